Context: an optimization exercise on an open-source flow, tuned for small area. The choices shown serve that exercise and are no tape-out recipe.
RTL that was checked went through simulation tests only; none was proved equivalent to the original.
Order is by start time. A run may have started before the one above it ended, and the first run may already hold edits.
Not every run is shown, and edits may drop behaviour that the tests do not exercise.
Function not checked in runs 3, 4 and 9 to 11: the RTL went through the layout flow alone.
In runs 10 to 13 the design's own scripts or RTL, not TritonCTS, make the clock network.
The clock input has no modelled driver; a real chip could not lean on it and would need a root buffer or a full tree.
Power is estimated from default activity; no workload was simulated.

==> design/flow/design.v <==
module RX (
    input CLK,
    input RST,
    input Rx,
    output reg DI,
    output reg enviando
);
reg IDLE;
reg [3:0] bitcounter;
reg [$clog2(5208):0] counter;
reg CLKinterno;
reg activo;
reg [$clog2(384):0] lineCounter;
reg [1:0] filterCounter;
wire tick = (counter == 5208/2) && !CLKinterno;
reg n_IDLE;
reg [3:0] n_bitcounter;
reg n_DI;
reg n_enviando;
reg n_activo;
reg [$clog2(384):0] n_lineCounter;
reg [1:0] n_filterCounter;
always @(posedge CLK) begin
    if (RST) begin
        counter <= 0;
        CLKinterno <= 0;
    end else if (counter==5208/2) begin
        counter <= 0;
        CLKinterno <= ~CLKinterno;
    end
    else begin
        counter <= counter+1;
    end
end
always @(*) begin
    n_IDLE = IDLE;
    n_bitcounter = bitcounter;
    n_DI = DI;
    n_enviando = enviando;
    n_activo = activo;
    n_lineCounter = lineCounter;
    n_filterCounter = filterCounter;
    case (n_IDLE)
        1'b1: begin 
            n_DI=0;
            n_bitcounter=0;
            n_enviando=0;
            n_activo=0;
            if (Rx==0) begin
                n_IDLE = 0;
                n_activo=1;
            end
        end
        1'b0: begin 
            if (n_activo) begin
                if (n_enviando) begin
                    n_enviando = 0;
                    n_DI=0;
                end
                n_bitcounter = n_bitcounter+1;
                if (n_bitcounter == 1 || n_bitcounter == 5) begin
                    if (n_lineCounter==384) begin
                        n_DI=0;
                        n_enviando=0;
                        if (n_filterCounter==3)begin
                            n_lineCounter=0;
                            n_filterCounter=0;
                        end else begin
                            n_filterCounter=n_filterCounter+1;
                        end
                    end else begin
                        n_DI = Rx;
                        n_enviando=1;
                        n_lineCounter=n_lineCounter+1;
                    end
                end
                if (n_bitcounter==8) begin
                    n_activo=0;
                end
            end else begin
                n_DI=0;
                n_enviando=0;
                n_bitcounter =0;
                n_IDLE =1;
            end
        end
    endcase
end
always @(posedge CLK) begin
    if (RST) begin
        bitcounter <= 0;
        IDLE <= 1;
        DI <= 0;
        enviando <= 0;
        activo <= 0;
        lineCounter <= 0;
        filterCounter <= 0;
    end else if (tick) begin
        IDLE <= n_IDLE;
        bitcounter <= n_bitcounter;
        DI <= n_DI;
        enviando <= n_enviando;
        activo <= n_activo;
        lineCounter <= n_lineCounter;
        filterCounter <= n_filterCounter;
    end
end
endmodule
module enviaDatos (
	input DI,
	input enviando,
	input CLK,
	input RST,
	output DO,
	output CLKimpr
);
reg [63:0] serialPara1;
reg [63:0] serialPara2;
reg [8:0] cuentaBits;
reg enable;
reg CLK200khz;
reg [7:0] cCLK;
reg [9:0] cCLKimpr;
reg enableCLKimpr;
reg enviando2;
wire tick = (cCLK >= 125) && !CLK200khz;
wire x;
and(x, enableCLKimpr, ~CLK200khz);
assign CLKimpr = x;
assign DO = serialPara2[0];
always @(posedge CLK) begin
	if (RST) begin
		cCLK <= 0;
		CLK200khz <= 0;
	end else if (cCLK >= 125) begin
		cCLK <= 0;
		CLK200khz <= ~CLK200khz;
	end else begin
		cCLK <= cCLK + 1;
	end
end
always @(posedge CLK) begin
	if (RST) begin
		serialPara1 <= 0;
		serialPara2 <= 0;
		enable <= 0;
		cuentaBits <= 0;
		enableCLKimpr <= 0;
		cCLKimpr <= 0;
		enviando2 <= 0;
	end else if (tick) begin
	enviando2 <= enviando;
    if (enviando && !enviando2) begin
        serialPara1 <= {DI, serialPara1[63:1]};
        cuentaBits  <= cuentaBits + 1;
    end
	if (cuentaBits==64) begin 
		enable<=1;
		enableCLKimpr<=1;
		cuentaBits<=0;
	end
	if (enable) begin
		serialPara2 <= serialPara1;
		enable <=0; 
	end
	else begin
		serialPara2 <= serialPara2 >> 1;
	end
	if (enableCLKimpr) begin
		if (cCLKimpr>=384) begin
			cCLKimpr<=0;
			enableCLKimpr<=0;
		end else begin
			cCLKimpr<=cCLKimpr+1;
		end
	end
	end
end
endmodule
module LATSTB(
    input  CLKimpr,
    input  CLK,
    input  RST,
    input  DO,
    output reg LAT,
    output reg STB
);
reg [9:0] numDatos;
reg [2:0] paquete;
reg termine;
reg lat_toggle;
reg lat_sync0;
reg lat_sync1;
reg lat_sync1_d;
reg lat_event;
reg [5:0] cLAT;
reg enableLAT;
reg [12:0] cSTB;
reg enableSTB;
reg [9:0] posicion;
reg CLKimpr_d;
wire tick = CLKimpr && !CLKimpr_d;
always @(*) begin
    case (paquete)
        3'd0: posicion = 10'd64;
        3'd1: posicion = 10'd128;
        3'd2: posicion = 10'd192;
        3'd3: posicion = 10'd256;
        3'd4: posicion = 10'd320;
        3'd5: posicion = 10'd384;
        default: posicion = 10'd64;
    endcase
end
always @(posedge CLK) begin
    if (RST) begin
        CLKimpr_d <= 0;
        numDatos <= 0;
        paquete <= 0;
        termine <= 0;
        lat_toggle <= 0;
    end else begin
    CLKimpr_d <= CLKimpr;
    if (tick) begin
    if (numDatos == posicion) begin
        if (!termine) begin
            termine    <= 1;
            lat_toggle <= ~lat_toggle;
        end
    end
    if (numDatos == 10'd384) begin
        numDatos <= 0;
        termine  <= 0;
        if (paquete == 3'd5)
            paquete <= 0;
        else
            paquete <= paquete + 1;
    end
    else begin
        numDatos <= numDatos + 1;
    end
    end
    end
end
always @(posedge CLK) begin
    if (RST) begin
        lat_sync0   <= 0;
        lat_sync1   <= 0;
        lat_sync1_d <= 0;
        lat_event   <= 0;
        LAT         <= 0;
        enableLAT   <= 0;
        cLAT        <= 0;
        STB         <= 0;
        enableSTB   <= 0;
        cSTB        <= 0;
    end else begin
    lat_sync0   <= lat_toggle;
    lat_sync1   <= lat_sync0;
    lat_event   <= (lat_sync1 != lat_sync1_d);
    lat_sync1_d <= lat_sync1;
    if (lat_event)
        enableLAT <= 1;
    if (enableLAT) begin
        LAT <= 1;
        if (cLAT == 6'd10) begin
            LAT       <= 0;
            enableLAT <= 0;
            cLAT      <= 0;
            enableSTB <= 1;
        end
        else
            cLAT <= cLAT + 1;
    end
    if (enableSTB) begin
        STB <= 1;
        if (cSTB == 13'd2500) begin
            STB <= 0;
            enableSTB <= 0;
            cSTB <= 0;
        end
        else
            cSTB <= cSTB + 1;
    end
    end
end
endmodule
module pwm (
    input CLK,
    input RST,
    input [7:0] duty,
    output reg pwmOut
);
reg [16:0] counter;
reg [31:0] duty_scaled;
always @(posedge CLK) begin
    if (RST) begin
        duty_scaled <= 0;
        counter <= 0;
        pwmOut <= 0;
    end else begin
    duty_scaled <= duty * 17'd390;
    if (counter >= 17'd99999)
        counter <= 0;
    else
        counter <= counter + 1;
    pwmOut <= (counter < duty_scaled);
    end
end
endmodule
module Motor(
    input mover,
    input CLK,
    input RST,
    output INA,
    output INA2,
    output INB,
    output INB2
);
parameter STEP_FREQ_DIV = 375000-1;  
localparam [7:0] duty = 8'd180; 
reg CLKint;
reg [$clog2(STEP_FREQ_DIV-1):0] counter;
reg [3:0] PASO;
localparam sentido = 1'b1;
reg [7:0] dutyA;
reg [7:0] dutyA2;
reg [7:0] dutyB;
reg [7:0] dutyB2;
wire pwmINA;
wire pwmINA2;
wire pwmINB;
wire pwmINB2;
assign INA = pwmINA;
assign INA2 = pwmINA2;
assign INB = pwmINB;
assign INB2 = pwmINB2;
wire tick = (counter >= STEP_FREQ_DIV) && !CLKint;
always @(posedge CLK) begin
    if (RST) begin
        counter <= 0;
        CLKint <= 0;
    end else if (counter>=STEP_FREQ_DIV) begin
        counter<=0;
        CLKint<=~CLKint;
    end
    else begin
        counter <= counter+1;
    end
end
always @(posedge CLK) begin
    if (RST) begin
        PASO <= 4'b0000;
    end else if (tick) begin
    if (mover) begin
        case(PASO)
            4'b0000: PASO<=4'b0001; 
            4'b0001: PASO<=(sentido) ? 4'b0101 : 4'b1001;
            4'b0101: PASO<=(sentido) ? 4'b0100 : 4'b0001;
            4'b0100: PASO<=(sentido) ? 4'b0110 : 4'b0101;
            4'b0110: PASO<=(sentido) ? 4'b0010 : 4'b0100;
            4'b0010: PASO<=(sentido) ? 4'b1010 : 4'b0110;
            4'b1010: PASO<=(sentido) ? 4'b1000 : 4'b0010;
            4'b1000: PASO<=(sentido) ? 4'b1001 : 4'b1010;
            4'b1001: PASO<=(sentido) ? 4'b0001 : 4'b1000;
            default: PASO<=PASO;
        endcase
    end
    else begin
        PASO<=4'b0000;
    end
    end
end
always @(*) begin
    case(PASO)
        4'b0001: begin
            dutyA =0;
            dutyA2 =0;
            dutyB =0;
            dutyB2 = duty; end
        4'b0101: begin
            dutyA  = 0;
            dutyA2 = duty;
            dutyB  = 0;
            dutyB2 = duty; end
        4'b0100: begin
            dutyA  = 0;
            dutyA2 = duty;
            dutyB  = 0;
            dutyB2 = 0; end
        4'b0110: begin
            dutyA  = 0;
            dutyA2 = duty;
            dutyB  = duty;
            dutyB2 = 0; end
        4'b0010: begin
            dutyA  = 0;
            dutyA2 = 0;
            dutyB  = duty;
            dutyB2 = 0; end
        4'b1010: begin
            dutyA  = duty;
            dutyA2 = 0;
            dutyB  = duty;
            dutyB2 = 0; end
        4'b1000: begin
            dutyA  = duty;
            dutyA2 = 0;
            dutyB  = 0;
            dutyB2 = 0; end
        4'b1001: begin
            dutyA  = duty;
            dutyA2 = 0;
            dutyB  = 0;
            dutyB2 = duty; end
        default: begin
            dutyA  = 0;
            dutyA2 = 0;
            dutyB  = 0;
            dutyB2 = 0; end
    endcase
end
pwm p1(
    .CLK(CLK),
    .RST(RST),
    .duty(dutyA),
    .pwmOut(pwmINA)
);
pwm p2(
    .CLK(CLK),
    .RST(RST),
    .duty(dutyA2),
    .pwmOut(pwmINA2)
);
pwm p3(
    .CLK(CLK),
    .RST(RST),
    .duty(dutyB),
    .pwmOut(pwmINB)
);
pwm p4(
    .CLK(CLK),
    .RST(RST),
    .duty(dutyB2),
    .pwmOut(pwmINB2)
);
endmodule
module moverMotor(
    input STB,
    input CLK,
    input RST,
    output INA,
    output INA2,
    output INB,
    output INB2
);
reg [3:0] cSTB;
reg [$clog2(20000000):0] cMotor;
reg enableMotor;
reg [1:0] magia;
wire x;
assign x=magia[0];
always @(posedge CLK) begin
    if (RST)
        magia <= 2'b00;
    else
    case (magia)
        2'b00: magia <= STB ? 2'b01:2'b00;
        2'b01: magia <= 2'b10;
        2'b10: magia <= STB? 2'b10: 2'b00;
        default: magia <= 2'b00;
    endcase
end
always @(posedge CLK) begin
    if (RST) begin
        cSTB <= 0;
        cMotor <= 0;
        enableMotor <= 0;
    end else if (enableMotor) begin
        if (cMotor>=20000000) begin
            cMotor<=0;
            enableMotor<= 0;
        end else begin
            cMotor<=cMotor+1;
        end
    end else begin
        if (x) begin
            if (cSTB==5) begin
                cSTB<=0;
                enableMotor <=1;
            end else begin
                cSTB<=cSTB+1;
            end
        end
    end
end
Motor m(
    .mover(enableMotor),
    .CLK(CLK),
    .RST(RST),
    .INA(INA),
    .INA2(INA2),
    .INB(INB),
    .INB2(INB2)
);
endmodule
module RETO(
    input Rx,
    input CLK,
    input RST,
    output INA,
    output INA2,
    output INB,
    output INB2,
    output DO,
    output LAT,
    output STB,
    output CLKimpr
);
wire DI;
wire enviando;
wire DO_;
wire CLKimpr_;
wire STB_;
assign DO=DO_;
assign CLKimpr=CLKimpr_;
assign STB=STB_;
RX r1(
    .CLK(CLK),
    .RST(RST),
    .Rx(Rx),
    .DI(DI),
    .enviando(enviando)
);
enviaDatos ed1(
    .DI(DI),
    .enviando(enviando),
    .CLK(CLK),
    .RST(RST),
    .DO(DO_),
    .CLKimpr(CLKimpr_)
);
LATSTB l(
    .DO(DO_),
    .CLKimpr(CLKimpr_),
    .CLK(CLK),
    .RST(RST),
    .LAT(LAT),
    .STB(STB_)
);
moverMotor mt(
    .STB(STB_),
    .CLK(CLK),
    .RST(RST),
    .INA(INA),
    .INA2(INA2),
    .INB(INB),
    .INB2(INB2)
);
endmodule
==> design/flow/run.sh <==
#!/bin/bash
# synth_recipe.tcl (not shown) runs the flow's synth.tcl, then flattens the netlist and writes it again
# the make line also repeats each setting of config.mk as NAME=value (left out here)
make -C /OpenROAD-flow-scripts/flow DESIGN_CONFIG=/design/flow/config.mk WORK_HOME=/design/flow/orfs CLKGATE_MAP_FILE= SYNTH_SCRIPT=/design/flow/synth_recipe.tcl finish
==> design/flow/config.mk <==
export PLATFORM = sky130hd
export DESIGN_NAME = RETO
export DESIGN_NICKNAME = RETO
export VERILOG_FILES = /design/flow/design.v
export SDC_FILE = /design/flow/constraint.sdc
export NUM_CORES = 4
export LEC_CHECK = 0
export CAP_MARGIN = 20
export CORE_MARGIN = 2
export CORE_UTILIZATION = 40
export SLEW_MARGIN = 20
==> design/flow/constraint.sdc <==
create_clock -name core_clock -period 20.0 [get_ports {CLK}]
set_input_delay 4.0000 -clock core_clock [delete_from_list [all_inputs] [get_ports {CLK}]]
set_output_delay 4.0000 -clock core_clock [all_outputs]
set_load 0.01 [all_outputs]
==> results of run 1 <==
-- logic make-up after synthesis --
| kind of cell | share of synthesized area [%] |
|---|---|
| AOI/OAI and AO/OA | 13.17 |
| xor gates and xnor gates | 6.635 |
| DFF | 44.43 |
| adders and majority gates | 3.851 |
| other | 0.02219 |
| and+or+nand+nor | 24.29 |
| muxes | 4.095 |
| buffers and inverters | 3.510 |
-- layout by cell type (no fill, tap or decap), types with 4 or more instances in the layout --
cell / netlist / layout
sky130_fd_sc_hd__and2_1: 13 / 13
sky130_fd_sc_hd__clkbuf_16: 0 / 45
sky130_fd_sc_hd__nor4b_1: 7 / 7
sky130_fd_sc_hd__nand4_1: 46 / 46
sky130_fd_sc_hd__or2_2: 5 / 5
sky130_fd_sc_hd__o21ai_0: 42 / 42
sky130_fd_sc_hd__ha_1: 52 / 52
sky130_fd_sc_hd__nand2_1: 221 / 220
sky130_fd_sc_hd__and3_1: 28 / 28
sky130_fd_sc_hd__clkbuf_1: 76 / 7
sky130_fd_sc_hd__nor2_1: 287 / 286
sky130_fd_sc_hd__a31o_2: 7 / 7
sky130_fd_sc_hd__nand3_1: 85 / 85
sky130_fd_sc_hd__nor2b_1: 17 / 17
sky130_fd_sc_hd__a21boi_0: 4 / 4
sky130_fd_sc_hd__inv_1: 52 / 52
sky130_fd_sc_hd__a31oi_1: 18 / 17
sky130_fd_sc_hd__nor3_1: 39 / 39
sky130_fd_sc_hd__or4_1: 10 / 10
sky130_fd_sc_hd__buf_4: 1 / 8
sky130_fd_sc_hd__dfxtp_1: 375 / 374
sky130_fd_sc_hd__o31ai_1: 11 / 10
sky130_fd_sc_hd__a311oi_1: 9 / 9
sky130_fd_sc_hd__o41ai_1: 5 / 5
sky130_fd_sc_hd__nand2b_1: 19 / 19
sky130_fd_sc_hd__o21a_1: 6 / 6
sky130_fd_sc_hd__and4_1: 10 / 10
sky130_fd_sc_hd__xnor2_1: 61 / 61
sky130_fd_sc_hd__or4b_1: 4 / 4
sky130_fd_sc_hd__nor4_1: 25 / 25
sky130_fd_sc_hd__a21oi_1: 118 / 118
sky130_fd_sc_hd__clkbuf_8: 1 / 15
sky130_fd_sc_hd__clkdlybuf4s50_1: 0 / 9
sky130_fd_sc_hd__clkinv_2: 0 / 5
sky130_fd_sc_hd__or3_1: 12 / 12
sky130_fd_sc_hd__xor2_1: 67 / 67
sky130_fd_sc_hd__a211oi_1: 69 / 69
sky130_fd_sc_hd__mux2i_1: 68 / 68
sky130_fd_sc_hd__nor3b_1: 7 / 7
sky130_fd_sc_hd__o211ai_1: 7 / 7
-- worst register-to-register path, cell delays in order, from the launching register on --
cell and delay [ps]:
sky130_fd_sc_hd__dfxtp_1 360, sky130_fd_sc_hd__inv_1 70, sky130_fd_sc_hd__ha_1 140, sky130_fd_sc_hd__nor3b_1 220, sky130_fd_sc_hd__and4_1 270, sky130_fd_sc_hd__nand4_1 550
sky130_fd_sc_hd__or4_1 700, sky130_fd_sc_hd__a21oi_1 160
-- cell type report --
cell class	instances	area share, %
Tap cell	539	3.574
Timing Repair Buffer	20	1.021
Clock inverter	9	0.5371
Sequential cell	375	39.81
Multi-Input combinational cell	1447	46.83
Clock buffer	67	7.201
Inverter	52	1.034
-- sequential cells by signal (all words and copies together) (netlist names), 4 cells and up --
signal	flops
mt.cMotor	26
mt.m.p4.counter	17
ed1.cCLK	8
mt.m.p3.counter	17
ed1.cCLKimpr	10
ed1.serialPara1	64
ed1.serialPara2	64
mt.m.PASO	4
r1.counter	14
l.cLAT	6
mt.m.p1.counter	17
mt.m.p2.counter	17
ed1.cuentaBits	9
l.numDatos	10
l.cSTB	13
r1.bitcounter	4
r1.lineCounter	10
mt.m.counter	20
mt.cSTB	4
-- how the worst min path moves through the flow --
stage          depth (start not counted)              startpoint                endpoint  slack, ps
2_1_floorplan                          2  l.lat_event$_SDFF_PP0_  l.enableLAT$_SDFF_PP0_        410
3_5_place_dp                           2  l.lat_event$_SDFF_PP0_  l.enableLAT$_SDFF_PP0_        420
6_report                               1  mt.magia[1]$_SDFF_PP0_  mt.magia[0]$_SDFF_PP0_        440
5_1_grt                                1  mt.magia[1]$_SDFF_PP0_  mt.magia[0]$_SDFF_PP0_        450
3_3_place_gp                           1  mt.magia[1]$_SDFF_PP0_  mt.magia[0]$_SDFF_PP0_        420
4_1_cts                                1  mt.magia[1]$_SDFF_PP0_  mt.magia[0]$_SDFF_PP0_        440
-- power groups by stage --
stage / clock, mW / sequential, mW / combinational, mW
floorplan: 0 / 0.774 / 0.0237
global route: 0.851 / 0.760 / 0.0340
finish: 0.796 / 0.760 / 0.0296
global placement: 0 / 0.776 / 0.0288
CTS: 0.819 / 0.759 / 0.0299
detailed placement: 0 / 0.776 / 0.0297
-- stage by stage --
stage               cells  cell area [um2]  total power [mW]  worst slack (ps)  util (%)
detailed placement   2432            17370            0.8056             13630     41.49
finish               2509            18870             1.585             14130     45.09
floorplan            1971            16900            0.7976             14690         -
global route         2509            18870             1.645             14000     45.09
global placement     2432            17370            0.8047             13730     41.49
CTS                  2508            18830             1.609             14100     44.98
-- per-layer routing --
| layer | global-route usage [%] | vias to the layer above | routed length (um) |
|---|---|---|---|
| met5 | 0 | - | 0 |
| met4 | 4.329 | 0 | 615 |
| met3 | 2.993 | 48 | 1150 |
| met2 | 24.67 | 129 | 14620 |
| met1 | 19.97 | 6129 | 16260 |
| li1 | - | 6850 | - |
==> results_tabular.tex, run 1 <==
\begin{tabular}{lr}
\hline
Metric & Value \\
\hline
\multicolumn{2}{l}{\textbf{Detailed routing}} \\
\quad DR iter-0 viols & 581 \\
\quad Post-Route WL & 32640 um \\
\quad Vias & 13160 \\
\quad Residual DRC & 0 \\
\quad Post-route ant nets & 0 \\
\quad Detailed Routing Iterations Pass 1 & 5 \\
\quad Routed length per placed instance & 13.01 um \\
\quad Detailed-route vias per instance & 5.244 \\
\multicolumn{2}{l}{\textbf{Die}} \\
\quad Die Outline Area & 0.04390 mm2 \\
\quad Die extent in x & 209.5 um \\
\quad Chip height & 209.5 um \\
\quad Number of placement rows & 75 \\
\quad Starting density of the core & 40.37\% \\
\quad Core Area & 0.04185 mm2 \\
\quad Total I/O pin count & 11 \\
\multicolumn{2}{l}{\textbf{Power}} \\
\quad Total leakage power & 6.154 nW \\
\quad Gate power share & 1.9\% \\
\quad VDD IR-drop max & 0.05331 mV \\
\quad Cell-internal power & 1.252 mW \\
\quad Clk pwr share & 50.2\% \\
\quad Net switching share of the total power & 21.01\% \\
\quad Relative contribution of sequential cells to total power & 47.9\% \\
\quad NetSw & 0.3330 mW \\
\quad Power density over cell area & 84.00 mW/mm2 \\
\multicolumn{2}{l}{\textbf{Critical path}} \\
\quad CP delay by family, top & buffers and inverters \\
\quad Cell-by-cell trace of the critical path & inv\_1, nand2\_1, inv\_1, clkdlybuf4s50\_1 \\
\quad Crit path from & ed1.CLK200khz\$\_SDFFE\_PP0N\_ \\
\quad Crit path max fanout & 5 \\
\quad Delay contributed by the slowest stage of the critical path & 560 ps \\
\quad Type of the worst setup path & flip-flop to primary output \\
\quad Crit-path slowest cell & sky130\_fd\_sc\_hd\_\_clkdlybuf4s50\_1 \\
\quad Critical path data arrival time & 1870 ps \\
\quad Capture point of the worst path & CLKimpr \\
\quad Critical Path Source Type & flip-flop \\
\quad Number of buffers and inverters on the critical path & 3 \\
\quad Count of cell instances traversed by the critical path & 4 \\
\quad Endpoint kind of the worst setup timing path & primary output \\
\quad Reg2reg end & r1.lineCounter[8]\$\_SDFFE\_PP0P\_ \\
\quad Worst path required time & 16000 ps \\
\quad Cell depth of the worst flop-to-flop path & 7 \\
\quad Source of the worst register-to-register timing path & r1.counter[0]\$\_SDFF\_PP0\_ \\
\quad Internal reg-to-reg setup slack & 17460 ps \\
\quad Library cell appearing most often on the critical path & sky130\_fd\_sc\_hd\_\_inv\_1 \\
\multicolumn{2}{l}{\textbf{Yosys}} \\
\quad Post-synthesis instance area & 0.01690 mm2 \\
\quad Cells after synthesis & 1971 \\
\quad Portion of synthesized cell area occupied by the leading cell type & 44.43\% \\
\quad EDFF count, synth & 0 \\
\quad Synth async-reset ratio & 0\% \\
\quad \#FFs+latches synth & 375 \\
\quad Number of distinct library cells after synthesis & 87 \\
\quad Sequential cell area fraction in the yosys report & 44.43\% \\
\quad Yosys warning total & 6 \\
\quad List of most frequent post-synthesis cells & sky130\_fd\_sc\_hd\_\_dfxtp\_1 (375), sky130\_fd\_sc\_hd\_\_nor2\_1 (287), sky130\_fd\_sc\_hd\_\_nand2\_1 (221) \\
\quad Flip-flop cell with the highest count after synthesis & sky130\_fd\_sc\_hd\_\_dfxtp\_1 \\
\quad Syn\_nets & 2026 \\
\quad Dominant cell type by area after synthesis & sky130\_fd\_sc\_hd\_\_dfxtp\_1 \\
\quad Top post-synthesis cells by area & sky130\_fd\_sc\_hd\_\_dfxtp\_1 (44\%), sky130\_fd\_sc\_hd\_\_nor2\_1 (6.4\%), sky130\_fd\_sc\_hd\_\_nand2\_1 (4.9\%) \\
\quad Most repeated cell in the gate-level netlist after synthesis & sky130\_fd\_sc\_hd\_\_dfxtp\_1 \\
\quad Average size of a mapped cell & 8.572 um2 \\
\multicolumn{2}{l}{\textbf{Layout}} \\
\quad Filler cell count & 4056 \\
\quad Sequential cell area & 0.007511 mm2 \\
\quad Area added between synthesis and finish & 11.68\% \\
\quad Layout cell share with drive strength beyond 1 & 5.939\% \\
\quad Multi-input logic area & 0.008836 mm2 \\
\quad N\_diodes & 0 \\
\quad Final \#Nets & 1993 \\
\multicolumn{2}{l}{\textbf{Clocking}} \\
\quad Cts-stage hold buffer count & 0 \\
\quad Max clock buf depth & 3 \\
\quad Sink count of the clock tree & 375 \\
\quad Clock-pin slew reported for the worst setup and hold paths after clock tree synthesis & 60 ps \\
\quad Total clock buffers created by CTS & 42 \\
\quad Post-CTS setup buffers & 0 \\
\quad Total of cells resized after clock tree synthesis & 0 \\
\quad Cell at the root of the clock tree & sky130\_fd\_sc\_hd\_\_clkbuf\_16 \\
\quad Clock network latency to the later pin of the worst-skew pair & 560 ps \\
\quad \# H-tree levels & 2 \\
\quad Clock tree from TritonCTS & built \\
\multicolumn{2}{l}{\textbf{GRT}} \\
\quad All-layer global routing usage & 14.98\% \\
\quad Congestion Overflow GR & 0 \\
\quad Global-route wire length before repair & 57170 um \\
\quad Via count of the first global-routing pass & 12350 \\
\quad Pin count of the biggest net entering global routing & 123 \\
\quad Number of antenna violations at the first check in global routing & 0 \\
\multicolumn{2}{l}{\textbf{STA}} \\
\quad Post-layout minimum cycle time & 5874 ps \\
\quad Final TNS setup & 0 ps \\
\quad Hold Violations, Final & 0 \\
\quad Worst slew margin relative to its limit & 44.91\% \\
\quad Fmax & 170.2 MHz \\
\quad Worst-case clock skew & 16.70 ps \\
\quad Total count of max-transition violations in the final report & 0 \\
\quad Measured slew at the worst slew-check pin & 826.3 ps \\
\quad Share of the clock period used by the worst path after layout & 29.37\% \\
\quad \# setup viols final & 0 \\
\quad Unrepaired setup endpoints after global routing & false \\
\quad Min Hold Slack & 435.1 ps \\
\multicolumn{2}{l}{\textbf{Place}} \\
\quad Buffers added on ports & 10 \\
\quad Final weighted congestion in routability-driven placement & 0.8078 \\
\quad Post-DP HPWL & 20050 um \\
\multicolumn{2}{l}{\textbf{Run}} \\
\quad Number of violations of the max-capacitance limit & 0 \\
\multicolumn{2}{l}{\textbf{Hold path}} \\
\quad Tightest Hold Check Type & flip-flop to flip-flop \\
\multicolumn{2}{l}{\textbf{Status}} \\
\quad Status & timing/DRC/antenna clean \\
\hline
\end{tabular}
==> run 2: changes to the inputs <==
==> design/flow/design.v (replaced) <==
module RETO(
    input Rx,
    input CLK,
    input RST,
    output INA,
    output INA2,
    output INB,
    output INB2,
    output DO,
    output LAT,
    output STB,
    output CLKimpr
);
reg [11:0] rxc;
reg        rxph;
wire rxc_end = (rxc & 12'd2604) == 12'd2604;    
wire rxtick  = rxc_end && !rxph;
always @(posedge CLK) begin
    if (RST) begin
        rxc  <= 0;
        rxph <= 0;
    end else if (rxc_end) begin
        rxc  <= 0;
        rxph <= ~rxph;
    end else begin
        rxc <= rxc + 1'b1;
    end
end
reg [3:0] st;
reg       DI;
reg       env;
reg [8:0] L;
wire cand   = (st == 4'd1) || (st == 4'd5);
wire accept = !(L[8] && L[7]);
wire L_end  = (L & 9'd387) == 9'd387;
always @(posedge CLK) begin
    if (RST) begin
        st  <= 0;
        DI  <= 0;
        env <= 0;
        L   <= 0;
    end else if (rxtick) begin
        if (st == 4'd0)
            st <= Rx ? 4'd0 : 4'd1;
        else if (st == 4'd9)
            st <= 4'd0;
        else
            st <= st + 1'b1;
        env <= cand && accept;
        DI  <= cand && accept && Rx;
        if (cand)
            L <= L_end ? 9'd0 : L + 1'b1;
    end
end
reg [6:0] c;
reg       ph;
wire c_end  = (c & 7'd125) == 7'd125;
wire edtick = c_end && !ph;
always @(posedge CLK) begin
    if (RST) begin
        c  <= 0;
        ph <= 0;
    end else if (c_end) begin
        c  <= 0;
        ph <= ~ph;
    end else begin
        c <= c + 1'b1;
    end
end
reg       env2;
reg [8:0] K;
wire start = env && !env2 && (L[5:0] == 6'd0);
always @(posedge CLK) begin
    if (RST) begin
        env2 <= 0;
        K    <= 9'd511;
    end else if (edtick) begin
        env2 <= env;
        if (start)
            K <= 0;
        else if (K != 9'd511)
            K <= K + 1'b1;
    end
end
wire en = (K != 0) && (K <= 9'd385);
assign CLKimpr = en && !ph;
reg [5:0]  rot;
reg [63:0] ring;
reg        S;
reg        DOr;
wire wr = env && (rot == L[5:0]);
always @(posedge CLK) begin
    if (RST)
        rot <= 0;
    else
        rot <= rot + 1'b1;
end
always @(posedge CLK) begin
    ring <= {wr ? DI : ring[0], ring[63:1]};
    if (rot == K[5:0])
        S <= ring[0];
end
always @(posedge CLK) begin
    if (RST)
        DOr <= 0;
    else if (edtick)
        DOr <= (K != 0) && (K <= 9'd64) && S;
end
assign DO = DOr;
wire [2:0] q  = (L[8:6] == 3'd0) ? 3'd6 : L[8:6];
wire       kq = (K[8:6] == q);
wire [5:0] d  = K[5:0];
assign LAT = kq && (d == 6'd1) && !ph && (c >= 7'd6) && (c <= 7'd15);
assign STB = kq && (((d == 6'd1) && !ph && (c >= 7'd17)) ||
                    ((d >= 6'd2) && (d <= 6'd10)) ||
                    ((d == 6'd11) && ph && (c <= 7'd122)));
wire x2 = kq && (d == 6'd1) && !ph && (c == 7'd20);
reg [2:0]  cSTB;
reg        menab;        
reg [16:0] cM;           
wire ph20 = !ph && (c == 7'd20);
wire ph41 = !ph && (c == 7'd41);
always @(posedge CLK) begin
    if (RST) begin
        cSTB  <= 0;
        menab <= 0;
        cM    <= 0;
    end else if (menab) begin
        if (ph41 && (cM == 17'd79365))
            menab <= 0;
        if (ph20)
            cM <= cM + 1'b1;
    end else if (x2) begin
        cM <= 0;
        if (cSTB == 3'd5) begin
            cSTB  <= 0;
            menab <= 1;
        end else begin
            cSTB <= cSTB + 1'b1;
        end
    end
end
reg [15:0] lo;
reg        h;
reg [3:0]  km;
wire lo_end = (lo & 16'd49999) == 16'd49999;
always @(posedge CLK) begin
    if (RST) begin
        lo <= 0;
        h  <= 0;
        km <= 0;
    end else if (lo_end) begin
        lo <= 0;
        h  <= ~h;
        km <= ((km & 4'd14) == 4'd14) ? 4'd0 : km + 1'b1;
    end else begin
        lo <= lo + 1'b1;
    end
end
reg [3:0] PASO;
wire ptick = (km == 4'd7) && (lo == 16'd25001);
always @(posedge CLK) begin
    if (RST)
        PASO <= 0;
    else if (ptick) begin
        if (menab)
            case (PASO)
                4'b0000: PASO <= 4'b0001;
                4'b0001: PASO <= 4'b0101;
                4'b0101: PASO <= 4'b0100;
                4'b0100: PASO <= 4'b0110;
                4'b0110: PASO <= 4'b0010;
                4'b0010: PASO <= 4'b1010;
                4'b1010: PASO <= 4'b1000;
                4'b1000: PASO <= 4'b1001;
                4'b1001: PASO <= 4'b0001;
                default: PASO <= PASO;
            endcase
        else
            PASO <= 0;
    end
end
wire pw = h ? (lo <= 16'd20200) : (lo != 0);
assign INA  = pw && PASO[3];
assign INA2 = pw && PASO[2];
assign INB  = pw && PASO[1];
assign INB2 = pw && PASO[0];
endmodule
==> results_tabular.tex, run 2 <==
\begin{tabular}{lr}
\hline
Metric & Value \\
\hline
\multicolumn{2}{l}{\textbf{Status}} \\
\quad Status & timing/DRC/antenna clean \\
\multicolumn{2}{l}{\textbf{Layout}} \\
\quad Filler cell count & 1516 \\
\quad Final \#Nets & 708 \\
\quad N\_diodes & 0 \\
\quad Post-route standard cell area excluding fillers & 0.007355 mm2 \\
\quad Register bank with the most flops & ring \\
\quad Most frequent cells in the layout & sky130\_fd\_sc\_hd\_\_dfxtp\_1 (163), sky130\_fd\_sc\_hd\_\_nor2\_1 (79), sky130\_fd\_sc\_hd\_\_a21oi\_1 (39) \\
\quad Layout cell share with drive strength beyond 1 & 6.857\% \\
\quad Area added between synthesis and finish & 12.30\% \\
\quad Biggest regs & ring (64), cM (17), lo (16) \\
\quad Most frequent standard cell in the layout excluding fill and tap cells & sky130\_fd\_sc\_hd\_\_dfxtp\_1 \\
\quad Number of flip-flops under the largest register name & 64 \\
\multicolumn{2}{l}{\textbf{Critical path}} \\
\quad Cell depth of the worst flop-to-flop path & 6 \\
\quad Internal reg-to-reg setup slack & 17710 ps \\
\quad Delay contributed by the slowest stage of the critical path & 530 ps \\
\quad Cell-by-cell trace of the critical path & and4\_1, o31a\_1, a211o\_1, a21boi\_0, and2\_1, clkdlybuf4s50\_1 \\
\quad Number of buffers and inverters on the critical path & 1 \\
\quad Reg2reg end & cM[3]\$\_SDFFE\_PP0P\_ \\
\quad Source of the worst register-to-register timing path & c[0]\$\_SDFF\_PP0\_ \\
\quad Type of the worst setup path & flip-flop to primary output \\
\quad CP delay by family, top & compound AO/OA/AOI/OAI gates \\
\quad Critical path data arrival time & 2540 ps \\
\quad Crit-path slowest cell & sky130\_fd\_sc\_hd\_\_clkdlybuf4s50\_1 \\
\quad Critical Path Source Type & flip-flop \\
\quad Worst path required time & 16000 ps \\
\quad Crit path max fanout & 7 \\
\quad Endpoint kind of the worst setup timing path & primary output \\
\multicolumn{2}{l}{\textbf{Yosys}} \\
\quad Sequential cell area fraction in the yosys report & 50.29\% \\
\quad Cells after synthesis & 696 \\
\quad Dominant cell type by area after synthesis & sky130\_fd\_sc\_hd\_\_dfxtp\_1 \\
\quad Average size of a mapped cell & 9.409 um2 \\
\quad EDFF count, synth & 1 \\
\quad List of most frequent post-synthesis cells & sky130\_fd\_sc\_hd\_\_dfxtp\_1 (163), sky130\_fd\_sc\_hd\_\_nor2\_1 (79), sky130\_fd\_sc\_hd\_\_a21oi\_1 (39) \\
\quad \#FFs+latches synth & 164 \\
\quad Most repeated cell in the gate-level netlist after synthesis & sky130\_fd\_sc\_hd\_\_dfxtp\_1 \\
\quad Syn\_nets & 717 \\
\quad Yosys warning total & 1 \\
\quad Flip-flop cell with the highest count after synthesis & sky130\_fd\_sc\_hd\_\_dfxtp\_1 \\
\quad Portion of synthesized cell area occupied by the leading cell type & 49.83\% \\
\quad Top post-synthesis cells by area & sky130\_fd\_sc\_hd\_\_dfxtp\_1 (50\%), sky130\_fd\_sc\_hd\_\_nor2\_1 (4.5\%), sky130\_fd\_sc\_hd\_\_xnor2\_1 (4.0\%) \\
\quad Post-synthesis instance area & 0.006549 mm2 \\
\quad Number of distinct library cells after synthesis & 72 \\
\quad Synth async-reset ratio & 0\% \\
\multicolumn{2}{l}{\textbf{Die}} \\
\quad Die Outline Area & 0.01741 mm2 \\
\quad Chip height & 132.0 um \\
\quad Die extent in x & 132.0 um \\
\quad Number of placement rows & 46 \\
\quad Starting density of the core & 41.08\% \\
\quad Core Area & 0.01594 mm2 \\
\quad Total I/O pin count & 11 \\
\multicolumn{2}{l}{\textbf{Detailed routing}} \\
\quad Routed length per placed instance & 13.46 um \\
\quad Detailed Routing Iterations Pass 1 & 4 \\
\quad Detailed-route vias per instance & 5.204 \\
\quad Post-Route WL & 12330 um \\
\quad Residual DRC & 0 \\
\quad Vias & 4767 \\
\quad DR iter-0 viols & 347 \\
\quad Post-route ant nets & 0 \\
\multicolumn{2}{l}{\textbf{Clocking}} \\
\quad Post-CTS setup buffers & 0 \\
\quad Clock-pin slew reported for the worst setup and hold paths after clock tree synthesis & 70 ps \\
\quad Sink count of the clock tree & 164 \\
\quad Max clock buf depth & 2 \\
\quad Clock network latency to the later pin of the worst-skew pair & 420 ps \\
\quad Cell at the root of the clock tree & sky130\_fd\_sc\_hd\_\_clkbuf\_16 \\
\quad \# H-tree levels & 4 \\
\quad Clock tree from TritonCTS & built \\
\quad Total clock buffers created by CTS & 17 \\
\quad Total of cells resized after clock tree synthesis & 0 \\
\quad Cts-stage hold buffer count & 0 \\
\multicolumn{2}{l}{\textbf{STA}} \\
\quad Worst-case clock skew & 6.206 ps \\
\quad \# setup viols final & 0 \\
\quad Worst slew margin relative to its limit & 34.68\% \\
\quad Hold Violations, Final & 0 \\
\quad Unrepaired setup endpoints after global routing & false \\
\quad Measured slew at the worst slew-check pin & 979.8 ps \\
\quad Total count of max-transition violations in the final report & 0 \\
\quad Post-layout minimum cycle time & 6543 ps \\
\quad Fmax & 152.8 MHz \\
\quad Share of the clock period used by the worst path after layout & 32.72\% \\
\quad Min Hold Slack & 326.6 ps \\
\quad Final TNS setup & 0 ps \\
\multicolumn{2}{l}{\textbf{Place}} \\
\quad Post-DP HPWL & 8156 um \\
\quad Total cell area at the placement stage & 0.006756 mm2 \\
\quad Final weighted congestion in routability-driven placement & 0.8165 \\
\quad Buffers added on ports & 10 \\
\multicolumn{2}{l}{\textbf{Power}} \\
\quad Total leakage power & 2.657 nW \\
\quad NetSw & 0.1489 mW \\
\quad Relative contribution of sequential cells to total power & 49.7\% \\
\quad Cell-internal power & 0.5190 mW \\
\quad Gate power share & 1.6\% \\
\quad Power density over cell area & 90.80 mW/mm2 \\
\quad Clk pwr share & 48.7\% \\
\quad VDD IR-drop max & 0.06125 mV \\
\quad Net switching share of the total power & 22.29\% \\
\multicolumn{2}{l}{\textbf{Hold path}} \\
\quad Tightest Hold Check Type & flip-flop to flip-flop \\
\quad HP Start & ring[7]\$\_DFF\_P\_ \\
\quad Sink of the worst hold path & ring[6]\$\_DFF\_P\_ \\
\quad Worst hold path cell count & 0 \\
\multicolumn{2}{l}{\textbf{GRT}} \\
\quad Number of antenna violations at the first check in global routing & 0 \\
\quad Pin count of the biggest net entering global routing & 53 \\
\quad All-layer global routing usage & 15.09\% \\
\quad Congestion Overflow GR & 0 \\
\quad Via count of the first global-routing pass & 4652 \\
\quad Global-route wire length before repair & 21870 um \\
\multicolumn{2}{l}{\textbf{Run}} \\
\quad Number of violations of the max-capacitance limit & 0 \\
\hline
\end{tabular}
[run 2: how the worst max path moves through the flow]
stage                           startpoint                 end  slack [ps]  cells after the start
after global routing      lo[9]$_SDFF_PP0_                INA2       13300                      6
after CTS                 lo[9]$_SDFF_PP0_                INA2       13410                      6
after detailed placement               RST   rxc[8]$_SDFF_PP0_       13740                      4
final                     lo[9]$_SDFF_PP0_                INA2       13460                      6
after floorplan           lo[8]$_SDFF_PP0_                 INA       14470                      6
after global placement                 RST  rxc[10]$_SDFF_PP0_       13830                      4
[run 2: layout make-up]
type	count	area (um2)	share of cell area [%]
inverter	24	90.09	1.225
sequential	164	3293	44.78
multi-input combinational	469	3000	40.80
tap	216	270.3	3.675
clock buffer	20	466.7	6.346
clock inverter	12	131.4	1.786
timing repair buffer	11	102.6	1.395
[run 2: per-stage QoR]
stage | instances | total power [mW] | util (%) | setup slack [ps]
floorplan | 696 | 0.3469 | - | 14470
global placement | 884 | 0.3494 | 42.38 | 13830
detailed placement | 884 | 0.3499 | 42.38 | 13740
CTS | 916 | 0.6757 | 46.13 | 13410
global route | 916 | 0.6925 | 46.13 | 13300
finish | 916 | 0.6678 | 46.13 | 13460
[run 2: power by group through the flow]
stage | logic (mW) | registers [mW] | clock network, mW
after floorplan | 0.00893 | 0.338 | 0
after global placement | 0.0103 | 0.339 | 0
after detailed placement | 0.0106 | 0.339 | 0
after CTS | 0.0107 | 0.332 | 0.333
after global routing | 0.0119 | 0.332 | 0.348
final | 0.0104 | 0.332 | 0.326
[run 2: routing by layer]
metal | GRT usage, % | wire [um] | part of all wire, % | up-vias
met4 | 5.556 | 141 | 1.1 | 0
met2 | 23.58 | 5720 | 46 | 68
met5 | 0 | 0 | 0 | -
met3 | 4.344 | 451 | 3.7 | 13
li1 | - | - | - | 2437
met1 | 19.85 | 6015 | 49 | 2249
[run 2: logic make-up after synthesis]
family	share of synthesized area [%]
buffers and inverters	3.898
xor gates and xnor gates	7.489
muxes	0.1719
adders and majority gates	3.439
AOI/OAI and AO/OA	12.42
DFF	50.29
and+or+nand+nor	22.30
==> run 3: changes to the inputs <==
--- a/design/flow/design.v
+++ b/design/flow/design.v
@@ -13,16 +13,11 @@
 );
-reg [11:0] rxc;
-reg        rxph;
-wire rxc_end = (rxc & 12'd2604) == 12'd2604;    
-wire rxtick  = rxc_end && !rxph;
+reg [12:0] rxs;
+wire rxtick = (rxs == 13'd6713);
 always @(posedge CLK) begin
-    if (RST) begin
-        rxc  <= 0;
-        rxph <= 0;
-    end else if (rxc_end) begin
-        rxc  <= 0;
-        rxph <= ~rxph;
-    end else begin
-        rxc <= rxc + 1'b1;
-    end
+    if (RST)
+        rxs <= 13'd7005;
+    else if (rxtick)
+        rxs <= 0;
+    else
+        rxs <= {rxs[11:0], ~(rxs[12] ^ rxs[0])};
 end
@@ -54,15 +49,19 @@
 end
-reg [6:0] c;
+reg [5:0] cl;
+reg       ch;
 reg       ph;
-wire c_end  = (c & 7'd125) == 7'd125;
-wire edtick = c_end && !ph;
+wire cl_end = (cl & 6'd62) == 6'd62;            
+wire edtick = cl_end && ch && !ph;
 always @(posedge CLK) begin
     if (RST) begin
-        c  <= 0;
+        cl <= 0;
+        ch <= 0;
         ph <= 0;
-    end else if (c_end) begin
-        c  <= 0;
-        ph <= ~ph;
+    end else if (cl_end) begin
+        cl <= 0;
+        ch <= ~ch;
+        if (ch)
+            ph <= ~ph;
     end else begin
-        c <= c + 1'b1;
+        cl <= cl + 1'b1;
     end
@@ -86,17 +85,17 @@
 assign CLKimpr = en && !ph;
-reg [5:0]  rot;
-reg [63:0] ring;
+reg [62:0] ring;
 reg        S;
 reg        DOr;
-wire wr = env && (rot == L[5:0]);
+wire [5:0] wslot = (&L[5:0]) ? 6'd1 : L[5:0];
+wire [5:0] rslot = (&K[5:0]) ? 6'd1 : K[5:0];
+wire wr    = env && (cl == wslot);
+wire kread = ((K[8:6] == 3'd0) && (K[5:1] != 5'd0)) || (K == 9'd64);   
+wire rd    = kread && (cl == rslot);
+wire rd0   = env && (L[5:0] == 6'd1);
 always @(posedge CLK) begin
-    if (RST)
-        rot <= 0;
-    else
-        rot <= rot + 1'b1;
-end
-always @(posedge CLK) begin
-    ring <= {wr ? DI : ring[0], ring[63:1]};
-    if (rot == K[5:0])
+    ring <= {wr ? DI : ring[0], ring[62:1]};
+    if (rd)
         S <= ring[0];
+    else if (rd0)
+        S <= DI;
 end
@@ -112,12 +111,12 @@
 wire [5:0] d  = K[5:0];
-assign LAT = kq && (d == 6'd1) && !ph && (c >= 7'd6) && (c <= 7'd15);
-assign STB = kq && (((d == 6'd1) && !ph && (c >= 7'd17)) ||
+assign LAT = kq && (d == 6'd1) && !ph && !ch && (cl >= 6'd6) && (cl <= 6'd15);
+assign STB = kq && (((d == 6'd1) && !ph && (ch || (cl >= 6'd17))) ||
                     ((d >= 6'd2) && (d <= 6'd10)) ||
-                    ((d == 6'd11) && ph && (c <= 7'd122)));
-wire x2 = kq && (d == 6'd1) && !ph && (c == 7'd20);
+                    ((d == 6'd11) && ph && (!ch || (cl <= 6'd59))));
+wire x2 = kq && (d == 6'd1) && !ph && !ch && (cl == 6'd20);
 reg [2:0]  cSTB;
 reg        menab;        
-reg [16:0] cM;           
-wire ph20 = !ph && (c == 7'd20);
-wire ph41 = !ph && (c == 7'd41);
+reg [16:0] cM;
+wire ph20 = !ph && !ch && (cl == 6'd20);
+wire ph41 = !ph && !ch && (cl == 6'd41);
 always @(posedge CLK) begin
@@ -126,10 +125,6 @@
         menab <= 0;
-        cM    <= 0;
     end else if (menab) begin
-        if (ph41 && (cM == 17'd79365))
+        if (ph41 && (cM == 17'd46593))
             menab <= 0;
-        if (ph20)
-            cM <= cM + 1'b1;
     end else if (x2) begin
-        cM <= 0;
         if (cSTB == 3'd5) begin
@@ -141,2 +136,8 @@
     end
+end
+always @(posedge CLK) begin
+    if (RST || (x2 && !menab))
+        cM <= 0;
+    else if (ph20)
+        cM <= {cM[15:0], ~(cM[16] ^ cM[1])};
 end
@@ -154,3 +155,3 @@
         h  <= ~h;
-        km <= ((km & 4'd14) == 4'd14) ? 4'd0 : km + 1'b1;
+        km <= {km[2:0], ~(km[3] ^ km[0])};
     end else begin
@@ -160,3 +161,3 @@
 reg [3:0] PASO;
-wire ptick = (km == 4'd7) && (lo == 16'd25001);
+wire ptick = (km == 4'd3) && (lo == 16'd25001);
 always @(posedge CLK) begin
==> results_tabular.tex, run 3 <==
\begin{tabular}{lr}
\hline
Metric & Value \\
\hline
\multicolumn{2}{l}{\textbf{Status}} \\
\quad Status & timing/DRC/antenna clean \\
\multicolumn{2}{l}{\textbf{STA}} \\
\quad Worst-case clock skew & 9.276 ps \\
\quad Share of the clock period used by the worst path after layout & 33.15\% \\
\quad Unrepaired setup endpoints after global routing & false \\
\quad Final TNS setup & 0 ps \\
\quad \# setup viols final & 0 \\
\quad Total count of max-transition violations in the final report & 0 \\
\quad Hold Violations, Final & 0 \\
\quad Fmax & 150.8 MHz \\
\quad Post-layout minimum cycle time & 6630 ps \\
\quad Min Hold Slack & 324.8 ps \\
\quad Measured slew at the worst slew-check pin & 848.2 ps \\
\quad Worst slew margin relative to its limit & 43.24\% \\
\multicolumn{2}{l}{\textbf{Die}} \\
\quad Total I/O pin count & 11 \\
\quad Die extent in x & 127.3 um \\
\quad Core Area & 0.01503 mm2 \\
\quad Number of placement rows & 45 \\
\quad Starting density of the core & 40.43\% \\
\quad Chip height & 127.3 um \\
\quad Die Outline Area & 0.01620 mm2 \\
\multicolumn{2}{l}{\textbf{Layout}} \\
\quad N\_diodes & 0 \\
\quad Number of flip-flops under the largest register name & 63 \\
\quad Post-route standard cell area excluding fillers & 0.006935 mm2 \\
\quad Biggest regs & ring (63), cM (17), lo (16) \\
\quad Register bank with the most flops & ring \\
\quad Most frequent cells in the layout & sky130\_fd\_sc\_hd\_\_dfxtp\_1 (156), sky130\_fd\_sc\_hd\_\_nor2\_1 (72), sky130\_fd\_sc\_hd\_\_a21oi\_1 (33) \\
\quad Most frequent standard cell in the layout excluding fill and tap cells & sky130\_fd\_sc\_hd\_\_dfxtp\_1 \\
\quad Area added between synthesis and finish & 14.10\% \\
\quad Final \#Nets & 644 \\
\quad Filler cell count & 1394 \\
\quad Layout cell share with drive strength beyond 1 & 9.688\% \\
\multicolumn{2}{l}{\textbf{Yosys}} \\
\quad Top post-synthesis cells by area & sky130\_fd\_sc\_hd\_\_dfxtp\_1 (51\%), sky130\_fd\_sc\_hd\_\_nor2\_1 (4.4\%), sky130\_fd\_sc\_hd\_\_mux2i\_1 (3.3\%) \\
\quad Syn\_nets & 641 \\
\quad \#FFs+latches synth & 157 \\
\quad Cells after synthesis & 624 \\
\quad Sequential cell area fraction in the yosys report & 51.87\% \\
\quad Number of distinct library cells after synthesis & 67 \\
\quad List of most frequent post-synthesis cells & sky130\_fd\_sc\_hd\_\_dfxtp\_1 (156), sky130\_fd\_sc\_hd\_\_nor2\_1 (72), sky130\_fd\_sc\_hd\_\_a21oi\_1 (33) \\
\quad EDFF count, synth & 1 \\
\quad Average size of a mapped cell & 9.741 um2 \\
\quad Flip-flop cell with the highest count after synthesis & sky130\_fd\_sc\_hd\_\_dfxtp\_1 \\
\quad Dominant cell type by area after synthesis & sky130\_fd\_sc\_hd\_\_dfxtp\_1 \\
\quad Yosys warning total & 1 \\
\quad Synth async-reset ratio & 0\% \\
\quad Portion of synthesized cell area occupied by the leading cell type & 51.38\% \\
\quad Most repeated cell in the gate-level netlist after synthesis & sky130\_fd\_sc\_hd\_\_dfxtp\_1 \\
\quad Post-synthesis instance area & 0.006078 mm2 \\
\multicolumn{2}{l}{\textbf{Power}} \\
\quad Power density over cell area & 94.12 mW/mm2 \\
\quad VDD IR-drop max & 0.06655 mV \\
\quad Total leakage power & 2.673 nW \\
\quad Total Power Consumption & 0.6527 mW \\
\multicolumn{2}{l}{\textbf{Clocking}} \\
\quad Total of cells resized after clock tree synthesis & 0 \\
\quad Cell at the root of the clock tree & sky130\_fd\_sc\_hd\_\_clkbuf\_16 \\
\quad Clock tree from TritonCTS & built \\
\quad Total clock buffers created by CTS & 17 \\
\quad \# H-tree levels & 4 \\
\quad Cts-stage hold buffer count & 0 \\
\quad Clock-pin slew reported for the worst setup and hold paths after clock tree synthesis & 70 ps \\
\quad Sink count of the clock tree & 157 \\
\quad Clock network latency to the later pin of the worst-skew pair & 420 ps \\
\quad Max clock buf depth & 2 \\
\quad Post-CTS setup buffers & 0 \\
\multicolumn{2}{l}{\textbf{Detailed routing}} \\
\quad Vias & 4360 \\
\quad Detailed Routing Iterations Pass 1 & 5 \\
\quad Routed length per placed instance & 14.16 um \\
\quad Detailed-route vias per instance & 5.266 \\
\quad Post-route ant nets & 0 \\
\quad DR iter-0 viols & 351 \\
\quad Residual DRC & 0 \\
\quad Post-Route WL & 11720 um \\
\multicolumn{2}{l}{\textbf{Hold path}} \\
\quad Tightest Hold Check Type & flip-flop to flip-flop \\
\multicolumn{2}{l}{\textbf{GRT}} \\
\quad Congestion Overflow GR & 0 \\
\quad Number of antenna violations at the first check in global routing & 0 \\
\quad Global-route wire length before repair & 19930 um \\
\quad Via count of the first global-routing pass & 4179 \\
\quad All-layer global routing usage & 15.01\% \\
\quad Pin count of the biggest net entering global routing & 42 \\
\multicolumn{2}{l}{\textbf{Critical path}} \\
\quad Critical Path Source Type & flip-flop \\
\quad Endpoint kind of the worst setup timing path & primary output \\
\quad Critical path data arrival time & 2630 ps \\
\quad Crit path max fanout & 10 \\
\quad Worst path required time & 16000 ps \\
\quad Type of the worst setup path & flip-flop to primary output \\
\multicolumn{2}{l}{\textbf{Place}} \\
\quad Final weighted congestion in routability-driven placement & 0.8386 \\
\quad Buffers added on ports & 10 \\
\quad Post-DP HPWL & 7634 um \\
\quad Total cell area at the placement stage & 0.006314 mm2 \\
\multicolumn{2}{l}{\textbf{Run}} \\
\quad Number of violations of the max-capacitance limit & 0 \\
\hline
\end{tabular}
[run 3: cell count changes after synthesis, sizes merged, moves of 6 or more]
cell,previous run,this run
nand2,38,32
nor3,18,12
nand4,20,14
nand3,33,21
clkbuf,31,21
a21oi,39,33
xor2,26,20
nor2,79,72
a31oi,9,3
xnor2,30,16
mux2i,0,20
dfxtp,163,156
[run 3: routing by layer]
metal  track usage (%)  part of all wire (%)
met1             19.85                    50
met2             24.32                    46
met3             3.769                   3.2
met4             4.525                  0.87
met5                 0                     0
[run 3: critical path, cell delays in order, from the launching register on]
cell and delay (ps):
sky130_fd_sc_hd__dfxtp_1 520, sky130_fd_sc_hd__xnor2_1 110, sky130_fd_sc_hd__a31oi_1 200, sky130_fd_sc_hd__a2bb2oi_1 720
sky130_fd_sc_hd__nor3_1 150, sky130_fd_sc_hd__clkdlybuf4s50_1 510
[run 3: logic make-up (layout without fill, tap and decap cells)]
family	after synthesis	in the layout	share of synthesized area, %
muxes	23	23	3.849
buffers and inverters	51	67	3.438
xor gates and xnor gates	36	36	5.187
DFF	157	157	51.87
AOI/OAI and AO/OA	105	105	11.36
and+or+nand+nor	238	238	21.41
adders and majority gates	14	14	2.882
[run 3: metrics by stage]
stage               util (%)  setup WS (ps)  cells
floorplan                  -          14470    624
global placement       42.00          13750    796
detailed placement     42.00          13650    796
CTS                    46.11          13350    828
global route           46.13          13210    828
finish                 46.13          13370    828
[run 3: cell type report]
cell class | count | area, um2 | share of cell area, %
multi-input combinational | 416 | 2720 | 39.22
timing repair buffer | 14 | 130.1 | 1.876
sequential | 157 | 3153 | 45.46
clock buffer | 17 | 425.4 | 6.134
inverter | 21 | 78.83 | 1.137
tap | 188 | 235.2 | 3.392
clock inverter | 15 | 192.7 | 2.778
[run 3: final timing paths]
check	startpoint	to	slack, ps	cells past startpoint
setup / recovery	K[7]$_SDFFE_PP1P_	LAT	13370	5
hold / removal	ring[2]$_DFF_P_	ring[1]$_DFF_P_	320	0
setup reg to reg	K[1]$_SDFFE_PP1P_	S$_DFFE_PP_	17190	6
hold reg to reg	ring[2]$_DFF_P_	ring[1]$_DFF_P_	320	0
[run 3: power by group]
group | leakage, nW | internal, mW | switching, mW | total, mW
Sequential | 1.27 | 0.315 | 0.00310 | 0.319
Combinational | 1.11 | 0.00497 | 0.00697 | 0.0119
Clock | 0.296 | 0.171 | 0.151 | 0.322
Total | 2.67 | 0.491 | 0.161 | 0.653
==> run 4: changes to the inputs <==
--- a/design/flow/config.mk
+++ b/design/flow/config.mk
@@ -10,2 +10,3 @@
 export CORE_UTILIZATION = 40
+export CTS_BUF_LIST = sky130_fd_sc_hd__clkbuf_8
 export SLEW_MARGIN = 20
==> results_tabular.tex, run 4 <==
\begin{tabular}{lr}
\hline
Metric & Value \\
\hline
\multicolumn{2}{l}{\textbf{STA}} \\
\quad Share of the clock period used by the worst path after layout & 33.39\% \\
\quad Total count of max-transition violations in the final report & 0 \\
\quad \# setup viols final & 0 \\
\quad Fmax & 149.7 MHz \\
\quad Min Hold Slack & 331.4 ps \\
\quad Hold Violations, Final & 0 \\
\quad Measured slew at the worst slew-check pin & 847.2 ps \\
\quad Post-layout minimum cycle time & 6678 ps \\
\quad Worst-case clock skew & 8.957 ps \\
\quad Worst slew margin relative to its limit & 43.30\% \\
\quad Final TNS setup & 0 ps \\
\quad Final setup slack of the worst path & 13320 ps \\
\quad Unrepaired setup endpoints after global routing & false \\
\multicolumn{2}{l}{\textbf{Yosys}} \\
\quad Number of distinct library cells after synthesis & 67 \\
\quad Portion of synthesized cell area occupied by the leading cell type & 51.38\% \\
\quad Syn\_nets & 641 \\
\quad Dominant cell type by area after synthesis & sky130\_fd\_sc\_hd\_\_dfxtp\_1 \\
\quad Synth async-reset ratio & 0\% \\
\quad Top post-synthesis cells by area & sky130\_fd\_sc\_hd\_\_dfxtp\_1 (51\%), sky130\_fd\_sc\_hd\_\_nor2\_1 (4.4\%), sky130\_fd\_sc\_hd\_\_mux2i\_1 (3.3\%) \\
\quad \#FFs+latches synth & 157 \\
\quad Combinational family with the most area after synthesis & simple AND/OR/NAND/NOR gates \\
\quad Average size of a mapped cell & 9.741 um2 \\
\quad Sequential cell area fraction in the yosys report & 51.87\% \\
\quad Cells after synthesis & 624 \\
\quad Post-synthesis instance area & 0.006078 mm2 \\
\quad Yosys warning total & 1 \\
\quad Area share of fa/ha/maj cells after synthesis & 2.882\% \\
\quad List of most frequent post-synthesis cells & sky130\_fd\_sc\_hd\_\_dfxtp\_1 (156), sky130\_fd\_sc\_hd\_\_nor2\_1 (72), sky130\_fd\_sc\_hd\_\_a21oi\_1 (33) \\
\quad Most repeated cell in the gate-level netlist after synthesis & sky130\_fd\_sc\_hd\_\_dfxtp\_1 \\
\quad Fraction of synthesized cell area in xor and xnor cells & 5.187\% \\
\quad Flip-flop cell with the highest count after synthesis & sky130\_fd\_sc\_hd\_\_dfxtp\_1 \\
\quad Synthesized-area fraction occupied by ao, oa, aoi and oai cells & 11.36\% \\
\quad EDFF count, synth & 1 \\
\quad Simple-gate share of the synthesized area & 21.41\% \\
\quad Multiplexer share of the synthesized area & 3.849\% \\
\multicolumn{2}{l}{\textbf{Power}} \\
\quad NetSw & 0.1509 mW \\
\quad Total leakage power & 2.586 nW \\
\quad VDD IR-drop max & 0.06139 mV \\
\quad Clk pwr share & 41.9\% \\
\quad Relative contribution of sequential cells to total power & 56.0\% \\
\quad Cell-internal power & 0.4180 mW \\
\quad Net switching share of the total power & 26.53\% \\
\quad Power density over cell area & 84.36 mW/mm2 \\
\quad Gate power share & 2.1\% \\
\multicolumn{2}{l}{\textbf{Die}} \\
\quad Core Area & 0.01503 mm2 \\
\quad Starting density of the core & 40.43\% \\
\quad Die Outline Area & 0.01620 mm2 \\
\quad Chip height & 127.3 um \\
\quad Die extent in x & 127.3 um \\
\quad Number of placement rows & 45 \\
\quad Total I/O pin count & 11 \\
\multicolumn{2}{l}{\textbf{Clocking}} \\
\quad Clock network latency to the later pin of the worst-skew pair & 450 ps \\
\quad Cts-stage hold buffer count & 0 \\
\quad Clock tree from TritonCTS & built \\
\quad Total of cells resized after clock tree synthesis & 0 \\
\quad Post-CTS setup buffers & 0 \\
\quad Cell at the root of the clock tree & sky130\_fd\_sc\_hd\_\_clkbuf\_8 \\
\quad \# H-tree levels & 4 \\
\quad Total clock buffers created by CTS & 17 \\
\quad Max clock buf depth & 2 \\
\quad Sink count of the clock tree & 157 \\
\quad Clock-pin slew reported for the worst setup and hold paths after clock tree synthesis & 100 ps \\
\multicolumn{2}{l}{\textbf{Detailed routing}} \\
\quad Residual DRC & 0 \\
\quad Metal3 WL & 306 um \\
\quad Met2 routed WL & 5322 um \\
\quad Post-route ant nets & 0 \\
\quad Routed length per placed instance & 14.01 um \\
\quad Uppermost layer routed & met4 \\
\quad Vias & 4358 \\
\quad Detailed-route vias per instance & 5.263 \\
\quad Detailed Routing Iterations Pass 1 & 4 \\
\quad DR iter-0 viols & 323 \\
\quad Post-Route WL & 11600 um \\
\quad Met1 routed wirelength after detailed routing & 5812 um \\
\multicolumn{2}{l}{\textbf{Layout}} \\
\quad Non-filler cells, final & 828 \\
\quad N\_diodes & 0 \\
\quad Register bank with the most flops & ring \\
\quad Number of flip-flops under the largest register name & 63 \\
\quad Biggest regs & ring (63), cM (17), lo (16) \\
\quad Final \#Nets & 644 \\
\quad Layout cell share with drive strength beyond 1 & 9.688\% \\
\quad Most frequent standard cell in the layout excluding fill and tap cells & sky130\_fd\_sc\_hd\_\_dfxtp\_1 \\
\quad Area added between synthesis and finish & 10.95\% \\
\quad Most frequent cells in the layout & sky130\_fd\_sc\_hd\_\_dfxtp\_1 (156), sky130\_fd\_sc\_hd\_\_nor2\_1 (72), sky130\_fd\_sc\_hd\_\_a21oi\_1 (33) \\
\multicolumn{2}{l}{\textbf{Hold path}} \\
\quad Tightest Hold Check Type & flip-flop to flip-flop \\
\quad Worst hold path cell count & 0 \\
\quad HP Start & ring[16]\$\_DFF\_P\_ \\
\multicolumn{2}{l}{\textbf{Critical path}} \\
\quad Critical Path Source Type & flip-flop \\
\quad Source of the worst register-to-register timing path & K[1]\$\_SDFFE\_PP1P\_ \\
\quad Cell depth of the worst flop-to-flop path & 6 \\
\quad Endpoint kind of the worst setup timing path & primary output \\
\quad Worst path required time & 16000 ps \\
\quad Delay contributed by the slowest stage of the critical path & 720 ps \\
\quad CP delay by family, top & compound AO/OA/AOI/OAI gates \\
\quad Critical path data arrival time & 2680 ps \\
\quad Crit-path slowest cell & sky130\_fd\_sc\_hd\_\_a2bb2oi\_1 \\
\quad Type of the worst setup path & flip-flop to primary output \\
\quad Cell-by-cell trace of the critical path & xnor2\_1, a31oi\_1, a2bb2oi\_1, nor3\_1, clkdlybuf4s50\_1 \\
\quad Count of cell instances traversed by the critical path & 5 \\
\quad Crit path from & K[7]\$\_SDFFE\_PP1P\_ \\
\quad Crit path max fanout & 10 \\
\quad Number of buffers and inverters on the critical path & 1 \\
\multicolumn{2}{l}{\textbf{Place}} \\
\quad Post-DP HPWL & 7634 um \\
\quad Buffers added on ports & 10 \\
\quad Worst setup slack before clock tree synthesis & 13650 ps \\
\quad Final weighted congestion in routability-driven placement & 0.8386 \\
\quad Number of cells after detailed placement & 796 \\
\multicolumn{2}{l}{\textbf{Run}} \\
\quad Number of violations of the max-capacitance limit & 0 \\
\multicolumn{2}{l}{\textbf{GRT}} \\
\quad Global-route wire length before repair & 19840 um \\
\quad All-layer global routing usage & 15.03\% \\
\quad Congestion Overflow GR & 0 \\
\quad Number of antenna violations at the first check in global routing & 0 \\
\quad Via count of the first global-routing pass & 4173 \\
\quad Pin count of the biggest net entering global routing & 42 \\
\multicolumn{2}{l}{\textbf{Status}} \\
\quad Status & timing/DRC/antenna clean \\
\hline
\end{tabular}
## run 4: cell counts after synthesis
No cell type changed its count.
## run 4: area by class of cell
type | count | area, um2
fill | 1413 | 8289
clock buffer | 17 | 234.0
timing repair buffer | 14 | 130.1
clock inverter | 15 | 192.7
tap | 188 | 235.2
inverter | 21 | 78.83
multi-input combinational | 416 | 2720
sequential | 157 | 3153
## run 4: logic make-up after synthesis
kind of cell | Yosys count
compound gates | 105
buf+inv | 51
xor+xnor | 36
fa+ha+maj | 14
simple gates | 238
flops | 157
mux | 23
## run 4: worst reg2reg max path: stages (launching register included)
cell and delay, ps:
sky130_fd_sc_hd__dfxtp_1 530, sky130_fd_sc_hd__ha_1 340, sky130_fd_sc_hd__nand3_1 200, sky130_fd_sc_hd__or2_2 360
sky130_fd_sc_hd__o311a_1 300, sky130_fd_sc_hd__nor4_1 460, sky130_fd_sc_hd__mux2_2 400
## run 4: layer usage
metal / track usage [%] / vias to the layer above
met4: 5.688 / 0
met5: 0 / -
met2: 23.91 / 47
met1: 19.71 / 2075
met3: 3.894 / 15
li1: - / 2221
## run 4: worst paths after layout
check / end / slack, ps
setup reg to reg: S$_DFFE_PP_ / 17180
hold reg to reg: ring[15]$_DFF_P_ / 330
hold / removal: ring[15]$_DFF_P_ / 330
setup / recovery: LAT / 13320
## run 4: power groups by stage
stage | logic (mW) | registers (mW) | clock network [mW]
after floorplan | 0.00992 | 0.324 | 0
after global placement | 0.0116 | 0.326 | 0
after detailed placement | 0.0120 | 0.326 | 0
after CTS | 0.0120 | 0.318 | 0.247
after global routing | 0.0138 | 0.319 | 0.260
final | 0.0119 | 0.318 | 0.239
## run 4: stage by stage
stage	util [%]	power, mW	instance area, um2
final	44.86	0.5689	6744
after CTS	44.84	0.5770	6740
after floorplan	-	0.3340	6078
after global routing	44.86	0.5928	6744
after detailed placement	42.00	0.3376	6314
after global placement	42.00	0.3371	6314
==> run 5: changes to the inputs <==
--- a/design/flow/design.v
+++ b/design/flow/design.v
@@ -74,3 +74,3 @@
         env2 <= 0;
-        K    <= 9'd511;
+        K    <= 9'd448;
     end else if (edtick) begin
@@ -79,3 +79,3 @@
             K <= 0;
-        else if (K != 9'd511)
+        else if (K[8:6] != 3'd7)
             K <= K + 1'b1;
@@ -138,3 +138,3 @@
 always @(posedge CLK) begin
-    if (RST || (x2 && !menab))
+    if (x2 && !menab)
         cM <= 0;
@@ -146,7 +146,8 @@
 reg [3:0]  km;
-wire lo_end = (lo & 16'd49999) == 16'd49999;
+reg        pw;           
+wire lo_end = (lo == 16'd33928);
 always @(posedge CLK) begin
     if (RST) begin
-        lo <= 0;
-        h  <= 0;
+        lo <= 16'd33928;
+        h  <= 1'b1;
         km <= 0;
@@ -157,7 +158,15 @@
     end else begin
-        lo <= lo + 1'b1;
+        lo <= {lo[14:0], ~(lo[15] ^ lo[2])};
     end
 end
+always @(posedge CLK) begin
+    if (RST)
+        pw <= 0;
+    else if (lo_end && h)
+        pw <= 1;
+    else if (h && (lo == 16'd42215))
+        pw <= 0;
+end
 reg [3:0] PASO;
-wire ptick = (km == 4'd3) && (lo == 16'd25001);
+wire ptick = (km == 4'd6) && (lo == 16'd31823);
 always @(posedge CLK) begin
@@ -183,3 +192,2 @@
 end
-wire pw = h ? (lo <= 16'd20200) : (lo != 0);
 assign INA  = pw && PASO[3];
==> results_tabular.tex, run 5 <==
\begin{tabular}{lr}
\hline
Metric & Value \\
\hline
\multicolumn{2}{l}{\textbf{Critical path}} \\
\quad Type of the worst setup path & flip-flop to primary output \\
\quad Critical path data arrival time & 2690 ps \\
\quad Cell-by-cell trace of the critical path & or4\_1, o311a\_1, a311oi\_1, clkdlybuf4s50\_1 \\
\quad Number of buffers and inverters on the critical path & 1 \\
\quad Worst path required time & 16000 ps \\
\quad Cell depth of the worst flop-to-flop path & 6 \\
\quad Source of the worst register-to-register timing path & cl[0]\$\_SDFF\_PP0\_ \\
\quad Crit path max fanout & 11 \\
\quad Crit-path slowest cell & sky130\_fd\_sc\_hd\_\_or4\_1 \\
\quad Endpoint kind of the worst setup timing path & primary output \\
\quad Delay contributed by the slowest stage of the critical path & 630 ps \\
\quad CP delay by family, top & simple AND/OR/NAND/NOR gates \\
\quad Critical Path Source Type & flip-flop \\
\quad Count of cell instances traversed by the critical path & 4 \\
\quad Crit path from & K[2]\$\_SDFFE\_PP0P\_ \\
\multicolumn{2}{l}{\textbf{Clocking}} \\
\quad Post-CTS setup buffers & 0 \\
\quad Clock-pin slew reported for the worst setup and hold paths after clock tree synthesis & 80 ps \\
\quad Cts-stage hold buffer count & 0 \\
\quad Total clock buffers created by CTS & 17 \\
\quad Clock tree from TritonCTS & built \\
\quad \# H-tree levels & 4 \\
\quad Cell at the root of the clock tree & sky130\_fd\_sc\_hd\_\_clkbuf\_8 \\
\quad Sink count of the clock tree & 158 \\
\quad Max clock buf depth & 2 \\
\quad Total of cells resized after clock tree synthesis & 0 \\
\quad Clock network latency to the later pin of the worst-skew pair & 450 ps \\
\multicolumn{2}{l}{\textbf{Yosys}} \\
\quad Simple-gate share of the synthesized area & 21.75\% \\
\quad Number of distinct library cells after synthesis & 70 \\
\quad Cells after synthesis & 563 \\
\quad Dominant cell type by area after synthesis & sky130\_fd\_sc\_hd\_\_dfxtp\_1 \\
\quad Multiplexer share of the synthesized area & 4.539\% \\
\quad List of most frequent post-synthesis cells & sky130\_fd\_sc\_hd\_\_dfxtp\_1 (157), sky130\_fd\_sc\_hd\_\_nor2\_1 (64), sky130\_fd\_sc\_hd\_\_a21oi\_1 (22), sky130\_fd\_sc\_hd\_\_mux2i\_1 (22) \\
\quad Top post-synthesis cells by area & sky130\_fd\_sc\_hd\_\_dfxtp\_1 (54\%), sky130\_fd\_sc\_hd\_\_nor2\_1 (4.1\%), sky130\_fd\_sc\_hd\_\_mux2i\_1 (3.8\%) \\
\quad Yosys warning total & 1 \\
\quad Fraction of synthesized cell area in xor and xnor cells & 4.646\% \\
\quad Flip-flop cell with the highest count after synthesis & sky130\_fd\_sc\_hd\_\_dfxtp\_1 \\
\quad Post-synthesis instance area & 0.005844 mm2 \\
\quad EDFF count, synth & 1 \\
\quad Syn\_nets & 576 \\
\quad Synth async-reset ratio & 0\% \\
\quad \#FFs+latches synth & 158 \\
\quad Sequential cell area fraction in the yosys report & 54.29\% \\
\quad Portion of synthesized cell area occupied by the leading cell type & 53.78\% \\
\quad Average size of a mapped cell & 10.38 um2 \\
\quad Area share of fa/ha/maj cells after synthesis & 2.141\% \\
\quad Most repeated cell in the gate-level netlist after synthesis & sky130\_fd\_sc\_hd\_\_dfxtp\_1 \\
\quad Synthesized-area fraction occupied by ao, oa, aoi and oai cells & 9.463\% \\
\quad Combinational family with the most area after synthesis & simple AND/OR/NAND/NOR gates \\
\multicolumn{2}{l}{\textbf{STA}} \\
\quad Worst slew margin relative to its limit & 28.05\% \\
\quad Post-layout minimum cycle time & 6686 ps \\
\quad Min Hold Slack & 324.0 ps \\
\quad Fmax & 149.6 MHz \\
\quad Measured slew at the worst slew-check pin & 1079 ps \\
\quad \# setup viols final & 0 \\
\quad Final TNS setup & 0 ps \\
\quad Hold Violations, Final & 0 \\
\quad Unrepaired setup endpoints after global routing & false \\
\quad Worst-case clock skew & 20.40 ps \\
\quad Share of the clock period used by the worst path after layout & 33.43\% \\
\quad Total count of max-transition violations in the final report & 0 \\
\quad Final setup slack of the worst path & 13310 ps \\
\multicolumn{2}{l}{\textbf{Hold path}} \\
\quad Tightest Hold Check Type & flip-flop to flip-flop \\
\quad Worst hold path cell count & 0 \\
\quad HP Start & ring[17]\$\_DFF\_P\_ \\
\multicolumn{2}{l}{\textbf{GRT}} \\
\quad Pin count of the biggest net entering global routing & 58 \\
\quad All-layer global routing usage & 14.14\% \\
\quad Congestion Overflow GR & 0 \\
\quad Via count of the first global-routing pass & 3859 \\
\quad Global-route wire length before repair & 18120 um \\
\quad Number of antenna violations at the first check in global routing & 0 \\
\multicolumn{2}{l}{\textbf{Layout}} \\
\quad Register bank with the most flops & ring \\
\quad N\_diodes & 0 \\
\quad Most frequent standard cell in the layout excluding fill and tap cells & sky130\_fd\_sc\_hd\_\_dfxtp\_1 \\
\quad Number of flip-flops under the largest register name & 63 \\
\quad Most frequent cells in the layout & sky130\_fd\_sc\_hd\_\_dfxtp\_1 (157), sky130\_fd\_sc\_hd\_\_nor2\_1 (64), sky130\_fd\_sc\_hd\_\_a21oi\_1 (22), sky130\_fd\_sc\_hd\_\_mux2i\_1 (22) \\
\quad Layout cell share with drive strength beyond 1 & 10.05\% \\
\quad Final \#Nets & 578 \\
\quad Post-route standard cell area excluding fillers & 0.006431 mm2 \\
\quad Area added between synthesis and finish & 10.04\% \\
\quad Biggest regs & ring (63), cM (17), lo (16) \\
\quad Filler cell count & 1375 \\
\multicolumn{2}{l}{\textbf{Power}} \\
\quad Cell-internal power & 0.4287 mW \\
\quad Net switching share of the total power & 23.37\% \\
\quad Total Power Consumption & 0.5595 mW \\
\quad Total leakage power & 2.540 nW \\
\quad Relative contribution of sequential cells to total power & 57.6\% \\
\quad NetSw & 0.1308 mW \\
\quad Power density over cell area & 87.00 mW/mm2 \\
\quad Clk pwr share & 40.1\% \\
\quad Gate power share & 2.2\% \\
\quad VDD IR-drop max & 0.06198 mV \\
\multicolumn{2}{l}{\textbf{Place}} \\
\quad Final weighted congestion in routability-driven placement & 0.8351 \\
\quad Worst setup slack before clock tree synthesis & 13780 ps \\
\quad Total cell area at the placement stage & 0.006052 mm2 \\
\quad Post-DP HPWL & 6783 um \\
\quad Buffers added on ports & 10 \\
\multicolumn{2}{l}{\textbf{Die}} \\
\quad Number of placement rows & 44 \\
\quad Total I/O pin count & 11 \\
\quad Chip height & 124.9 um \\
\quad Starting density of the core & 40.52\% \\
\quad Core Area & 0.01442 mm2 \\
\quad Die extent in x & 124.9 um \\
\quad Die Outline Area & 0.01559 mm2 \\
\multicolumn{2}{l}{\textbf{Detailed routing}} \\
\quad DR iter-0 viols & 225 \\
\quad Detailed Routing Iterations Pass 1 & 4 \\
\quad Routed length per placed instance & 13.53 um \\
\quad Detailed-route vias per instance & 5.099 \\
\quad Vias & 3880 \\
\quad Post-route ant nets & 0 \\
\quad Residual DRC & 0 \\
\quad Post-Route WL & 10290 um \\
\multicolumn{2}{l}{\textbf{Status}} \\
\quad Status & timing/DRC/antenna clean \\
\multicolumn{2}{l}{\textbf{Run}} \\
\quad Number of violations of the max-capacitance limit & 0 \\
\hline
\end{tabular}
==> run 5: logic make-up (layout without fill, tap and decap cells) <==
family          count (synthesis)  in the layout
compound gates                 78             78
xor+xnor                       31             31
fa+ha+maj                      10             10
buf+inv                        44             58
flops                         158            158
mux                            26             26
simple gates                  216            216
==> run 5: final cells by class <==
type | instances | area [um2] | share of cell area, %
Sequential cell | 158 | 3173 | 49.34
Multi-Input combinational cell | 361 | 2486 | 38.66
Clock buffer | 18 | 247.7 | 3.852
Tap cell | 184 | 230.2 | 3.580
Clock inverter | 13 | 131.4 | 2.043
Timing Repair Buffer | 11 | 102.6 | 1.595
Inverter | 16 | 60.06 | 0.9339
==> run 5: worst register-to-register path, cell delays in order, from the launching register on <==
cell and delay (ps):
sky130_fd_sc_hd__dfxtp_1 380, sky130_fd_sc_hd__inv_1 200, sky130_fd_sc_hd__ha_1 180, sky130_fd_sc_hd__nand2b_1 70, sky130_fd_sc_hd__or3_1 790, sky130_fd_sc_hd__nor4_4 840, sky130_fd_sc_hd__mux2_1 390
==> run 5: through the flow <==
| stage | cells | util (%) |
|---|---|---|
| detailed placement | 730 | 41.96 |
| CTS | 761 | 44.59 |
| global placement | 730 | 41.96 |
| global route | 761 | 44.59 |
| finish | 761 | 44.59 |
| floorplan | 563 | - |
==> run 5: final timing paths <==
path	end	slack, ps
max	CLKimpr	13310
min reg2reg	ring[16]$_DFF_P_	320
min	ring[16]$_DFF_P_	320
max reg2reg	cSTB[0]$_SDFFE_PP0P_	17030
==> run 5: power groups by stage <==
| stage | Combinational [mW] | Clock (mW) | Sequential, mW |
|---|---|---|---|
| floorplan | 0.0110 | 0 | 0.328 |
| global placement | 0.0123 | 0 | 0.330 |
| detailed placement | 0.0125 | 0 | 0.330 |
| CTS | 0.0126 | 0.233 | 0.322 |
| global route | 0.0141 | 0.247 | 0.323 |
| finish | 0.0125 | 0.225 | 0.322 |
==> run 5: metal layers <==
layer	vias to the layer above	routed length, um	share of wire, %	GRT usage [%]
li1	1963	-	-	-
met1	1861	5206	51	18.29
met2	41	4669	45	21.67
met3	15	227	2.2	4.167
met4	0	189	1.8	6.797
met5	-	0	0	0
==> run 6: changes to the inputs <==
==> design/flow/flow/run.sh (new file) <==
#!/bin/bash
# The standard layout, except that clock tree synthesis inserts no dummy
# loads and builds the tree from clkbuf_8 buffers only.
set -euo pipefail
export CTS_ARGS="-sink_clustering_enable -repair_clock_nets -dont_use_dummy_load -buf_list sky130_fd_sc_hd__clkbuf_8"
bash standard.sh > standard.log 2>&1
==> design/flow/standard.sh (new file) <==
#!/bin/bash
# synth_recipe.tcl (not shown) runs the flow's synth.tcl, then flattens the netlist and writes it again
# the make line also repeats each setting of config.mk as NAME=value (left out here)
make -C /OpenROAD-flow-scripts/flow DESIGN_CONFIG=/design/flow/config.mk WORK_HOME=/design/flow/orfs CLKGATE_MAP_FILE= SYNTH_SCRIPT=/design/flow/synth_recipe.tcl "${@:-finish}"
--- a/design/flow/config.mk
+++ b/design/flow/config.mk
@@ -10,3 +10,2 @@
 export CORE_UTILIZATION = 40
-export CTS_BUF_LIST = sky130_fd_sc_hd__clkbuf_8
 export SLEW_MARGIN = 20
removed: design/flow/run.sh
==> results_tabular.tex, run 6 <==
\begin{tabular}{lr}
\hline
Metric & Value \\
\hline
\multicolumn{2}{l}{\textbf{Status}} \\
\quad Status & timing/DRC/antenna clean \\
\multicolumn{2}{l}{\textbf{Clocking}} \\
\quad Cell at the root of the clock tree & sky130\_fd\_sc\_hd\_\_clkbuf\_8 \\
\quad \# H-tree levels & 4 \\
\quad Total of cells resized after clock tree synthesis & 0 \\
\quad Total clock buffers created by CTS & 17 \\
\quad Clock network latency to the later pin of the worst-skew pair & 440 ps \\
\quad Max clock buf depth & 2 \\
\quad Cts-stage hold buffer count & 0 \\
\quad Clock tree from TritonCTS & built \\
\quad Sink count of the clock tree & 158 \\
\quad Clock-pin slew reported for the worst setup and hold paths after clock tree synthesis & 80 ps \\
\quad Post-CTS setup buffers & 0 \\
\multicolumn{2}{l}{\textbf{Yosys}} \\
\quad Top post-synthesis cells by area & sky130\_fd\_sc\_hd\_\_dfxtp\_1 (54\%), sky130\_fd\_sc\_hd\_\_nor2\_1 (4.1\%), sky130\_fd\_sc\_hd\_\_mux2i\_1 (3.8\%) \\
\quad Sequential cell area fraction in the yosys report & 54.29\% \\
\quad Post-synthesis instance area & 0.005844 mm2 \\
\quad Number of distinct library cells after synthesis & 70 \\
\quad EDFF count, synth & 1 \\
\quad Synth async-reset ratio & 0\% \\
\quad Yosys warning total & 1 \\
\quad Flip-flop cell with the highest count after synthesis & sky130\_fd\_sc\_hd\_\_dfxtp\_1 \\
\quad \#FFs+latches synth & 158 \\
\quad Syn\_nets & 576 \\
\quad Average size of a mapped cell & 10.38 um2 \\
\quad Cells after synthesis & 563 \\
\quad Most repeated cell in the gate-level netlist after synthesis & sky130\_fd\_sc\_hd\_\_dfxtp\_1 \\
\quad Portion of synthesized cell area occupied by the leading cell type & 53.78\% \\
\quad List of most frequent post-synthesis cells & sky130\_fd\_sc\_hd\_\_dfxtp\_1 (157), sky130\_fd\_sc\_hd\_\_nor2\_1 (64), sky130\_fd\_sc\_hd\_\_a21oi\_1 (22), sky130\_fd\_sc\_hd\_\_mux2i\_1 (22) \\
\quad Dominant cell type by area after synthesis & sky130\_fd\_sc\_hd\_\_dfxtp\_1 \\
\multicolumn{2}{l}{\textbf{GRT}} \\
\quad Global-route wire length before repair & 17920 um \\
\quad Number of antenna violations at the first check in global routing & 0 \\
\quad Via count of the first global-routing pass & 3843 \\
\quad Pin count of the biggest net entering global routing & 58 \\
\quad Congestion Overflow GR & 0 \\
\quad All-layer global routing usage & 13.97\% \\
\multicolumn{2}{l}{\textbf{Place}} \\
\quad Final weighted congestion in routability-driven placement & 0.8351 \\
\quad Buffers added on ports & 10 \\
\quad Worst setup slack before clock tree synthesis & 13780 ps \\
\quad Post-DP HPWL & 6783 um \\
\multicolumn{2}{l}{\textbf{STA}} \\
\quad Share of the clock period used by the worst path after layout & 33.27\% \\
\quad Final setup slack of the worst path & 13350 ps \\
\quad Fmax & 150.3 MHz \\
\quad Worst slew margin relative to its limit & 27.85\% \\
\quad Total count of max-transition violations in the final report & 0 \\
\quad Hold Violations, Final & 0 \\
\quad Min Hold Slack & 314.5 ps \\
\quad Final TNS setup & 0 ps \\
\quad Unrepaired setup endpoints after global routing & false \\
\quad \# setup viols final & 0 \\
\quad Post-layout minimum cycle time & 6654 ps \\
\quad Worst-case clock skew & 33.26 ps \\
\quad Measured slew at the worst slew-check pin & 1082 ps \\
\multicolumn{2}{l}{\textbf{Critical path}} \\
\quad Crit path max fanout & 11 \\
\quad Critical Path Source Type & flip-flop \\
\quad Internal reg-to-reg setup slack & 17020 ps \\
\quad Source of the worst register-to-register timing path & cl[0]\$\_SDFF\_PP0\_ \\
\quad Worst path required time & 16000 ps \\
\quad Reg2reg end & cSTB[0]\$\_SDFFE\_PP0P\_ \\
\quad Cell depth of the worst flop-to-flop path & 6 \\
\quad Critical path data arrival time & 2650 ps \\
\quad Endpoint kind of the worst setup timing path & primary output \\
\quad Type of the worst setup path & flip-flop to primary output \\
\multicolumn{2}{l}{\textbf{Die}} \\
\quad Die Outline Area & 0.01559 mm2 \\
\quad Chip height & 124.9 um \\
\quad Number of placement rows & 44 \\
\quad Starting density of the core & 40.52\% \\
\quad Die extent in x & 124.9 um \\
\quad Core Area & 0.01442 mm2 \\
\quad Total I/O pin count & 11 \\
\multicolumn{2}{l}{\textbf{Detailed routing}} \\
\quad DR iter-0 viols & 209 \\
\quad Post-route ant nets & 0 \\
\quad Vias & 3866 \\
\quad Detailed Routing Iterations Pass 1 & 4 \\
\quad Residual DRC & 0 \\
\quad Routed length per placed instance & 13.71 um \\
\quad Detailed-route vias per instance & 5.175 \\
\quad Post-Route WL & 10240 um \\
\multicolumn{2}{l}{\textbf{Layout}} \\
\quad N\_diodes & 0 \\
\quad Area added between synthesis and finish & 7.557\% \\
\quad Biggest regs & ring (63), cM (17), lo (16) \\
\quad Register bank with the most flops & ring \\
\quad Most frequent standard cell in the layout excluding fill and tap cells & sky130\_fd\_sc\_hd\_\_dfxtp\_1 \\
\quad Layout cell share with drive strength beyond 1 & 7.815\% \\
\quad Final \#Nets & 578 \\
\quad Number of flip-flops under the largest register name & 63 \\
\quad Most frequent cells in the layout & sky130\_fd\_sc\_hd\_\_dfxtp\_1 (157), sky130\_fd\_sc\_hd\_\_nor2\_1 (64), sky130\_fd\_sc\_hd\_\_a21oi\_1 (22), sky130\_fd\_sc\_hd\_\_mux2i\_1 (22) \\
\multicolumn{2}{l}{\textbf{Power}} \\
\quad Power density over cell area & 80.19 mW/mm2 \\
\quad Total leakage power & 2.463 nW \\
\quad VDD IR-drop max & 0.04914 mV \\
\quad Total Power Consumption & 0.5041 mW \\
\multicolumn{2}{l}{\textbf{Hold path}} \\
\quad Tightest Hold Check Type & flip-flop to flip-flop \\
\quad HP Start & ring[17]\$\_DFF\_P\_ \\
\quad Sink of the worst hold path & ring[16]\$\_DFF\_P\_ \\
\quad Worst hold path cell count & 0 \\
\multicolumn{2}{l}{\textbf{Run}} \\
\quad Number of violations of the max-capacitance limit & 0 \\
\hline
\end{tabular}
run 6: cell counts after synthesis:
Identical to the previous run, type by type.
run 6: area by class of cell:
cell class | count | area, um2
Clock buffer | 17 | 234.0
Fill cell | 1388 | 8138
Inverter | 16 | 60.06
Multi-Input combinational cell | 361 | 2486
Sequential cell | 158 | 3173
Tap cell | 184 | 230.2
Timing Repair Buffer | 11 | 102.6
run 6: worst max-delay path, stage by stage (launching register included):
cell	delay (ps)
sky130_fd_sc_hd__dfxtp_1	410
sky130_fd_sc_hd__nor4_1	470
sky130_fd_sc_hd__nand2_1	300
sky130_fd_sc_hd__a211o_1	290
sky130_fd_sc_hd__a21oi_1	200
sky130_fd_sc_hd__clkdlybuf4s50_1	570
run 6: metrics by stage:
stage	utilization, %	instances	area [um2]
final	43.58	747	6286
after global routing	43.58	747	6286
after CTS	43.58	747	6286
after detailed placement	41.96	730	6052
after global placement	41.96	730	6052
after floorplan	-	563	5844
run 6: logic make-up (layout without fill, tap and decap cells):
family	after synthesis	count (layout)	share of synthesized area [%]
flops	158	158	54.29
fa+ha+maj	10	10	2.141
mux	26	26	4.539
buf+inv	44	44	3.169
simple gates	216	216	21.75
compound gates	78	78	9.463
xor+xnor	31	31	4.646
run 6: routing by layer:
metal  GRT usage [%]  share of wire (%)  up-vias
li1                -                  -     1949
met5               0                  0        -
met3           3.995                2.9       14
met2           21.73                 45       48
met1           17.89                 50     1855
met4           6.732                1.6        0
run 6: worst max path at each step:
| stage | from | end | slack, ps | cells past startpoint |
|---|---|---|---|---|
| 4_1_cts | K[2]$_SDFFE_PP0P_ | CLKimpr | 13310 | 4 |
| 3_5_place_dp | K[2]$_SDFFE_PP0P_ | CLKimpr | 13780 | 4 |
| 2_1_floorplan | K[3]$_SDFFE_PP0P_ | CLKimpr | 14300 | 4 |
| 6_report | K[2]$_SDFFE_PP0P_ | STB | 13350 | 5 |
| 5_1_grt | K[2]$_SDFFE_PP0P_ | STB | 13170 | 5 |
| 3_3_place_gp | K[2]$_SDFFE_PP0P_ | CLKimpr | 13790 | 4 |
run 6: power by group:
part,total [mW],internal (mW),switching (mW)
sequential,0.323,0.319,0.00383
clock,0.169,0.0749,0.0940
combinational,0.0124,0.00592,0.00651
total,0.504,0.400,0.104
==> run 7: changes to the inputs <==
--- a/design/flow/design.v
+++ b/design/flow/design.v
@@ -24,8 +24,8 @@
 reg [3:0] st;
-reg       DI;
-reg       env;
+reg       DI;            
 reg [8:0] L;
 wire cand   = (st == 4'd1) || (st == 4'd5);
-wire accept = !(L[8] && L[7]);
 wire L_end  = (L & 9'd387) == 9'd387;
+wire env    = st[1] && !st[0] && !st[3] && (L != 0) &&
+              !(L[8] && L[7] && (L[1] || L[0]));
 always @(posedge CLK) begin
@@ -33,4 +33,2 @@
         st  <= 0;
-        DI  <= 0;
-        env <= 0;
         L   <= 0;
@@ -43,4 +41,2 @@
             st <= st + 1'b1;
-        env <= cand && accept;
-        DI  <= cand && accept && Rx;
         if (cand)
@@ -49,2 +45,5 @@
 end
+always @(posedge CLK)
+    if (rxtick)
+        DI <= Rx;
 reg [5:0] cl;
@@ -116,4 +115,4 @@
 wire x2 = kq && (d == 6'd1) && !ph && !ch && (cl == 6'd20);
-reg [2:0]  cSTB;
-reg        menab;        
+reg [2:0]  m;
+wire menab = m[2] && m[1];
 reg [16:0] cM;
@@ -122,16 +121,9 @@
 always @(posedge CLK) begin
-    if (RST) begin
-        cSTB  <= 0;
-        menab <= 0;
-    end else if (menab) begin
+    if (RST)
+        m <= 0;
+    else if (menab) begin
         if (ph41 && (cM == 17'd46593))
-            menab <= 0;
-    end else if (x2) begin
-        if (cSTB == 3'd5) begin
-            cSTB  <= 0;
-            menab <= 1;
-        end else begin
-            cSTB <= cSTB + 1'b1;
-        end
-    end
+            m <= 0;
+    end else if (x2)
+        m <= m + 1'b1;
 end
==> results_tabular.tex, run 7 <==
\begin{tabular}{lr}
\hline
Metric & Value \\
\hline
\multicolumn{2}{l}{\textbf{Die}} \\
\quad Chip height & 124.2 um \\
\quad Number of placement rows & 43 \\
\quad Die extent in x & 124.2 um \\
\quad Total I/O pin count & 11 \\
\quad Die Outline Area & 0.01543 mm2 \\
\quad Starting density of the core & 41.33\% \\
\quad Core Area & 0.01399 mm2 \\
\multicolumn{2}{l}{\textbf{Yosys}} \\
\quad Sequential cell area fraction in the yosys report & 54.36\% \\
\quad Area share of fa/ha/maj cells after synthesis & 2.597\% \\
\quad Top post-synthesis cells by area & sky130\_fd\_sc\_hd\_\_dfxtp\_1 (53\%), sky130\_fd\_sc\_hd\_\_nor2\_1 (4.3\%), sky130\_fd\_sc\_hd\_\_mux2i\_1 (2.9\%) \\
\quad Combinational family with the most area after synthesis & simple AND/OR/NAND/NOR gates \\
\quad Synthesized-area fraction occupied by ao, oa, aoi and oai cells & 10.34\% \\
\quad List of most frequent post-synthesis cells & sky130\_fd\_sc\_hd\_\_dfxtp\_1 (154), sky130\_fd\_sc\_hd\_\_nor2\_1 (67), sky130\_fd\_sc\_hd\_\_nand2\_1 (36) \\
\quad Syn\_nets & 596 \\
\quad Portion of synthesized cell area occupied by the leading cell type & 53.32\% \\
\quad Yosys warning total & 1 \\
\quad \#FFs+latches synth & 156 \\
\quad Post-synthesis instance area & 0.005782 mm2 \\
\quad Most repeated cell in the gate-level netlist after synthesis & sky130\_fd\_sc\_hd\_\_dfxtp\_1 \\
\quad Average size of a mapped cell & 9.951 um2 \\
\quad Cells after synthesis & 581 \\
\quad Number of distinct library cells after synthesis & 66 \\
\quad Multiplexer share of the synthesized area & 3.527\% \\
\quad Synth async-reset ratio & 0\% \\
\quad Simple-gate share of the synthesized area & 22.03\% \\
\quad Flip-flop cell with the highest count after synthesis & sky130\_fd\_sc\_hd\_\_dfxtp\_1 \\
\quad Dominant cell type by area after synthesis & sky130\_fd\_sc\_hd\_\_dfxtp\_1 \\
\quad Fraction of synthesized cell area in xor and xnor cells & 3.787\% \\
\quad EDFF count, synth & 2 \\
\multicolumn{2}{l}{\textbf{GRT}} \\
\quad Global-route wire length before repair & 18370 um \\
\quad Pin count of the biggest net entering global routing & 66 \\
\quad Via count of the first global-routing pass & 3767 \\
\quad Congestion Overflow GR & 0 \\
\quad Number of antenna violations at the first check in global routing & 0 \\
\quad All-layer global routing usage & 14.31\% \\
\multicolumn{2}{l}{\textbf{Clocking}} \\
\quad Total clock buffers created by CTS & 17 \\
\quad Max clock buf depth & 2 \\
\quad Post-CTS setup buffers & 0 \\
\quad Clock tree from TritonCTS & built \\
\quad Cts-stage hold buffer count & 0 \\
\quad Clock-pin slew reported for the worst setup and hold paths after clock tree synthesis & 90 ps \\
\quad Cell at the root of the clock tree & sky130\_fd\_sc\_hd\_\_clkbuf\_8 \\
\quad \# H-tree levels & 4 \\
\quad Total of cells resized after clock tree synthesis & 0 \\
\quad Sink count of the clock tree & 156 \\
\quad Clock network latency to the later pin of the worst-skew pair & 450 ps \\
\multicolumn{2}{l}{\textbf{Critical path}} \\
\quad Cell-by-cell trace of the critical path & nor4\_1, nand2\_1, a2111oi\_0, clkdlybuf4s50\_1 \\
\quad Worst path required time & 16000 ps \\
\quad Delay contributed by the slowest stage of the critical path & 650 ps \\
\quad Critical Path Source Type & flip-flop \\
\quad Number of buffers and inverters on the critical path & 1 \\
\quad Endpoint kind of the worst setup timing path & primary output \\
\quad Type of the worst setup path & flip-flop to primary output \\
\quad CP delay by family, top & simple AND/OR/NAND/NOR gates \\
\quad Crit-path slowest cell & sky130\_fd\_sc\_hd\_\_clkdlybuf4s50\_1 \\
\quad Critical path data arrival time & 2740 ps \\
\quad Crit path max fanout & 12 \\
\multicolumn{2}{l}{\textbf{Layout}} \\
\quad Filler cell count & 1368 \\
\quad Layout cell share with drive strength beyond 1 & 7.033\% \\
\quad Area added between synthesis and finish & 7.661\% \\
\quad Final \#Nets & 600 \\
\quad N\_diodes & 0 \\
\quad Biggest regs & ring (63), cM (17), lo (16) \\
\quad Most frequent cells in the layout & sky130\_fd\_sc\_hd\_\_dfxtp\_1 (154), sky130\_fd\_sc\_hd\_\_nor2\_1 (67), sky130\_fd\_sc\_hd\_\_nand2\_1 (36) \\
\quad Most frequent standard cell in the layout excluding fill and tap cells & sky130\_fd\_sc\_hd\_\_dfxtp\_1 \\
\quad Number of flip-flops under the largest register name & 63 \\
\quad Register bank with the most flops & ring \\
\quad Non-filler cells, final & 763 \\
\multicolumn{2}{l}{\textbf{Run}} \\
\quad Number of violations of the max-capacitance limit & 0 \\
\multicolumn{2}{l}{\textbf{Hold path}} \\
\quad Tightest Hold Check Type & flip-flop to flip-flop \\
\multicolumn{2}{l}{\textbf{STA}} \\
\quad Final setup slack of the worst path & 13260 ps \\
\quad Worst slew margin relative to its limit & 55.98\% \\
\quad Min Hold Slack & 281.9 ps \\
\quad \# setup viols final & 0 \\
\quad Fmax & 148.3 MHz \\
\quad Measured slew at the worst slew-check pin & 660.4 ps \\
\quad Final TNS setup & 0 ps \\
\quad Total count of max-transition violations in the final report & 0 \\
\quad Post-layout minimum cycle time & 6744 ps \\
\quad Worst-case clock skew & 40.12 ps \\
\quad Unrepaired setup endpoints after global routing & false \\
\quad Hold Violations, Final & 0 \\
\quad Share of the clock period used by the worst path after layout & 33.72\% \\
\multicolumn{2}{l}{\textbf{Detailed routing}} \\
\quad Residual DRC & 0 \\
\quad DR iter-0 viols & 274 \\
\quad Routed length per placed instance & 13.82 um \\
\quad Vias & 4003 \\
\quad Detailed Routing Iterations Pass 1 & 5 \\
\quad Post-Route WL & 10550 um \\
\quad Detailed-route vias per instance & 5.246 \\
\quad Post-route ant nets & 0 \\
\multicolumn{2}{l}{\textbf{Place}} \\
\quad Buffers added on ports & 10 \\
\quad Final weighted congestion in routability-driven placement & 0.8343 \\
\quad Worst setup slack before clock tree synthesis & 13730 ps \\
\quad Post-DP HPWL & 6990 um \\
\quad Number of cells after detailed placement & 746 \\
\multicolumn{2}{l}{\textbf{Power}} \\
\quad VDD IR-drop max & 0.06399 mV \\
\quad Power density over cell area & 80.32 mW/mm2 \\
\quad Total leakage power & 2.368 nW \\
\quad Total Power Consumption & 0.5000 mW \\
\multicolumn{2}{l}{\textbf{Status}} \\
\quad Status & timing/DRC/antenna clean \\
\hline
\end{tabular}
-- run 7: area by class of cell --
class	instances	area, um2	area share [%]
clock buffer	17	234.0	3.759
inverter	16	60.06	0.9648
multi-input combinational	381	2445	39.28
sequential	156	3143	50.49
tap	180	225.2	3.618
timing repair buffer	13	117.6	1.889
-- run 7: cells by family (layout without fill, tap and decap cells) --
group	after synthesis	count (layout)
buffers and inverters	44	46
multiplexers	20	20
flip-flops	156	156
AO/OA/AOI/OAI	94	94
adder cells (fa/ha/maj)	12	12
AND/OR/NAND/NOR	230	230
XOR/XNOR	25	25
-- run 7: worst paths after layout --
path | start | end | slack [ps] | cells past startpoint
setup / recovery | K[3]$_SDFFE_PP0P_ | LAT | 13260 | 4
hold / removal | ring[13]$_DFF_P_ | ring[12]$_DFF_P_ | 280 | 0
setup reg to reg | cl[1]$_SDFF_PP0_ | m[1]$_SDFFE_PP0P_ | 17400 | 10
hold reg to reg | ring[13]$_DFF_P_ | ring[12]$_DFF_P_ | 280 | 0
-- run 7: per-stage QoR --
stage	util [%]	cell area, um2
final	44.50	6225
after global routing	44.50	6225
after floorplan	-	5782
after global placement	42.83	5991
after CTS	44.50	6225
after detailed placement	42.83	5991
-- run 7: power by group --
part / leakage, nW / switching [mW] / internal [mW]
Clock: 0.122 / 0.0938 / 0.0748
Combinational: 0.980 / 0.00638 / 0.00587
Sequential: 1.27 / 0.00387 / 0.315
-- run 7: layer usage --
layer / routed length [um] / track usage [%] / share of wire [%] / up-vias
li1: - / - / - / 2015
met1: 5327 / 20.02 / 51 / 1889
met2: 4651 / 20.80 / 44 / 86
met3: 419 / 4.045 / 4.0 / 13
met4: 149 / 5.750 / 1.4 / 0
met5: 0 / 0 / 0 / -
==> run 8: changes to the inputs <==
==> design/flow/flow/run.sh (replaced) <==
#!/bin/bash
# The standard layout, except that clock tree synthesis inserts no dummy
# loads and builds the tree from clkbuf_8 buffers only, and the ports are
# buffered with buf_1 cells.
set -euo pipefail
export CTS_ARGS="-sink_clustering_enable -repair_clock_nets -dont_use_dummy_load -buf_list sky130_fd_sc_hd__clkbuf_8"
export BUFFER_PORTS_ARGS="-buffer_cell sky130_fd_sc_hd__buf_1"
bash standard.sh > standard.log 2>&1
==> results_tabular.tex, run 8 <==
\begin{tabular}{lr}
\hline
Metric & Value \\
\hline
\multicolumn{2}{l}{\textbf{Status}} \\
\quad Status & timing/DRC/antenna clean \\
\multicolumn{2}{l}{\textbf{Clocking}} \\
\quad \# H-tree levels & 4 \\
\quad Cts-stage hold buffer count & 0 \\
\quad Max clock buf depth & 2 \\
\quad Post-CTS setup buffers & 0 \\
\quad Sink count of the clock tree & 156 \\
\quad Clock tree from TritonCTS & built \\
\quad Clock network latency to the later pin of the worst-skew pair & 440 ps \\
\quad Total clock buffers created by CTS & 17 \\
\quad Total of cells resized after clock tree synthesis & 0 \\
\quad Clock-pin slew reported for the worst setup and hold paths after clock tree synthesis & 90 ps \\
\quad Cell at the root of the clock tree & sky130\_fd\_sc\_hd\_\_clkbuf\_8 \\
\multicolumn{2}{l}{\textbf{Layout}} \\
\quad Final \#Nets & 600 \\
\quad Most frequent standard cell in the layout excluding fill and tap cells & sky130\_fd\_sc\_hd\_\_dfxtp\_1 \\
\quad Sequential cell area & 0.003143 mm2 \\
\quad Most frequent cells in the layout & sky130\_fd\_sc\_hd\_\_dfxtp\_1 (154), sky130\_fd\_sc\_hd\_\_nor2\_1 (67), sky130\_fd\_sc\_hd\_\_nand2\_1 (36) \\
\quad Non-filler cells, final & 763 \\
\quad Register bank with the most flops & ring \\
\quad N\_diodes & 0 \\
\quad Layout cell share with drive strength beyond 1 & 7.033\% \\
\quad Biggest regs & ring (63), cM (17), lo (16) \\
\quad Filler cell count & 1372 \\
\quad Area added between synthesis and finish & 6.687\% \\
\quad Multi-input logic area & 0.002445 mm2 \\
\quad Number of flip-flops under the largest register name & 63 \\
\multicolumn{2}{l}{\textbf{Detailed routing}} \\
\quad Post-route ant nets & 0 \\
\quad Routed length per placed instance & 13.95 um \\
\quad Residual DRC & 0 \\
\quad Detailed-route vias per instance & 5.212 \\
\quad DR iter-0 viols & 204 \\
\quad Vias & 3977 \\
\quad Detailed Routing Iterations Pass 1 & 5 \\
\quad Post-Route WL & 10650 um \\
\multicolumn{2}{l}{\textbf{Run}} \\
\quad Number of violations of the max-capacitance limit & 0 \\
\multicolumn{2}{l}{\textbf{Yosys}} \\
\quad Post-synthesis instance area & 0.005782 mm2 \\
\quad Sequential cell area fraction in the yosys report & 54.36\% \\
\quad Number of distinct library cells after synthesis & 66 \\
\quad Average size of a mapped cell & 9.951 um2 \\
\quad Top post-synthesis cells by area & sky130\_fd\_sc\_hd\_\_dfxtp\_1 (53\%), sky130\_fd\_sc\_hd\_\_nor2\_1 (4.3\%), sky130\_fd\_sc\_hd\_\_mux2i\_1 (2.9\%) \\
\quad Portion of synthesized cell area occupied by the leading cell type & 53.32\% \\
\quad Synth async-reset ratio & 0\% \\
\quad Most repeated cell in the gate-level netlist after synthesis & sky130\_fd\_sc\_hd\_\_dfxtp\_1 \\
\quad Syn\_nets & 596 \\
\quad List of most frequent post-synthesis cells & sky130\_fd\_sc\_hd\_\_dfxtp\_1 (154), sky130\_fd\_sc\_hd\_\_nor2\_1 (67), sky130\_fd\_sc\_hd\_\_nand2\_1 (36) \\
\quad \#FFs+latches synth & 156 \\
\quad Cells after synthesis & 581 \\
\quad Yosys warning total & 1 \\
\quad Dominant cell type by area after synthesis & sky130\_fd\_sc\_hd\_\_dfxtp\_1 \\
\quad Flip-flop cell with the highest count after synthesis & sky130\_fd\_sc\_hd\_\_dfxtp\_1 \\
\quad EDFF count, synth & 2 \\
\multicolumn{2}{l}{\textbf{Power}} \\
\quad Power density over cell area & 80.89 mW/mm2 \\
\quad VDD IR-drop max & 0.05417 mV \\
\quad Gate power share & 2.4\% \\
\quad Total leakage power & 2.348 nW \\
\quad Clk pwr share & 33.6\% \\
\quad Cell-internal power & 0.3959 mW \\
\quad NetSw & 0.1031 mW \\
\quad Relative contribution of sequential cells to total power & 64.0\% \\
\quad Net switching share of the total power & 20.66\% \\
\multicolumn{2}{l}{\textbf{Critical path}} \\
\quad Critical path data arrival time & 2290 ps \\
\quad Endpoint kind of the worst setup timing path & primary output \\
\quad Crit path max fanout & 12 \\
\quad Worst path required time & 16000 ps \\
\quad Type of the worst setup path & flip-flop to primary output \\
\quad Critical Path Source Type & flip-flop \\
\multicolumn{2}{l}{\textbf{Die}} \\
\quad Total I/O pin count & 11 \\
\quad Core Area & 0.01399 mm2 \\
\quad Chip height & 124.2 um \\
\quad Starting density of the core & 41.33\% \\
\quad Die extent in x & 124.2 um \\
\quad Die Outline Area & 0.01543 mm2 \\
\quad Number of placement rows & 43 \\
\multicolumn{2}{l}{\textbf{GRT}} \\
\quad Via count of the first global-routing pass & 3768 \\
\quad Pin count of the biggest net entering global routing & 66 \\
\quad Global-route wire length before repair & 18330 um \\
\quad Congestion Overflow GR & 0 \\
\quad All-layer global routing usage & 14.34\% \\
\quad Number of antenna violations at the first check in global routing & 0 \\
\multicolumn{2}{l}{\textbf{STA}} \\
\quad Min Hold Slack & 305.7 ps \\
\quad Total count of max-transition violations in the final report & 0 \\
\quad Measured slew at the worst slew-check pin & 653.4 ps \\
\quad Worst slew margin relative to its limit & 56.44\% \\
\quad Final TNS setup & 0 ps \\
\quad Share of the clock period used by the worst path after layout & 31.45\% \\
\quad Post-layout minimum cycle time & 6290 ps \\
\quad Unrepaired setup endpoints after global routing & false \\
\quad Hold Violations, Final & 0 \\
\quad Fmax & 159.0 MHz \\
\quad \# setup viols final & 0 \\
\quad Worst-case clock skew & 31.77 ps \\
\multicolumn{2}{l}{\textbf{Place}} \\
\quad Buffers added on ports & 10 \\
\quad Post-DP HPWL & 7081 um \\
\quad Final weighted congestion in routability-driven placement & 0.8229 \\
\quad Number of cells after detailed placement & 746 \\
\multicolumn{2}{l}{\textbf{Hold path}} \\
\quad Tightest Hold Check Type & flip-flop to flip-flop \\
\hline
\end{tabular}
## run 8: final timing paths
path | cells past startpoint | end | from | slack, ps
setup / recovery | 4 | LAT | K[2]$_SDFFE_PP0P_ | 13710
hold / removal | 0 | ring[13]$_DFF_P_ | ring[14]$_DFF_P_ | 310
setup reg to reg | 10 | m[1]$_SDFFE_PP0P_ | cl[1]$_SDFF_PP0_ | 17400
hold reg to reg | 0 | ring[13]$_DFF_P_ | ring[14]$_DFF_P_ | 310
## run 8: layout make-up
cell class	instances	share of cell area [%]
Clock buffer	17	3.793
Tap cell	180	3.651
Sequential cell	156	50.95
Inverter	16	0.9736
Timing Repair Buffer	13	0.9939
Multi-Input combinational cell	381	39.63
## run 8: worst max-delay path, cell delays in order, from the launching register on
cell and delay, ps:
sky130_fd_sc_hd__dfxtp_1 430, sky130_fd_sc_hd__nor4_1 500, sky130_fd_sc_hd__nand2_1 180, sky130_fd_sc_hd__a2111oi_0 550, sky130_fd_sc_hd__buf_1 220
## run 8: kinds of logic after synthesis
group / Yosys count / share of synthesized area [%]
buffers and inverters: 44 / 3.354
AOI/OAI and AO/OA: 94 / 10.34
muxes: 20 / 3.527
and+or+nand+nor: 230 / 22.03
xor gates and xnor gates: 25 / 3.787
adders and majority gates: 12 / 2.597
DFF: 156 / 54.36
## run 8: power by group through the flow
stage	Clock (mW)	Combinational [mW]	Sequential, mW
6_report	0.168	0.0120	0.319
5_1_grt	0.187	0.0140	0.320
4_1_cts	0.176	0.0122	0.319
3_5_place_dp	0	0.0122	0.326
3_3_place_gp	0	0.0118	0.326
2_1_floorplan	0	0.0111	0.324
## run 8: metrics by stage
| stage | area (um2) | power [mW] | setup WS (ps) | util (%) |
|---|---|---|---|---|
| floorplan | 5782 | 0.3355 | 14380 | - |
| CTS | 6168 | 0.5069 | 13690 | 44.10 |
| finish | 6168 | 0.4990 | 13710 | 44.10 |
| global placement | 5934 | 0.3378 | 14220 | 42.42 |
| global route | 6168 | 0.5205 | 13550 | 44.10 |
| detailed placement | 5934 | 0.3383 | 14160 | 42.42 |
## run 8: metal layers
metal  GRT usage [%]  up-vias  share of wire [%]
li1                -     2016                  -
met4           5.552        0                1.5
met3           4.174       12                3.1
met1           19.98     1882                 51
met5               0        -                  0
met2           20.96       67                 44
==> run 9: changes to the inputs <==
--- a/design/flow/design.v
+++ b/design/flow/design.v
@@ -115,4 +115,3 @@
 wire x2 = kq && (d == 6'd1) && !ph && !ch && (cl == 6'd20);
-reg [2:0]  m;
-wire menab = m[2] && m[1];
+reg        menab;
 reg [16:0] cM;
@@ -120,15 +119,20 @@
 wire ph41 = !ph && !ch && (cl == 6'd41);
+reg  cMstep;
+wire x1 = kq && (d == 6'd1);
+always @(posedge CLK)
+    cMstep <= !ph && !ch && (cl == 6'd19) && (menab || x1);
+wire mon  = !menab && cM[4] && cMstep;
+wire moff = menab && ph41 && (cM == 17'd46593);
 always @(posedge CLK) begin
     if (RST)
-        m <= 0;
-    else if (menab) begin
-        if (ph41 && (cM == 17'd46593))
-            m <= 0;
-    end else if (x2)
-        m <= m + 1'b1;
+        menab <= 0;
+    else if (mon)
+        menab <= 1;
+    else if (moff)
+        menab <= 0;
 end
 always @(posedge CLK) begin
-    if (x2 && !menab)
+    if (RST || mon || moff)
         cM <= 0;
-    else if (ph20)
+    else if (cMstep)
         cM <= {cM[15:0], ~(cM[16] ^ cM[1])};
==> design/flow/flow/run.sh (replaced) <==
#!/bin/bash
# The standard layout (standard.sh) with three changes made through ORFS's
# own variables: after floorplan, logic gates that synthesis sized up get the
# smallest cell of their family (flow/downsize.tcl); the ports are buffered
# with buf_1 cells; clock tree synthesis inserts no dummy loads and builds the
# tree from clkbuf_8 buffers only. The make output goes to standard.log.
set -euo pipefail
here=$(pwd)
export POST_FLOORPLAN_TCL="$here/flow/downsize.tcl"
export BUFFER_PORTS_ARGS="-buffer_cell sky130_fd_sc_hd__buf_1"
export CTS_ARGS="-sink_clustering_enable -repair_clock_nets -dont_use_dummy_load -buf_list sky130_fd_sc_hd__clkbuf_8"
bash standard.sh > standard.log 2>&1
==> design/flow/flow/downsize.tcl (new file) <==
# Run after floorplan (POST_FLOORPLAN_TCL): give every logic gate that
# synthesis sized up the smallest-area cell of its own family (same function
# and pins, another drive strength). Flip-flops, buffers and physical cells
# are left alone; the placement's repair step sizes up again where needed.
set db [ord::get_db]
set dont_use $::env(DONT_USE_CELLS)
array set best {}
foreach lib [$db getLibs] {
  foreach m [$lib getMasters] {
    set name [$m getName]
    if {[lsearch -exact $dont_use $name] >= 0} { continue }
    if {![regexp {^(sky130_fd_sc_hd__[a-z0-9]+)_([0-9]+)$} $name -> base drive]} { continue }
    set a [expr {[$m getWidth] * [$m getHeight]}]
    if {![info exists best($base)] || $a < [lindex $best($base) 1]} {
      set best($base) [list $m $a]
    }
  }
}
set swapped 0
foreach inst [[ord::get_db_block] getInsts] {
  set name [[$inst getMaster] getName]
  if {![regexp {^(sky130_fd_sc_hd__[a-z0-9]+)_([0-9]+)$} $name -> base drive]} { continue }
  if {[regexp {__(df|edf|sdf|dl|buf|clk|tap|fill|decap|conb|diode|probe|lpflow)} $name]} { continue }
  if {![info exists best($base)]} { continue }
  set m [lindex $best($base) 0]
  if {[$m getName] ne $name} {
    if {[$inst swapMaster $m]} { incr swapped }
  }
}
puts "downsize: $swapped cells swapped to their family's smallest cell"
==> results_tabular.tex, run 9 <==
\begin{tabular}{lr}
\hline
Metric & Value \\
\hline
\multicolumn{2}{l}{\textbf{Critical path}} \\
\quad Count of cell instances traversed by the critical path & 6 \\
\quad CP delay by family, top & simple AND/OR/NAND/NOR gates \\
\quad Capture point of the worst path & LAT \\
\quad Endpoint kind of the worst setup timing path & primary output \\
\quad Crit-path slowest cell & sky130\_fd\_sc\_hd\_\_nor4b\_1 \\
\quad Cell depth of the worst flop-to-flop path & 5 \\
\quad Reg2reg end & S\$\_DFFE\_PP\_ \\
\quad Number of buffers and inverters on the critical path & 1 \\
\quad Internal reg-to-reg setup slack & 17370 ps \\
\quad Crit path max fanout & 6 \\
\quad Worst path required time & 16000 ps \\
\quad Critical Path Source Type & flip-flop \\
\quad Type of the worst setup path & flip-flop to primary output \\
\quad Delay contributed by the slowest stage of the critical path & 470 ps \\
\quad Crit path from & L[6]\$\_SDFFE\_PP0P\_ \\
\quad Source of the worst register-to-register timing path & K[2]\$\_SDFFE\_PP0P\_ \\
\quad Critical path data arrival time & 2270 ps \\
\quad Cell-by-cell trace of the critical path & nor3\_1, a22oi\_1, nor2b\_1, o21ai\_0, nor4b\_1, buf\_1 \\
\multicolumn{2}{l}{\textbf{Clocking}} \\
\quad Clock network latency to the later pin of the worst-skew pair & 440 ps \\
\quad Cts-stage hold buffer count & 0 \\
\quad Total clock buffers created by CTS & 17 \\
\quad Max clock buf depth & 2 \\
\quad Clock-pin slew reported for the worst setup and hold paths after clock tree synthesis & 80 ps \\
\quad Post-CTS setup buffers & 0 \\
\quad \# H-tree levels & 4 \\
\quad Total of cells resized after clock tree synthesis & 0 \\
\quad Cell at the root of the clock tree & sky130\_fd\_sc\_hd\_\_clkbuf\_8 \\
\quad Clock tree from TritonCTS & built \\
\quad Sink count of the clock tree & 155 \\
\multicolumn{2}{l}{\textbf{Layout}} \\
\quad Final \#Nets & 585 \\
\quad N\_diodes & 0 \\
\quad Number of flip-flops under the largest register name & 63 \\
\quad Most frequent standard cell in the layout excluding fill and tap cells & sky130\_fd\_sc\_hd\_\_dfxtp\_1 \\
\quad Area added between synthesis and finish & 5.700\% \\
\quad Most frequent cells in the layout & sky130\_fd\_sc\_hd\_\_dfxtp\_1 (153), sky130\_fd\_sc\_hd\_\_nor2\_1 (65), sky130\_fd\_sc\_hd\_\_nand2\_1 (30) \\
\quad Layout cell share with drive strength beyond 1 & 3.684\% \\
\quad Biggest regs & ring (63), cM (17), lo (16) \\
\quad Register bank with the most flops & ring \\
\multicolumn{2}{l}{\textbf{Yosys}} \\
\quad Synth async-reset ratio & 0\% \\
\quad Post-synthesis instance area & 0.005729 mm2 \\
\quad Cells after synthesis & 574 \\
\quad Sequential cell area fraction in the yosys report & 54.51\% \\
\quad List of most frequent post-synthesis cells & sky130\_fd\_sc\_hd\_\_dfxtp\_1 (153), sky130\_fd\_sc\_hd\_\_nor2\_1 (65), sky130\_fd\_sc\_hd\_\_a21oi\_1 (29) \\
\quad Yosys warning total & 1 \\
\quad Portion of synthesized cell area occupied by the leading cell type & 53.46\% \\
\quad Flip-flop cell with the highest count after synthesis & sky130\_fd\_sc\_hd\_\_dfxtp\_1 \\
\quad Dominant cell type by area after synthesis & sky130\_fd\_sc\_hd\_\_dfxtp\_1 \\
\quad Syn\_nets & 587 \\
\quad EDFF count, synth & 2 \\
\quad \#FFs+latches synth & 155 \\
\quad Number of distinct library cells after synthesis & 64 \\
\quad Average size of a mapped cell & 9.981 um2 \\
\quad Most repeated cell in the gate-level netlist after synthesis & sky130\_fd\_sc\_hd\_\_dfxtp\_1 \\
\quad Top post-synthesis cells by area & sky130\_fd\_sc\_hd\_\_dfxtp\_1 (53\%), sky130\_fd\_sc\_hd\_\_nor2\_1 (4.3\%), sky130\_fd\_sc\_hd\_\_mux2i\_1 (3.1\%) \\
\multicolumn{2}{l}{\textbf{STA}} \\
\quad Final setup slack of the worst path & 13730 ps \\
\quad Share of the clock period used by the worst path after layout & 31.34\% \\
\quad Worst slew margin relative to its limit & 38.99\% \\
\quad Unrepaired setup endpoints after global routing & false \\
\quad Final TNS setup & 0 ps \\
\quad Post-layout minimum cycle time & 6268 ps \\
\quad Hold Violations, Final & 0 \\
\quad \# setup viols final & 0 \\
\quad Measured slew at the worst slew-check pin & 914.0 ps \\
\quad Total count of max-transition violations in the final report & 0 \\
\quad Fmax & 159.5 MHz \\
\quad Worst-case clock skew & 35.51 ps \\
\multicolumn{2}{l}{\textbf{Detailed routing}} \\
\quad Routed length per placed instance & 13.95 um \\
\quad Vias & 3909 \\
\quad Residual DRC & 0 \\
\quad DR iter-0 viols & 305 \\
\quad Detailed Routing Iterations Pass 1 & 5 \\
\quad Detailed-route vias per instance & 5.212 \\
\quad Post-route ant nets & 0 \\
\quad Post-Route WL & 10470 um \\
\multicolumn{2}{l}{\textbf{Die}} \\
\quad Starting density of the core & 41.12\% \\
\quad Chip height & 123.7 um \\
\quad Die extent in x & 123.7 um \\
\quad Total I/O pin count & 11 \\
\quad Core Area & 0.01393 mm2 \\
\quad Die Outline Area & 0.01530 mm2 \\
\quad Number of placement rows & 43 \\
\multicolumn{2}{l}{\textbf{Run}} \\
\quad Number of violations of the max-capacitance limit & 0 \\
\multicolumn{2}{l}{\textbf{GRT}} \\
\quad Via count of the first global-routing pass & 3682 \\
\quad All-layer global routing usage & 15.14\% \\
\quad Pin count of the biggest net entering global routing & 59 \\
\quad Congestion Overflow GR & 0 \\
\quad Global-route wire length before repair & 17990 um \\
\quad Number of antenna violations at the first check in global routing & 0 \\
\multicolumn{2}{l}{\textbf{Place}} \\
\quad Buffers added on ports & 10 \\
\quad Worst setup slack before clock tree synthesis & 14170 ps \\
\quad Post-DP HPWL & 6925 um \\
\quad Final weighted congestion in routability-driven placement & 0.8632 \\
\multicolumn{2}{l}{\textbf{Hold path}} \\
\quad Tightest Hold Check Type & flip-flop to flip-flop \\
\multicolumn{2}{l}{\textbf{Status}} \\
\quad Status & timing/DRC/antenna clean \\
\multicolumn{2}{l}{\textbf{Power}} \\
\quad Total leakage power & 2.104 nW \\
\quad Power density over cell area & 81.62 mW/mm2 \\
\quad VDD IR-drop max & 0.05929 mV \\
\hline
\end{tabular}
[run 9: worst min-delay path by stage]
stage	start	end	slack, ps	cells after the start
after floorplan	ring[1]$_DFF_P_	ring[0]$_DFF_P_	310	0
after global placement	ring[16]$_DFF_P_	ring[15]$_DFF_P_	310	0
after detailed placement	ring[48]$_DFF_P_	ring[47]$_DFF_P_	310	0
after CTS	ring[11]$_DFF_P_	ring[10]$_DFF_P_	310	0
after global routing	ring[11]$_DFF_P_	ring[10]$_DFF_P_	310	0
final	ring[11]$_DFF_P_	ring[10]$_DFF_P_	310	0
[run 9: report_power, final]
group | internal (mW) | total, mW | switching [mW]
Combinational | 0.00484 | 0.0117 | 0.00689
Sequential | 0.313 | 0.317 | 0.00385
Clock | 0.0747 | 0.165 | 0.0907
[run 9: kinds of logic after synthesis]
family | synth area share, %
AO/OA/AOI/OAI | 8.758
XOR/XNOR | 4.127
adder cells (fa/ha/maj) | 2.184
buffers and inverters | 3.407
flip-flops | 54.51
multiplexers | 3.538
AND/OR/NAND/NOR | 23.48
[run 9: layer usage]
layer	share of wire, %	vias up	global-route usage [%]
li1	-	1981	-
met1	51	1851	20.67
met2	43	60	21.70
met3	3.8	17	4.121
met4	1.8	0	8.097
met5	0	-	0
[run 9: worst register-to-register path: stages (launching register included)]
cell,delay [ps]
sky130_fd_sc_hd__dfxtp_1,420
sky130_fd_sc_hd__or4_1,620
sky130_fd_sc_hd__o21ai_0,160
sky130_fd_sc_hd__o311ai_0,190
sky130_fd_sc_hd__nor4_1,620
sky130_fd_sc_hd__mux2_1,380
[run 9: cell type report]
| class | count | area [um2] |
|---|---|---|
| Fill cell | 1308 | 7879 |
| Sequential cell | 155 | 3123 |
| Multi-Input combinational cell | 373 | 2371 |
| Clock buffer | 17 | 234.0 |
| Tap cell | 180 | 225.2 |
| Timing Repair Buffer | 12 | 53.80 |
| Inverter | 13 | 48.80 |
[run 9: stage by stage]
| stage | instance area, um2 | total power, mW | utilization [%] | cells | hold slack (ps) |
|---|---|---|---|---|---|
| 2_1_floorplan | 5729 | 0.3333 | - | 574 | 309.6 |
| 3_3_place_gp | 5822 | 0.3352 | 41.78 | 733 | 312.9 |
| 3_5_place_dp | 5822 | 0.3358 | 41.78 | 733 | 312.1 |
| 4_1_cts | 6056 | 0.5020 | 43.46 | 750 | 311.0 |
| 5_1_grt | 6056 | 0.5167 | 43.46 | 750 | 312.5 |
| 6_report | 6056 | 0.4943 | 43.46 | 750 | 309.9 |
==> run 10: changes to the inputs <==
==> design/flow/flow/run.sh (replaced) <==
#!/bin/bash
# The standard layout (standard.sh) with three changes made through ORFS's
# own variables: after floorplan, logic gates that synthesis sized up get the
# smallest cell of their family (flow/downsize.tcl); the ports are buffered
# with buf_1 cells; and the clock tree is a root clkbuf_8 driving as few leaf
# clkbuf_8 as keep the clock-pin slew low (flow/clocktree.tcl, in place of
# clock_tree_synthesis). The make output goes to standard.log.
set -euo pipefail
here=$(pwd)
export POST_FLOORPLAN_TCL="$here/flow/downsize.tcl"
export BUFFER_PORTS_ARGS="-buffer_cell sky130_fd_sc_hd__buf_1"
export PRE_CTS_TCL="$here/flow/clocktree.tcl"
bash standard.sh > standard.log 2>&1
==> design/flow/flow/clocktree.tcl (new file) <==
# Run before clock tree synthesis (PRE_CTS_TCL): build the clock tree by
# hand and turn clock_tree_synthesis into a no-op. The clock port drives one
# root clkbuf_8; the root drives N leaf clkbuf_8, each placed at the centre of
# a group of flip-flops (k-means on their positions) and driving that group's
# clock pins. N starts at ceil(sinks / 20) and grows until the worst estimated
# clock-pin slew is at most 100 ps.

proc mct_centres { sinks nbuf } {
  set n [llength $sinks]
  set sorted [lsort -real -index 1 $sinks]
  set cx {}; set cy {}
  for {set k 0} {$k < $nbuf} {incr k} {
    set s [lindex $sorted [expr {int(($k + 0.5) * $n / $nbuf)}]]
    lappend cx [lindex $s 1]; lappend cy [lindex $s 2]
  }
  for {set iter 0} {$iter < 60} {incr iter} {
    set assign {}
    foreach s $sinks {
      set best 0; set bd 1e30
      for {set k 0} {$k < $nbuf} {incr k} {
        set d [expr {abs([lindex $s 1] - [lindex $cx $k]) + abs([lindex $s 2] - [lindex $cy $k])}]
        if {$d < $bd} { set bd $d; set best $k }
      }
      lappend assign $best
    }
    set sx [lrepeat $nbuf 0.0]; set sy [lrepeat $nbuf 0.0]; set cnt [lrepeat $nbuf 0]
    foreach s $sinks a $assign {
      lset sx $a [expr {[lindex $sx $a] + [lindex $s 1]}]
      lset sy $a [expr {[lindex $sy $a] + [lindex $s 2]}]
      lset cnt $a [expr {[lindex $cnt $a] + 1}]
    }
    for {set k 0} {$k < $nbuf} {incr k} {
      if {[lindex $cnt $k] > 0} {
        lset cx $k [expr {[lindex $sx $k] / [lindex $cnt $k]}]
        lset cy $k [expr {[lindex $sy $k] / [lindex $cnt $k]}]
      }
    }
  }
  return [list $cx $cy $assign $cnt]
}

proc mct_build { clknet sinks nbuf bufcell } {
  set block [ord::get_db_block]
  set db [ord::get_db]
  lassign [mct_centres $sinks $nbuf] cx cy assign cnt
  set master [$db findMaster $bufcell]
  set made {}
  set root [odb::dbInst_create $block $master "clkbuf_man_root"]
  set rnet [odb::dbNet_create $block "clknet_man_root"]
  $rnet setSigType CLOCK
  [$root findITerm A] connect $clknet
  [$root findITerm X] connect $rnet
  set mx 0.0; set my 0.0
  for {set k 0} {$k < $nbuf} {incr k} {
    set mx [expr {$mx + [lindex $cx $k] / $nbuf}]
    set my [expr {$my + [lindex $cy $k] / $nbuf}]
  }
  $root setLocation [expr {int($mx)}] [expr {int($my)}]
  $root setPlacementStatus PLACED
  lappend made [list $root $rnet]
  set nets {}
  for {set k 0} {$k < $nbuf} {incr k} {
    set inst [odb::dbInst_create $block $master "clkbuf_man_$k"]
    set net [odb::dbNet_create $block "clknet_man_$k"]
    $net setSigType CLOCK
    [$inst findITerm A] connect $rnet
    [$inst findITerm X] connect $net
    $inst setLocation [expr {int([lindex $cx $k])}] [expr {int([lindex $cy $k])}]
    $inst setPlacementStatus PLACED
    lappend nets $net
    lappend made [list $inst $net]
  }
  foreach s $sinks a $assign {
    set it [lindex $s 0]
    $it disconnect
    $it connect [lindex $nets $a]
  }
  puts "manual clock tree: [llength $sinks] sinks, root + $nbuf x $bufcell, group sizes $cnt"
  return $made
}

proc mct_undo { clknet sinks made } {
  foreach s $sinks {
    set it [lindex $s 0]
    $it disconnect
    $it connect $clknet
  }
  foreach m $made {
    lassign $m inst net
    odb::dbInst_destroy $inst
    odb::dbNet_destroy $net
  }
}

proc mct_worst_slew { } {
  estimate_parasitics -placement
  set worst 0
  foreach pin [get_pins -hierarchical */CLK] {
    set s [get_property $pin slew_max]
    if {$s > $worst} { set worst $s }
  }
  return $worst
}

proc manual_clock_tree { bufcell target_ns } {
  set block [ord::get_db_block]
  set clknet [[$block findBTerm CLK] getNet]
  set sinks {}
  foreach it [$clknet getITerms] {
    set bb [[$it getInst] getBBox]
    lappend sinks [list $it [expr {([$bb xMin] + [$bb xMax]) / 2.0}] [expr {([$bb yMin] + [$bb yMax]) / 2.0}]]
  }
  set nbuf [expr {([llength $sinks] + 19) / 20}]
  while {1} {
    set made [mct_build $clknet $sinks $nbuf $bufcell]
    set_propagated_clock [all_clocks]
    set w [mct_worst_slew]
    puts "manual clock tree: $nbuf leaves, worst estimated clock-pin slew [format %.1f [expr {$w * 1000}]] ps"
    if {$w <= $target_ns || $nbuf >= 40} { break }
    mct_undo $clknet $sinks $made
    incr nbuf
  }
}

manual_clock_tree sky130_fd_sc_hd__clkbuf_8 0.100
rename clock_tree_synthesis {}
proc clock_tree_synthesis { args } {
  puts "clock_tree_synthesis skipped: the clock tree was built by flow/clocktree.tcl"
}
--- a/design/flow/config.mk
+++ b/design/flow/config.mk
@@ -9,3 +9,3 @@
 export CORE_MARGIN = 2
-export CORE_UTILIZATION = 40
+export CORE_UTILIZATION = 70
 export SLEW_MARGIN = 20
==> results_tabular.tex, run 10 <==
\begin{tabular}{lr}
\hline
Metric & Value \\
\hline
\multicolumn{2}{l}{\textbf{Power}} \\
\quad Relative contribution of sequential cells to total power & 66.1\% \\
\quad VDD IR-drop max & 0.07533 mV \\
\quad Gate power share & 2.4\% \\
\quad Clk pwr share & 31.4\% \\
\quad Cell-internal power & 0.3801 mW \\
\quad Power density over cell area & 81.04 mW/mm2 \\
\quad Total leakage power & 2.083 nW \\
\quad NetSw & 0.09946 mW \\
\quad Net switching share of the total power & 20.74\% \\
\multicolumn{2}{l}{\textbf{Yosys}} \\
\quad Top post-synthesis cells by area & sky130\_fd\_sc\_hd\_\_dfxtp\_1 (53\%), sky130\_fd\_sc\_hd\_\_nor2\_1 (4.3\%), sky130\_fd\_sc\_hd\_\_mux2i\_1 (3.1\%) \\
\quad List of most frequent post-synthesis cells & sky130\_fd\_sc\_hd\_\_dfxtp\_1 (153), sky130\_fd\_sc\_hd\_\_nor2\_1 (65), sky130\_fd\_sc\_hd\_\_a21oi\_1 (29) \\
\quad Yosys warning total & 1 \\
\quad Fraction of synthesized cell area in xor and xnor cells & 4.128\% \\
\quad \#FFs+latches synth & 155 \\
\quad Portion of synthesized cell area occupied by the leading cell type & 53.46\% \\
\quad Dominant cell type by area after synthesis & sky130\_fd\_sc\_hd\_\_dfxtp\_1 \\
\quad Average size of a mapped cell & 9.981 um2 \\
\quad Combinational family with the most area after synthesis & simple AND/OR/NAND/NOR gates \\
\quad Simple-gate share of the synthesized area & 23.48\% \\
\quad Sequential cell area fraction in the yosys report & 54.51\% \\
\quad Number of distinct library cells after synthesis & 64 \\
\quad Cells after synthesis & 574 \\
\quad Most repeated cell in the gate-level netlist after synthesis & sky130\_fd\_sc\_hd\_\_dfxtp\_1 \\
\quad Synth async-reset ratio & 0\% \\
\quad Post-synthesis instance area & 0.005729 mm2 \\
\quad Syn\_nets & 587 \\
\quad EDFF count, synth & 2 \\
\quad Synthesized-area fraction occupied by ao, oa, aoi and oai cells & 8.757\% \\
\quad Area share of fa/ha/maj cells after synthesis & 2.184\% \\
\quad Multiplexer share of the synthesized area & 3.538\% \\
\quad Flip-flop cell with the highest count after synthesis & sky130\_fd\_sc\_hd\_\_dfxtp\_1 \\
\multicolumn{2}{l}{\textbf{GRT}} \\
\quad Pin count of the biggest net entering global routing & 59 \\
\quad Via count of the first global-routing pass & 3659 \\
\quad Number of antenna violations at the first check in global routing & 0 \\
\quad All-layer global routing usage & 23.66\% \\
\quad Congestion Overflow GR & 0 \\
\quad Global-route wire length before repair & 17400 um \\
\multicolumn{2}{l}{\textbf{Critical path}} \\
\quad Endpoint kind of the worst setup timing path & primary output \\
\quad Worst path required time & 16000 ps \\
\quad Critical path data arrival time & 2260 ps \\
\quad Source of the worst register-to-register timing path & K[0]\$\_SDFFE\_PP0P\_ \\
\quad Cell depth of the worst flop-to-flop path & 6 \\
\quad Critical Path Source Type & flip-flop \\
\quad Internal reg-to-reg setup slack & 17320 ps \\
\quad Crit path from & L[6]\$\_SDFFE\_PP0P\_ \\
\quad Cell-by-cell trace of the critical path & nor3\_1, a22oi\_1, nor2b\_1, o21ai\_0, nor4b\_1, buf\_1 \\
\quad Crit-path slowest cell & sky130\_fd\_sc\_hd\_\_nor4b\_1 \\
\quad Crit path max fanout & 6 \\
\quad Reg2reg end & S\$\_DFFE\_PP\_ \\
\quad Type of the worst setup path & flip-flop to primary output \\
\quad Delay contributed by the slowest stage of the critical path & 460 ps \\
\multicolumn{2}{l}{\textbf{Layout}} \\
\quad Biggest regs & ring (63), cM (17), lo (16) \\
\quad Filler cell count & 551 \\
\quad Layout cell share with drive strength beyond 1 & 3.175\% \\
\quad Final \#Nets & 582 \\
\quad Area added between synthesis and finish & 3.276\% \\
\quad Register bank with the most flops & ring \\
\quad Most frequent standard cell in the layout excluding fill and tap cells & sky130\_fd\_sc\_hd\_\_dfxtp\_1 \\
\quad Number of flip-flops under the largest register name & 63 \\
\quad Most frequent cells in the layout & sky130\_fd\_sc\_hd\_\_dfxtp\_1 (153), sky130\_fd\_sc\_hd\_\_nor2\_1 (65), sky130\_fd\_sc\_hd\_\_nand2\_1 (30) \\
\quad N\_diodes & 0 \\
\multicolumn{2}{l}{\textbf{Hold path}} \\
\quad Worst hold path cell count & 0 \\
\quad Tightest Hold Check Type & flip-flop to flip-flop \\
\quad HP Start & ring[39]\$\_DFF\_P\_ \\
\quad Sink of the worst hold path & ring[38]\$\_DFF\_P\_ \\
\multicolumn{2}{l}{\textbf{Detailed routing}} \\
\quad Residual DRC & 0 \\
\quad Uppermost layer routed & met4 \\
\quad Detailed-route vias per instance & 5.946 \\
\quad Detailed Routing Iterations Pass 1 & 5 \\
\quad Vias & 3978 \\
\quad Routed length per placed instance & 15.72 um \\
\quad Post-route ant nets & 0 \\
\quad Post-Route WL & 10520 um \\
\quad Met1 routed wirelength after detailed routing & 5028 um \\
\quad Metal3 WL & 462 um \\
\quad Met2 routed WL & 4876 um \\
\quad DR iter-0 viols & 195 \\
\multicolumn{2}{l}{\textbf{Clocking}} \\
\quad Clock-pin slew reported for the worst setup and hold paths after clock tree synthesis & 100 ps \\
\quad Post-CTS setup buffers & 0 \\
\quad Total of cells resized after clock tree synthesis & 0 \\
\quad Clock network latency to the later pin of the worst-skew pair & 430 ps \\
\quad Cts-stage hold buffer count & 0 \\
\multicolumn{2}{l}{\textbf{STA}} \\
\quad Measured slew at the worst slew-check pin & 928.6 ps \\
\quad Fmax & 159.7 MHz \\
\quad Hold Violations, Final & 0 \\
\quad Worst slew margin relative to its limit & 38.01\% \\
\quad \# setup viols final & 0 \\
\quad Worst-case clock skew & 36.30 ps \\
\quad Total count of max-transition violations in the final report & 0 \\
\quad Unrepaired setup endpoints after global routing & false \\
\quad Share of the clock period used by the worst path after layout & 31.30\% \\
\quad Post-layout minimum cycle time & 6260 ps \\
\quad Final TNS setup & 0 ps \\
\quad Min Hold Slack & 311.0 ps \\
\multicolumn{2}{l}{\textbf{Place}} \\
\quad Post-DP HPWL & 7099 um \\
\quad Buffers added on ports & 10 \\
\quad Final weighted congestion in routability-driven placement & 0.8736 \\
\multicolumn{2}{l}{\textbf{Die}} \\
\quad Chip height & 94.47 um \\
\quad Die Outline Area & 0.008925 mm2 \\
\quad Die extent in x & 94.47 um \\
\quad Total I/O pin count & 11 \\
\quad Number of placement rows & 32 \\
\quad Starting density of the core & 73.01\% \\
\quad Core Area & 0.007848 mm2 \\
\multicolumn{2}{l}{\textbf{Run}} \\
\quad Number of violations of the max-capacitance limit & 0 \\
\multicolumn{2}{l}{\textbf{Status}} \\
\quad Status & timing/DRC/antenna clean \\
\hline
\end{tabular}
[run 10: changes by cell type in the layout (fill, tap and decap cells not counted), sizes merged]
cell and change:
clkbuf -3
[run 10: final cells by class]
class,instances,area (um2),share of cell area (%)
sequential,155,3123,52.78
multi-input combinational,373,2371,40.07
buffer,14,192.7,3.257
tap,102,127.6,2.157
timing repair buffer,12,53.80,0.9093
inverter,13,48.80,0.8247
[run 10: through the flow]
stage	power, mW	area (um2)	util [%]	worst slack, ps	instances
floorplan	0.3333	5729	-	14470	574
global placement	0.3350	5724	72.94	14330	655
detailed placement	0.3358	5724	72.94	14200	655
CTS	0.4825	5917	75.40	13730	669
global route	0.4944	5917	75.40	13530	669
finish	0.4795	5917	75.40	13740	669
[run 10: worst max-delay path, delay by kind of cell (launching register included)]
kind            cells  cell delay (ps)
buf+inv             1              200
flops               1              380
compound gates      2              340
simple gates        3              920
[run 10: logic make-up (layout without fill, tap and decap cells)]
kind of cell    Yosys count  count (layout)
fa+ha+maj                10              10
xor+xnor                 27              27
mux                      20              20
flops                   155             155
buf+inv                  46              39
compound gates           79              79
simple gates            237             237
[run 10: worst max path at each step]
stage	cells after the start	to
after floorplan	6	LAT
after global placement	5	CLKimpr
after detailed placement	5	CLKimpr
after CTS	6	LAT
after global routing	6	LAT
final	6	LAT
[run 10: routing by layer]
layer / global-route usage [%] / up-vias
met1: 32.83 / 1894
met5: 0 / -
met4: 4.106 / 0
met2: 40.83 / 95
met3: 2.554 / 11
li1: - / 1978
[run 10: power by group through the flow]
stage	registers [mW]	clock network (mW)	logic (mW)
after floorplan	0.322	0	0.0112
after global placement	0.324	0	0.0112
after detailed placement	0.324	0	0.0117
after CTS	0.317	0.154	0.0118
after global routing	0.317	0.164	0.0131
final	0.317	0.151	0.0117
==> run 11: changes to the inputs <==
--- a/design/flow/flow/clocktree.tcl
+++ b/design/flow/flow/clocktree.tcl
@@ -1,7 +1 @@
-# Run before clock tree synthesis (PRE_CTS_TCL): build the clock tree by
-# hand and turn clock_tree_synthesis into a no-op. The clock port drives one
-# root clkbuf_8; the root drives N leaf clkbuf_8, each placed at the centre of
-# a group of flip-flops (k-means on their positions) and driving that group's
-# clock pins. N starts at ceil(sinks / 20) and grows until the worst estimated
-# clock-pin slew is at most 100 ps.
 
@@ -9,2 +3,3 @@
   set n [llength $sinks]
+  set cap [expr {($n + $nbuf - 1) / $nbuf + 1}]
   set sorted [lsort -real -index 1 $sinks]
@@ -15,11 +10,20 @@
   }
-  for {set iter 0} {$iter < 60} {incr iter} {
-    set assign {}
+  for {set iter 0} {$iter < 30} {incr iter} {
+    # capacitated assignment: nearest free centre first, at most cap sinks
+    # per centre, so the leaf loads stay balanced
+    set pairs {}
+    set i 0
     foreach s $sinks {
-      set best 0; set bd 1e30
       for {set k 0} {$k < $nbuf} {incr k} {
-        set d [expr {abs([lindex $s 1] - [lindex $cx $k]) + abs([lindex $s 2] - [lindex $cy $k])}]
-        if {$d < $bd} { set bd $d; set best $k }
+        lappend pairs [list [expr {abs([lindex $s 1] - [lindex $cx $k]) + abs([lindex $s 2] - [lindex $cy $k])}] $i $k]
       }
-      lappend assign $best
+      incr i
+    }
+    set assign [lrepeat $n -1]
+    set load [lrepeat $nbuf 0]
+    foreach p [lsort -real -index 0 $pairs] {
+      lassign $p d i k
+      if {[lindex $assign $i] >= 0 || [lindex $load $k] >= $cap} { continue }
+      lset assign $i $k
+      lset load $k [expr {[lindex $load $k] + 1}]
     }
@@ -124,3 +128,3 @@
 
-manual_clock_tree sky130_fd_sc_hd__clkbuf_8 0.100
+manual_clock_tree sky130_fd_sc_hd__clkbuf_8 0.110
 rename clock_tree_synthesis {}
==> results_tabular.tex, run 11 <==
\begin{tabular}{lr}
\hline
Metric & Value \\
\hline
\multicolumn{2}{l}{\textbf{Yosys}} \\
\quad List of most frequent post-synthesis cells & sky130\_fd\_sc\_hd\_\_dfxtp\_1 (153), sky130\_fd\_sc\_hd\_\_nor2\_1 (65), sky130\_fd\_sc\_hd\_\_a21oi\_1 (29) \\
\quad EDFF count, synth & 2 \\
\quad Syn\_nets & 587 \\
\quad Average size of a mapped cell & 9.981 um2 \\
\quad Sequential cell area fraction in the yosys report & 54.51\% \\
\quad Most repeated cell in the gate-level netlist after synthesis & sky130\_fd\_sc\_hd\_\_dfxtp\_1 \\
\quad Flip-flop cell with the highest count after synthesis & sky130\_fd\_sc\_hd\_\_dfxtp\_1 \\
\quad Yosys warning total & 1 \\
\quad \#FFs+latches synth & 155 \\
\quad Cells after synthesis & 574 \\
\quad Post-synthesis instance area & 0.005729 mm2 \\
\quad Number of distinct library cells after synthesis & 64 \\
\quad Top post-synthesis cells by area & sky130\_fd\_sc\_hd\_\_dfxtp\_1 (53\%), sky130\_fd\_sc\_hd\_\_nor2\_1 (4.3\%), sky130\_fd\_sc\_hd\_\_mux2i\_1 (3.1\%) \\
\quad Portion of synthesized cell area occupied by the leading cell type & 53.46\% \\
\quad Dominant cell type by area after synthesis & sky130\_fd\_sc\_hd\_\_dfxtp\_1 \\
\quad Synth async-reset ratio & 0\% \\
\multicolumn{2}{l}{\textbf{Power}} \\
\quad Total leakage power & 2.054 nW \\
\quad Relative contribution of sequential cells to total power & 69.2\% \\
\quad Total Power Consumption & 0.4581 mW \\
\quad Cell-internal power & 0.3632 mW \\
\quad Gate power share & 2.6\% \\
\quad Net switching share of the total power & 20.72\% \\
\quad Power density over cell area & 78.15 mW/mm2 \\
\quad Clk pwr share & 28.2\% \\
\quad NetSw & 0.09490 mW \\
\quad VDD IR-drop max & 0.07008 mV \\
\multicolumn{2}{l}{\textbf{Clocking}} \\
\quad Clock network latency to the later pin of the worst-skew pair & 400 ps \\
\quad Total of cells resized after clock tree synthesis & 0 \\
\quad Post-CTS setup buffers & 0 \\
\quad Cts-stage hold buffer count & 0 \\
\quad Clock-pin slew reported for the worst setup and hold paths after clock tree synthesis & 100 ps \\
\multicolumn{2}{l}{\textbf{GRT}} \\
\quad All-layer global routing usage & 23.56\% \\
\quad Congestion Overflow GR & 0 \\
\quad Number of antenna violations at the first check in global routing & 0 \\
\quad Global-route wire length before repair & 17330 um \\
\quad Via count of the first global-routing pass & 3617 \\
\quad Pin count of the biggest net entering global routing & 59 \\
\multicolumn{2}{l}{\textbf{STA}} \\
\quad \# setup viols final & 0 \\
\quad Measured slew at the worst slew-check pin & 941.2 ps \\
\quad Post-layout minimum cycle time & 6239 ps \\
\quad Hold Violations, Final & 0 \\
\quad Worst-case clock skew & 23.52 ps \\
\quad Total count of max-transition violations in the final report & 0 \\
\quad Worst slew margin relative to its limit & 37.17\% \\
\quad Share of the clock period used by the worst path after layout & 31.20\% \\
\quad Unrepaired setup endpoints after global routing & false \\
\quad Fmax & 160.3 MHz \\
\quad Final TNS setup & 0 ps \\
\multicolumn{2}{l}{\textbf{Detailed routing}} \\
\quad Vias & 3933 \\
\quad Post-route ant nets & 0 \\
\quad Detailed Routing Iterations Pass 1 & 5 \\
\quad Detailed-route vias per instance & 5.914 \\
\quad Post-Route WL & 10480 um \\
\quad Routed length per placed instance & 15.76 um \\
\quad DR iter-0 viols & 236 \\
\quad Residual DRC & 0 \\
\multicolumn{2}{l}{\textbf{Die}} \\
\quad Total I/O pin count & 11 \\
\quad Die Outline Area & 0.008925 mm2 \\
\quad Starting density of the core & 73.01\% \\
\quad Die extent in x & 94.47 um \\
\quad Core Area & 0.007848 mm2 \\
\quad Chip height & 94.47 um \\
\quad Number of placement rows & 32 \\
\multicolumn{2}{l}{\textbf{Status}} \\
\quad Status & timing/DRC/antenna clean \\
\multicolumn{2}{l}{\textbf{Place}} \\
\quad Post-DP HPWL & 7099 um \\
\quad Number of cells after detailed placement & 655 \\
\quad Buffers added on ports & 10 \\
\quad Final weighted congestion in routability-driven placement & 0.8736 \\
\multicolumn{2}{l}{\textbf{Critical path}} \\
\quad Number of buffers and inverters on the critical path & 1 \\
\quad Crit-path slowest cell & sky130\_fd\_sc\_hd\_\_or4\_1 \\
\quad Endpoint kind of the worst setup timing path & primary output \\
\quad Count of cell instances traversed by the critical path & 5 \\
\quad Critical Path Source Type & flip-flop \\
\quad Cell-by-cell trace of the critical path & or4\_1, or2\_0, nor4\_1, a311oi\_1, buf\_1 \\
\quad Crit path max fanout & 13 \\
\quad CP delay by family, top & simple AND/OR/NAND/NOR gates \\
\quad Worst path required time & 16000 ps \\
\quad Delay contributed by the slowest stage of the critical path & 620 ps \\
\quad Type of the worst setup path & flip-flop to primary output \\
\quad Cell depth of the worst flop-to-flop path & 5 \\
\quad Critical path data arrival time & 2240 ps \\
\multicolumn{2}{l}{\textbf{Hold path}} \\
\quad Tightest Hold Check Type & flip-flop to flip-flop \\
\quad Worst hold path cell count & 0 \\
\multicolumn{2}{l}{\textbf{Layout}} \\
\quad N\_diodes & 0 \\
\quad Filler cell count & 560 \\
\quad Register bank with the most flops & ring \\
\quad Area added between synthesis and finish & 2.315\% \\
\quad Most frequent standard cell in the layout excluding fill and tap cells & sky130\_fd\_sc\_hd\_\_dfxtp\_1 \\
\quad Layout cell share with drive strength beyond 1 & 2.487\% \\
\quad Final \#Nets & 578 \\
\quad Most frequent cells in the layout & sky130\_fd\_sc\_hd\_\_dfxtp\_1 (153), sky130\_fd\_sc\_hd\_\_nor2\_1 (65), sky130\_fd\_sc\_hd\_\_nand2\_1 (30) \\
\quad Biggest regs & ring (63), cM (17), lo (16) \\
\quad Number of flip-flops under the largest register name & 63 \\
\quad Non-filler cells, final & 665 \\
\multicolumn{2}{l}{\textbf{Run}} \\
\quad Number of violations of the max-capacitance limit & 0 \\
\hline
\end{tabular}
[run 11: cell counts after synthesis]
Identical to the previous run, type by type.
[run 11: layout make-up]
class	count	area [um2]	share of cell area [%]
Sequential cell	155	3123	53.28
Multi-Input combinational cell	373	2371	40.45
Buffer	10	137.6	2.348
Tap cell	102	127.6	2.177
Timing Repair Buffer	12	53.80	0.9178
Inverter	13	48.80	0.8324
[run 11: final timing paths]
path                                        start               end  slack (ps)
worst max-delay path            K[2]$_SDFFE_PP0P_           CLKimpr       13760
worst min register to register   ring[13]$_DFF_P_  ring[12]$_DFF_P_         340
worst max register to register  K[2]$_SDFFE_PP0P_       S$_DFFE_PP_       17320
worst min-delay path             ring[13]$_DFF_P_  ring[12]$_DFF_P_         340
[run 11: cells by family (layout without fill, tap and decap cells)]
family	after synthesis	in the layout	synth area share, %
mux	20	20	3.538
xor+xnor	27	27	4.127
flops	155	155	54.51
fa+ha+maj	10	10	2.184
compound gates	79	79	8.758
buf+inv	46	35	3.407
simple gates	237	237	23.48
[run 11: power groups by stage]
| stage | Combinational [mW] | Sequential, mW | Clock [mW] |
|---|---|---|---|
| 2_1_floorplan | 0.0112 | 0.322 | 0 |
| 3_3_place_gp | 0.0112 | 0.324 | 0 |
| 3_5_place_dp | 0.0117 | 0.324 | 0 |
| 4_1_cts | 0.0118 | 0.317 | 0.133 |
| 5_1_grt | 0.0132 | 0.318 | 0.143 |
| 6_report | 0.0118 | 0.317 | 0.129 |
[run 11: layer usage]
metal	vias to the layer above	track usage, %	wire length [um]	part of all wire [%]
li1	1970	-	-	-
met1	1865	33.14	5007	48
met2	87	40.60	4877	47
met3	11	2.394	474	4.5
met4	0	3.382	124	1.2
met5	-	0	0	0
[run 11: through the flow]
stage	hold WS, ps	util [%]	area (um2)	setup WS [ps]
finish	335.2	74.70	5862	13760
global route	340.8	74.70	5862	13540
CTS	336.5	74.70	5862	13750
detailed placement	312.1	72.94	5724	14200
global placement	311.2	72.94	5724	14330
floorplan	309.6	-	5729	14470
==> run 12: changes to the inputs <==
--- a/design/flow/design.v
+++ b/design/flow/design.v
@@ -114,3 +114,2 @@
                     ((d == 6'd11) && ph && (!ch || (cl <= 6'd59))));
-wire x2 = kq && (d == 6'd1) && !ph && !ch && (cl == 6'd20);
 reg        menab;
@@ -122,3 +121,3 @@
 always @(posedge CLK)
-    cMstep <= !ph && !ch && (cl == 6'd19) && (menab || x1);
+    cMstep <= !RST && !ph && !ch && (cl == 6'd19) && (menab || x1);
 wire mon  = !menab && cM[4] && cMstep;
==> results_tabular.tex, run 12 <==
\begin{tabular}{lr}
\hline
Metric & Value \\
\hline
\multicolumn{2}{l}{\textbf{Detailed routing}} \\
\quad Vias & 4056 \\
\quad Post-Route WL & 10560 um \\
\quad Residual DRC & 0 \\
\quad Post-route ant nets & 0 \\
\quad DR iter-0 viols & 249 \\
\quad Detailed-route vias per instance & 6.000 \\
\quad Detailed Routing Iterations Pass 1 & 5 \\
\quad Routed length per placed instance & 15.62 um \\
\multicolumn{2}{l}{\textbf{Layout}} \\
\quad Layout cell share with drive strength beyond 1 & 2.265\% \\
\quad Biggest regs & ring (63), cM (17), lo (16) \\
\quad Most frequent standard cell in the layout excluding fill and tap cells & sky130\_fd\_sc\_hd\_\_dfxtp\_1 \\
\quad Filler cell count & 571 \\
\quad Register bank with the most flops & ring \\
\quad Number of flip-flops under the largest register name & 63 \\
\quad N\_diodes & 0 \\
\quad Non-filler cells, final & 676 \\
\quad Most frequent cells in the layout & sky130\_fd\_sc\_hd\_\_dfxtp\_1 (153), sky130\_fd\_sc\_hd\_\_nor2\_1 (54), sky130\_fd\_sc\_hd\_\_a21oi\_1 (41) \\
\quad Final \#Nets & 589 \\
\quad Area added between synthesis and finish & 3.002\% \\
\multicolumn{2}{l}{\textbf{Yosys}} \\
\quad Top post-synthesis cells by area & sky130\_fd\_sc\_hd\_\_dfxtp\_1 (54\%), sky130\_fd\_sc\_hd\_\_a21oi\_1 (3.6\%), sky130\_fd\_sc\_hd\_\_nor2\_1 (3.6\%) \\
\quad Most repeated cell in the gate-level netlist after synthesis & sky130\_fd\_sc\_hd\_\_dfxtp\_1 \\
\quad Combinational family with the most area after synthesis & simple AND/OR/NAND/NOR gates \\
\quad Flip-flop cell with the highest count after synthesis & sky130\_fd\_sc\_hd\_\_dfxtp\_1 \\
\quad Area share of fa/ha/maj cells after synthesis & 2.192\% \\
\quad Multiplexer share of the synthesized area & 3.550\% \\
\quad \#FFs+latches synth & 155 \\
\quad Sequential cell area fraction in the yosys report & 54.70\% \\
\quad Post-synthesis instance area & 0.005709 mm2 \\
\quad Cells after synthesis & 582 \\
\quad Yosys warning total & 1 \\
\quad Synthesized-area fraction occupied by ao, oa, aoi and oai cells & 12.47\% \\
\quad Synth async-reset ratio & 0\% \\
\quad Portion of synthesized cell area occupied by the leading cell type & 53.65\% \\
\quad Average size of a mapped cell & 9.810 um2 \\
\quad EDFF count, synth & 2 \\
\quad Simple-gate share of the synthesized area & 21.24\% \\
\quad Syn\_nets & 595 \\
\quad Fraction of synthesized cell area in xor and xnor cells & 2.761\% \\
\quad List of most frequent post-synthesis cells & sky130\_fd\_sc\_hd\_\_dfxtp\_1 (153), sky130\_fd\_sc\_hd\_\_nor2\_1 (54), sky130\_fd\_sc\_hd\_\_a21oi\_1 (41) \\
\quad Number of distinct library cells after synthesis & 59 \\
\quad Dominant cell type by area after synthesis & sky130\_fd\_sc\_hd\_\_dfxtp\_1 \\
\multicolumn{2}{l}{\textbf{STA}} \\
\quad Measured slew at the worst slew-check pin & 1122 ps \\
\quad Total count of max-transition violations in the final report & 0 \\
\quad Worst-case clock skew & 13.99 ps \\
\quad Hold Violations, Final & 0 \\
\quad Post-layout minimum cycle time & 6180 ps \\
\quad Worst slew margin relative to its limit & 24.18\% \\
\quad Unrepaired setup endpoints after global routing & false \\
\quad Final TNS setup & 0 ps \\
\quad Share of the clock period used by the worst path after layout & 30.90\% \\
\quad Fmax & 161.8 MHz \\
\quad \# setup viols final & 0 \\
\multicolumn{2}{l}{\textbf{Hold path}} \\
\quad Sink of the worst hold path & ring[23]\$\_DFF\_P\_ \\
\quad Tightest Hold Check Type & flip-flop to flip-flop \\
\quad Worst hold path cell count & 0 \\
\quad HP Start & ring[24]\$\_DFF\_P\_ \\
\multicolumn{2}{l}{\textbf{Place}} \\
\quad Post-DP HPWL & 7142 um \\
\quad Number of cells after detailed placement & 666 \\
\quad Buffers added on ports & 10 \\
\quad Final weighted congestion in routability-driven placement & 0.9351 \\
\multicolumn{2}{l}{\textbf{Die}} \\
\quad Die Outline Area & 0.008894 mm2 \\
\quad Number of placement rows & 32 \\
\quad Core Area & 0.007807 mm2 \\
\quad Chip height & 94.31 um \\
\quad Total I/O pin count & 11 \\
\quad Starting density of the core & 73.13\% \\
\quad Die extent in x & 94.31 um \\
\multicolumn{2}{l}{\textbf{Power}} \\
\quad Net switching share of the total power & 20.82\% \\
\quad Power density over cell area & 78.00 mW/mm2 \\
\quad Cell-internal power & 0.3632 mW \\
\quad VDD IR-drop max & 0.08777 mV \\
\quad Gate power share & 2.5\% \\
\quad NetSw & 0.09552 mW \\
\quad Clk pwr share & 28.5\% \\
\quad Total leakage power & 2.060 nW \\
\quad Relative contribution of sequential cells to total power & 69.0\% \\
\multicolumn{2}{l}{\textbf{GRT}} \\
\quad Number of antenna violations at the first check in global routing & 0 \\
\quad All-layer global routing usage & 24.30\% \\
\quad Global-route wire length before repair & 17880 um \\
\quad Congestion Overflow GR & 0 \\
\quad Pin count of the biggest net entering global routing & 66 \\
\quad Via count of the first global-routing pass & 3836 \\
\multicolumn{2}{l}{\textbf{Critical path}} \\
\quad Source of the worst register-to-register timing path & K[0]\$\_SDFFE\_PP0P\_ \\
\quad Reg2reg end & S\$\_DFFE\_PP\_ \\
\quad Cell depth of the worst flop-to-flop path & 6 \\
\quad Crit path max fanout & 7 \\
\quad Endpoint kind of the worst setup timing path & primary output \\
\quad Internal reg-to-reg setup slack & 17320 ps \\
\quad Critical path data arrival time & 2180 ps \\
\quad Worst path required time & 16000 ps \\
\quad Critical Path Source Type & flip-flop \\
\quad Type of the worst setup path & flip-flop to primary output \\
\multicolumn{2}{l}{\textbf{Clocking}} \\
\quad Post-CTS setup buffers & 0 \\
\quad Clock-pin slew reported for the worst setup and hold paths after clock tree synthesis & 110 ps \\
\quad Cts-stage hold buffer count & 0 \\
\quad Total of cells resized after clock tree synthesis & 0 \\
\quad Clock network latency to the later pin of the worst-skew pair & 400 ps \\
\multicolumn{2}{l}{\textbf{Run}} \\
\quad Number of violations of the max-capacitance limit & 0 \\
\multicolumn{2}{l}{\textbf{Status}} \\
\quad Status & timing/DRC/antenna clean \\
\hline
\end{tabular}
-- run 12: layer usage --
metal  up-vias  wire, um  GRT usage [%]
met4         0       172          3.623
met2       103      4973          42.38
met5         -         0              0
li1       2023         -              -
met1      1911      4881          33.59
met3        19       529          2.568
-- run 12: power groups by stage --
stage               sequential [mW]  clock (mW)  combinational, mW
finish                        0.317       0.131             0.0113
global route                  0.317       0.145             0.0128
CTS                           0.317       0.133             0.0113
detailed placement            0.324           0             0.0113
global placement              0.323           0             0.0109
floorplan                     0.322           0             0.0101
-- run 12: worst max path at each step --
stage | depth (start not counted) | from | endpoint | slack (ps)
5_1_grt | 6 | L[6]$_SDFFE_PP0P_ | LAT | 13630
3_5_place_dp | 6 | L[8]$_SDFFE_PP0P_ | LAT | 14290
2_1_floorplan | 6 | L[7]$_SDFFE_PP0P_ | LAT | 14300
4_1_cts | 6 | L[8]$_SDFFE_PP0P_ | LAT | 13820
6_report | 6 | L[8]$_SDFFE_PP0P_ | LAT | 13820
3_3_place_gp | 6 | L[6]$_SDFFE_PP0P_ | LAT | 14380
-- run 12: worst max-delay path: stages (launching register included) --
cell and delay, ps:
sky130_fd_sc_hd__dfxtp_1 380, sky130_fd_sc_hd__nor3_1 400, sky130_fd_sc_hd__a22o_1 220, sky130_fd_sc_hd__a22o_1 160
sky130_fd_sc_hd__nand2_1 80, sky130_fd_sc_hd__a2111oi_0 350, sky130_fd_sc_hd__buf_1 200
-- run 12: kinds of logic (layout without fill, tap and decap cells) --
kind of cell / count (synthesis) / after routing
buffers and inverters: 46 / 38
adder cells (fa/ha/maj): 10 / 10
AND/OR/NAND/NOR: 221 / 221
flip-flops: 155 / 155
multiplexers: 20 / 20
AO/OA/AOI/OAI: 112 / 112
XOR/XNOR: 18 / 18
-- run 12: layout make-up --
type / instances / area, um2 / area share [%]
Multi-Input combinational cell: 381 / 2379 / 40.45
Tap cell: 102 / 127.6 / 2.170
Sequential cell: 155 / 3123 / 53.11
Inverter: 16 / 60.06 / 1.021
Timing Repair Buffer: 12 / 53.80 / 0.9149
Buffer: 10 / 137.6 / 2.340
-- run 12: per-stage QoR --
stage	setup slack (ps)	instance area, um2	hold slack, ps	utilization, %	total power, mW
after global routing	13630	5881	337.7	75.32	0.4749
after floorplan	14300	5709	309.6	-	0.3325
after detailed placement	14290	5743	312.1	73.56	0.3350
after global placement	14380	5743	312.1	73.56	0.3344
after CTS	13820	5881	333.3	75.32	0.4612
final	13820	5881	332.8	75.32	0.4587
==> run 13: changes to the inputs <==
--- a/design/flow/design.v
+++ b/design/flow/design.v
@@ -67,12 +67,17 @@
 end
-reg       env2;
+reg       pend;
 reg [8:0] K;
-wire start = env && !env2 && (L[5:0] == 6'd0);
 always @(posedge CLK) begin
-    if (RST) begin
-        env2 <= 0;
-        K    <= 9'd448;
-    end else if (edtick) begin
-        env2 <= env;
-        if (start)
+    if (RST)
+        pend <= 0;
+    else if (rxtick && cand && (&L[5:0]))
+        pend <= 1;
+    else if (edtick)
+        pend <= 0;
+end
+always @(posedge CLK) begin
+    if (RST)
+        K <= 9'd448;
+    else if (edtick) begin
+        if (pend)
             K <= 0;
==> results_tabular.tex, run 13 <==
\begin{tabular}{lr}
\hline
Metric & Value \\
\hline
\multicolumn{2}{l}{\textbf{Hold path}} \\
\quad Tightest Hold Check Type & flip-flop to flip-flop \\
\multicolumn{2}{l}{\textbf{Yosys}} \\
\quad List of most frequent post-synthesis cells & sky130\_fd\_sc\_hd\_\_dfxtp\_1 (153), sky130\_fd\_sc\_hd\_\_nor2\_1 (62), sky130\_fd\_sc\_hd\_\_nand2\_1 (31) \\
\quad Most repeated cell in the gate-level netlist after synthesis & sky130\_fd\_sc\_hd\_\_dfxtp\_1 \\
\quad Flip-flop cell with the highest count after synthesis & sky130\_fd\_sc\_hd\_\_dfxtp\_1 \\
\quad Average size of a mapped cell & 10.25 um2 \\
\quad Number of distinct library cells after synthesis & 69 \\
\quad Yosys warning total & 1 \\
\quad Dominant cell type by area after synthesis & sky130\_fd\_sc\_hd\_\_dfxtp\_1 \\
\quad Syn\_nets & 570 \\
\quad EDFF count, synth & 2 \\
\quad Top post-synthesis cells by area & sky130\_fd\_sc\_hd\_\_dfxtp\_1 (54\%), sky130\_fd\_sc\_hd\_\_nor2\_1 (4.1\%), sky130\_fd\_sc\_hd\_\_mux2i\_1 (3.0\%) \\
\quad Sequential cell area fraction in the yosys report & 54.70\% \\
\quad Post-synthesis instance area & 0.005709 mm2 \\
\quad Cells after synthesis & 557 \\
\quad \#FFs+latches synth & 155 \\
\quad Portion of synthesized cell area occupied by the leading cell type & 53.65\% \\
\quad Synth async-reset ratio & 0\% \\
\multicolumn{2}{l}{\textbf{Clocking}} \\
\quad Total of cells resized after clock tree synthesis & 0 \\
\quad Post-CTS setup buffers & 0 \\
\quad Cts-stage hold buffer count & 0 \\
\quad Clock-pin slew reported for the worst setup and hold paths after clock tree synthesis & 90 ps \\
\quad Clock network latency to the later pin of the worst-skew pair & 400 ps \\
\multicolumn{2}{l}{\textbf{Detailed routing}} \\
\quad Vias & 3745 \\
\quad Residual DRC & 0 \\
\quad Post-Route WL & 9385 um \\
\quad Post-route ant nets & 0 \\
\quad Detailed-route vias per instance & 5.718 \\
\quad DR iter-0 viols & 130 \\
\quad Routed length per placed instance & 14.33 um \\
\quad Detailed Routing Iterations Pass 1 & 4 \\
\multicolumn{2}{l}{\textbf{Layout}} \\
\quad Final \#Nets & 568 \\
\quad Most frequent standard cell in the layout excluding fill and tap cells & sky130\_fd\_sc\_hd\_\_dfxtp\_1 \\
\quad Most frequent cells in the layout & sky130\_fd\_sc\_hd\_\_dfxtp\_1 (153), sky130\_fd\_sc\_hd\_\_nor2\_1 (62), sky130\_fd\_sc\_hd\_\_nand2\_1 (31) \\
\quad Number of flip-flops under the largest register name & 63 \\
\quad Layout cell share with drive strength beyond 1 & 2.532\% \\
\quad Register bank with the most flops & ring \\
\quad Post-route standard cell area excluding fillers & 0.005814 mm2 \\
\quad Area added between synthesis and finish & 1.841\% \\
\quad Final cell utilization of the core & 74.47\% \\
\quad Biggest regs & ring (63), cM (17), lo (16) \\
\quad N\_diodes & 0 \\
\multicolumn{2}{l}{\textbf{STA}} \\
\quad Total count of max-transition violations in the final report & 0 \\
\quad Worst slew margin relative to its limit & 38.12\% \\
\quad Hold Violations, Final & 0 \\
\quad Share of the clock period used by the worst path after layout & 31.82\% \\
\quad Measured slew at the worst slew-check pin & 927.0 ps \\
\quad Final setup slack of the worst path & 13640 ps \\
\quad \# setup viols final & 0 \\
\quad Post-layout minimum cycle time & 6365 ps \\
\quad Fmax & 157.1 MHz \\
\quad Unrepaired setup endpoints after global routing & false \\
\quad Worst-case clock skew & 22.40 ps \\
\quad Final TNS setup & 0 ps \\
\multicolumn{2}{l}{\textbf{Power}} \\
\quad VDD IR-drop max & 0.07626 mV \\
\quad Total leakage power & 2.027 nW \\
\quad Power density over cell area & 79.51 mW/mm2 \\
\multicolumn{2}{l}{\textbf{GRT}} \\
\quad Grt peak-use layer & met2 \\
\quad Pin count of the biggest net entering global routing & 56 \\
\quad Global-route wire length before repair & 16180 um \\
\quad Via count of the first global-routing pass & 3519 \\
\quad Global routing met2 resource utilization & 37.26\% \\
\quad Number of antenna violations at the first check in global routing & 0 \\
\quad Congestion Overflow GR & 0 \\
\quad Met1 Track Usage GR & 30.44\% \\
\quad All-layer global routing usage & 21.83\% \\
\quad Global-route met3 utilization & 2.889\% \\
\multicolumn{2}{l}{\textbf{Place}} \\
\quad Total cell area at the placement stage & 0.005663 mm2 \\
\quad Buffers added on ports & 10 \\
\quad Post-DP HPWL & 6434 um \\
\quad Final weighted congestion in routability-driven placement & 0.9146 \\
\quad Worst setup slack before clock tree synthesis & 14080 ps \\
\multicolumn{2}{l}{\textbf{Critical path}} \\
\quad Critical path data arrival time & 2360 ps \\
\quad Worst path required time & 16000 ps \\
\quad Crit path max fanout & 6 \\
\quad Critical Path Source Type & flip-flop \\
\quad Type of the worst setup path & flip-flop to primary output \\
\quad Endpoint kind of the worst setup timing path & primary output \\
\multicolumn{2}{l}{\textbf{Die}} \\
\quad Total I/O pin count & 11 \\
\quad Number of placement rows & 32 \\
\quad Starting density of the core & 73.13\% \\
\quad Core Area & 0.007807 mm2 \\
\quad Die Outline Area & 0.008894 mm2 \\
\quad Die extent in x & 94.31 um \\
\quad Chip height & 94.31 um \\
\multicolumn{2}{l}{\textbf{Status}} \\
\quad Status & timing/DRC/antenna clean \\
\multicolumn{2}{l}{\textbf{Run}} \\
\quad Number of violations of the max-capacitance limit & 0 \\
\hline
\end{tabular}
==> run 13: power by group <==
part / internal (mW) / switching, mW / leakage, nW
clock network: 0.0495 / 0.0848 / 0.0791
registers: 0.313 / 0.00363 / 1.26
logic: 0.00516 / 0.00624 / 0.690
==> run 13: worst paths after layout <==
path | slack (ps) | from | cells after the start | end
worst max-delay path | 13640 | L[6]$_SDFFE_PP0P_ | 6 | LAT
worst min-delay path | 330 | ring[8]$_DFF_P_ | 0 | ring[7]$_DFF_P_
worst max register to register | 17620 | K[0]$_SDFFE_PP0P_ | 6 | S$_DFFE_PP_
worst min register to register | 330 | ring[8]$_DFF_P_ | 0 | ring[7]$_DFF_P_
==> run 13: final cells by class <==
| cell class | count | area, um2 |
|---|---|---|
| plain buffers | 11 | 151.4 |
| inverters | 16 | 60.06 |
| multi-input cells | 359 | 2298 |
| flip-flops and latches | 155 | 3123 |
| fillers | 562 | 1993 |
| well taps | 102 | 127.6 |
| repair buffers | 12 | 53.80 |
==> run 13: through the flow <==
stage	std cells	hold WS, ps	power, mW
after floorplan	557	309.6	0.3335
after global placement	644	312.8	0.3345
after detailed placement	644	312.1	0.3352
after CTS	655	331.5	0.4652
after global routing	655	340.1	0.4778
final	655	331.4	0.4623
==> run 13: routing by layer <==
layer  up-vias  part of all wire (%)
met4         0                   1.6
li1       1917                     -
met3        14                   3.4
met2        50                    46
met5         -                     0
met1      1764                    49
==> run 13: cells by family (layout without fill, tap and decap cells) <==
group                    Yosys count  count (layout)  share of synthesized area [%]
AND/OR/NAND/NOR                  222             222                          21.85
flip-flops                       155             155                          54.70
AO/OA/AOI/OAI                     78              78                          9.490
buffers and inverters             43              39                          3.791
XOR/XNOR                          30              30                          4.602
multiplexers                      19              19                          3.375
adder cells (fa/ha/maj)           10              10                          2.192
==> run 13: worst max-delay path: stages (launching register included) <==
cell	delay, ps
sky130_fd_sc_hd__dfxtp_1	390
sky130_fd_sc_hd__nor3_1	320
sky130_fd_sc_hd__a22o_1	200
sky130_fd_sc_hd__a22o_1	150
sky130_fd_sc_hd__or3b_1	390
sky130_fd_sc_hd__a2111oi_0	330
sky130_fd_sc_hd__buf_1	200

==> static timing again, ports no longer ideal <==
No port has a modelled driver above. Below, the same layouts with a new extraction and two added sets of constraints. Step 1 sets driving cells, clkbuf_16 on the clock port and buf_2 on the other inputs (assumed; they add their load-dependent delay and slew). Step 2 moves the port delays by t, midway between the first and last clock arrival at a register: inputs arrive t later, outputs are due t later. That takes back most of the time a late clock gives input paths. Slacks: no drivers / after step 1 / after step 2; pairs: no drivers / after step 1.
| run | t (ns) | setup slack, ns | worst data-port slew with drivers (ns) |
|---|---|---|---|
| run 1 | 0.601 | 14.126 / 14.072 / 13.663 | 0.04 |
| run 2 | 0.460 | 13.457 / 13.415 / 13.842 | 0.05 |
| run 3 | 0.457 | 13.370 / 13.329 / 13.786 | 0.03 |
| run 4 | 0.484 | 13.322 / 13.287 / 13.771 | 0.03 |
| run 5 | 0.473 | 13.314 / 13.278 / 13.751 | 0.04 |
| run 6 | 0.458 | 13.346 / 13.310 / 13.768 | 0.04 |
| run 7 | 0.462 | 13.256 / 13.220 / 13.682 | 0.03 |
| run 8 | 0.455 | 13.710 / 13.674 / 14.129 | 0.03 |
| run 9 | 0.462 | 13.732 / 13.695 / 14.156 | 0.04 |
| run 10 | 0.444 | 13.740 / 13.711 / 14.154 | 0.03 |
| run 11 | 0.415 | 13.761 / 13.730 / 14.145 | 0.03 |
| run 12 | 0.417 | 13.820 / 13.793 / 14.211 | 0.04 |
| run 13 | 0.417 | 13.635 / 13.606 / 14.023 | 0.03 |
After both steps every run listed still meets setup and hold. The setup slack of run 1, which loses most, moves by -0.054 ns with the drivers and by -0.463 ns with both steps.
